Background: an optimization exercise with open tools, aiming at small area, a short achievable clock period and few clock cycles per item. Do not read the settings as production practice.
At most, simulation tests tie the RTL to the original design; equivalence was not proved.
The runs stand in the order in which they began. Some may have run side by side, so a run need not build on the results above it, and the first need not be the original design.
Some runs may be left out. An edit can pass the tests and still lose a function that they never use.
No functional check of the RTL was part of runs 2 to 6 and 12 to 14.

==> design/flow/design.v <==
module Counter_arb#(parameter mx_cnt = 32) (count, clk, en, rst);
  output reg [$clog2(mx_cnt)-1:0] count;
  input clk;
  input en;
  input rst;
     always @(posedge clk or posedge rst)begin
       if (rst)begin
           count <= 0;
       end else if (en) begin
         if(count == mx_cnt-1)begin
           count <= 0;
         end else begin
           count <= count + 1;
         end
       end
     end
endmodule
module fifo_flops_no_full #(parameter depth = 16,parameter bits = 32)(
  input [bits-1:0] Din,
  output reg [bits-1:0] Dout,
  input push,
  input pop,
  input clk,
  output reg pndng,
  input rst
);
  reg [bits-1:0] q[depth-1:0];
  reg [$clog2(depth):0] count;
  reg [$clog2(depth):0] nxt_count;
  integer k;
  genvar i;
  generate
    for(i=0;i<depth;i=i+1)begin:_dp_
       if(i==0)begin: _dp2_
         always@(posedge clk or posedge rst)begin
           if(rst) q[i] <= {bits{1'b0}};
           else if(push) q[i] <= Din;
         end
       end else begin: _dp3_
         always@(posedge clk or posedge rst)begin
           if(rst) q[i] <= {bits{1'b0}};
           else if(push) q[i] <= q[i-1];
         end
       end
    end
  endgenerate
  always@(*)begin
    Dout = {bits{1'b0}};
    for(k=0;k<depth;k=k+1)
      Dout = Dout | ((count==k+1)?q[k]:{bits{1'b0}});
  end
  always@(*)begin
    case({push,pop})
      2'b00: nxt_count = count;
      2'b01: begin
        if(count == 0) begin
          nxt_count = 0;
        end else begin
          nxt_count =count - 1;
        end
      end
      2'b10:begin
         if(count == depth)begin
           nxt_count = count;
         end else begin
           nxt_count = count+1;
        end
      end
      2'b11: nxt_count = count;
    endcase
    pndng = (count==0)?{1'b0}:{1'b1};
  end
  always@(posedge clk or posedge rst)begin
    if(rst) begin
      count <= 0;
    end else begin
      count <= nxt_count;
    end
  end
endmodule
module router_bus_gnrtr #(parameter pck_sz = 40, parameter num_ntrfs=4, parameter broadcast = {8{1'b1}}, parameter fifo_depth=8,parameter id_c = 2,parameter id_r = 2,parameter columns= 4, parameter rows = 4)(
  input clk,
  input reset,
  input [num_ntrfs*pck_sz-1:0] data_out_i_in,
  input [num_ntrfs-1:0] pndng_i_in,
  input [num_ntrfs-1:0] pop,
  output [num_ntrfs-1:0] popin,
  output [num_ntrfs-1:0] pndng,
  output [num_ntrfs*pck_sz-1:0] data_out
);
  wire pop_i;
  wire push_i;
  wire [num_ntrfs-1:0]pndng_i;
  wire [num_ntrfs*pck_sz-1:0] data_out_i;
  wire [$clog2(num_ntrfs)-1:0]trn;
  wire [pck_sz-1:0] data_in_i;
  genvar i;
  generate
    for(i=0;i<num_ntrfs; i=i+1)begin:_nu_
      router_bus_interface #(.pck_sz(pck_sz),.num_ntrfs(num_ntrfs), .ntrfs_id(i),.broadcast(broadcast),.fifo_depth(fifo_depth),.id_c(id_c),.id_r(id_r),.rows(rows), .columns(columns)) rtr_ntrfs_ (
        .clk(clk),
        .reset(reset),
        .data_in_i(data_in_i),
        .trn(trn),
        .pop(pop[i]),
        .pop_i(pop_i),
        .push_i(push_i),
        .data_out_i(data_out_i[i*pck_sz +: pck_sz]),
        .data_out_i_in(data_out_i_in[i*pck_sz +: pck_sz]),
        .data_out(data_out[i*pck_sz +: pck_sz]),
        .pndng(pndng[i]),
        .pndng_i(pndng_i[i]),
        .popin(popin[i]),
        .pndng_i_in(pndng_i_in[i])
    );
    end
  endgenerate
  Router_arbiter #(.num_ntrfs(num_ntrfs),.pck_sz(pck_sz)) arbitro(
  .reset(reset),
  .clk(clk),
  .pndng_i(pndng_i),
  .data_out_i(data_out_i),
  .trn(trn),
  .push_i(push_i),
  .pop_i(pop_i),
  .data_in_i(data_in_i)
);
endmodule 
module router_bus_interface #(parameter pck_sz = 40, parameter num_ntrfs=4, parameter [7:0]ntrfs_id = 0, parameter broadcast = {8{1'b1}}, parameter fifo_depth=4, parameter id_c=0,parameter id_r=0, parameter rows= 4, parameter columns=4) (
  input clk,
  input reset,
  input [pck_sz-1:0]data_in_i,
  input [$clog2(num_ntrfs)-1:0]trn,
  input pop_i,
  input push_i,
  input pop,
  output [pck_sz-1:0]data_out_i,
  input [pck_sz-1:0]data_out_i_in,
  output [pck_sz-1:0]data_out,
  output pndng,
  output pndng_i,
  output logic popin,
  input pndng_i_in
  );
  logic pre_psh;
  logic pre_pop;
  logic psh;
  fifo_flops_no_full #(.depth(fifo_depth),.bits(pck_sz))fifo_out (
    .Din(data_in_i),
    .Dout(data_out),
    .push(psh),
    .pop(pop),
    .clk(clk),
    .pndng(pndng),
    .rst(reset)
  );
  s_routing_table #(.id_r(id_r),.id_c(id_c),.pckg_sz(pck_sz), .rows(rows),.columns(columns)) rt (
  .Data_in(data_out_i_in),
  .Data_out_i(data_out_i)
);
  assign psh = pre_psh & push_i;
  assign popin = pre_pop & pop_i;
  assign pre_psh = ((ntrfs_id == data_in_i[pck_sz-1:pck_sz-8])|(data_in_i[pck_sz-1:pck_sz-8]== broadcast))?1:0; 
  assign pre_pop = (ntrfs_id == trn)?1:0;
  assign pndng_i = pndng_i_in;
endmodule
module rtr_rbtr_cntrl (
  input clk,
  input en,
  input rst,
  input pndng,
  output logic cnt_en,
  output logic push_i,
  output logic pop_i
);
 reg [1:0]cur_st;
 logic [1:0]nxt_st;
 parameter rst_st = 0;
 parameter psh1_st = 1;
 parameter cnt1_st = 2;
 parameter pop1_st = 3;
 always_comb begin
   case(cur_st)
     rst_st: begin
       nxt_st = pndng?psh1_st:cnt1_st;
     end 
     psh1_st: nxt_st = pop1_st;
     pop1_st: nxt_st = cnt1_st;
     cnt1_st: nxt_st = rst_st;
     default: nxt_st = rst_st;
  endcase
 end
 always@(posedge clk or posedge rst) begin
   if(rst) cur_st <= rst_st;
   else if(en) cur_st <= nxt_st;
 end
 always_comb begin
  case(cur_st)
    rst_st: begin
      cnt_en = 0;
      push_i = 0;
      pop_i = 0;
    end
    psh1_st: begin
      cnt_en = 0;
      push_i = 1;
      pop_i = 0;
    end
    pop1_st: begin
      cnt_en = 0;
      push_i = 0;
      pop_i = 1;
    end
    default: begin
      cnt_en =1;
      push_i = 0;
      pop_i = 0;
    end
  endcase
 end
endmodule
module param_mux #(parameter num_slct_lns = 2, parameter pck_sz = 4) (
  input  [num_slct_lns-1:0] select,
  input  [(2**num_slct_lns)*pck_sz-1:0]input_signal,
  output [pck_sz-1:0] out
);
  assign out = input_signal[select*pck_sz +: pck_sz];
endmodule
module param_mux_single_bit #(parameter num_slct_lns = 2) (
  input  [num_slct_lns-1:0] select,
  input  [(2**num_slct_lns)-1:0]input_signal,
  output out
);
  assign out = input_signal[select];
endmodule
module Router_arbiter #(parameter num_ntrfs=4, parameter pck_sz = 32) (
  input reset,
  input clk,
  input [num_ntrfs-1:0]pndng_i,
  input [num_ntrfs*pck_sz-1:0]data_out_i,
  output [$clog2(num_ntrfs)-1:0]trn,
  output push_i,
  output pop_i,
  output [pck_sz-1:0]data_in_i
);
  logic clk_en;
  logic cnt_en;
  wire pndng;
  assign clk_en = (pndng_i == 0)?0:1;
Counter_arb #(.mx_cnt(num_ntrfs)) contador(
  .count(trn), 
  .clk(clk), 
  .en(clk_en & cnt_en),
  .rst(reset)
 );
param_mux_single_bit #(.num_slct_lns($clog2(num_ntrfs))) pndng_mx(
 .select(trn),
 .input_signal(pndng_i),
 .out(pndng)
);
param_mux #(.num_slct_lns($clog2(num_ntrfs)),.pck_sz(pck_sz)) data_mx(
 .select(trn),
 .input_signal(data_out_i),
 .out(data_in_i)
);
rtr_rbtr_cntrl arbitro (
  .clk(clk),
  .en(clk_en),
  .rst(reset),
  .pndng(pndng),
  .cnt_en(cnt_en),
  .push_i(push_i),
  .pop_i(pop_i)
);
endmodule
module s_routing_table #(parameter id_r =0, parameter id_c = 0, parameter pckg_sz =32, parameter columns=4, parameter rows=4) (
  input [pckg_sz-1:0] Data_in,
  output logic [pckg_sz-1:0] Data_out_i
);
  always_comb begin
    Data_out_i[pckg_sz-9:0] = Data_in[pckg_sz-9:0];
    Data_out_i[pckg_sz-1:pckg_sz-8] = 8'd4;  
    if((id_r != rows)&(id_r != 1)&(id_c != columns)&(id_c != 1)) begin  
      if(Data_in[pckg_sz-17]) begin  
        if(Data_in[pckg_sz-9:pckg_sz-12] < id_r) begin
          Data_out_i[pckg_sz-1:pckg_sz-8] = 8'd0;
        end
        if(Data_in[pckg_sz-9: pckg_sz-12] > id_r) begin
          Data_out_i[pckg_sz-1:pckg_sz-8] = 8'd2;
        end
        if(Data_in[pckg_sz-9: pckg_sz-12] == id_r) begin
          if(Data_in[pckg_sz-13: pckg_sz-16] < id_c) begin
            Data_out_i[pckg_sz-1:pckg_sz-8] = 8'd3;
          end
          if(Data_in[pckg_sz-13: pckg_sz-16] > id_c) begin
            Data_out_i[pckg_sz-1:pckg_sz-8] = 8'd1;
          end
          if(Data_in[pckg_sz-13: pckg_sz-16]== id_c) begin
            Data_out_i[pckg_sz-1:pckg_sz-8] = 8'd4;
          end
        end
      end else begin  
        if(Data_in[pckg_sz-13: pckg_sz-16] < id_c) begin
          Data_out_i[pckg_sz-1:pckg_sz-8] = 8'd3;
        end
        if(Data_in[pckg_sz-13: pckg_sz-16] > id_c) begin
          Data_out_i[pckg_sz-1:pckg_sz-8] = 8'd1;
        end
        if(Data_in[pckg_sz-13: pckg_sz-16] == id_c) begin
          if(Data_in[pckg_sz-9: pckg_sz-12] < id_r) begin
            Data_out_i[pckg_sz-1:pckg_sz-8] = 8'd0;
          end
          if(Data_in[pckg_sz-9: pckg_sz-12] > id_r) begin
            Data_out_i[pckg_sz-1:pckg_sz-8] = 8'd2;
          end
          if(Data_in[pckg_sz-9: pckg_sz-12] == id_r) begin
            Data_out_i[pckg_sz-1:pckg_sz-8] = 8'd4;
          end
        end
      end
    end else begin  
      if(((Data_in[pckg_sz-9:pckg_sz-12] < id_r)&(id_r == 1))| 
         ((Data_in[pckg_sz-9:pckg_sz-12] > id_r)&(id_r == rows))| 
         ((Data_in[pckg_sz-13:pckg_sz-16] < id_c)&(id_c == 1))| 
         ((Data_in[pckg_sz-13:pckg_sz-16] > id_c)&(id_c == columns))) begin  
        if((Data_in[pckg_sz-9:pckg_sz-12] < id_r)&(id_r == 1)) begin  
          if(Data_in[pckg_sz-13: pckg_sz-16] == id_c) begin  
            Data_out_i[pckg_sz-1:pckg_sz-8] = 8'd0;
          end
          if(Data_in[pckg_sz-13: pckg_sz-16] < id_c)begin  
            Data_out_i[pckg_sz-1:pckg_sz-8] = 8'd3;
          end
          if(Data_in[pckg_sz-13: pckg_sz-16] > id_c)begin  
            Data_out_i[pckg_sz-1:pckg_sz-8] = 8'd1;
          end
        end
        if((Data_in[pckg_sz-9:pckg_sz-12] > id_r)&(id_r == rows)) begin  
          if(Data_in[pckg_sz-13: pckg_sz-16] == id_c) begin  
            Data_out_i[pckg_sz-1:pckg_sz-8] = 8'd2;
          end
          if(Data_in[pckg_sz-13: pckg_sz-16] < id_c)begin  
            Data_out_i[pckg_sz-1:pckg_sz-8] = 8'd3;
          end
          if(Data_in[pckg_sz-13: pckg_sz-16] > id_c)begin  
            Data_out_i[pckg_sz-1:pckg_sz-8] = 8'd1;
          end
        end
        if((Data_in[pckg_sz-13:pckg_sz-16] < id_c)&(id_c == 1)) begin  
          if(Data_in[pckg_sz-9: pckg_sz-12] == id_r) begin  
            Data_out_i[pckg_sz-1:pckg_sz-8] = 8'd3;
          end
          if(Data_in[pckg_sz-9: pckg_sz-12] < id_r)begin  
            Data_out_i[pckg_sz-1:pckg_sz-8] = 8'd0;
          end
          if(Data_in[pckg_sz-9: pckg_sz-12] > id_r)begin  
            Data_out_i[pckg_sz-1:pckg_sz-8] = 8'd2;
          end
        end
        if((Data_in[pckg_sz-13:pckg_sz-16] > id_c)&(id_c == columns)) begin  
          if(Data_in[pckg_sz-9: pckg_sz-12] == id_r) begin  
            Data_out_i[pckg_sz-1:pckg_sz-8] = 8'd1;
          end
          if(Data_in[pckg_sz-9: pckg_sz-12] < id_r)begin  
            Data_out_i[pckg_sz-1:pckg_sz-8] = 8'd0;
          end
          if(Data_in[pckg_sz-9: pckg_sz-12] > id_r)begin  
            Data_out_i[pckg_sz-1:pckg_sz-8] = 8'd2;
          end
        end
      end else begin  
        if(Data_in[pckg_sz-17]) begin  
          if(Data_in[pckg_sz-9:pckg_sz-12] < id_r) begin
            Data_out_i[pckg_sz-1:pckg_sz-8] = 8'd0;
          end
          if(Data_in[pckg_sz-9: pckg_sz-12] > id_r) begin
            Data_out_i[pckg_sz-1:pckg_sz-8] = 8'd2;
          end
          if(Data_in[pckg_sz-9: pckg_sz-12] == id_r) begin
            if(Data_in[pckg_sz-13: pckg_sz-16] < id_c) begin
              Data_out_i[pckg_sz-1:pckg_sz-8] = 8'd3;
            end
            if(Data_in[pckg_sz-13: pckg_sz-16] > id_c) begin
              Data_out_i[pckg_sz-1:pckg_sz-8] = 8'd1;
            end
            if(Data_in[pckg_sz-13: pckg_sz-16]== id_c) begin
              Data_out_i[pckg_sz-1:pckg_sz-8] = 8'd4;
            end
          end
        end else begin  
          if(Data_in[pckg_sz-13: pckg_sz-16] < id_c) begin
            Data_out_i[pckg_sz-1:pckg_sz-8] = 8'd3;
          end
          if(Data_in[pckg_sz-13: pckg_sz-16] > id_c) begin
            Data_out_i[pckg_sz-1:pckg_sz-8] = 8'd1;
          end
          if(Data_in[pckg_sz-13: pckg_sz-16] == id_c) begin
            if(Data_in[pckg_sz-9: pckg_sz-12] < id_r) begin
              Data_out_i[pckg_sz-1:pckg_sz-8] = 8'd0;
            end
            if(Data_in[pckg_sz-9: pckg_sz-12] > id_r) begin
              Data_out_i[pckg_sz-1:pckg_sz-8] = 8'd2;
            end
            if(Data_in[pckg_sz-9: pckg_sz-12] == id_r) begin
              Data_out_i[pckg_sz-1:pckg_sz-8] = 8'd4;
            end
          end
        end
      end
    end 
  end 
endmodule
==> design/flow/run.sh <==
#!/bin/bash
# synth_recipe.tcl (not shown) runs the flow's synth.tcl, then flattens the netlist and writes it again
# the make line also repeats each setting of config.mk as NAME=value (left out here)
make -C /OpenROAD-flow-scripts/flow DESIGN_CONFIG=/design/flow/config.mk WORK_HOME=/design/flow/orfs CLKGATE_MAP_FILE= SYNTH_SCRIPT=/design/flow/synth_recipe.tcl finish
==> design/flow/config.mk <==
export PLATFORM = sky130hd
export DESIGN_NAME = router_bus_gnrtr
export DESIGN_NICKNAME = router_bus_gnrtr
export VERILOG_FILES = /design/flow/design.v
export SDC_FILE = /design/flow/constraint.sdc
export NUM_CORES = 4
export LEC_CHECK = 0
export CAP_MARGIN = 20
export CORE_MARGIN = 2
export CORE_UTILIZATION = 40
export SLEW_MARGIN = 20
==> design/flow/constraint.sdc <==
create_clock -name core_clock -period 5.0 [get_ports {clk}]
set_input_delay 1.0000 -clock core_clock [delete_from_list [all_inputs] [get_ports {clk}]]
set_output_delay 1.0000 -clock core_clock [all_outputs]
set_load 0.01 [all_outputs]
==> metrics.csv, run 1 <==
stage,metric,value,unit
detailed_routing,wl,129000,µm
global_route,global_route.usage.met1,27.1,%
setup_path,end_kind,output port,
cts,cts_tree,yes,
cts,clockBufferDepth,3,
setup_path,path_max_fanout,22,
setup_path,reg2reg_slack,1.53,ns
synthesis,syn_avg_cell_area,14.3,µm²
setup_path,path_class,reg -> out,
setup_path,cp.arrival,3.45,ns
cts,cts_hold_buf,0,
timing,timing.setup.tns,0,ns
synthesis,async_flop_share,100,%
floorplan,chipWidth,359,µm
timing,maxSlewViolCount,0,
detailed_routing,drc,0,
setup_path,r2r-start,arbitro.contador.count[0]$_DFFE_PP0P_,
worst_hold_path,whs_endpoint,_nu_[2].rtr_ntrfs_.fifo_out.q[7][21]$_DFFE_PP0P_,
setup_path,required,4.00,ns
worst_hold_path,hold_path_class,reg -> reg,
cts,clk_pin_slew_worst_paths,0.06,ns
timing,setup_violations,0,
timing,fin_crit,4.45,ns
synthesis,synth_cells,3515,
synthesis,synth-seq-cells,1140,
place,place_hpwl,81500,µm
cts,cts_resized,0,
global_route,grtUsageMet2,30.1,%
global_route,grt_pass1_vias,31300,
global_route,antenna_found_initial,51,
final_layout,synthToLayoutAreaGrowth,17.2,%
global_route,grt_max_degree,156,
global_route,overflow,0,
timing,hold_viol_final,0,
detailed_routing,vias,31100,
detailed_routing,wl_per_cell,23.5,µm
floorplan,num_rows,130,
detailed_routing,dr.pass1.iters,7,
synthesis,synth_top_family_by_area,multiplexers,
cts,clock_latency,0.72,ns
floorplan,die-area,129000,µm²
floorplan,die_h,359,µm
global_route,use_met3,6.35,%
synthesis,ys.flop_type,dfrtp_1,
timing,finalCritPeriodShare,89.0,%
synthesis,synth_mux_area_share,26.9,%
worst_hold_path,hold_path_depth,1,
timing,rsz0062_at_grt,false,
global_route,grtUsageTotal,19.9,%
job,drv_cap,0,
detailed_routing,vias_per_cell,5.66,
place,globalplace.congestion,0.803,
floorplan,initial_core_util,40.2,%
timing,max_freq,225,MHz
global_route,busiest_layer,met2,
synthesis,synthXorXnorAreaFrac,0.0522,%
detailed_routing,drt_iter0_markers,2550,
synthesis,ys_seq_area_share,56.7,%
cts,cts_buffers,121,
place,portBuffers,285,
final_layout,drive_gt1_share,35.0,%
timing,slew_headroom,33.4,%
worst_hold_path,hold_start,_nu_[2].rtr_ntrfs_.fifo_out.q[7][21]$_DFFE_PP0P_,
cts,post-cts-setup-buffer-count,0,
detailed_routing,antenna_left,0,
setup_path,worstSetupStartpointType,flip-flop,
outcome,status,no timing/DRC/antenna violations,
setup_path,rr_endpoint,_nu_[0].rtr_ntrfs_.fifo_out.q[5][17]$_DFFE_PP0P_,
cts,cts_sinks,1140,
timing,finClkSkew,0.0281,ns
synthesis,yosys.area_share.simple,3.12,%
synthesis,synth-edff-count,0,
final_layout,fin_nets,3936,
synthesis,syn_area,50400,µm²
cts,cts_root_buf,clkbuf_16,
timing,worst_slew_pin_slew,0.999,ns
floorplan,top_level_ports,338,
cts,h-tree-depth,3,
synthesis,yosysWarnings,5,
synthesis,yosys.area_share.adder,0.671,%
synthesis,synth-compound-area-share,9.35,%
synthesis,synthDistinctLibCells,53,
global_route,grt_first_pass_wirelength,197000,µm
floorplan,coreArea,125000,µm²
setup_path,reg2reg_depth,8,
[worst max path at each step]
stage	startpoint	slack, ns	cells after the start	to
detailed placement	data_out_i_in[30]	0.37	9	_nu_[1].rtr_ntrfs_.fifo_out.q[2][28]$_DFFE_PP0P_
CTS	_nu_[1].rtr_ntrfs_.fifo_out.count[0]$_DFFE_PP0P_	0.47	8	data_out[59]
global route	_nu_[2].rtr_ntrfs_.fifo_out.count[2]$_DFFE_PP0P_	0.40	6	data_out[99]
finish	_nu_[1].rtr_ntrfs_.fifo_out.count[0]$_DFFE_PP0P_	0.55	8	data_out[59]
global placement	data_out_i_in[30]	0.39	9	_nu_[1].rtr_ntrfs_.fifo_out.q[6][32]$_DFFE_PP0P_
floorplan	reset	-11.74	1	_nu_[0].rtr_ntrfs_.fifo_out.count[0]$_DFFE_PP0P_
[final cells by class]
cell class,count,area (µm²)
fillers,11000,66200
flip-flops and latches,1140,28500
multi-input cells,2085,20300
repair buffers,373,3850
clock buffers,186,3690
well taps,1650,2060
clock inverters,32,452
inverters,18,71.3
diodes,14,35.0
[synth_stat cells, drive strengths merged, types with 4 or more instances]
master | number | area [µm²]
a211o | 5 | 43.8
a21o | 4 | 30.0
a21oi | 7 | 35.0
a22o | 4 | 35.0
a22oi | 560 | 4200
and2 | 32 | 200
and3 | 4 | 25.0
buf | 153 | 1060
clkbuf | 138 | 518
dfrtp | 1140 | 28500
ha | 27 | 338
inv | 18 | 67.6
mux2 | 1102 | 12700
mux2i | 8 | 80.1
mux4 | 33 | 743
nand2 | 15 | 56.3
nand2b | 4 | 25.0
nand4 | 145 | 907
nor2 | 20 | 75.1
nor2b | 12 | 75.1
nor3 | 5 | 25.0
nor3b | 4 | 30.0
o211ai | 4 | 30.0
o21ai | 23 | 115
o22a | 5 | 43.8
or4 | 5 | 37.5
[cells by family (layout without fill, tap and decap cells)]
logic type	Yosys count	after routing
compound gates	632	632
xor+xnor	3	3
fa+ha+maj	27	27
buf+inv	309	609
flops	1140	1140
mux	1143	1143
other cells	1	34
simple gates	260	260
[sequential cells by signal, summed over array words and instances, names as in the netlist]
signal and cells:
arbitro.contador.count 2, arbitro.arbitro.cur_st 2, _nu_.rtr_ntrfs_.fifo_out.count 16, _nu_.rtr_ntrfs_.fifo_out.q 1120
[critical path: stages, from the launching register on]
cell             delay (ns)
dfrtp_1                0.43
inv_1                  0.16
ha_1                   0.28
nand2_1                0.12
nor2_4                 0.52
buf_12                 0.28
a22oi_1                0.11
nand4_1                0.25
clkdlybuf4s50_1        0.59
[layout by cell type (no fill, tap or decap), types with 7 or more instances in the layout]
master	n
mux2i_1	8
bufinv_16	9
ha_1	27
buf_12	27
buf_4	61
dfrtp_1	1138
nor2_1	15
mux2_4	80
diode_2	14
clkinv_2	13
clkbuf_16	124
mux4_2	33
conb_1	20
nor2b_1	12
nand2_1	14
clkdlybuf4s50_1	285
a22oi_1	560
clkbuf_1	27
clkbuf_8	35
mux2_1	86
inv_1	17
o21ai_0	23
and2_1	32
nand4_1	145
a21oi_1	7
mux2_2	936
[through the flow]
step,setup slack [ns],utilization [%],hold slack (ns),cells,cell area [µm²]
floorplan,-11.74,-,0.453,3534,50400
global placement,0.389,43.8,0.469,5266,54800
detailed placement,0.367,43.8,0.475,5266,54800
CTS,0.470,47.1,0.493,5484,59000
global route,0.396,47.1,0.506,5488,59000
finish,0.549,47.1,0.488,5498,59000
[routing by layer]
layer / part of all wire, % / vias up
met2: 45 / 866
met4: 2.6 / 36
met5: 0.18 / -
met3: 8.6 / 213
met1: 44 / 16200
li1: - / 13800
Testbench counts, summed over its fixed seeds: cycles 19,192, packets 4,800.
Power of run 1 is not shown: the default activity estimate is doubtful for this run.
==> inputs of run 2 (changes only) <==
==> design/flow/design.v (replaced) <==
module rr_arbiter #(parameter n = 4) (
  input clk,
  input rst,
  input [n-1:0] req,
  output logic [n-1:0] gnt
);
  reg [n-1:0] prio;
  integer k, d, j;
  logic path, clear;
  always_comb begin
    for (k = 0; k < n; k = k + 1) begin
      path = 1'b0;
      for (d = 0; d < n; d = d + 1) begin
        clear = prio[(k + n - d) % n];
        for (j = 1; j <= d; j = j + 1)
          clear = clear & ~req[(k + n - j) % n];
        path = path | clear;
      end
      gnt[k] = req[k] & path;
    end
  end
  always @(posedge clk or posedge rst) begin
    if (rst) prio <= {{(n-1){1'b0}}, 1'b1};
    else if (|req) prio <= {gnt[n-2:0], gnt[n-1]};
  end
endmodule
module out_fifo #(parameter depth = 8, parameter bits = 32) (
  input clk,
  input rst,
  input [bits-1:0] din,
  input push,
  input pop,
  output logic [bits-1:0] dout,
  output reg pndng
);
  reg [bits-1:0] q [depth-1:0];
  reg [depth-1:0] wp;    
  reg [depth-1:0] rp;    
  wire do_pop = pop & pndng;
  integer k;
  genvar i;
  generate
    for (i = 0; i < depth; i = i + 1) begin : _e_
      always @(posedge clk)
        if (push & wp[i]) q[i] <= din;
    end
  endgenerate
  always_comb begin
    dout = {bits{1'b0}};
    for (k = 0; k < depth; k = k + 1)
      dout = dout | (q[k] & {bits{rp[k]}});
  end
  wire last = ({rp[depth-2:0], rp[depth-1]} == wp);
  always @(posedge clk or posedge rst) begin
    if (rst) begin
      wp <= {{(depth-1){1'b0}}, 1'b1};
      rp <= {{(depth-1){1'b0}}, 1'b1};
      pndng <= 1'b0;
    end else begin
      if (push) wp <= {wp[depth-2:0], wp[depth-1]};
      if (do_pop) rp <= {rp[depth-2:0], rp[depth-1]};
      if (push) pndng <= 1'b1;
      else if (do_pop & last) pndng <= 1'b0;
    end
  end
endmodule
module router_bus_gnrtr #(parameter pck_sz = 40, parameter num_ntrfs=4, parameter broadcast = {8{1'b1}}, parameter fifo_depth=8,parameter id_c = 2,parameter id_r = 2,parameter columns= 4, parameter rows = 4)(
  input clk,
  input reset,
  input [num_ntrfs*pck_sz-1:0] data_out_i_in,
  input [num_ntrfs-1:0] pndng_i_in,
  input [num_ntrfs-1:0] pop,
  output [num_ntrfs-1:0] popin,
  output [num_ntrfs-1:0] pndng,
  output [num_ntrfs*pck_sz-1:0] data_out
);
  localparam pb = pck_sz - 8;     
  logic [3:0] req [0:3];    
  logic [3:0] gnt [0:3];
  logic [3:0] drop;         
  logic [3:0] take;
  logic [pb-1:0] win [0:3];
  genvar i, o;
  generate
    for (i = 0; i < 4; i = i + 1) begin : _in_
      wire [3:0] r = data_out_i_in[i*pck_sz + pb - 1 -: 4];
      wire [3:0] c = data_out_i_in[i*pck_sz + pb - 5 -: 4];
      wire m = data_out_i_in[i*pck_sz + pb - 9];
      wire rlt = r < id_r, rgt = r > id_r, clt = c < id_c, cgt = c > id_c;
      wire req0 = m ? rlt : (!clt & !cgt & rlt);
      wire req2 = m ? rgt : (!clt & !cgt & rgt);
      wire req3 = m ? (!rlt & !rgt & clt) : clt;
      wire req1 = m ? (!rlt & !rgt & cgt) : cgt;
      always_comb begin
        req[0][i] = pndng_i_in[i] & req0;
        req[1][i] = pndng_i_in[i] & req1;
        req[2][i] = pndng_i_in[i] & req2;
        req[3][i] = pndng_i_in[i] & req3;
        drop[i] = pndng_i_in[i] & !req0 & !req1 & !req2 & !req3;
        take[i] = drop[i] | gnt[0][i] | gnt[1][i] | gnt[2][i] | gnt[3][i];
      end
      assign popin[i] = take[i];
    end
    for (o = 0; o < 4; o = o + 1) begin : _out_
      rr_arbiter #(.n(4)) arb (
        .clk(clk), .rst(reset), .req(req[o]), .gnt(gnt[o])
      );
      always_comb begin
        win[o] = {pb{1'b0}};
        for (int j = 0; j < 4; j = j + 1)
          win[o] = win[o] | (data_out_i_in[j*pck_sz +: pb] & {pb{gnt[o][j]}});
      end
      out_fifo #(.depth(fifo_depth), .bits(pb)) fifo_out (
        .clk(clk), .rst(reset), .din(win[o]), .push(|req[o]), .pop(pop[o]),
        .dout(data_out[o*pck_sz +: pb]), .pndng(pndng[o])
      );
      assign data_out[o*pck_sz + pb +: 8] = 8'(o);
    end
  endgenerate
endmodule
==> run 2 against run 1 <==
Still clean on timing, DRC and antenna; first-iteration DRC count rose by 63%; global-route usage rose by 5.0 points; maximum frequency fell by 9.4%; critical path depth rose by 1; largest cell class unchanged.
==> metrics.csv, run 2 <==
stage,metric,value,unit
timing,hold_viol_final,0,
synthesis,synthDistinctLibCells,60,
setup_path,crit_top_cell,clkdlybuf4s50_1,
timing,worst_slew_pin_slew,1.05,ns
timing,setup_ws,0.0888,ns
synthesis,synth_top_area_cell,edfxtp_1,
final_layout,layout_commonest_cell,edfxtp_1,
final_layout,fin_nets,3157,
timing,setup_violations,0,
setup_path,r2r-start,_out_[0].fifo_out.rp[0]$_DFFE_PP1P_,
floorplan,initial_core_util,40.4,%
timing,timing.setup.tns,0,ns
synthesis,synth_cells,2622,
setup_path,cp.arrival,3.91,ns
setup_path,required,4.00,ns
worst_hold_path,hold_path_class,reg -> reg,
detailed_routing,drc,0,
synthesis,synth-seq-cells,1108,
place,place_hpwl,85800,µm
timing,slew_headroom,30.0,%
detailed_routing,wl,142000,µm
final_layout,synthToLayoutAreaGrowth,20.8,%
floorplan,coreArea,107000,µm²
cts,cts_sinks,1108,
final_layout,multi_input_comb_area,9850,µm²
floorplan,die-area,111000,µm²
cts,cts_resized,0,
place,globalplace.congestion,0.928,
synthesis,synth-edff-count,1024,
global_route,grt_pass1_vias,27300,
cts,clk_pin_slew_worst_paths,0.06,ns
detailed_routing,antenna_left,0,
setup_path,crit_chain,clkdlybuf4s50_1 -> nor4b_2 -> o21ai_1 -> a21oi_1 -> buf_4 -> a211oi_4 -> a311o_1 -> or4_1 -> clkdlybuf4s50_1,
global_route,grt_first_pass_wirelength,199000,µm
setup_path,rr_endpoint,_out_[0].fifo_out.pndng$_DFFE_PP0P_,
place,portBuffers,273,
worst_hold_path,hold_path_depth,1,
setup_path,path_max_fanout,3,
final_layout,final_cells,4495,
setup_path,worstSetupStartpointType,input port,
synthesis,synth_top_cell_area_share,71.1,%
synthesis,ys.flop_type,edfxtp_1,
cts,h-tree-depth,3,
final_layout,drive_gt1_share,13.9,%
global_route,antenna_found_initial,11,
cts,clockBufferDepth,3,
synthesis,async_flop_share,7.58,%
synthesis,yosysWarnings,9,
setup_path,reg2reg_slack,2.27,ns
setup_path,cp_slowest_cell,clkdlybuf4s50_1,
final_layout,n_fill_cell,8816,
setup_path,cpPeakStageDelay,0.51,ns
global_route,overflow,0,
synthesis,synth.most_common_cell,edfxtp_1,
detailed_routing,dr.pass1.iters,10,
floorplan,num_rows,120,
timing,finalCritPeriodShare,98.2,%
setup_path,path_class,in -> out,
final_layout,reg.largest.list,"_out_.fifo_out.q: 1024 flops, _out_.fifo_out.rp: 32 flops, _out_.fifo_out.wp: 32 flops",
global_route,grtUsageTotal,24.9,%
final_layout,regMostFlops,_out_.fifo_out.q,
floorplan,chipWidth,333,µm
synthesis,syn_avg_cell_area,16.5,µm²
synthesis,synthTopCellsByCount,"1024 x edfxtp_1, 540 x a22oi_1, 180 x clkbuf_1",
final_layout,layout_common_cells,"1024 x edfxtp_1, 540 x a22oi_1, 273 x clkdlybuf4s50_1",
place,pre_cts_ws,0.0771,ns
worst_hold_path,hold_start,_out_[2].fifo_out.wp[6]$_DFFE_PP0N_,
synthesis,synthTopCellsByArea,"edfxtp_1 71%, a22oi_1 9.4%, dfrtp_1 4.2%",
timing,rsz0062_at_grt,false,
detailed_routing,drt_iter0_markers,4168,
timing,holdWs,0.511,ns
final_layout,largest_reg_flops,1024,
synthesis,ys_seq_area_share,76.0,%
detailed_routing,wl_per_cell,31.6,µm
floorplan,top_level_ports,338,
global_route,grt_max_degree,62,
timing,maxSlewViolCount,0,
cts,post-cts-setup-buffer-count,0,
setup_path,end_kind,output port,
setup_path,crit_path_start,data_out_i_in[66],
cts,cts_tree,yes,
timing,fin_crit,4.91,ns
outcome,status,no timing/DRC/antenna violations,
timing,finClkSkew,0.0305,ns
job,drv_cap,0,
cts,cts_hold_buf,0,
floorplan,die_h,333,µm
detailed_routing,vias,28300,
synthesis,syn_area,43200,µm²
timing,max_freq,204,MHz
final_layout,final-seq-area,32900,µm²
worst_hold_path,whs_endpoint,_out_[2].fifo_out.wp[6]$_DFFE_PP0N_,
cts,clock_latency,0.70,ns
detailed_routing,vias_per_cell,6.29,
cts,cts_root_buf,clkbuf_16,
place,place_inst,4280,
setup_path,reg2reg_depth,5,
cts,cts_buffers,108,
## run 2: cell types whose count changed after synthesis, sizes merged, moves of 30 or more
cell,change
a221o,+62
clkbuf,+42
dfrtp,-1068
nand2,+103
mux2,-1062
a21o,+30
mux4,-33
nand3,+37
buf,-102
a222oi,+34
a32o,+60
edfxtp,+1024
## run 2: kinds of logic after synthesis
logic type | after synthesis | synth area share, %
other | 2 | 0.0174
and+or+nand+nor | 361 | 4.48
AOI/OAI and AO/OA | 833 | 15.3
buffers and inverters | 246 | 2.52
DFF | 1108 | 76.0
xor gates and xnor gates | 32 | 0.648
muxes | 40 | 1.04
## run 2: worst max path at each step
stage	cells after the start	slack, ns	to
2_1_floorplan	7	0.73	_out_[1].fifo_out.q[0][0]$_DFFE_PP_
3_3_place_gp	8	0.05	popin[3]
3_5_place_dp	8	0.08	popin[3]
4_1_cts	8	0.07	popin[3]
5_1_grt	10	0.01	popin[3]
6_report	9	0.09	popin[3]
## run 2: metrics by stage
step / utilization, % / instance area, µm²
2_1_floorplan: - / 43500
3_3_place_gp: 45.3 / 48500
3_5_place_dp: 45.3 / 48500
4_1_cts: 48.8 / 52200
5_1_grt: 48.8 / 52200
6_report: 48.8 / 52200
## run 2: critical path: cells and delay by family
kind	cells	cell delay (ns)
buffers and inverters	3	1.18
AOI/OAI and AO/OA	4	0.80
and+or+nand+nor	2	0.92
## run 2: layer usage
metal | vias up | routed length (µm) | global-route usage, %
li1 | 11600 | - | -
met1 | 14400 | 57600 | 35.3
met4 | 8 | 4150 | 7.51
met3 | 291 | 16800 | 6.66
met2 | 1900 | 63600 | 37.5
met5 | - | 49 | 0
## run 2: layout make-up
class	instances	share of cell area [%]
diodes	9	0.0431
clock buffers	139	5.55
clock inverters	67	1.52
inverters	15	0.113
well taps	1403	3.36
multi-input cells	1346	18.9
flip-flops and latches	1108	63.0
repair buffers	408	7.53
Power of run 2 is not shown: the default activity estimate is doubtful for this run.
==> inputs of run 3 (changes only) <==
--- a/design/flow/design.v
+++ b/design/flow/design.v
@@ -111,8 +111,24 @@
           win[o] = win[o] | (data_out_i_in[j*pck_sz +: pb] & {pb{gnt[o][j]}});
       end
-      out_fifo #(.depth(fifo_depth), .bits(pb)) fifo_out (
-        .clk(clk), .rst(reset), .din(win[o]), .push(|req[o]), .pop(pop[o]),
-        .dout(data_out[o*pck_sz +: pb]), .pndng(pndng[o])
-      );
+      if (o == 0) begin : _o0_
+        logic [pb-4:0] dq;
+        out_fifo #(.depth(fifo_depth), .bits(pb-3)) fifo_out (
+          .clk(clk), .rst(reset), .din({win[o][pb-4], win[o][pb-5:0]}), .push(|req[o]), .pop(pop[o]),
+          .dout(dq), .pndng(pndng[o])
+        );
+        assign data_out[o*pck_sz +: pb] = {3'b000, dq};
+      end else if (o == 3) begin : _o3_
+        logic [pb-4:0] dq;
+        out_fifo #(.depth(fifo_depth), .bits(pb-3)) fifo_out (
+          .clk(clk), .rst(reset), .din({win[o][pb-1 -: 4], win[o][pb-8:0]}), .push(|req[o]), .pop(pop[o]),
+          .dout(dq), .pndng(pndng[o])
+        );
+        assign data_out[o*pck_sz +: pb] = {dq[pb-4 -: 4], 3'b000, dq[pb-8:0]};
+      end else begin : _o12_
+        out_fifo #(.depth(fifo_depth), .bits(pb)) fifo_out (
+          .clk(clk), .rst(reset), .din(win[o]), .push(|req[o]), .pop(pop[o]),
+          .dout(data_out[o*pck_sz +: pb]), .pndng(pndng[o])
+        );
+      end
       assign data_out[o*pck_sz + pb +: 8] = 8'(o);
     end
==> design/flow/flow/run.sh (new file) <==
#!/bin/bash
set -euo pipefail
export BUFFER_PORTS_ARGS="-buffer_cell sky130_fd_sc_hd__buf_2"
bash standard.sh > flow_make.log 2>&1
==> design/flow/standard.sh (new file) <==
#!/bin/bash
# synth_recipe.tcl (not shown) runs the flow's synth.tcl, then flattens the netlist and writes it again
# the make line also repeats each setting of config.mk as NAME=value (left out here)
make -C /OpenROAD-flow-scripts/flow DESIGN_CONFIG=/design/flow/config.mk WORK_HOME=/design/flow/orfs CLKGATE_MAP_FILE= SYNTH_SCRIPT=/design/flow/synth_recipe.tcl "${@:-finish}"
--- a/design/flow/config.mk
+++ b/design/flow/config.mk
@@ -9,3 +9,4 @@
 export CORE_MARGIN = 2
 export CORE_UTILIZATION = 40
+export SETUP_SLACK_MARGIN = 1.5
 export SLEW_MARGIN = 20
removed: design/flow/run.sh
==> run 3 against run 2 <==
Now fails the layout checks on antenna rules; maximum frequency grew 18%; critical path depth grew 1; global-route usage grew 0.24 points; sequential cell count shrank 48; final cell count shrank 1.9%; register-to-register slack lost 0.32 ns; largest cell class unchanged; via count shrank 1.2%; cell area shrank 4.5%; setup slack gained 0.76 ns; sequential share of layout area grew 0.13 points; critical endpoint is now popin[0]; count of clock-buffer cells in the layout grew 7; critical path type unchanged.
==> metrics.csv, run 3 <==
stage,metric,value,unit
cts,h-tree-depth,3,
final_layout,layout_commonest_cell,edfxtp_1,
final_layout,final_core_util,48.1,%
timing,max_freq,241,MHz
timing,finalCritPeriodShare,82.9,%
timing,finClkSkew,0.0186,ns
synthesis,synth_top_area_cell,edfxtp_1,
synthesis,synth.most_common_cell,edfxtp_1,
outcome,status,failed layout checks,
place,globalplace.congestion,0.871,
global_route,overflow,0,
outcome,layout.failed_checks,antenna rules,
floorplan,top_level_ports,338,
setup_path,required,4.00,ns
global_route,antenna_found_initial,40,
global_route,grtUsageMet2,37.1,%
timing,hold_viol_final,0,
synthesis,syn_area,42000,µm²
place,portBuffers,267,
synthesis,synthDistinctLibCells,69,
job,drv_cap,0,
timing,setup_violations,0,
detailed_routing,wl,140000,µm
setup_path,path_max_fanout,6,
setup_path,cpPeakStageDelay,0.59,ns
setup_path,reg2reg_slack,1.95,ns
detailed_routing,dr.pass1.iters,6,
global_route,grtUsageTotal,25.1,%
setup_path,worstSetupStartpointType,input port,
setup_path,path_class,in -> out,
global_route,grt_max_degree,65,
synthesis,synth_top_cell_area_share,69.8,%
floorplan,coreArea,104000,µm²
floorplan,num_rows,118,
setup_path,cp.arrival,3.15,ns
synthesis,synth-edff-count,976,
cts,cts_root_buf,clkbuf_16,
detailed_routing,vias_per_cell,6.33,
global_route,busiest_layer,met2,
global_route,grt_first_pass_wirelength,194000,µm
global_route,grt_pass1_vias,26400,
setup_path,crit_chain,buf_8 -> or4b_4 -> a211oi_4 -> buf_4 -> buf_6 -> or2_4 -> o21a_1 -> nor2_2 -> or4_4 -> buf_6,
final_layout,layout_common_cells,"976 x edfxtp_1, 490 x a22oi_1, 252 x buf_2",
cts,cts_buffers,107,
cts,cts_hold_buf,0,
floorplan,chipWidth,328,µm
synthesis,synthTopCellsByCount,"976 x edfxtp_1, 490 x a22oi_1, 177 x clkbuf_1",
cts,cts_tree,yes,
worst_hold_path,hold_path_class,in -> async,
cts,clk_pin_slew_worst_paths,0.06,ns
synthesis,ys.flop_type,edfxtp_1,
synthesis,syn_avg_cell_area,16.2,µm²
cts,clock_latency,0.71,ns
timing,fin_crit,4.15,ns
setup_path,crit_top_cell,buf_6,
detailed_routing,drc,0,
floorplan,die-area,108000,µm²
floorplan,initial_core_util,40.5,%
final_layout,largest_reg_flops,512,
cts,clockBufferDepth,3,
global_route,global_route.usage.met1,36.2,%
detailed_routing,drt_iter0_markers,4103,
timing,maxSlewViolCount,0,
detailed_routing,vias,27900,
synthesis,synthTopCellsByArea,"edfxtp_1 70%, a22oi_1 8.8%, dfrtp_1 4.3%",
timing,slew_headroom,32.3,%
timing,timing.setup.tns,0,ns
place,place_area,44900,µm²
synthesis,ys_seq_area_share,74.8,%
setup_path,end_kind,output port,
final_layout,synthToLayoutAreaGrowth,18.8,%
global_route,use_met3,7.50,%
setup_path,cp_slowest_cell,or4b_4,
detailed_routing,wl_per_cell,31.7,µm
final_layout,fin_nets,3087,
detailed_routing,antenna_left,1,
synthesis,yosysWarnings,11,
synthesis,synth_cells,2588,
final_layout,regMostFlops,_out_.genblk1._o12_.fifo_out.q,
timing,worst_slew_pin_slew,1.01,ns
final_layout,drive_gt1_share,25.3,%
final_layout,finish.instance_area,49900,µm²
final_layout,reg.largest.list,"_out_.genblk1._o12_.fifo_out.q: 512 flops, _out_._o0_.fifo_out.q: 232 flops, _out_.genblk1._o3_.fifo_out.q: 232 flops",
cts,cts_sinks,1060,
floorplan,die_h,328,µm
place,place_hpwl,84900,µm
timing,rsz0062_at_grt,true,
synthesis,async_flop_share,7.92,%
synthesis,synth-seq-cells,1060,
run 3: cell types whose count changed in the layout (fill, tap and decap cells not counted), sizes merged, moves of 30 or more:
cell,change
a221o,+56
o22ai,+30
inv,+58
clkdlybuf4s50,-273
nand2,-39
a22oi,-50
buf,+279
a222oi,-34
conb,-42
edfxtp,-48
run 3: metrics by stage:
step           worst slack (ns)  hold WS, ns  std cells
2_1_floorplan              1.16        0.470       2624
5_1_grt                   0.832        0.521       4395
3_5_place_dp              0.554        0.503       4098
6_report                  0.853        0.471       4408
4_1_cts                   0.833        0.487       4346
3_3_place_gp              0.604        0.493       4098
run 3: logic make-up after synthesis:
logic type,synth area share [%]
muxes,0.858
AOI/OAI and AO/OA,16.4
and+or+nand+nor,3.96
other,0.0179
DFF,74.8
buffers and inverters,3.26
xor gates and xnor gates,0.668
run 3: path summary, 6_finish.rpt:
path,start,to,cells after the start
max,data_out_i_in[111],popin[0],10
min,reset,_out_[3].genblk1._o3_.fifo_out.rp[3]$_DFFE_PP0P_,2
max reg2reg,_out_[3].arb.prio[1]$_DFFE_PP0N_,_out_[3].genblk1._o3_.fifo_out.q[4][9]$_DFFE_PP_,18
min reg2reg,_out_[0]._o0_.fifo_out.wp[4]$_DFFE_PP0N_,_out_[0]._o0_.fifo_out.wp[4]$_DFFE_PP0N_,1
max in group asynchronous,reset,_out_[0]._o0_.fifo_out.rp[0]$_DFFE_PP1P_,3
min in group core_clock,_out_[0]._o0_.fifo_out.wp[4]$_DFFE_PP0N_,_out_[0]._o0_.fifo_out.wp[4]$_DFFE_PP0N_,1
run 3: metal layers:
layer / share of wire [%] / up-vias
met5: 0.20 / -
met4: 2.6 / 42
met3: 12 / 254
met2: 44 / 1703
met1: 41 / 14500
li1: - / 11400
run 3: area by class of cell:
| type | instances | area, µm² |
|---|---|---|
| well taps | 1380 | 1730 |
| clock buffers | 146 | 2850 |
| inverters | 72 | 273 |
| multi-input cells | 1255 | 9980 |
| repair buffers | 421 | 3040 |
| flip-flops and latches | 1060 | 31500 |
| fillers | 8708 | 53900 |
| diodes | 19 | 47.5 |
| clock inverters | 55 | 472 |
run 3: worst max-delay path: cells and delay by family:
family                 cells  cell delay [ns]
AND/OR/NAND/NOR            4             1.19
AO/OA/AOI/OAI              2             0.43
buffers and inverters      4             0.53
run 3: repair_timing:
| item | CTS | global route |
|---|---|---|
| endpoints found under the setup margin | 67 | 466 |
| gates cloned | 3 | 6 |
| setup buffers | 44 | 37 |
| pin swaps | 22 | 45 |
| resized for setup | 70 | 111 |
Power of run 3 is not shown: the default activity estimate is doubtful for this run.
==> inputs of run 4 (changes only) <==
==> design/flow/design.v (replaced) <==
module rr_pick #(parameter n = 4) (
  input [n-1:0] req,
  input [n-1:0] prio,
  output logic [n-1:0] gnt
);
  integer k, d, j;
  logic path, clear;
  always_comb begin
    for (k = 0; k < n; k = k + 1) begin
      path = 1'b0;
      for (d = 0; d < n; d = d + 1) begin
        clear = prio[(k + n - d) % n];
        for (j = 1; j <= d; j = j + 1)
          clear = clear & ~req[(k + n - j) % n];
        path = path | clear;
      end
      gnt[k] = req[k] & path;
    end
  end
endmodule
module out_fifo #(parameter bits = 32) (
  input clk,
  input rst,
  input [2:0] ctr,
  input [bits-1:0] din,
  input push,                  
  input pop,
  output logic [bits-1:0] dout,
  output reg pndng,
  output can_push,
  output can_push_nxt         
);
  reg [bits-1:0] r [7:0];
  reg [7:0] v;                 
  reg [7:0] h;                 
  reg [2:0] oq [7:0];          
  reg [3:0] ow, orp;           
  wire do_pop = pop & pndng;
  integer k;
  assign can_push = ~v[7];
  always @(posedge clk) begin
    r[0] <= push ? din : r[7];
    for (k = 1; k < 8; k = k + 1) r[k] <= r[k-1];
  end
  always_comb begin
    dout = {bits{1'b0}};
    for (k = 0; k < 8; k = k + 1)
      dout = dout | (r[k] & {bits{h[k]}});
  end
  wire [3:0] orp1 = orp + 4'd1;
  wire [2:0] nxt_ph = oq[orp1[2:0]];
  wire [2:0] nxt_pos = ctr - nxt_ph;
  always @(posedge clk)
    if (push) oq[ow[2:0]] <= ctr;
  wire empty = (ow == orp);
  wire one = (ow == orp1);
  wire new_head = push & (empty | (one & do_pop));
  wire [7:0] vp = v & ~(h & {8{do_pop}});
  assign can_push_nxt = ~vp[6];
  always @(posedge clk) begin
    if (new_head) h <= 8'd1;
    else if (do_pop) h <= 8'd1 << nxt_pos;
    else h <= {h[6:0], h[7]};
  end
  always @(posedge clk or posedge rst) begin
    if (rst) begin
      v <= 8'd0;
      ow <= 4'd0;
      orp <= 4'd0;
      pndng <= 1'b0;
    end else begin
      v <= {vp[6:0], push | vp[7]};
      if (push) ow <= ow + 4'd1;
      if (do_pop) orp <= orp1;
      pndng <= push | (pndng & ~(do_pop & one));
    end
  end
endmodule
module router_bus_gnrtr #(parameter pck_sz = 40, parameter num_ntrfs=4, parameter broadcast = {8{1'b1}}, parameter fifo_depth=8,parameter id_c = 2,parameter id_r = 2,parameter columns= 4, parameter rows = 4)(
  input clk,
  input reset,
  input [num_ntrfs*pck_sz-1:0] data_out_i_in,
  input [num_ntrfs-1:0] pndng_i_in,
  input [num_ntrfs-1:0] pop,
  output [num_ntrfs-1:0] popin,
  output [num_ntrfs-1:0] pndng,
  output [num_ntrfs*pck_sz-1:0] data_out
);
  localparam pb = pck_sz - 8;     
  reg [pb-1:0] sd [0:3];    
  reg [3:0] sq [0:3];       
  reg [3:0] gr [0:3];       
  reg [3:0] acc;            
  reg [3:0] prio [0:3];     
  reg [2:0] ctr;            
  logic [3:0] take;
  logic [3:0] sq_n [0:3];
  logic [3:0] req_n [0:3];   
  logic [3:0] gr_n [0:3];
  logic [3:0] prio_n [0:3];
  logic [3:0] room_n;        
  logic [3:0] leave;
  logic [pb-1:0] win [0:3];
  always @(posedge clk or posedge reset)
    if (reset) ctr <= 3'd0;
    else ctr <= ctr + 3'd1;
  genvar i, o;
  generate
    for (i = 0; i < 4; i = i + 1) begin : _in_
      wire [3:0] r = data_out_i_in[i*pck_sz + pb - 1 -: 4];
      wire [3:0] c = data_out_i_in[i*pck_sz + pb - 5 -: 4];
      wire m = data_out_i_in[i*pck_sz + pb - 9];
      wire rlt = r < id_r, rgt = r > id_r, clt = c < id_c, cgt = c > id_c;
      wire [3:0] fd;    
      assign fd[0] = m ? rlt : (!clt & !cgt & rlt);
      assign fd[2] = m ? rgt : (!clt & !cgt & rgt);
      assign fd[3] = m ? (!rlt & !rgt & clt) : clt;
      assign fd[1] = m ? (!rlt & !rgt & cgt) : cgt;
      assign take[i] = pndng_i_in[i] & acc[i];
      assign popin[i] = take[i];
      assign leave[i] = gr[0][i] | gr[1][i] | gr[2][i] | gr[3][i];
      always_comb begin
        if (take[i]) sq_n[i] = fd;
        else if (leave[i]) sq_n[i] = 4'd0;
        else sq_n[i] = sq[i];
      end
      always @(posedge clk)
        if (take[i]) sd[i] <= data_out_i_in[i*pck_sz +: pb];
      always @(posedge clk or posedge reset)
        if (reset) begin
          sq[i] <= 4'd0;
          acc[i] <= 1'b1;
        end else begin
          sq[i] <= sq_n[i];
          acc[i] <= (sq_n[i] == 4'd0) | gr_n[0][i] | gr_n[1][i] | gr_n[2][i] | gr_n[3][i];
        end
    end
    for (o = 0; o < 4; o = o + 1) begin : _out_
      wire can_push, can_push_nxt;
      assign room_n[o] = can_push_nxt;
      always_comb begin
        for (int j = 0; j < 4; j = j + 1)
          req_n[o][j] = sq_n[j][o] & room_n[o];
        prio_n[o] = (|gr[o]) ? {gr[o][2:0], gr[o][3]} : prio[o];
      end
      rr_pick #(.n(4)) arb (.req(req_n[o]), .prio(prio_n[o]), .gnt(gr_n[o]));
      always @(posedge clk or posedge reset)
        if (reset) begin
          gr[o] <= 4'd0;
          prio[o] <= 4'd1;
        end else begin
          gr[o] <= gr_n[o];
          prio[o] <= prio_n[o];
        end
      always_comb begin
        win[o] = {pb{1'b0}};
        for (int j = 0; j < 4; j = j + 1)
          win[o] = win[o] | (sd[j] & {pb{gr[o][j]}});
      end
      if (o == 0) begin : _o0_
        logic [pb-4:0] dq;
        out_fifo #(.bits(pb-3)) fifo_out (
          .clk(clk), .rst(reset), .ctr(ctr), .can_push(can_push), .can_push_nxt(can_push_nxt),
          .din({win[o][pb-4], win[o][pb-5:0]}), .push(|gr[o]), .pop(pop[o]),
          .dout(dq), .pndng(pndng[o])
        );
        assign data_out[o*pck_sz +: pb] = {3'b000, dq};
      end else if (o == 3) begin : _o3_
        logic [pb-4:0] dq;
        out_fifo #(.bits(pb-3)) fifo_out (
          .clk(clk), .rst(reset), .ctr(ctr), .can_push(can_push), .can_push_nxt(can_push_nxt),
          .din({win[o][pb-1 -: 4], win[o][pb-8:0]}), .push(|gr[o]), .pop(pop[o]),
          .dout(dq), .pndng(pndng[o])
        );
        assign data_out[o*pck_sz +: pb] = {dq[pb-4 -: 4], 3'b000, dq[pb-8:0]};
      end else begin : _o12_
        out_fifo #(.bits(pb)) fifo_out (
          .clk(clk), .rst(reset), .ctr(ctr), .can_push(can_push), .can_push_nxt(can_push_nxt),
          .din(win[o]), .push(|gr[o]), .pop(pop[o]),
          .dout(data_out[o*pck_sz +: pb]), .pndng(pndng[o])
        );
      end
      assign data_out[o*pck_sz + pb +: 8] = 8'(o);
    end
  endgenerate
endmodule
==> run 4 against run 3 <==
Setup slack better by 0.71 ns; final cell count is 15% higher; synthesized cell count is 28% higher; global-route usage is 0.98 points lower; clock skew is 0.036 ns higher; area after synthesis is 2.2% higher; the run now finishes clean; maximum frequency is 21% higher; cell area is 0.45% higher; non-clock buffer count is 110 lower.
==> metrics.csv, run 4 <==
stage,metric,value,unit
setup_path,required,4.00,ns
timing,setup_violations,0,
detailed_routing,dr.pass1.iters,6,
setup_path,worstSetupEndpoint,data_out[42],
final_layout,fin_nets,3718,
synthesis,syn_area,42900,µm²
cts,clk_pin_slew_worst_paths,0.06,ns
synthesis,syn_avg_cell_area,12.9,µm²
worst_hold_path,hold_start,_out_[0]._o0_.fifo_out.r[0][20]$_DFF_P_,
synthesis,ys_seq_area_share,69.9,%
final_layout,reg.largest.list,"_out_.genblk1._o12_.fifo_out.r: 512 flops, _out_._o0_.fifo_out.r: 232 flops, _out_.genblk1._o3_.fifo_out.r: 232 flops",
synthesis,synthTopCellsByArea,"dfxtp_1 47%, edfxtp_1 16%, a22oi_1 13%",
floorplan,chipWidth,332,µm
global_route,grt_pass1_vias,28500,
setup_path,path_max_fanout,18,
final_layout,regMostFlops,_out_.genblk1._o12_.fifo_out.r,
global_route,overflow,0,
synthesis,synth_cells,3321,
detailed_routing,vias_per_cell,5.81,
cts,cts_tree,yes,
timing,fin_crit,3.44,ns
floorplan,coreArea,107000,µm²
timing,hold_viol_final,0,
synthesis,synthDistinctLibCells,77,
detailed_routing,drt_iter0_markers,3051,
floorplan,top_level_ports,338,
synthesis,synth.most_common_cell,dfxtp_1,
detailed_routing,wl_met3,11400,µm
setup_path,r2r-start,_out_[1].genblk1._o12_.fifo_out.orp[0]$_DFFE_PP0P_,
floorplan,die-area,110000,µm²
final_layout,layout_commonest_cell,dfxtp_1,
detailed_routing,drc,0,
setup_path,reg2reg_slack,1.76,ns
global_route,grt_first_pass_wirelength,198000,µm
synthesis,synthTopCellsByCount,"1008 x dfxtp_1, 753 x a22oi_1, 224 x edfxtp_1",
global_route,grt_max_degree,124,
timing,slew_headroom,35.1,%
worst_hold_path,hold_path_class,reg -> reg,
floorplan,initial_core_util,40.2,%
cts,clock_latency,0.76,ns
setup_path,worstSetupStartpointType,flip-flop,
cts,clockBufferDepth,3,
final_layout,synthToLayoutAreaGrowth,16.7,%
job,drv_cap,0,
detailed_routing,antenna_left,0,
timing,finalCritPeriodShare,68.7,%
setup_path,cp.arrival,2.44,ns
place,place_hpwl,90700,µm
synthesis,synth_top_area_cell,dfxtp_1,
final_layout,layout_common_cells,"982 x dfxtp_1, 753 x a22oi_1, 267 x buf_2",
timing,worst_slew_pin_slew,0.973,ns
timing,finClkSkew,0.0548,ns
global_route,antenna_found_initial,19,
global_route,grtUsageTotal,24.1,%
cts,cts_sinks,1355,
outcome,status,no timing/DRC/antenna violations,
setup_path,path_class,reg -> out,
synthesis,synth-seq-cells,1355,
floorplan,num_rows,120,
detailed_routing,vias,29400,
detailed_routing,wl_per_cell,26.8,µm
timing,maxSlewViolCount,0,
cts,cts_root_buf,clkbuf_16,
final_layout,drive_gt1_share,17.3,%
detailed_routing,top_layer,met5,
timing,rsz0062_at_grt,false,
synthesis,synth_top_cell_area_share,47.0,%
setup_path,rr_endpoint,_out_[1].genblk1._o12_.fifo_out.h[4]$_SDFF_PP0_,
synthesis,async_flop_share,9.08,%
detailed_routing,wl,136000,µm
setup_path,crit_path_start,_out_[1].genblk1._o12_.fifo_out.h[7]$_SDFF_PP0_,
setup_path,end_kind,output port,
detailed_routing,wl_met2,62100,µm
timing,timing.setup.tns,0,ns
synthesis,yosysWarnings,23,
cts,cts_buffers,134,
place,portBuffers,267,
synthesis,ys.flop_type,dfxtp_1,
synthesis,synth-edff-count,224,
place,globalplace.congestion,0.903,
setup_path,reg2reg_depth,10,
final_layout,n_fill_cell,9372,
floorplan,die_h,332,µm
final_layout,largest_reg_flops,512,
detailed_routing,met1Wirelength,56800,µm
timing,max_freq,291,MHz
cts,h-tree-depth,4,
==> run 4: cell types whose count changed after synthesis, sizes merged, moves of 34 or more <==
cell and change:
clkbuf +34, xnor2 +38, a22oi +263, a31oi +128, edfxtp -752, dfxtp +1008
dfrtp +43, inv -41, a21o -40, a221o -118, nor2 +164
==> run 4: worst min path at each step <==
stage | endpoint | slack (ns) | cells after the start
2_1_floorplan | _out_[0]._o0_.fifo_out.r[1][10]$_DFF_P_ | 0.33 | 0
3_3_place_gp | _out_[2].genblk1._o12_.fifo_out.r[6][20]$_DFF_P_ | 0.33 | 0
3_5_place_dp | _out_[0]._o0_.fifo_out.r[4][0]$_DFF_P_ | 0.34 | 0
4_1_cts | _out_[0]._o0_.fifo_out.r[3][16]$_DFF_P_ | 0.33 | 0
5_1_grt | _out_[0]._o0_.fifo_out.r[1][20]$_DFF_P_ | 0.34 | 0
6_report | _out_[0]._o0_.fifo_out.r[1][20]$_DFF_P_ | 0.34 | 0
==> run 4: layout make-up <==
type | instances | area (µm²) | area share (%)
diodes | 7 | 17.5 | 0.0350
clock inverters | 53 | 803 | 1.60
flip-flops and latches | 1355 | 30100 | 60.0
well taps | 1403 | 1760 | 3.50
repair buffers | 311 | 1690 | 3.37
inverters | 32 | 125 | 0.250
clock buffers | 194 | 3910 | 7.81
multi-input cells | 1697 | 11800 | 23.5
==> run 4: layer usage <==
layer / track usage (%) / vias up
met2: 37.7 / 1437
met1: 32.5 / 14700
met3: 5.58 / 276
li1: - / 12900
met5: 0 / -
met4: 9.39 / 10
==> run 4: cells by family (layout without fill, tap and decap cells) <==
group	count (synthesis)	count (layout)	synth area share [%]
XOR/XNOR	68	68	1.39
AND/OR/NAND/NOR	531	531	6.31
AO/OA/AOI/OAI	1007	1007	17.2
buffers and inverters	305	590	3.12
flip-flops	1355	1355	69.9
adder cells (fa/ha/maj)	17	17	0.566
other	2	45	0.0175
multiplexers	36	36	1.55
==> run 4: metrics by stage <==
stage | hold WS [ns] | instances | area [µm²] | util, % | worst slack [ns]
4_1_cts | 0.325 | 5045 | 50100 | 46.9 | 1.51
6_report | 0.335 | 5052 | 50100 | 46.9 | 1.56
3_5_place_dp | 0.336 | 4798 | 45300 | 42.5 | 1.69
3_3_place_gp | 0.332 | 4798 | 45300 | 42.5 | 1.67
5_1_grt | 0.338 | 5049 | 50100 | 46.9 | 1.50
2_1_floorplan | 0.331 | 3357 | 43100 | - | 1.81
==> run 4: what timing repair did <==
item,4_1_cts,5_1_grt
cloned,0,0
hold buffers,0,0
resized for setup,11,9
setup buffers,0,0
setup endpoints to repair,42,23
==> run 4: critical path, cell delays in order, from the launching register on <==
cell and delay [ns]:
dfxtp_2 0.65, buf_4 0.39, a22oi_1 0.13, nand4_1 0.26
buf_2 0.23
Power of run 4 is not shown: the default activity estimate is doubtful for this run.
==> inputs of run 5 (changes only) <==
--- a/design/flow/design.v
+++ b/design/flow/design.v
@@ -35,5 +35,5 @@
   reg [7:0] h;                 
   reg [2:0] oq [7:0];          
-  reg [3:0] ow, orp;           
+  reg [2:0] ow, orp;           
   wire do_pop = pop & pndng;
   integer k;
@@ -48,12 +48,11 @@
       dout = dout | (r[k] & {bits{h[k]}});
   end
-  wire [3:0] orp1 = orp + 4'd1;
-  wire [2:0] nxt_ph = oq[orp1[2:0]];
-  wire [2:0] nxt_pos = ctr - nxt_ph;
+  reg [2:0] nph;
+  reg [3:0] cnt;
+  wire [2:0] orp2 = orp + 3'd2;
+  wire [2:0] nxt_pos = ctr - nph;
   always @(posedge clk)
-    if (push) oq[ow[2:0]] <= ctr;
-  wire empty = (ow == orp);
-  wire one = (ow == orp1);
-  wire new_head = push & (empty | (one & do_pop));
+    if (push) oq[ow] <= ctr;
+  wire new_head = push & ((cnt == 4'd0) | ((cnt == 4'd1) & do_pop));
   wire [7:0] vp = v & ~(h & {8{do_pop}});
   assign can_push_nxt = ~vp[6];
@@ -62,16 +61,20 @@
     else if (do_pop) h <= 8'd1 << nxt_pos;
     else h <= {h[6:0], h[7]};
+    if (do_pop) nph <= (cnt >= 4'd3) ? oq[orp2] : ctr;
+    else if (cnt < 4'd2) nph <= ctr;
   end
   always @(posedge clk or posedge rst) begin
     if (rst) begin
       v <= 8'd0;
-      ow <= 4'd0;
-      orp <= 4'd0;
+      ow <= 3'd0;
+      orp <= 3'd0;
+      cnt <= 4'd0;
       pndng <= 1'b0;
     end else begin
       v <= {vp[6:0], push | vp[7]};
-      if (push) ow <= ow + 4'd1;
-      if (do_pop) orp <= orp1;
-      pndng <= push | (pndng & ~(do_pop & one));
+      if (push) ow <= ow + 3'd1;
+      if (do_pop) orp <= orp + 3'd1;
+      cnt <= cnt + {3'd0, push} - {3'd0, do_pop};
+      pndng <= push | (pndng & ~(do_pop & (cnt == 4'd1)));
     end
   end
--- a/design/flow/config.mk
+++ b/design/flow/config.mk
@@ -9,4 +9,4 @@
 export CORE_MARGIN = 2
 export CORE_UTILIZATION = 40
-export SETUP_SLACK_MARGIN = 1.5
+export SETUP_SLACK_MARGIN = 2.2
 export SLEW_MARGIN = 20
==> run 5 against run 4 <==
Final cell count grew 7.6%; area after synthesis grew 2.1%; setup slack gained 0.14 ns; first-iteration DRC count grew 18%; sequential cell count grew 20; non-clock buffer count grew 249; synthesized cell count grew 3.3%; clock skew shrank 0.027 ns; utilization grew 5.2 points; cell area grew 13%; critical path depth is the same; register-to-register slack gained 0.56 ns; critical endpoint is now data_out[61]; highest routed layer is now met4.
==> metrics.csv, run 5 <==
stage,metric,value,unit
timing,max_freq,303,MHz
setup_path,critPathBufInv,2,
synthesis,synth_top_cell_area_share,46.1,%
final_layout,fin_nets,4117,
synthesis,synth_top_area_cell,dfxtp_1,
final_layout,largest_reg_flops,512,
setup_path,cp_top_family,buffers and inverters,
cts,cts_root_buf,clkbuf_16,
floorplan,num_rows,121,
floorplan,top_level_ports,338,
job,drv_cap,0,
setup_path,crit_cells,4,
detailed_routing,vias,32200,
detailed_routing,drt_iter0_markers,3605,
final_layout,synthToLayoutAreaGrowth,29.3,%
setup_path,r2r-start,gr[2][0]$_DFF_PP0_,
place,place_area,46300,µm²
final_layout,reg.largest.list,"_out_.genblk1._o12_.fifo_out.r: 512 flops, _out_._o0_.fifo_out.r: 232 flops, _out_.genblk1._o3_.fifo_out.r: 232 flops",
place,globalplace.congestion,0.961,
synthesis,synthTopCellsByCount,"1008 x dfxtp_1, 756 x a22oi_1, 236 x edfxtp_1",
final_layout,drive_gt1_share,29.9,%
cts,clockBufferDepth,3,
timing,setup_ws,1.70,ns
global_route,antenna_found_initial,13,
setup_path,rr_endpoint,acc[1]$_DFF_PP1_,
synthesis,synth-edff-count,236,
synthesis,synthTopCellsByArea,"dfxtp_1 46%, edfxtp_1 16%, a22oi_1 13%",
timing,slew_headroom,37.1,%
setup_path,crit_chain,buf_6 -> a22oi_2 -> nand4_1 -> buf_2,
floorplan,chipWidth,335,µm
synthesis,ys.flop_type,dfxtp_1,
worst_hold_path,hold_path_class,reg -> reg,
global_route,grt_first_pass_wirelength,219000,µm
final_layout,layout_commonest_cell,dfxtp_1,
synthesis,yosysWarnings,23,
timing,worst_slew_pin_slew,0.938,ns
cts,cts_sinks,1375,
setup_path,end_kind,output port,
synthesis,synth-seq-cells,1375,
place,pre_cts_ws,1.56,ns
cts,clock_latency,0.75,ns
setup_path,reg2reg_slack,2.32,ns
outcome,status,no timing/DRC/antenna violations,
setup_path,cpPeakStageDelay,0.48,ns
synthesis,async_flop_share,9.53,%
setup_path,worstSetupEndpoint,data_out[61],
place,place_hpwl,92900,µm
detailed_routing,wl,158000,µm
setup_path,cp.arrival,2.30,ns
final_layout,finish.instance_area,56600,µm²
cts,cts_buffers,138,
timing,hold_viol_final,0,
floorplan,die-area,112000,µm²
synthesis,ys_seq_area_share,69.7,%
setup_path,crit_path_start,_out_[1].genblk1._o12_.fifo_out.h[7]$_SDFF_PP0_,
detailed_routing,vias_per_cell,5.92,
synthesis,synth.most_common_cell,dfxtp_1,
timing,setup_violations,0,
setup_path,reg2reg_depth,8,
global_route,grt_max_degree,132,
worst_hold_path,hold_start,_out_[0]._o0_.fifo_out.r[4][21]$_DFF_P_,
detailed_routing,dr.pass1.iters,7,
synthesis,synthDistinctLibCells,72,
global_route,grt_pass1_vias,30900,
final_layout,regMostFlops,_out_.genblk1._o12_.fifo_out.r,
cts,h-tree-depth,4,
cts,clk_pin_slew_worst_paths,0.07,ns
timing,timing.setup.tns,0,ns
timing,maxSlewViolCount,0,
synthesis,synth_cells,3431,
setup_path,worstSetupStartpointType,flip-flop,
setup_path,required,4.00,ns
timing,finClkSkew,0.0278,ns
global_route,overflow,0,
setup_path,path_max_fanout,6,
final_layout,layout_common_cells,"976 x dfxtp_1, 448 x a22oi_1, 308 x a22oi_2",
cts,cts_hold_buf,0,
floorplan,die_h,335,µm
setup_path,path_class,reg -> out,
synthesis,syn_area,43800,µm²
setup_path,cp_slowest_cell,nand4_1,
timing,fin_crit,3.30,ns
synthesis,syn_avg_cell_area,12.8,µm²
detailed_routing,drc,0,
detailed_routing,wl_per_cell,29.1,µm
place,portBuffers,267,
cts,cts_tree,yes,
floorplan,initial_core_util,40.3,%
detailed_routing,antenna_left,0,
timing,rsz0062_at_grt,true,
global_route,grtUsageTotal,26.9,%
timing,finalCritPeriodShare,65.9,%
floorplan,coreArea,109000,µm²
-- run 5: cell count changes in the layout (fill, tap and decap cells not counted), moves of 16 or more --
| cell | change |
|---|---|
| a22oi_1 | -305 |
| a22oi_2 | +308 |
| buf_12 | +53 |
| buf_16 | +26 |
| buf_2 | -22 |
| buf_4 | +73 |
| buf_6 | +87 |
| buf_8 | +22 |
| dfxtp_2 | -16 |
| dfxtp_4 | +22 |
| ha_1 | +24 |
| inv_1 | +32 |
| mux2i_1 | +22 |
| nor2_1 | +16 |
-- run 5: worst min-delay path by stage --
| stage | endpoint | slack [ns] | depth (start not counted) |
|---|---|---|---|
| finish | _out_[0]._o0_.fifo_out.r[5][21]$_DFF_P_ | 0.34 | 0 |
| CTS | _out_[2].genblk1._o12_.fifo_out.r[6][0]$_DFF_P_ | 0.34 | 0 |
| detailed placement | _out_[1].genblk1._o12_.fifo_out.r[2][1]$_DFF_P_ | 0.34 | 0 |
| floorplan | _out_[3].genblk1._o3_.fifo_out.r[1][25]$_DFF_P_ | 0.33 | 0 |
| global route | _out_[1].genblk1._o12_.fifo_out.r[4][23]$_DFF_P_ | 0.35 | 0 |
| global placement | _out_[0]._o0_.fifo_out.r[6][17]$_DFF_P_ | 0.33 | 0 |
-- run 5: area by class of cell --
| class | instances | area, µm² |
|---|---|---|
| clock inverters | 47 | 633 |
| well taps | 1414 | 1770 |
| fillers | 9129 | 52100 |
| repair buffers | 560 | 5450 |
| diodes | 8 | 20.0 |
| inverters | 69 | 282 |
| clock buffers | 205 | 4160 |
| flip-flops and latches | 1375 | 30700 |
| multi-input cells | 1758 | 13600 |
-- run 5: worst reg2reg max path, cell delays in order, from the launching register on --
cell       delay (ns)
dfrtp_2          0.43
buf_8            0.19
or4_4            0.57
nor2_4           0.22
o2bb2ai_4        0.19
o31ai_1          0.14
o211a_1          0.27
nor2_1           0.09
or4b_1           0.47
-- run 5: cells by family (layout without fill, tap and decap cells) --
kind of cell             count (synthesis)  after routing  share of synthesized area (%)
XOR/XNOR                                41             41                          0.820
multiplexers                            44             44                           1.35
flip-flops                            1375           1375                           69.7
other                                    2             46                         0.0171
AND/OR/NAND/NOR                        545            545                           6.11
buffers and inverters                  334            881                           3.25
adder cells (fa/ha/maj)                 45             45                           1.42
AO/OA/AOI/OAI                         1045           1045                           17.3
-- run 5: per-layer routing --
metal / vias up / global-route usage, % / part of all wire (%)
met3: 346 / 7.98 / 11
met5: - / 0 / 0
met2: 1817 / 40.3 / 43
li1: 13800 / - / -
met1: 16200 / 36.6 / 41
met4: 0 / 10.7 / 4.3
-- run 5: what timing repair did --
action	CTS	global route
setup endpoints to repair	136	136
resized for setup	343	253
buffers inserted	163	61
gates cloned	20	7
pin swaps	148	178
-- run 5: metrics by stage --
step,util (%),hold WS [ns],cells
CTS,50.3,0.339,5360
detailed placement,42.6,0.336,4925
global route,52.1,0.353,5435
finish,52.1,0.343,5436
global placement,42.6,0.333,4925
floorplan,-,0.331,3467
Power of run 5 is not shown: the default activity estimate is doubtful for this run.
==> inputs of run 6 (changes only) <==
--- a/design/flow/config.mk
+++ b/design/flow/config.mk
@@ -9,4 +9,5 @@
 export CORE_MARGIN = 2
 export CORE_UTILIZATION = 40
+export CTS_BUF_LIST = sky130_fd_sc_hd__clkbuf_8
 export SETUP_SLACK_MARGIN = 2.2
 export SLEW_MARGIN = 20
==> run 6 against run 5 <==
First-iteration DRC count rose by 2.1%; via count increased by 0.70%; critical endpoint is now data_out[65]; wire length shrank 0.66%; area after synthesis unchanged; sequential share of layout area increased by 0.83 points; final cell count grew 2.4%; still clean on timing, DRC and antenna.
==> metrics.csv, run 6 <==
stage,metric,value,unit
worst_hold_path,hold_path_class,in -> async,
timing,fin_crit,3.42,ns
cts,clk_pin_slew_worst_paths,0.06,ns
detailed_routing,vias,32400,
synthesis,synth_top_cell_area_share,46.1,%
timing,hold_viol_final,0,
setup_path,end_kind,output port,
global_route,overflow,0,
floorplan,die_h,335,µm
global_route,antenna_found_initial,16,
timing,timing.setup.tns,0,ns
setup_path,required,4.00,ns
detailed_routing,wl_per_cell,28.2,µm
final_layout,layout_common_cells,"976 x dfxtp_1, 460 x a22oi_1, 296 x a22oi_2",
final_layout,finish.instance_area,55800,µm²
timing,setup_violations,0,
cts,clock_latency,0.90,ns
setup_path,path_class,reg -> out,
detailed_routing,drc,0,
outcome,status,no timing/DRC/antenna violations,
detailed_routing,dr.pass1.iters,7,
cts,cts_sinks,1375,
detailed_routing,antenna_left,0,
timing,rsz0062_at_grt,true,
place,place_inst,4925,
global_route,grt_pass1_vias,31500,
cts,cts_tree,yes,
timing,worst_slew_pin_slew,1.00,ns
detailed_routing,drt_iter0_markers,3680,
final_layout,regMostFlops,_out_.genblk1._o12_.fifo_out.r,
place,portBuffers,267,
final_layout,layout_commonest_cell,dfxtp_1,
synthesis,synth-compound-area-share,17.3,%
timing,finalCritPeriodShare,68.4,%
synthesis,synth_mux_area_share,1.35,%
global_route,grt_max_degree,132,
synthesis,ys_seq_area_share,69.7,%
synthesis,synth_top_family_by_area,compound AO/OA/AOI/OAI gates,
synthesis,synthTopCellsByCount,"1008 x dfxtp_1, 756 x a22oi_1, 236 x edfxtp_1",
floorplan,top_level_ports,338,
final_layout,synthToLayoutAreaGrowth,27.3,%
timing,max_freq,292,MHz
floorplan,chipWidth,335,µm
synthesis,synthDistinctLibCells,72,
final_layout,reg.largest.list,"_out_.genblk1._o12_.fifo_out.r: 512 flops, _out_._o0_.fifo_out.r: 232 flops, _out_.genblk1._o3_.fifo_out.r: 232 flops",
synthesis,syn_area,43800,µm²
synthesis,syn_avg_cell_area,12.8,µm²
synthesis,yosysWarnings,23,
cts,cts_root_buf,clkbuf_8,
place,globalplace.congestion,0.961,
global_route,grtUsageTotal,27.0,%
detailed_routing,vias_per_cell,5.82,
synthesis,yosys.area_share.simple,6.11,%
final_layout,drive_gt1_share,30.0,%
timing,maxSlewViolCount,0,
synthesis,yosys.area_share.adder,1.42,%
floorplan,initial_core_util,40.3,%
place,place_area,46300,µm²
final_layout,fin_nets,4177,
final_layout,final_core_util,51.3,%
cts,cts_buffers,209,
cts,h-tree-depth,4,
synthesis,synth.most_common_cell,dfxtp_1,
synthesis,ys.flop_type,dfxtp_1,
place,place_hpwl,92900,µm
floorplan,coreArea,109000,µm²
timing,slew_headroom,32.8,%
synthesis,synth_top_area_cell,dfxtp_1,
detailed_routing,wl,157000,µm
cts,clockBufferDepth,3,
setup_path,worstSetupStartpointType,flip-flop,
floorplan,num_rows,121,
job,drv_cap,0,
synthesis,synth-edff-count,236,
final_layout,largest_reg_flops,512,
synthesis,synthXorXnorAreaFrac,0.820,%
timing,finClkSkew,0.0751,ns
synthesis,synth_cells,3431,
final_layout,final_cells,5569,
floorplan,die-area,112000,µm²
setup_path,path_max_fanout,6,
synthesis,synth-seq-cells,1375,
global_route,grt_first_pass_wirelength,220000,µm
synthesis,async_flop_share,9.53,%
synthesis,synthTopCellsByArea,"dfxtp_1 46%, edfxtp_1 16%, a22oi_1 13%",
setup_path,cp.arrival,2.42,ns
run 6: per-layer routing:
metal / wire length, µm / GRT usage, % / share of wire, %
met5: 52 / 0 / 0.033
met2: 67500 / 39.3 / 43
met1: 64900 / 37.4 / 41
met3: 17300 / 7.17 / 11
met4: 7320 / 12.7 / 4.7
run 6: worst max-delay path, stage by stage, from the launching register on:
cell and delay, ns:
dfxtp_4 0.40, buf_4 0.20, a22oi_2 0.16, nand4_1 0.46, buf_2 0.33
run 6: final cells by class:
class | instances | area (µm²)
clock inverters | 143 | 721
clock buffers | 249 | 3430
diodes | 12 | 30.0
fillers | 9297 | 52900
inverters | 69 | 282
flip-flops and latches | 1375 | 30700
well taps | 1414 | 1770
repair buffers | 549 | 5290
multi-input cells | 1758 | 13600
run 6: final timing paths:
check | start | endpoint | slack, ns | cells after the start
max | _out_[1].genblk1._o12_.fifo_out.h[3]$_SDFF_PP0_ | data_out[65] | 1.58 | 4
min | reset | _out_[0]._o0_.fifo_out.cnt[2]$_DFF_PP0_ | 0.28 | 3
max reg2reg | acc[3]$_DFF_PP1_ | acc[1]$_DFF_PP1_ | 2.30 | 11
min reg2reg | _out_[1].genblk1._o12_.fifo_out.r[3][9]$_DFF_P_ | _out_[1].genblk1._o12_.fifo_out.r[4][9]$_DFF_P_ | 0.28 | 0
max in group asynchronous | reset | _out_[2].genblk1._o12_.fifo_out.orp[1]$_DFFE_PP0P_ | 4.00 | 3
min in group core_clock | data_out_i_in[135] | sd[3][15]$_DFFE_PP_ | 0.28 | 1
run 6: what timing repair did:
action	in CTS	in global routing
pin swaps	161	159
gates cloned	20	3
buffers inserted	171	46
endpoints found under the hold margin	0	0
hold buffers	0	0
resized for setup	357	223
setup endpoints to repair	136	146
run 6: cell families (layout without fill, tap and decap cells):
logic type      Yosys count  in the layout
compound gates         1045           1045
xor+xnor                 41             41
fa+ha+maj                45             45
buf+inv                 334           1010
flops                  1375           1375
mux                      44             44
other cells               2             50
simple gates            545            545
run 6: through the flow:
stage | hold WS (ns) | setup WS [ns]
final | 0.276 | 1.58
after global routing | 0.242 | 1.53
after CTS | 0.192 | 1.62
after detailed placement | 0.336 | 1.56
after global placement | 0.333 | 1.59
after floorplan | 0.331 | 2.08
Power of run 6 is not shown: the default activity estimate is doubtful for this run.
==> inputs of run 7 (changes only) <==
--- a/design/flow/design.v
+++ b/design/flow/design.v
@@ -23,58 +23,71 @@
   input rst,
   input [2:0] ctr,
-  input [bits-1:0] din,
-  input push,                  
+  input [bits-1:0] d0, d1, d2, d3,   
+  input [3:0] sel,             
   input pop,
-  output logic [bits-1:0] dout,
+  output [bits-1:0] dout,
   output reg pndng,
-  output can_push,
-  output can_push_nxt         
+  output can_push_nxt          
 );
-  reg [bits-1:0] r [7:0];
-  reg [7:0] v;                 
-  reg [7:0] h;                 
-  reg [2:0] oq [7:0];          
+  reg [bits-1:0] hd;           
+  reg [bits-1:0] r [6:0];
+  reg [6:0] v;                 
+  reg [6:0] h;                 
+  reg [2:0] oq [6:0];          
   reg [2:0] ow, orp;           
+  reg [2:0] nph;               
+  reg [2:0] cnt;               
+  integer k;
+  function automatic [2:0] inc7(input [2:0] x);
+    inc7 = (x == 3'd6) ? 3'd0 : x + 3'd1;
+  endfunction
+  wire push = |sel;
+  wire [bits-1:0] win = (d0 & {bits{sel[0]}}) | (d1 & {bits{sel[1]}}) |
+                        (d2 & {bits{sel[2]}}) | (d3 & {bits{sel[3]}});
   wire do_pop = pop & pndng;
-  integer k;
-  assign can_push = ~v[7];
+  wire adv = ~pndng | do_pop;            
+  wire ring_any = (cnt != 3'd0);
+  wire from_ring = adv & ring_any;
+  wire to_ring = push & ~(adv & ~ring_any);
+  logic [bits-1:0] rd;
+  always_comb begin
+    rd = {bits{1'b0}};
+    for (k = 0; k < 7; k = k + 1)
+      rd = rd | (r[k] & {bits{h[k]}});
+  end
+  assign dout = hd;
   always @(posedge clk) begin
-    r[0] <= push ? din : r[7];
-    for (k = 1; k < 8; k = k + 1) r[k] <= r[k-1];
+    if (adv) hd <= ring_any ? rd : win;
+    r[0] <= to_ring ? win : r[6];
+    for (k = 1; k < 7; k = k + 1) r[k] <= r[k-1];
   end
-  always_comb begin
-    dout = {bits{1'b0}};
-    for (k = 0; k < 8; k = k + 1)
-      dout = dout | (r[k] & {bits{h[k]}});
-  end
-  reg [2:0] nph;
-  reg [3:0] cnt;
-  wire [2:0] orp2 = orp + 3'd2;
-  wire [2:0] nxt_pos = ctr - nph;
+  wire [2:0] dpos = ctr - nph;
+  wire [2:0] nxt_pos = (ctr >= nph) ? dpos : dpos - 3'd1;
+  wire [2:0] orp2 = inc7(inc7(orp));
   always @(posedge clk)
-    if (push) oq[ow] <= ctr;
-  wire new_head = push & ((cnt == 4'd0) | ((cnt == 4'd1) & do_pop));
-  wire [7:0] vp = v & ~(h & {8{do_pop}});
-  assign can_push_nxt = ~vp[6];
+    if (to_ring) oq[ow] <= ctr;
+  wire new_old = to_ring & ((cnt == 3'd0) | ((cnt == 3'd1) & from_ring));
+  wire [6:0] vp = v & ~(h & {7{from_ring}});
+  assign can_push_nxt = ~vp[5];
   always @(posedge clk) begin
-    if (new_head) h <= 8'd1;
-    else if (do_pop) h <= 8'd1 << nxt_pos;
-    else h <= {h[6:0], h[7]};
-    if (do_pop) nph <= (cnt >= 4'd3) ? oq[orp2] : ctr;
-    else if (cnt < 4'd2) nph <= ctr;
+    if (new_old) h <= 7'd1;
+    else if (from_ring) h <= 7'd1 << nxt_pos;
+    else h <= {h[5:0], h[6]};
+    if (from_ring) nph <= (cnt >= 3'd3) ? oq[orp2] : ctr;
+    else if (cnt < 3'd2) nph <= ctr;
   end
   always @(posedge clk or posedge rst) begin
     if (rst) begin
-      v <= 8'd0;
+      v <= 7'd0;
       ow <= 3'd0;
       orp <= 3'd0;
-      cnt <= 4'd0;
+      cnt <= 3'd0;
       pndng <= 1'b0;
     end else begin
-      v <= {vp[6:0], push | vp[7]};
-      if (push) ow <= ow + 3'd1;
-      if (do_pop) orp <= orp + 3'd1;
-      cnt <= cnt + {3'd0, push} - {3'd0, do_pop};
-      pndng <= push | (pndng & ~(do_pop & (cnt == 4'd1)));
+      v <= {vp[5:0], to_ring | vp[6]};
+      if (to_ring) ow <= inc7(ow);
+      if (from_ring) orp <= inc7(orp);
+      cnt <= cnt + {2'd0, to_ring} - {2'd0, from_ring};
+      pndng <= (pndng & ~do_pop) | ring_any | push;
     end
   end
@@ -104,8 +117,7 @@
   logic [3:0] room_n;        
   logic [3:0] leave;
-  logic [pb-1:0] win [0:3];
   always @(posedge clk or posedge reset)
     if (reset) ctr <= 3'd0;
-    else ctr <= ctr + 3'd1;
+    else ctr <= (ctr == 3'd6) ? 3'd0 : ctr + 3'd1;
   genvar i, o;
   generate
@@ -140,5 +152,5 @@
     end
     for (o = 0; o < 4; o = o + 1) begin : _out_
-      wire can_push, can_push_nxt;
+      wire can_push_nxt;
       assign room_n[o] = can_push_nxt;
       always_comb begin
@@ -156,14 +168,10 @@
           prio[o] <= prio_n[o];
         end
-      always_comb begin
-        win[o] = {pb{1'b0}};
-        for (int j = 0; j < 4; j = j + 1)
-          win[o] = win[o] | (sd[j] & {pb{gr[o][j]}});
-      end
       if (o == 0) begin : _o0_
         logic [pb-4:0] dq;
         out_fifo #(.bits(pb-3)) fifo_out (
-          .clk(clk), .rst(reset), .ctr(ctr), .can_push(can_push), .can_push_nxt(can_push_nxt),
-          .din({win[o][pb-4], win[o][pb-5:0]}), .push(|gr[o]), .pop(pop[o]),
+          .clk(clk), .rst(reset), .ctr(ctr), .can_push_nxt(can_push_nxt),
+          .d0({sd[0][pb-4], sd[0][pb-5:0]}), .d1({sd[1][pb-4], sd[1][pb-5:0]}),
+          .d2({sd[2][pb-4], sd[2][pb-5:0]}), .d3({sd[3][pb-4], sd[3][pb-5:0]}), .sel(gr[o]), .pop(pop[o]),
           .dout(dq), .pndng(pndng[o])
         );
@@ -172,6 +180,7 @@
         logic [pb-4:0] dq;
         out_fifo #(.bits(pb-3)) fifo_out (
-          .clk(clk), .rst(reset), .ctr(ctr), .can_push(can_push), .can_push_nxt(can_push_nxt),
-          .din({win[o][pb-1 -: 4], win[o][pb-8:0]}), .push(|gr[o]), .pop(pop[o]),
+          .clk(clk), .rst(reset), .ctr(ctr), .can_push_nxt(can_push_nxt),
+          .d0({sd[0][pb-1 -: 4], sd[0][pb-8:0]}), .d1({sd[1][pb-1 -: 4], sd[1][pb-8:0]}),
+          .d2({sd[2][pb-1 -: 4], sd[2][pb-8:0]}), .d3({sd[3][pb-1 -: 4], sd[3][pb-8:0]}), .sel(gr[o]), .pop(pop[o]),
           .dout(dq), .pndng(pndng[o])
         );
@@ -179,6 +188,6 @@
       end else begin : _o12_
         out_fifo #(.bits(pb)) fifo_out (
-          .clk(clk), .rst(reset), .ctr(ctr), .can_push(can_push), .can_push_nxt(can_push_nxt),
-          .din(win[o]), .push(|gr[o]), .pop(pop[o]),
+          .clk(clk), .rst(reset), .ctr(ctr), .can_push_nxt(can_push_nxt),
+          .d0(sd[0]), .d1(sd[1]), .d2(sd[2]), .d3(sd[3]), .sel(gr[o]), .pop(pop[o]),
           .dout(data_out[o*pck_sz +: pb]), .pndng(pndng[o])
         );
--- a/design/flow/config.mk
+++ b/design/flow/config.mk
@@ -9,5 +9,4 @@
 export CORE_MARGIN = 2
 export CORE_UTILIZATION = 40
-export CTS_BUF_LIST = sky130_fd_sc_hd__clkbuf_8
-export SETUP_SLACK_MARGIN = 2.2
+export SETUP_SLACK_MARGIN = 2.3
 export SLEW_MARGIN = 20
==> run 7 against run 6 <==
Worst hold slack improved by 0.046 ns; first-iteration DRC count up 27%; sequential cell count down 24; maximum frequency grew 24%; die area increased by 3.6%; sequential share of layout area up 3.2 points; count of clock-buffer cells in the layout fell by 55; setup slack improved by 0.66 ns.
==> metrics.csv, run 7 <==
stage,metric,value,unit
place,place_hpwl,101000,µm
final_layout,drive_gt1_share,17.3,%
worst_hold_path,hold_path_class,reg -> reg,
cts,cts_sinks,1351,
synthesis,synthDistinctLibCells,69,
cts,clockBufferDepth,3,
global_route,grt_max_degree,124,
outcome,status,no timing/DRC/antenna violations,
place,globalplace.congestion,0.946,
synthesis,synthTopCellsByArea,"dfxtp_1 39%, edfxtp_1 23%, a22oi_1 8.1%",
detailed_routing,antenna_left,0,
setup_path,worstSetupStartpointType,input port,
timing,fin_crit,2.76,ns
synthesis,ys.flop_type,dfxtp_1,
floorplan,initial_core_util,40.4,%
detailed_routing,drt_iter0_markers,4665,
floorplan,chipWidth,341,µm
timing,holdWs,0.322,ns
global_route,antenna_found_initial,24,
final_layout,final_core_util,47.6,%
final_layout,synthToLayoutAreaGrowth,17.9,%
floorplan,die-area,116000,µm²
place,portBuffers,267,
final_layout,final-seq-area,31200,µm²
timing,maxSlewViolCount,0,
timing,slew_headroom,24.4,%
final_layout,largest_reg_flops,448,
synthesis,synth-seq-cells,1351,
synthesis,synth-edff-count,346,
setup_path,path_class,in -> out,
synthesis,synthXorXnorAreaFrac,0.328,%
timing,rsz0062_at_grt,true,
floorplan,coreArea,112000,µm²
synthesis,async_flop_share,9.10,%
timing,setup_violations,0,
detailed_routing,vias_per_cell,5.94,
global_route,overflow,0,
floorplan,die_h,341,µm
synthesis,synthTopCellsByCount,"882 x dfxtp_1, 490 x a22oi_1, 346 x edfxtp_1",
timing,setup_ws,2.24,ns
synthesis,synth_cells,3655,
synthesis,synth-compound-area-share,18.6,%
synthesis,synth_top_family_by_area,compound AO/OA/AOI/OAI gates,
final_layout,multi_input_comb_area,13200,µm²
cts,h-tree-depth,4,
timing,max_freq,362,MHz
final_layout,layout_commonest_cell,dfxtp_1,
cts,cts_buffers,139,
setup_path,path_max_fanout,3,
synthesis,synth_mux_area_share,0.761,%
synthesis,ys_seq_area_share,68.6,%
synthesis,synth_top_cell_area_share,38.9,%
cts,clock_latency,0.77,ns
setup_path,end_kind,output port,
detailed_routing,drc,0,
setup_path,cp.arrival,1.76,ns
final_layout,layout_common_cells,"865 x dfxtp_1, 490 x a22oi_1, 346 x edfxtp_1",
final_layout,reg.largest.list,"_out_.genblk1._o12_.fifo_out.r: 448 flops, _out_._o0_.fifo_out.r: 203 flops, _out_.genblk1._o3_.fifo_out.r: 203 flops",
cts,cts_hold_buf,0,
synthesis,synth.most_common_cell,dfxtp_1,
synthesis,syn_avg_cell_area,12.4,µm²
floorplan,num_rows,123,
timing,hold_viol_final,0,
detailed_routing,dr.pass1.iters,7,
floorplan,top_level_ports,338,
final_layout,regMostFlops,_out_.genblk1._o12_.fifo_out.r,
cts,cts_root_buf,clkbuf_16,
cts,cts_tree,yes,
global_route,grt_pass1_vias,30700,
final_layout,n_fill_cell,9955,
synthesis,syn_area,45400,µm²
detailed_routing,wl,153000,µm
detailed_routing,wl_per_cell,27.8,µm
job,drv_cap,0,
synthesis,yosys.area_share.simple,6.90,%
cts,clk_pin_slew_worst_paths,0.06,ns
place,pre_cts_ws,1.42,ns
synthesis,yosys.area_share.adder,1.23,%
global_route,grtUsageTotal,25.7,%
setup_path,required,4.00,ns
timing,finalCritPeriodShare,55.3,%
global_route,grt_first_pass_wirelength,217000,µm
final_layout,fin_nets,4095,
detailed_routing,vias,32800,
synthesis,yosysWarnings,21,
timing,finClkSkew,0.0383,ns
synthesis,synth_top_area_cell,dfxtp_1,
timing,worst_slew_pin_slew,1.13,ns
timing,timing.setup.tns,0,ns
-- run 7: cell types whose count changed after synthesis, sizes merged, moves of 17 or more --
cell and delta:
nand4 -122, dfxtp -126, a222oi +122, a22oi -266, xnor2 -21, o21ai +21, o211ai +19, buf +26
edfxtp +110, nand3 +145, o2111ai +17, inv +36, a31oi +139, nor2 +98
-- run 7: worst paths after layout --
kind / slack [ns] / cells past startpoint / endpoint / start
setup / recovery: 2.24 / 4 / popin[0] / pndng_i_in[0]
hold / removal: 0.32 / 0 / _out_[3].genblk1._o3_.fifo_out.r[4][18]$_DFF_P_ / _out_[3].genblk1._o3_.fifo_out.r[3][18]$_DFF_P_
setup reg to reg: 2.32 / 5 / _out_[2].genblk1._o12_.fifo_out.hd[20]$_DFFE_PN_ / _out_[2].genblk1._o12_.fifo_out.h[3]$_SDFF_PP0_
hold reg to reg: 0.32 / 0 / _out_[3].genblk1._o3_.fifo_out.r[4][18]$_DFF_P_ / _out_[3].genblk1._o3_.fifo_out.r[3][18]$_DFF_P_
max in group asynchronous: 3.98 / 3 / gr[2][1]$_DFF_PP0_ / reset
min in group asynchronous: 0.45 / 3 / _out_[3].genblk1._o3_.fifo_out.ow[2]$_DFFE_PP0P_ / reset
-- run 7: through the flow --
| step | cells | instance area [µm²] |
|---|---|---|
| 6_report | 5515 | 53500 |
| 3_5_place_dp | 5229 | 48200 |
| 3_3_place_gp | 5229 | 48200 |
| 4_1_cts | 5499 | 53300 |
| 5_1_grt | 5506 | 53500 |
| 2_1_floorplan | 3691 | 45800 |
-- run 7: layout make-up --
| class | instances | share of cell area [%] |
|---|---|---|
| antenna | 11 | 0.0514 |
| clock buffer | 194 | 7.61 |
| clock inverter | 66 | 1.54 |
| inverter | 106 | 0.839 |
| multi-input combinational | 1950 | 24.6 |
| sequential | 1351 | 58.2 |
| tap | 1500 | 3.51 |
| timing repair buffer | 337 | 3.64 |
-- run 7: cells by family (layout without fill, tap and decap cells) --
family	after synthesis	in the layout
other	2	49
DFF	1351	1351
and+or+nand+nor	683	683
adders and majority gates	40	40
AOI/OAI and AO/OA	1144	1144
buffers and inverters	390	703
xor gates and xnor gates	17	17
muxes	28	28
-- run 7: worst max-delay path, stage by stage --
cell,delay [ns]
buf_2,0.14
nand2_4,0.09
clkinvlp_4,0.28
buf_6,0.23
-- run 7: what timing repair did --
| item | 4_1_cts | 5_1_grt |
|---|---|---|
| setup endpoints to repair | 120 | 59 |
| pin swaps | 2 | 6 |
| buffers inserted | 10 | 5 |
| hold endpoints to repair | 0 | 0 |
| gates resized for setup | 36 | 17 |
-- run 7: layer usage --
metal	vias to the layer above	GRT usage (%)	share of wire [%]
met4	14	9.73	3.8
met5	-	0.654	0.12
met2	1919	37.1	42
met3	298	7.83	12
met1	16200	36.0	42
li1	14400	-	-
Testbench counts for the RTL of run 7, summed over its fixed seeds: cycles 1,890, packets 4,800.
Power of run 7 is not shown: the default activity estimate is doubtful for this run.
==> inputs of run 8 (changes only) <==
--- a/design/flow/design.v
+++ b/design/flow/design.v
@@ -107,5 +107,6 @@
   reg [3:0] sq [0:3];       
   reg [3:0] gr [0:3];       
-  reg [3:0] acc;            
+  reg [3:0] nacc;           
+  reg [3:0] lv;             
   reg [3:0] prio [0:3];     
   reg [2:0] ctr;            
@@ -114,7 +115,5 @@
   logic [3:0] req_n [0:3];   
   logic [3:0] gr_n [0:3];
-  logic [3:0] prio_n [0:3];
   logic [3:0] room_n;        
-  logic [3:0] leave;
   always @(posedge clk or posedge reset)
     if (reset) ctr <= 3'd0;
@@ -132,21 +131,23 @@
       assign fd[3] = m ? (!rlt & !rgt & clt) : clt;
       assign fd[1] = m ? (!rlt & !rgt & cgt) : cgt;
-      assign take[i] = pndng_i_in[i] & acc[i];
+      assign take[i] = pndng_i_in[i] & ~nacc[i];
       assign popin[i] = take[i];
-      assign leave[i] = gr[0][i] | gr[1][i] | gr[2][i] | gr[3][i];
       always_comb begin
         if (take[i]) sq_n[i] = fd;
-        else if (leave[i]) sq_n[i] = 4'd0;
+        else if (lv[i]) sq_n[i] = 4'd0;
         else sq_n[i] = sq[i];
       end
       always @(posedge clk)
-        if (take[i]) sd[i] <= data_out_i_in[i*pck_sz +: pb];
+        if (~nacc[i]) sd[i] <= data_out_i_in[i*pck_sz +: pb];
+      wire lv_n = gr_n[0][i] | gr_n[1][i] | gr_n[2][i] | gr_n[3][i];
       always @(posedge clk or posedge reset)
         if (reset) begin
           sq[i] <= 4'd0;
-          acc[i] <= 1'b1;
+          nacc[i] <= 1'b0;
+          lv[i] <= 1'b0;
         end else begin
           sq[i] <= sq_n[i];
-          acc[i] <= (sq_n[i] == 4'd0) | gr_n[0][i] | gr_n[1][i] | gr_n[2][i] | gr_n[3][i];
+          nacc[i] <= (sq_n[i] != 4'd0) & ~lv_n;
+          lv[i] <= lv_n;
         end
     end
@@ -157,7 +158,6 @@
         for (int j = 0; j < 4; j = j + 1)
           req_n[o][j] = sq_n[j][o] & room_n[o];
-        prio_n[o] = (|gr[o]) ? {gr[o][2:0], gr[o][3]} : prio[o];
       end
-      rr_pick #(.n(4)) arb (.req(req_n[o]), .prio(prio_n[o]), .gnt(gr_n[o]));
+      rr_pick #(.n(4)) arb (.req(req_n[o]), .prio(prio[o]), .gnt(gr_n[o]));
       always @(posedge clk or posedge reset)
         if (reset) begin
@@ -166,5 +166,5 @@
         end else begin
           gr[o] <= gr_n[o];
-          prio[o] <= prio_n[o];
+          if (|gr_n[o]) prio[o] <= {gr_n[o][2:0], gr_n[o][3]};
         end
       if (o == 0) begin : _o0_
--- a/design/flow/config.mk
+++ b/design/flow/config.mk
@@ -9,4 +9,6 @@
 export CORE_MARGIN = 2
 export CORE_UTILIZATION = 40
-export SETUP_SLACK_MARGIN = 2.3
+export CTS_CLUSTER_DIAMETER = 80
+export CTS_CLUSTER_SIZE = 20
+export SETUP_SLACK_MARGIN = 2.4
 export SLEW_MARGIN = 20
==> run 8 against run 7 <==
Critical endpoint is now _out_[1].genblk1._o12_.fifo_out.h[1]$_SDFF_PP0_; maximum frequency increased by 5.7%; global-route usage fell by 2.9 points; utilization shrank 1.9 points; first-iteration DRC count is 13% lower; worst hold slack better by 0.012 ns; clock skew up 0.0050 ns; sequential cell count grew 4; via count down 4.2%; final cell count down 2.1%; register-to-register slack improved by 0.07 ns; synthesized cell count increased by 0.66%.
==> metrics.csv, run 8 <==
stage,metric,value,unit
setup_path,required,5.59,ns
cts,cts_sinks,1355,
synthesis,synth-seq-cells,1355,
final_layout,layout_commonest_cell,dfxtp_1,
global_route,antenna_found_initial,9,
detailed_routing,wl,138000,µm
timing,fin_crit,2.61,ns
timing,slew_headroom,32.6,%
synthesis,async_flop_share,9.37,%
setup_path,cp_slowest_cell,fa_2,
final_layout,reg.largest.list,"_out_.genblk1._o12_.fifo_out.r: 448 flops, _out_._o0_.fifo_out.r: 203 flops, _out_.genblk1._o3_.fifo_out.r: 203 flops",
synthesis,synth.most_common_cell,dfxtp_1,
timing,timing.setup.tns,0,ns
job,drv_cap,0,
timing,rsz0062_at_grt,true,
floorplan,num_rows,123,
detailed_routing,drt_iter0_markers,4078,
cts,clock_latency,0.70,ns
synthesis,ys.flop_type,dfxtp_1,
detailed_routing,dr.pass1.iters,10,
global_route,grt_first_pass_wirelength,198000,µm
synthesis,synth-edff-count,346,
floorplan,initial_core_util,40.5,%
synthesis,syn_avg_cell_area,12.4,µm²
detailed_routing,vias,31400,
worst_hold_path,hold_path_class,reg -> reg,
final_layout,fin_nets,4052,
floorplan,coreArea,113000,µm²
final_layout,n_fill_cell,10200,
detailed_routing,vias_per_cell,5.82,
setup_path,crit_chain,clkinvlp_4 -> buf_6 -> ha_1 -> inv_2 -> fa_2 -> inv_2 -> ha_1 -> inv_1 -> a211oi_2 -> xnor2_1 -> or3_4 -> o21ai_0,
final_layout,regMostFlops,_out_.genblk1._o12_.fifo_out.r,
synthesis,synthDistinctLibCells,95,
final_layout,largest_reg_flops,448,
synthesis,yosysWarnings,19,
global_route,overflow,0,
cts,cts_buffers,81,
final_layout,multi_input_comb_area,13600,µm²
setup_path,path_class,reg -> reg,
detailed_routing,antenna_left,0,
cts,h-tree-depth,3,
global_route,grt_pass1_vias,29600,
final_layout,synthToLayoutAreaGrowth,12.8,%
synthesis,synth_top_area_cell,dfxtp_1,
synthesis,synthTopCellsByArea,"dfxtp_1 39%, edfxtp_1 23%, a22oi_1 7.1%",
setup_path,cp.arrival,3.21,ns
synthesis,ys_seq_area_share,68.4,%
floorplan,die_h,342,µm
setup_path,critPathBufInv,5,
cts,clockBufferDepth,3,
cts,cts_root_buf,clkbuf_16,
detailed_routing,wl_per_cell,25.6,µm
place,globalplace.congestion,0.934,
setup_path,cp_top_family,adder cells,
synthesis,synth_cells,3679,
timing,finClkSkew,0.0432,ns
timing,finalCritPeriodShare,52.3,%
final_layout,drive_gt1_share,16.0,%
place,portBuffers,267,
global_route,grtUsageTotal,22.8,%
floorplan,chipWidth,342,µm
cts,clk_pin_slew_worst_paths,0.08,ns
timing,max_freq,382,MHz
setup_path,cpPeakStageDelay,0.47,ns
timing,maxSlewViolCount,0,
setup_path,path_max_fanout,5,
setup_path,worstSetupStartpointType,flip-flop,
synthesis,synth_top_cell_area_share,38.7,%
detailed_routing,drc,0,
cts,cts_tree,yes,
final_layout,final-seq-area,31300,µm²
timing,hold_viol_final,0,
final_layout,layout_common_cells,"863 x dfxtp_1, 431 x a22oi_1, 346 x edfxtp_1",
place,place_hpwl,92000,µm
floorplan,die-area,117000,µm²
setup_path,end_kind,flip-flop,
timing,worst_slew_pin_slew,1.01,ns
timing,setup_violations,0,
floorplan,top_level_ports,338,
synthesis,syn_area,45700,µm²
global_route,grt_max_degree,93,
outcome,status,no timing/DRC/antenna violations,
synthesis,synthTopCellsByCount,"882 x dfxtp_1, 431 x a22oi_1, 346 x edfxtp_1",
[run 8: cell types whose count changed after synthesis, sizes merged, moves of 10 or more]
cell,before,now
buf,88,67
a221oi,6,33
a22o,0,32
a22oi,490,431
o2111ai,17,1
nand3,158,107
a21oi,55,30
nor2,286,318
o211ai,22,12
o21ai,50,81
clkbuf,196,218
nand2,130,148
[run 8: worst paths after layout]
check | from | endpoint | slack (ns) | cells past startpoint
max in group asynchronous | reset | ctr[0]$_DFF_PP0_ | 3.48 | 3
setup reg to reg | ctr[0]$_DFF_PP0_ | _out_[1].genblk1._o12_.fifo_out.h[1]$_SDFF_PP0_ | 2.39 | 12
hold reg to reg | _out_[1].genblk1._o12_.fifo_out.r[4][1]$_DFF_P_ | _out_[1].genblk1._o12_.fifo_out.r[5][1]$_DFF_P_ | 0.33 | 0
hold / removal | _out_[1].genblk1._o12_.fifo_out.r[4][1]$_DFF_P_ | _out_[1].genblk1._o12_.fifo_out.r[5][1]$_DFF_P_ | 0.33 | 0
min in group asynchronous | reset | _out_[0]._o0_.fifo_out.pndng$_DFF_PP0_ | 0.49 | 2
setup / recovery | ctr[0]$_DFF_PP0_ | _out_[1].genblk1._o12_.fifo_out.h[1]$_SDFF_PP0_ | 2.39 | 12
[run 8: cell families after synthesis]
family,after synthesis,share of synthesized area [%]
and+or+nand+nor,718,7.20
AOI/OAI and AO/OA,1133,18.5
other,2,0.0165
muxes,28,0.732
DFF,1355,68.4
adders and majority gates,40,1.23
xor gates and xnor gates,13,0.249
buffers and inverters,390,3.65
[run 8: cell type report]
| cell class | count | share of cell area [%] |
|---|---|---|
| diodes | 1 | 0.00486 |
| clock buffers | 125 | 4.44 |
| multi-input cells | 1970 | 26.4 |
| flip-flops and latches | 1355 | 60.7 |
| inverters | 104 | 0.884 |
| clock inverters | 12 | 0.231 |
| well taps | 1500 | 3.64 |
| repair buffers | 330 | 3.68 |
[run 8: layer usage]
layer	global-route usage, %	vias to the layer above	share of wire, %
met1	31.1	15500	41
met3	5.25	236	9.6
met2	35.3	1487	45
li1	-	14200	-
met4	8.31	4	3.5
met5	0.776	-	0.10
[run 8: stage by stage]
step | std cells | util, % | instance area (µm²) | setup slack [ns] | hold WS, ns
6_report | 5397 | 45.7 | 51500 | 2.39 | 0.334
5_1_grt | 5397 | 45.7 | 51500 | 2.27 | 0.347
4_1_cts | 5385 | 45.4 | 51300 | 2.28 | 0.341
3_5_place_dp | 5240 | 43.1 | 48600 | 1.51 | 0.336
3_3_place_gp | 5240 | 43.1 | 48600 | 1.50 | 0.332
2_1_floorplan | 3715 | - | 46400 | 1.83 | 0.330
[run 8: what timing repair did]
item                                    CTS  global route
hold buffers                              0             0
gates cloned                              1             0
endpoints found under the setup margin  191            49
gates resized for setup                  48            52
pin swaps                                 8            20
buffers inserted                          7            11
Testbench counts for the RTL of run 8, summed over its fixed seeds: cycles 1,890, packets 4,800.
Power of run 8 is not shown: the default activity estimate is doubtful for this run.
==> inputs of run 9 (changes only) <==
--- a/design/flow/design.v
+++ b/design/flow/design.v
@@ -23,4 +23,5 @@
   input rst,
   input [2:0] ctr,
+  input [6:0] ct1h,            
   input [bits-1:0] d0, d1, d2, d3,   
   input [3:0] sel,             
@@ -36,5 +37,5 @@
   reg [2:0] oq [6:0];          
   reg [2:0] ow, orp;           
-  reg [2:0] nph;               
+  reg [6:0] nph;               
   reg [2:0] cnt;               
   integer k;
@@ -49,5 +50,5 @@
   wire ring_any = (cnt != 3'd0);
   wire from_ring = adv & ring_any;
-  wire to_ring = push & ~(adv & ~ring_any);
+  wire to_ring = push;
   logic [bits-1:0] rd;
   always_comb begin
@@ -58,10 +59,16 @@
   assign dout = hd;
   always @(posedge clk) begin
-    if (adv) hd <= ring_any ? rd : win;
+    if (from_ring) hd <= rd;
     r[0] <= to_ring ? win : r[6];
     for (k = 1; k < 7; k = k + 1) r[k] <= r[k-1];
   end
-  wire [2:0] dpos = ctr - nph;
-  wire [2:0] nxt_pos = (ctr >= nph) ? dpos : dpos - 3'd1;
+  logic [6:0] nxt_pos;
+  integer c;
+  always_comb
+    for (k = 0; k < 7; k = k + 1) begin
+      nxt_pos[k] = 1'b0;
+      for (c = 0; c < 7; c = c + 1)
+        nxt_pos[k] = nxt_pos[k] | (ct1h[c] & nph[(c + 7 - k) % 7]);
+    end
   wire [2:0] orp2 = inc7(inc7(orp));
   always @(posedge clk)
@@ -72,8 +79,8 @@
   always @(posedge clk) begin
     if (new_old) h <= 7'd1;
-    else if (from_ring) h <= 7'd1 << nxt_pos;
+    else if (from_ring) h <= nxt_pos;
     else h <= {h[5:0], h[6]};
-    if (from_ring) nph <= (cnt >= 3'd3) ? oq[orp2] : ctr;
-    else if (cnt < 3'd2) nph <= ctr;
+    if (from_ring) nph <= (cnt >= 3'd3) ? 7'd1 << oq[orp2] : ct1h;
+    else if (cnt < 3'd2) nph <= ct1h;
   end
   always @(posedge clk or posedge rst) begin
@@ -89,5 +96,5 @@
       if (from_ring) orp <= inc7(orp);
       cnt <= cnt + {2'd0, to_ring} - {2'd0, from_ring};
-      pndng <= (pndng & ~do_pop) | ring_any | push;
+      pndng <= (pndng & ~do_pop) | ring_any;
     end
   end
@@ -111,4 +118,5 @@
   reg [3:0] prio [0:3];     
   reg [2:0] ctr;            
+  reg [6:0] ct1h;           
   logic [3:0] take;
   logic [3:0] sq_n [0:3];
@@ -117,6 +125,11 @@
   logic [3:0] room_n;        
   always @(posedge clk or posedge reset)
-    if (reset) ctr <= 3'd0;
-    else ctr <= (ctr == 3'd6) ? 3'd0 : ctr + 3'd1;
+    if (reset) begin
+      ctr <= 3'd0;
+      ct1h <= 7'd1;
+    end else begin
+      ctr <= (ctr == 3'd6) ? 3'd0 : ctr + 3'd1;
+      ct1h <= {ct1h[5:0], ct1h[6]};
+    end
   genvar i, o;
   generate
@@ -171,5 +184,5 @@
         logic [pb-4:0] dq;
         out_fifo #(.bits(pb-3)) fifo_out (
-          .clk(clk), .rst(reset), .ctr(ctr), .can_push_nxt(can_push_nxt),
+          .clk(clk), .rst(reset), .ctr(ctr), .ct1h(ct1h), .can_push_nxt(can_push_nxt),
           .d0({sd[0][pb-4], sd[0][pb-5:0]}), .d1({sd[1][pb-4], sd[1][pb-5:0]}),
           .d2({sd[2][pb-4], sd[2][pb-5:0]}), .d3({sd[3][pb-4], sd[3][pb-5:0]}), .sel(gr[o]), .pop(pop[o]),
@@ -180,5 +193,5 @@
         logic [pb-4:0] dq;
         out_fifo #(.bits(pb-3)) fifo_out (
-          .clk(clk), .rst(reset), .ctr(ctr), .can_push_nxt(can_push_nxt),
+          .clk(clk), .rst(reset), .ctr(ctr), .ct1h(ct1h), .can_push_nxt(can_push_nxt),
           .d0({sd[0][pb-1 -: 4], sd[0][pb-8:0]}), .d1({sd[1][pb-1 -: 4], sd[1][pb-8:0]}),
           .d2({sd[2][pb-1 -: 4], sd[2][pb-8:0]}), .d3({sd[3][pb-1 -: 4], sd[3][pb-8:0]}), .sel(gr[o]), .pop(pop[o]),
@@ -188,5 +201,5 @@
       end else begin : _o12_
         out_fifo #(.bits(pb)) fifo_out (
-          .clk(clk), .rst(reset), .ctr(ctr), .can_push_nxt(can_push_nxt),
+          .clk(clk), .rst(reset), .ctr(ctr), .ct1h(ct1h), .can_push_nxt(can_push_nxt),
           .d0(sd[0]), .d1(sd[1]), .d2(sd[2]), .d3(sd[3]), .sel(gr[o]), .pop(pop[o]),
           .dout(data_out[o*pck_sz +: pb]), .pndng(pndng[o])
==> design/flow/flow/run.sh (replaced) <==
#!/bin/bash
set -euo pipefail
export BUFFER_PORTS_ARGS="-buffer_cell sky130_fd_sc_hd__buf_1"
bash standard.sh > flow_make.log 2>&1
--- a/design/flow/config.mk
+++ b/design/flow/config.mk
@@ -8,7 +8,7 @@
 export CAP_MARGIN = 20
 export CORE_MARGIN = 2
-export CORE_UTILIZATION = 40
+export CORE_UTILIZATION = 55
 export CTS_CLUSTER_DIAMETER = 80
 export CTS_CLUSTER_SIZE = 20
-export SETUP_SLACK_MARGIN = 2.4
+export SETUP_SLACK_MARGIN = 2.5
 export SLEW_MARGIN = 20
==> run 9 against run 8 <==
Count of clock-buffer cells in the layout rose by 9; maximum frequency rose by 5.0%; synthesized cell count fell by 5.5%; cell area fell by 3.4%; global-route usage rose by 9.2 points; clock skew fell by 0.020 ns; register-to-register slack improved by 0.22 ns; area after synthesis fell by 0.98%; critical path depth fell by 4; wire length rose by 0.60%; largest cell class unchanged.
==> metrics.csv, run 9 <==
stage,metric,value,unit
outcome,status,no timing/DRC/antenna violations,
detailed_routing,vias,31300,
timing,rsz0062_at_grt,false,
synthesis,synthDistinctLibCells,85,
place,place_inst,4619,
setup_path,worstSetupEndpoint,nacc[3]$_DFF_PP0_,
cts,clockBufferDepth,3,
global_route,antenna_found_initial,5,
synthesis,synth.most_common_cell,dfxtp_1,
place,place_hpwl,90700,µm
floorplan,chipWidth,291,µm
cts,h-tree-depth,3,
final_layout,largest_reg_flops,448,
setup_path,cp.arrival,3.05,ns
timing,fin_crit,2.49,ns
timing,setup_violations,0,
setup_path,end_kind,flip-flop,
setup_path,rr_endpoint,_out_[1].genblk1._o12_.fifo_out.r[0][13]$_DFF_P_,
synthesis,async_flop_share,9.72,%
setup_path,reg2reg_depth,5,
cts,clock_latency,0.65,ns
setup_path,r2r-start,gr[1][3]$_DFF_PP0_,
detailed_routing,antenna_left,0,
global_route,grt_max_degree,135,
cts,clk_pin_slew_worst_paths,0.09,ns
place,globalplace.congestion,0.936,
synthesis,synth_top_cell_area_share,39.1,%
setup_path,crit_chain,buf_1 -> nor4b_1 -> o211ai_1 -> nand2_2 -> o21ai_2 -> and3_1 -> o311a_1 -> nor4b_2,
cts,cts_buffers,78,
synthesis,ys.flop_type,dfxtp_1,
cts,cts_sinks,1378,
detailed_routing,drt_iter0_markers,4203,
place,portBuffers,267,
final_layout,layout_commonest_cell,dfxtp_1,
synthesis,synth-seq-cells,1378,
detailed_routing,vias_per_cell,6.54,
detailed_routing,dr.pass1.iters,14,
final_layout,final_cells,4781,
final_layout,synthToLayoutAreaGrowth,10.1,%
synthesis,synth-edff-count,362,
floorplan,die-area,84500,µm²
detailed_routing,wl_per_cell,29.0,µm
setup_path,cpPeakStageDelay,0.39,ns
synthesis,synthTopCellsByCount,"882 x dfxtp_1, 532 x a22oi_1, 362 x edfxtp_1",
final_layout,reg.largest.list,"_out_.genblk1._o12_.fifo_out.r: 448 flops, _out_._o0_.fifo_out.r: 203 flops, _out_.genblk1._o3_.fifo_out.r: 203 flops",
worst_hold_path,hold_path_class,reg -> reg,
detailed_routing,wl,139000,µm
job,drv_cap,0,
final_layout,drive_gt1_share,8.39,%
floorplan,die_h,291,µm
synthesis,synth_top_area_cell,dfxtp_1,
global_route,grtUsageTotal,32.0,%
floorplan,top_level_ports,338,
worst_hold_path,hold_start,_out_[0]._o0_.fifo_out.r[2][20]$_DFF_P_,
global_route,grt_first_pass_wirelength,202000,µm
setup_path,reg2reg_slack,2.61,ns
floorplan,coreArea,81700,µm²
detailed_routing,drc,0,
global_route,grt_pass1_vias,30700,
synthesis,synthTopCellsByArea,"dfxtp_1 39%, edfxtp_1 24%, a22oi_1 8.8%",
setup_path,path_max_fanout,7,
timing,timing.setup.tns,0,ns
global_route,overflow,0,
timing,slew_headroom,20.8,%
synthesis,synth_cells,3478,
final_layout,layout_common_cells,"863 x dfxtp_1, 532 x a22oi_1, 362 x edfxtp_1",
setup_path,required,5.56,ns
synthesis,syn_area,45200,µm²
cts,cts_tree,yes,
timing,worst_slew_pin_slew,1.19,ns
synthesis,syn_avg_cell_area,13.0,µm²
timing,hold_viol_final,0,
setup_path,path_class,in -> reg,
floorplan,num_rows,105,
setup_path,worstSetupStartpointType,input port,
timing,finClkSkew,0.0235,ns
timing,maxSlewViolCount,0,
setup_path,crit_path_start,data_out_i_in[104],
timing,finalCritPeriodShare,49.8,%
synthesis,ys_seq_area_share,70.5,%
final_layout,fin_nets,3841,
setup_path,cp_slowest_cell,o311a_1,
floorplan,initial_core_util,55.3,%
final_layout,regMostFlops,_out_.genblk1._o12_.fifo_out.r,
timing,max_freq,402,MHz
synthesis,yosysWarnings,19,
cts,cts_root_buf,clkbuf_16,
## run 9: cell count changes after synthesis, sizes merged, moves of 16 or more
cell	before	now
a22o	32	10
a221oi	33	7
a31oi	268	158
edfxtp	346	362
nand3	107	142
a22oi	431	532
a21o	26	9
o21ai	81	59
nand2	148	114
nand2b	19	35
ha	32	16
a222oi	122	150
nor2	318	190
## run 9: worst min-delay path by stage
stage | slack, ns | endpoint | cells past startpoint
finish | 0.34 | _out_[0]._o0_.fifo_out.r[3][20]$_DFF_P_ | 0
global route | 0.34 | _out_[2].genblk1._o12_.fifo_out.r[5][21]$_DFF_P_ | 0
CTS | 0.33 | _out_[1].genblk1._o12_.fifo_out.r[2][25]$_DFF_P_ | 0
detailed placement | 0.34 | _out_[0]._o0_.fifo_out.r[4][21]$_DFF_P_ | 0
global placement | 0.33 | _out_[0]._o0_.fifo_out.r[6][5]$_DFF_P_ | 0
floorplan | 0.33 | _out_[3].genblk1._o3_.fifo_out.r[4][25]$_DFF_P_ | 0
## run 9: final cells by class
cell class,instances,area [µm²]
Clock buffer,134,2160
Fill cell,6443,32000
Antenna cell,2,5.00
Clock inverter,4,53.8
Inverter,88,353
Multi-Input combinational cell,1770,12300
Sequential cell,1378,31900
Tap cell,1070,1340
Timing Repair Buffer,335,1570
## run 9: kinds of logic (layout without fill, tap and decap cells)
| logic type | count (synthesis) | count (layout) | share of synthesized area (%) |
|---|---|---|---|
| other | 2 | 40 | 0.0166 |
| AO/OA/AOI/OAI | 1083 | 1083 | 18.2 |
| adder cells (fa/ha/maj) | 20 | 20 | 0.620 |
| AND/OR/NAND/NOR | 586 | 586 | 6.14 |
| XOR/XNOR | 4 | 4 | 0.0775 |
| flip-flops | 1378 | 1378 | 70.5 |
| buffers and inverters | 366 | 561 | 3.43 |
| multiplexers | 39 | 39 | 0.938 |
## run 9: per-layer routing
layer / wire, µm / vias to the layer above / global-route usage [%]
li1: - / 13600 / -
met1: 54300 / 15600 / 42.5
met2: 63900 / 1704 / 50.3
met3: 13100 / 329 / 6.50
met4: 7520 / 6 / 15.5
met5: 36 / - / 0
## run 9: what timing repair did
action	CTS	global route
endpoints found under the setup margin	141	70
buffers inserted	5	17
gates cloned	0	0
hold buffers	0	0
gates resized for setup	27	32
pin swaps	3	4
## run 9: per-stage QoR
step | setup slack, ns | hold slack (ns) | utilization (%) | cell area (µm²)
6_report | 2.51 | 0.337 | 60.9 | 49800
5_1_grt | 2.50 | 0.342 | 60.9 | 49700
4_1_cts | 2.48 | 0.335 | 60.6 | 49500
3_5_place_dp | 1.33 | 0.336 | 57.7 | 47100
3_3_place_gp | 1.37 | 0.334 | 57.7 | 47100
2_1_floorplan | 2.23 | 0.330 | - | 45700
## run 9: worst max-delay path: cells and delay by family
kind | cells | cell delay, ns
AND/OR/NAND/NOR | 4 | 1.10
AO/OA/AOI/OAI | 3 | 0.75
buffers and inverters | 1 | 0.19
Testbench counts for the RTL of run 9, summed over its fixed seeds: cycles 1,898, packets 4,800.
Power of run 9 is not shown: the default activity estimate is doubtful for this run.
==> inputs of run 10 (changes only) <==
==> design/flow/flow/run.sh (replaced) <==
#!/bin/bash
set -euo pipefail
export BUFFER_PORTS_ARGS="-buffer_cell sky130_fd_sc_hd__buf_2"
bash standard.sh > flow_make.log 2>&1
--- a/design/flow/config.mk
+++ b/design/flow/config.mk
@@ -8,5 +8,5 @@
 export CAP_MARGIN = 20
 export CORE_MARGIN = 2
-export CORE_UTILIZATION = 55
+export CORE_UTILIZATION = 40
 export CTS_CLUSTER_DIAMETER = 80
 export CTS_CLUSTER_SIZE = 20
==> run 10 against run 9 <==
Still clean; sequential share of layout area down 1.4 points; via count down 2.0%; maximum frequency up 0.31%; cell area up 2.3%; largest cell class unchanged.
==> metrics.csv, run 10 <==
stage,metric,value,unit
detailed_routing,wl,137000,µm
final_layout,drive_gt1_share,15.9,%
final_layout,final-seq-area,31900,µm²
timing,finalCritPeriodShare,49.7,%
synthesis,yosysWarnings,19,
detailed_routing,vias,30700,
synthesis,synth-edff-count,362,
floorplan,coreArea,112000,µm²
synthesis,synth_cells,3478,
synthesis,synth_top_cell_area_share,39.1,%
worst_hold_path,hold_start,_out_[3].genblk1._o3_.fifo_out.r[3][21]$_DFF_P_,
final_layout,n_fill_cell,10300,
floorplan,top_level_ports,338,
setup_path,path_max_fanout,6,
cts,clk_pin_slew_worst_paths,0.08,ns
setup_path,r2r-start,gr[1][1]$_DFF_PP0_,
detailed_routing,dr.pass1.iters,10,
cts,cts_root_buf,clkbuf_16,
worst_hold_path,hold_path_class,reg -> reg,
synthesis,syn_avg_cell_area,13.0,µm²
final_layout,reg.largest.list,"_out_.genblk1._o12_.fifo_out.r: 448 flops, _out_._o0_.fifo_out.r: 203 flops, _out_.genblk1._o3_.fifo_out.r: 203 flops",
timing,max_freq,403,MHz
detailed_routing,drc,0,
setup_path,end_kind,flip-flop,
synthesis,synthTopCellsByCount,"882 x dfxtp_1, 532 x a22oi_1, 362 x edfxtp_1",
final_layout,layout_commonest_cell,dfxtp_1,
synthesis,syn_area,45200,µm²
detailed_routing,vias_per_cell,5.87,
floorplan,chipWidth,340,µm
final_layout,regMostFlops,_out_.genblk1._o12_.fifo_out.r,
setup_path,required,5.55,ns
global_route,grt_first_pass_wirelength,198000,µm
detailed_routing,drt_iter0_markers,4062,
cts,cts_tree,yes,
place,place_hpwl,90200,µm
setup_path,crit_path_start,data_out_i_in[30],
synthesis,synthTopCellsByArea,"dfxtp_1 39%, edfxtp_1 24%, a22oi_1 8.8%",
synthesis,synth-compound-area-share,18.2,%
timing,setup_violations,0,
cts,cts_sinks,1378,
synthesis,ys_seq_area_share,70.5,%
synthesis,synth-seq-cells,1378,
setup_path,path_class,in -> reg,
final_layout,multi_input_comb_area,12300,µm²
timing,maxSlewViolCount,0,
timing,fin_crit,2.48,ns
global_route,overflow,0,
timing,setup_ws,2.52,ns
synthesis,synth_top_family_by_area,compound AO/OA/AOI/OAI gates,
global_route,grt_pass1_vias,28800,
cts,cts_buffers,81,
setup_path,crit_chain,buf_2 -> or4b_4 -> a221oi_2 -> or2_4 -> a21boi_2 -> o211ai_4 -> nand2b_1 -> or3_1,
timing,worst_slew_pin_slew,1.02,ns
final_layout,synthToLayoutAreaGrowth,12.5,%
place,pre_cts_ws,1.57,ns
floorplan,num_rows,123,
timing,rsz0062_at_grt,true,
cts,clockBufferDepth,3,
setup_path,cp_slowest_cell,or4b_4,
floorplan,die_h,340,µm
synthesis,yosys.area_share.adder,0.620,%
synthesis,synth_top_area_cell,dfxtp_1,
final_layout,layout_common_cells,"864 x dfxtp_1, 532 x a22oi_1, 362 x edfxtp_1",
final_layout,fin_nets,3850,
cts,clock_latency,0.68,ns
setup_path,worstSetupStartpointType,input port,
final_layout,largest_reg_flops,448,
synthesis,yosys.area_share.simple,6.14,%
job,drv_cap,0,
place,globalplace.congestion,0.926,
global_route,antenna_found_initial,18,
synthesis,synth_mux_area_share,0.938,%
floorplan,initial_core_util,40.2,%
detailed_routing,antenna_left,0,
synthesis,ys.flop_type,dfxtp_1,
place,portBuffers,267,
setup_path,cpPeakStageDelay,0.56,ns
synthesis,async_flop_share,9.72,%
synthesis,synthXorXnorAreaFrac,0.0775,%
timing,timing.setup.tns,0,ns
cts,h-tree-depth,3,
global_route,grt_max_degree,108,
synthesis,synth.most_common_cell,dfxtp_1,
timing,slew_headroom,31.7,%
synthesis,synthDistinctLibCells,85,
setup_path,cp.arrival,3.04,ns
floorplan,die-area,116000,µm²
timing,hold_viol_final,0,
global_route,grtUsageTotal,22.9,%
detailed_routing,wl_per_cell,26.3,µm
outcome,status,no timing/DRC/antenna violations,
timing,finClkSkew,0.0314,ns
==> run 10: cell counts after synthesis <==
Identical to the previous run, type by type.
==> run 10: per-stage QoR <==
| step | hold slack, ns | std cells | area (µm²) | utilization [%] |
|---|---|---|---|---|
| 2_1_floorplan | 0.330 | 3514 | 45700 | - |
| 3_3_place_gp | 0.332 | 5056 | 48000 | 42.8 |
| 3_5_place_dp | 0.336 | 5056 | 48000 | 42.8 |
| 4_1_cts | 0.331 | 5205 | 50700 | 45.1 |
| 5_1_grt | 0.336 | 5221 | 50900 | 45.3 |
| 6_report | 0.331 | 5222 | 50900 | 45.3 |
==> run 10: worst paths after layout <==
kind,slack (ns),endpoint,cells after the start
max,2.52,lv[2]$_DFF_PP0_,8
min,0.33,_out_[3].genblk1._o3_.fifo_out.r[4][21]$_DFF_P_,0
max reg2reg,2.58,_out_[1].genblk1._o12_.fifo_out.r[0][25]$_DFF_P_,7
min reg2reg,0.33,_out_[3].genblk1._o3_.fifo_out.r[4][21]$_DFF_P_,0
max in group asynchronous,3.47,_out_[3].genblk1._o3_.fifo_out.orp[2]$_DFFE_PP0N_,3
min in group asynchronous,0.43,prio[1][3]$_DFFE_PP0P_,2
==> run 10: layout make-up <==
class,instances,area share (%)
clock buffers,130,4.47
diodes,3,0.0148
well taps,1500,3.69
multi-input cells,1771,24.3
inverters,88,0.703
repair buffers,340,3.81
clock inverters,12,0.288
flip-flops and latches,1378,62.8
==> run 10: timing repair <==
item,in CTS,in global routing
buffers inserted,6,14
setup endpoints to repair,74,38
cloned,1,0
hold buffers,0,0
pin swaps,2,7
gates resized for setup,33,27
endpoints found under the hold margin,0,0
==> run 10: worst max-delay path, delay by kind of cell <==
family                 cells  cell delay (ns)
buffers and inverters      1             0.15
and+or+nand+nor            4             1.23
AOI/OAI and AO/OA          3             0.67
==> run 10: cells by family after synthesis <==
family	Yosys count
mux	39
compound gates	1083
xor+xnor	4
fa+ha+maj	20
simple gates	586
buf+inv	366
other cells	2
flops	1378
==> run 10: layer usage <==
layer	up-vias	share of wire, %	global-route usage (%)
met2	1515	45	35.6
met4	2	3.7	7.53
li1	13700	-	-
met3	243	10	6.13
met1	15200	41	31.0
met5	-	0.012	0
Power of run 10 is not shown: the default activity estimate is doubtful for this run.
==> inputs of run 11 (changes only) <==
--- a/design/flow/config.mk
+++ b/design/flow/config.mk
@@ -8,7 +8,7 @@
 export CAP_MARGIN = 20
 export CORE_MARGIN = 2
-export CORE_UTILIZATION = 40
+export CORE_UTILIZATION = 45
 export CTS_CLUSTER_DIAMETER = 80
 export CTS_CLUSTER_SIZE = 20
-export SETUP_SLACK_MARGIN = 2.5
+export SETUP_SLACK_MARGIN = 2.65
 export SLEW_MARGIN = 20
==> run 11 against run 10 <==
Sequential share of layout area fell by 0.35 points; maximum frequency rose by 1.1%; wire length fell by 1.2%; still clean; worst hold slack got worse by 0.024 ns; final cell count fell by 3.3%; via count rose by 0.20%; clock skew fell by 0.014 ns; critical path depth fell by 5; global-route usage rose by 2.7 points; register-to-register slack improved by 0.10 ns; die area fell by 11%; largest cell class unchanged.
==> metrics.csv, run 11 <==
stage,metric,value,unit
setup_path,reg2reg_slack,2.68,ns
detailed_routing,drt_iter0_markers,3952,
synthesis,synth_cells,3478,
synthesis,synth_top_area_cell,dfxtp_1,
final_layout,synthToLayoutAreaGrowth,13.2,%
synthesis,async_flop_share,9.72,%
timing,setup_violations,0,
timing,hold_viol_final,0,
detailed_routing,vias,30700,
timing,finalCritPeriodShare,49.1,%
synthesis,synthTopCellsByCount,"882 x dfxtp_1, 532 x a22oi_1, 362 x edfxtp_1",
final_layout,drive_gt1_share,17.8,%
detailed_routing,vias_per_cell,6.08,
place,portBuffers,267,
floorplan,chipWidth,321,µm
timing,max_freq,407,MHz
setup_path,worstSetupStartpointType,flip-flop,
place,globalplace.congestion,0.901,
floorplan,top_level_ports,338,
synthesis,synth-edff-count,362,
outcome,status,no timing/DRC/antenna violations,
job,drv_cap,0,
final_layout,finish.instance_area,51200,µm²
timing,slew_headroom,27.1,%
cts,cts_sinks,1378,
synthesis,synth-seq-cells,1378,
final_layout,final_cells,5051,
global_route,use_met3,5.62,%
floorplan,initial_core_util,45.3,%
setup_path,end_kind,output port,
cts,clockBufferDepth,3,
global_route,grt_max_degree,120,
cts,cts_buffers,79,
detailed_routing,drc,0,
synthesis,ys_seq_area_share,70.5,%
timing,maxSlewViolCount,0,
place,place_hpwl,89100,µm
synthesis,syn_area,45200,µm²
synthesis,syn_avg_cell_area,13.0,µm²
detailed_routing,dr.pass1.iters,13,
setup_path,r2r-start,nacc[0]$_DFF_PP0_,
global_route,busiest_layer,met2,
global_route,grt_pass1_vias,29200,
synthesis,synth.most_common_cell,dfxtp_1,
final_layout,fin_nets,3883,
final_layout,largest_reg_flops,448,
place,place_inst,4851,
timing,worst_slew_pin_slew,1.09,ns
cts,h-tree-depth,3,
synthesis,ys.flop_type,dfxtp_1,
final_layout,layout_commonest_cell,dfxtp_1,
final_layout,regMostFlops,_out_.genblk1._o12_.fifo_out.r,
final_layout,reg.largest.list,"_out_.genblk1._o12_.fifo_out.r: 448 flops, _out_._o0_.fifo_out.r: 203 flops, _out_.genblk1._o3_.fifo_out.r: 203 flops",
timing,rsz0062_at_grt,true,
cts,cts_root_buf,clkbuf_16,
global_route,antenna_found_initial,6,
detailed_routing,antenna_left,0,
cts,cts_tree,yes,
timing,timing.setup.tns,0,ns
floorplan,die_h,321,µm
final_layout,layout_common_cells,"861 x dfxtp_1, 532 x a22oi_1, 362 x edfxtp_1",
place,place_area,47800,µm²
setup_path,cp.arrival,1.45,ns
synthesis,synth_top_cell_area_share,39.1,%
global_route,grt_first_pass_wirelength,196000,µm
global_route,grtUsageTotal,25.5,%
setup_path,path_max_fanout,4,
setup_path,rr_endpoint,prio[1][2]$_DFFE_PP0P_,
cts,clk_pin_slew_worst_paths,0.09,ns
detailed_routing,wl_per_cell,26.8,µm
synthesis,yosysWarnings,19,
cts,clock_latency,0.68,ns
floorplan,num_rows,116,
timing,fin_crit,2.45,ns
timing,finClkSkew,0.0171,ns
global_route,overflow,0,
floorplan,die-area,103000,µm²
floorplan,coreArea,99900,µm²
detailed_routing,wl,135000,µm
synthesis,synthDistinctLibCells,85,
synthesis,synthTopCellsByArea,"dfxtp_1 39%, edfxtp_1 24%, a22oi_1 8.8%",
setup_path,path_class,reg -> out,
worst_hold_path,hold_path_class,in -> async,
setup_path,reg2reg_depth,9,
global_route,global_route.usage.met1,34.6,%
setup_path,required,4.00,ns
global_route,grtUsageMet2,40.4,%
-- run 11: timing repair --
item / CTS / global route
hold buffers: 0 / 0
gates resized for setup: 65 / 68
setup endpoints to repair: 153 / 92
endpoints found under the hold margin: 0 / 0
setup buffers: 25 / 34
pin swaps: 9 / 26
-- run 11: area by class of cell --
class                   instances  area [µm²]
diodes                          1        2.50
clock buffers                 133        2270
fillers                      8659       48700
repair buffers                376        2270
clock inverters                 7        91.3
multi-input cells            1770       12600
well taps                    1298        1620
inverters                      88         368
flip-flops and latches       1378       31900
-- run 11: routing by layer --
| metal | vias to the layer above | wire [µm] | share of wire [%] |
|---|---|---|---|
| li1 | 13700 | - | - |
| met1 | 15300 | 54700 | 40 |
| met2 | 1466 | 62500 | 46 |
| met3 | 251 | 13000 | 9.6 |
| met4 | 2 | 5250 | 3.9 |
| met5 | - | 8 | 0.0059 |
-- run 11: through the flow --
step                setup WS (ns)  util, %  hold slack [ns]
floorplan                    2.23        -            0.330
global placement             1.57     47.8            0.331
detailed placement           1.61     47.9            0.335
CTS                          2.52     50.7            0.286
global route                 2.51     51.3            0.315
finish                       2.55     51.3            0.307
-- run 11: worst max-delay path by stage --
| stage | from | end | slack, ns | depth (start not counted) |
|---|---|---|---|---|
| after floorplan | data_out_i_in[30] | lv[2]$_DFF_PP0_ | 2.23 | 8 |
| after global placement | data_out_i_in[106] | nacc[3]$_DFF_PP0_ | 1.57 | 8 |
| after detailed placement | data_out_i_in[106] | nacc[3]$_DFF_PP0_ | 1.61 | 8 |
| after CTS | nacc[2]$_DFF_PP0_ | popin[2] | 2.52 | 3 |
| after global routing | nacc[2]$_DFF_PP0_ | popin[2] | 2.51 | 3 |
| final | nacc[2]$_DFF_PP0_ | popin[2] | 2.55 | 3 |
-- run 11: kinds of logic after synthesis --
logic type               Yosys count  share of synthesized area, %
flip-flops                      1378                          70.5
AO/OA/AOI/OAI                   1083                          18.2
AND/OR/NAND/NOR                  586                          6.14
buffers and inverters            366                          3.43
multiplexers                      39                         0.938
adder cells (fa/ha/maj)           20                         0.620
XOR/XNOR                           4                        0.0775
other                              2                        0.0166
-- run 11: worst max-delay path, stage by stage (launching register included) --
cell and delay (ns):
dfrtp_1 0.42, nand2b_4 0.19, inv_4 0.07, buf_6 0.11
Power of run 11 is not shown: the default activity estimate is doubtful for this run.
==> inputs of run 12 (changes only) <==
--- a/design/flow/design.v
+++ b/design/flow/design.v
@@ -26,4 +26,5 @@
   input [bits-1:0] d0, d1, d2, d3,   
   input [3:0] sel,             
+  input push,                  
   input pop,
   output [bits-1:0] dout,
@@ -43,5 +44,4 @@
     inc7 = (x == 3'd6) ? 3'd0 : x + 3'd1;
   endfunction
-  wire push = |sel;
   wire [bits-1:0] win = (d0 & {bits{sel[0]}}) | (d1 & {bits{sel[1]}}) |
                         (d2 & {bits{sel[2]}}) | (d3 & {bits{sel[3]}});
@@ -114,4 +114,5 @@
   reg [3:0] sq [0:3];       
   reg [3:0] gr [0:3];       
+  reg [3:0] psh;            
   reg [3:0] nacc;           
   reg [3:0] lv;             
@@ -176,7 +177,9 @@
         if (reset) begin
           gr[o] <= 4'd0;
+          psh[o] <= 1'b0;
           prio[o] <= 4'd1;
         end else begin
           gr[o] <= gr_n[o];
+          psh[o] <= |gr_n[o];
           if (|gr_n[o]) prio[o] <= {gr_n[o][2:0], gr_n[o][3]};
         end
@@ -186,5 +189,5 @@
           .clk(clk), .rst(reset), .ctr(ctr), .ct1h(ct1h), .can_push_nxt(can_push_nxt),
           .d0({sd[0][pb-4], sd[0][pb-5:0]}), .d1({sd[1][pb-4], sd[1][pb-5:0]}),
-          .d2({sd[2][pb-4], sd[2][pb-5:0]}), .d3({sd[3][pb-4], sd[3][pb-5:0]}), .sel(gr[o]), .pop(pop[o]),
+          .d2({sd[2][pb-4], sd[2][pb-5:0]}), .d3({sd[3][pb-4], sd[3][pb-5:0]}), .sel(gr[o]), .push(psh[o]), .pop(pop[o]),
           .dout(dq), .pndng(pndng[o])
         );
@@ -195,5 +198,5 @@
           .clk(clk), .rst(reset), .ctr(ctr), .ct1h(ct1h), .can_push_nxt(can_push_nxt),
           .d0({sd[0][pb-1 -: 4], sd[0][pb-8:0]}), .d1({sd[1][pb-1 -: 4], sd[1][pb-8:0]}),
-          .d2({sd[2][pb-1 -: 4], sd[2][pb-8:0]}), .d3({sd[3][pb-1 -: 4], sd[3][pb-8:0]}), .sel(gr[o]), .pop(pop[o]),
+          .d2({sd[2][pb-1 -: 4], sd[2][pb-8:0]}), .d3({sd[3][pb-1 -: 4], sd[3][pb-8:0]}), .sel(gr[o]), .push(psh[o]), .pop(pop[o]),
           .dout(dq), .pndng(pndng[o])
         );
@@ -202,5 +205,5 @@
         out_fifo #(.bits(pb)) fifo_out (
           .clk(clk), .rst(reset), .ctr(ctr), .ct1h(ct1h), .can_push_nxt(can_push_nxt),
-          .d0(sd[0]), .d1(sd[1]), .d2(sd[2]), .d3(sd[3]), .sel(gr[o]), .pop(pop[o]),
+          .d0(sd[0]), .d1(sd[1]), .d2(sd[2]), .d3(sd[3]), .sel(gr[o]), .push(psh[o]), .pop(pop[o]),
           .dout(data_out[o*pck_sz +: pb]), .pndng(pndng[o])
         );
==> run 12 against run 11 <==
Sequential share of layout area decreased by 0.79 points; die area is 0.60% higher; global-route usage rose by 2.0 points; utilization up 0.67 points; via count is 3.8% higher; still clean on timing, DRC and antenna; largest cell class unchanged; maximum frequency fell by 3.7%; cell area grew 1.6%.
==> metrics.csv, run 12 <==
stage,metric,value,unit
floorplan,die_h,322,µm
timing,worst_slew_pin_slew,1.15,ns
cts,cts_buffers,80,
setup_path,worstSetupStartpointType,input port,
setup_path,path_max_fanout,4,
global_route,antenna_found_initial,15,
global_route,grt_max_degree,70,
final_layout,largest_reg_flops,448,
synthesis,syn_avg_cell_area,13.0,µm²
synthesis,yosysWarnings,19,
final_layout,synthToLayoutAreaGrowth,14.3,%
synthesis,synth_top_cell_area_share,38.8,%
synthesis,synthDistinctLibCells,84,
floorplan,coreArea,100000,µm²
global_route,grtUsageTotal,27.5,%
final_layout,fin_nets,3926,
synthesis,ys.flop_type,dfxtp_1,
detailed_routing,dr.pass1.iters,10,
synthesis,ys_seq_area_share,70.3,%
synthesis,synth.most_common_cell,dfxtp_1,
detailed_routing,drc,0,
floorplan,top_level_ports,338,
job,drv_cap,0,
synthesis,synth-seq-cells,1382,
synthesis,synth_cells,3492,
synthesis,synth_top_area_cell,dfxtp_1,
final_layout,layout_commonest_cell,dfxtp_1,
outcome,status,no timing/DRC/antenna violations,
synthesis,yosys.area_share.simple,6.33,%
detailed_routing,vias,31900,
detailed_routing,wl,147000,µm
final_layout,reg.largest.list,"_out_.genblk1._o12_.fifo_out.r: 448 flops, _out_._o0_.fifo_out.r: 203 flops, _out_.genblk1._o3_.fifo_out.r: 203 flops",
place,portBuffers,267,
timing,setup_violations,0,
timing,finalCritPeriodShare,51.0,%
synthesis,synthTopCellsByArea,"dfxtp_1 39%, edfxtp_1 24%, a22oi_1 9.0%",
floorplan,initial_core_util,45.4,%
floorplan,die-area,104000,µm²
timing,maxSlewViolCount,0,
timing,hold_viol_final,0,
global_route,grt_first_pass_wirelength,207000,µm
timing,fin_crit,2.55,ns
timing,max_freq,392,MHz
place,globalplace.congestion,0.978,
place,place_hpwl,99600,µm
timing,finClkSkew,0.0374,ns
worst_hold_path,hold_path_class,reg -> reg,
cts,cts_root_buf,clkbuf_16,
synthesis,async_flop_share,9.99,%
cts,clockBufferDepth,3,
cts,cts_sinks,1382,
synthesis,synthTopCellsByCount,"882 x dfxtp_1, 548 x a22oi_1, 362 x edfxtp_1",
detailed_routing,drt_iter0_markers,4344,
global_route,overflow,0,
setup_path,required,5.56,ns
detailed_routing,wl_per_cell,28.8,µm
synthesis,synth_mux_area_share,0.710,%
timing,timing.setup.tns,0,ns
synthesis,synth-edff-count,362,
synthesis,synth_top_family_by_area,compound AO/OA/AOI/OAI gates,
synthesis,syn_area,45500,µm²
final_layout,drive_gt1_share,18.5,%
synthesis,synthXorXnorAreaFrac,0.0770,%
synthesis,yosys.area_share.adder,0.616,%
timing,slew_headroom,23.3,%
detailed_routing,antenna_left,0,
floorplan,chipWidth,322,µm
cts,clock_latency,0.69,ns
setup_path,end_kind,flip-flop,
cts,cts_tree,yes,
final_layout,regMostFlops,_out_.genblk1._o12_.fifo_out.r,
setup_path,path_class,in -> reg,
timing,rsz0062_at_grt,true,
cts,clk_pin_slew_worst_paths,0.09,ns
cts,h-tree-depth,3,
final_layout,layout_common_cells,"867 x dfxtp_1, 548 x a22oi_1, 362 x edfxtp_1",
floorplan,num_rows,116,
synthesis,synth-compound-area-share,18.7,%
setup_path,cp.arrival,3.11,ns
global_route,grt_pass1_vias,29300,
detailed_routing,vias_per_cell,6.26,
-- run 12: cell count changes after synthesis, moves of 11 or more --
cell      delta
mux2i_1     -11
nand3_1     -16
nand3b_1    +12
o41ai_1     +15
inv_1       -11
a22oi_1     +16
-- run 12: path summary, 6_finish.rpt --
path	cells past startpoint	to	startpoint	slack [ns]
max in group asynchronous	3	prio[1][0]$_DFFE_PP1P_	reset	3.65
min in group asynchronous	2	sq[3][0]$_DFF_PP0_	reset	0.47
worst max-delay path	8	psh[3]$_DFF_PP0_	data_out_i_in[31]	2.45
worst min register to register	0	_out_[1].genblk1._o12_.fifo_out.r[3][1]$_DFF_P_	_out_[1].genblk1._o12_.fifo_out.r[2][1]$_DFF_P_	0.34
worst max register to register	7	lv[2]$_DFF_PP0_	_out_[1].genblk1._o12_.fifo_out.h[5]$_SDFF_PP0_	2.60
worst min-delay path	0	_out_[1].genblk1._o12_.fifo_out.r[3][1]$_DFF_P_	_out_[1].genblk1._o12_.fifo_out.r[2][1]$_DFF_P_	0.34
-- run 12: layout make-up --
class / count / area, µm²
Inverter: 80 / 344
Clock buffer: 133 / 2310
Clock inverter: 9 / 124
Timing Repair Buffer: 396 / 2580
Tap cell: 1298 / 1620
Sequential cell: 1382 / 32000
Antenna cell: 2 / 5.00
Fill cell: 8625 / 48100
Multi-Input combinational cell: 1796 / 13000
-- run 12: logic make-up (layout without fill, tap and decap cells) --
group	Yosys count	in the layout
AO/OA/AOI/OAI	1109	1109
XOR/XNOR	4	4
adder cells (fa/ha/maj)	20	20
buffers and inverters	350	618
flip-flops	1382	1382
multiplexers	28	28
other	2	40
AND/OR/NAND/NOR	597	597
-- run 12: stage by stage --
stage / utilization, % / hold WS, ns / worst slack [ns] / instance area, µm² / cells
6_report: 51.9 / 0.341 / 2.45 / 52000 / 5096
3_5_place_dp: 48.2 / 0.335 / 1.59 / 48200 / 4877
4_1_cts: 51.2 / 0.338 / 2.52 / 51300 / 5063
2_1_floorplan: - / 0.330 / 2.05 / 46000 / 3528
3_3_place_gp: 48.1 / 0.332 / 1.60 / 48200 / 4874
5_1_grt: 51.9 / 0.345 / 2.42 / 52000 / 5095
-- run 12: what timing repair did --
| item | 4_1_cts | 5_1_grt |
|---|---|---|
| resized for setup | 88 | 82 |
| pin swaps | 35 | 44 |
| cloned | 0 | 2 |
| endpoints found under the setup margin | 83 | 56 |
| endpoints found under the hold margin | 0 | 0 |
| setup buffers | 44 | 28 |
| hold buffers | 0 | 0 |
-- run 12: critical path: stages --
cell and delay, ns:
buf_8 0.10, or4b_4 0.55, a211o_1 0.34, and2_4 0.17
o211ai_1 0.24, or2_4 0.19, inv_2 0.04, or4_4 0.49
-- run 12: metal layers --
| metal | GRT usage (%) | wire length [µm] | up-vias |
|---|---|---|---|
| met4 | 11.4 | 6870 | 10 |
| li1 | - | - | 13900 |
| met2 | 39.4 | 62100 | 1892 |
| met1 | 40.2 | 61800 | 15800 |
| met5 | 0 | 66 | - |
| met3 | 6.12 | 16200 | 293 |
Power of run 12 is not shown: the default activity estimate is doubtful for this run.
==> inputs of run 13 (changes only) <==
--- a/design/flow/design.v
+++ b/design/flow/design.v
@@ -116,4 +116,5 @@
   reg [3:0] psh;            
   reg [3:0] nacc;           
+  reg [3:0] sld;            
   reg [3:0] lv;             
   reg [3:0] prio [0:3];     
@@ -153,5 +154,5 @@
       end
       always @(posedge clk)
-        if (~nacc[i]) sd[i] <= data_out_i_in[i*pck_sz +: pb];
+        if (sld[i]) sd[i] <= data_out_i_in[i*pck_sz +: pb];
       wire lv_n = gr_n[0][i] | gr_n[1][i] | gr_n[2][i] | gr_n[3][i];
       always @(posedge clk or posedge reset)
@@ -159,8 +160,10 @@
           sq[i] <= 4'd0;
           nacc[i] <= 1'b0;
+          sld[i] <= 1'b1;
           lv[i] <= 1'b0;
         end else begin
           sq[i] <= sq_n[i];
           nacc[i] <= (sq_n[i] != 4'd0) & ~lv_n;
+          sld[i] <= (sq_n[i] == 4'd0) | lv_n;
           lv[i] <= lv_n;
         end
==> run 13 against run 12 <==
Maximum frequency is 3.3% lower; global-route usage is 1.8 points lower; cell area is 1.1% lower; die area is 0.31% lower; non-clock buffer count is 24 lower; count of clock-buffer cells in the layout is 1 higher; first-iteration DRC count is 11% higher; wire length is 6.6% lower; via count is 2.3% lower; still clean on timing, DRC and antenna; area after synthesis is 0.31% lower; clock skew is 0.0099 ns lower.
==> metrics.csv, run 13 <==
stage,metric,value,unit
worst_hold_path,hold_path_class,in -> async,
detailed_routing,wl,137000,µm
synthesis,synth-edff-count,362,
global_route,grtUsageTotal,25.7,%
timing,finalCritPeriodShare,52.8,%
cts,clock_latency,0.68,ns
global_route,antenna_found_initial,14,
synthesis,async_flop_share,10.2,%
floorplan,die_h,321,µm
floorplan,coreArea,100000,µm²
final_layout,reg.largest.list,"_out_.genblk1._o12_.fifo_out.r: 448 flops, _out_._o0_.fifo_out.r: 203 flops, _out_.genblk1._o3_.fifo_out.r: 203 flops",
timing,maxSlewViolCount,0,
detailed_routing,wl_met3,12300,µm
job,drv_cap,0,
global_route,grt_first_pass_wirelength,198000,µm
floorplan,top_level_ports,338,
floorplan,chipWidth,321,µm
synthesis,syn_area,45300,µm²
timing,worst_slew_pin_slew,1.19,ns
timing,setup_violations,0,
detailed_routing,dr.pass1.iters,10,
cts,clk_pin_slew_worst_paths,0.09,ns
place,portBuffers,267,
cts,cts_buffers,80,
synthesis,synth.most_common_cell,dfxtp_1,
synthesis,synthDistinctLibCells,73,
setup_path,crit_chain,buf_6 -> or4b_4 -> a211o_1 -> a311oi_2 -> buf_4 -> a21oi_4 -> o311ai_4 -> nand2_2 -> or4_4,
detailed_routing,wl_met2,62700,µm
timing,max_freq,379,MHz
synthesis,synthTopCellsByCount,"882 x dfxtp_1, 544 x a22oi_1, 362 x edfxtp_1",
detailed_routing,drc,0,
detailed_routing,vias,31100,
setup_path,required,5.60,ns
cts,cts_sinks,1386,
synthesis,synth_top_cell_area_share,38.9,%
floorplan,num_rows,116,
global_route,overflow,0,
final_layout,layout_common_cells,"864 x dfxtp_1, 544 x a22oi_1, 362 x edfxtp_1",
global_route,grt_max_degree,135,
cts,cts_tree,yes,
outcome,status,no timing/DRC/antenna violations,
final_layout,drive_gt1_share,17.2,%
synthesis,ys_seq_area_share,70.8,%
detailed_routing,met1Wirelength,57200,µm
detailed_routing,vias_per_cell,6.14,
setup_path,path_max_fanout,3,
timing,fin_crit,2.64,ns
final_layout,largest_reg_flops,448,
place,globalplace.congestion,0.896,
timing,hold_viol_final,0,
timing,timing.setup.tns,0,ns
cts,cts_hold_buf,0,
setup_path,cp_top_family,simple AND/OR/NAND/NOR gates,
final_layout,layout_commonest_cell,dfxtp_1,
setup_path,reg2reg_slack,2.55,ns
synthesis,synthTopCellsByArea,"dfxtp_1 39%, edfxtp_1 24%, a22oi_1 9.0%",
setup_path,rr_endpoint,sld[2]$_DFF_PP1_,
global_route,grt_pass1_vias,29200,
detailed_routing,antenna_left,0,
setup_path,cpPeakStageDelay,0.53,ns
detailed_routing,drt_iter0_markers,4804,
timing,slew_headroom,20.6,%
synthesis,synth-seq-cells,1386,
final_layout,fin_nets,3895,
setup_path,critPathBufInv,2,
setup_path,worstSetupStartpointType,input port,
detailed_routing,wl_per_cell,27.1,µm
timing,finClkSkew,0.0276,ns
cts,cts_root_buf,clkbuf_16,
floorplan,die-area,103000,µm²
timing,rsz0062_at_grt,true,
final_layout,regMostFlops,_out_.genblk1._o12_.fifo_out.r,
setup_path,cp_slowest_cell,or4b_4,
setup_path,reg2reg_depth,8,
final_layout,synthToLayoutAreaGrowth,13.4,%
floorplan,initial_core_util,45.3,%
synthesis,syn_avg_cell_area,13.0,µm²
setup_path,path_class,in -> reg,
cts,h-tree-depth,3,
setup_path,r2r-start,_out_[1].genblk1._o12_.fifo_out.h[5]$_SDFF_PP0_,
setup_path,cp.arrival,3.24,ns
cts,clockBufferDepth,3,
synthesis,ys.flop_type,dfxtp_1,
setup_path,end_kind,flip-flop,
synthesis,yosysWarnings,19,
place,place_hpwl,90500,µm
synthesis,synth_cells,3475,
synthesis,synth_top_area_cell,dfxtp_1,
detailed_routing,top_layer,met5,
[run 13: cell count changes after synthesis, moves of 7 or more]
cell / previous run / this run
nor2_1: 198 / 191
nand2_1: 106 / 118
inv_2: 7 / 0
o41ai_1: 16 / 2
o21ai_0: 56 / 68
nand2b_1: 38 / 48
nor3_1: 31 / 24
o311ai_0: 10 / 2
nand3_1: 126 / 141
nand3b_1: 15 / 8
[run 13: timing repair]
action	4_1_cts	5_1_grt
hold endpoints to repair	0	0
buffers inserted	34	27
pin swaps	15	12
endpoints found under the setup margin	127	79
gates cloned	0	1
resized for setup	92	24
[run 13: how the worst max path moves through the flow]
stage	end	slack, ns	cells after the start	startpoint
after global placement	_out_[1].genblk1._o12_.fifo_out.cnt[1]$_DFF_PP0_	1.51	10	pop[1]
final	sld[2]$_DFF_PP1_	2.36	9	data_out_i_in[146]
after CTS	sld[2]$_DFF_PP1_	2.46	9	data_out_i_in[146]
after detailed placement	_out_[1].genblk1._o12_.fifo_out.cnt[1]$_DFF_PP0_	1.45	10	pop[1]
after floorplan	sld[2]$_DFF_PP1_	1.89	7	data_out_i_in[146]
after global routing	sld[2]$_DFF_PP1_	2.33	9	data_out_i_in[146]
[run 13: worst reg2reg max path: stages (launching register included)]
cell and delay, ns:
dfxtp_1 0.33, clkbuf_8 0.33, inv_1 0.11, o31ai_1 0.26, buf_4 0.22, o21ai_2 0.15
o21ai_2 0.26, a21oi_2 0.18, or4_4 0.54
[run 13: logic make-up after synthesis]
| kind of cell | after synthesis | synth area share [%] |
|---|---|---|
| buffers and inverters | 338 | 3.15 |
| adder cells (fa/ha/maj) | 20 | 0.618 |
| AND/OR/NAND/NOR | 596 | 6.18 |
| multiplexers | 34 | 0.869 |
| XOR/XNOR | 4 | 0.0773 |
| flip-flops | 1386 | 70.8 |
| other | 2 | 0.0166 |
| AO/OA/AOI/OAI | 1095 | 18.3 |
[run 13: per-layer routing]
layer | global-route usage (%) | up-vias
met3 | 5.35 | 243
li1 | - | 13800
met5 | 0 | -
met2 | 40.0 | 1543
met1 | 35.8 | 15600
met4 | 8.90 | 4
[run 13: layout make-up]
cell class,instances,area (µm²)
fillers,8546,48600
flip-flops and latches,1386,32100
multi-input cells,1787,12600
repair buffers,372,2280
clock buffers,134,2280
well taps,1298,1620
inverters,78,342
clock inverters,11,116
diodes,2,5.00
[run 13: per-stage QoR]
stage / cells / hold WS, ns / utilization [%] / setup WS, ns / area (µm²)
2_1_floorplan: 3511 / 0.330 / - / 1.89 / 45900
3_3_place_gp: 4858 / 0.331 / 48.0 / 1.51 / 48000
3_5_place_dp: 4858 / 0.336 / 48.0 / 1.45 / 48000
4_1_cts: 5037 / 0.264 / 51.1 / 2.46 / 51100
5_1_grt: 5068 / 0.285 / 51.4 / 2.33 / 51400
6_report: 5068 / 0.286 / 51.4 / 2.36 / 51400
Power of run 13 is not shown: the default activity estimate is doubtful for this run.
==> inputs of run 14 (changes only) <==
--- a/design/flow/design.v
+++ b/design/flow/design.v
@@ -22,6 +22,4 @@
   input clk,
   input rst,
-  input [2:0] ctr,
-  input [6:0] ct1h,            
   input [bits-1:0] d0, d1, d2, d3,   
   input [3:0] sel,             
@@ -34,19 +32,14 @@
   reg [bits-1:0] hd;           
   reg [bits-1:0] r [6:0];
+  reg [2:0] dl [6:0];          
   reg [6:0] v;                 
   reg [6:0] h;                 
-  reg [2:0] oq [6:0];          
-  reg [2:0] ow, orp;           
-  reg [6:0] nph;               
-  reg [2:0] cnt;               
-  integer k;
-  function automatic [2:0] inc7(input [2:0] x);
-    inc7 = (x == 3'd6) ? 3'd0 : x + 3'd1;
-  endfunction
+  reg [2:0] sc;                
+  integer k, m;
   wire [bits-1:0] win = (d0 & {bits{sel[0]}}) | (d1 & {bits{sel[1]}}) |
                         (d2 & {bits{sel[2]}}) | (d3 & {bits{sel[3]}});
   wire do_pop = pop & pndng;
   wire adv = ~pndng | do_pop;            
-  wire ring_any = (cnt != 3'd0);
+  wire ring_any = |v;
   wire from_ring = adv & ring_any;
   wire to_ring = push;
@@ -58,42 +51,35 @@
   end
   assign dout = hd;
+  logic [6:0] nxt;
+  always_comb
+    for (k = 0; k < 7; k = k + 1) begin
+      nxt[k] = 1'b0;
+      for (m = 1; m < 7; m = m + 1)
+        nxt[k] = nxt[k] | ((dl[k] == m) & h[(k + m) % 7]);
+      nxt[k] = nxt[k] & v[k];
+    end
+  wire [6:0] vp = v & ~(h & {7{from_ring}});
+  wire new_old = to_ring & ~(|vp);
+  assign can_push_nxt = ~vp[5];
   always @(posedge clk) begin
     if (from_ring) hd <= rd;
     r[0] <= to_ring ? win : r[6];
-    for (k = 1; k < 7; k = k + 1) r[k] <= r[k-1];
-  end
-  logic [6:0] nxt_pos;
-  integer c;
-  always_comb
-    for (k = 0; k < 7; k = k + 1) begin
-      nxt_pos[k] = 1'b0;
-      for (c = 0; c < 7; c = c + 1)
-        nxt_pos[k] = nxt_pos[k] | (ct1h[c] & nph[(c + 7 - k) % 7]);
+    dl[0] <= to_ring ? sc : dl[6];
+    for (k = 1; k < 7; k = k + 1) begin
+      r[k] <= r[k-1];
+      dl[k] <= dl[k-1];
     end
-  wire [2:0] orp2 = inc7(inc7(orp));
-  always @(posedge clk)
-    if (to_ring) oq[ow] <= ctr;
-  wire new_old = to_ring & ((cnt == 3'd0) | ((cnt == 3'd1) & from_ring));
-  wire [6:0] vp = v & ~(h & {7{from_ring}});
-  assign can_push_nxt = ~vp[5];
-  always @(posedge clk) begin
     if (new_old) h <= 7'd1;
-    else if (from_ring) h <= nxt_pos;
+    else if (from_ring) h <= {nxt[5:0], nxt[6]};
     else h <= {h[5:0], h[6]};
-    if (from_ring) nph <= (cnt >= 3'd3) ? 7'd1 << oq[orp2] : ct1h;
-    else if (cnt < 3'd2) nph <= ct1h;
   end
   always @(posedge clk or posedge rst) begin
     if (rst) begin
       v <= 7'd0;
-      ow <= 3'd0;
-      orp <= 3'd0;
-      cnt <= 3'd0;
+      sc <= 3'd0;
       pndng <= 1'b0;
     end else begin
       v <= {vp[5:0], to_ring | vp[6]};
-      if (to_ring) ow <= inc7(ow);
-      if (from_ring) orp <= inc7(orp);
-      cnt <= cnt + {2'd0, to_ring} - {2'd0, from_ring};
+      sc <= to_ring ? 3'd1 : ((sc == 3'd6) ? 3'd0 : sc + 3'd1);
       pndng <= (pndng & ~do_pop) | ring_any;
     end
@@ -119,6 +105,4 @@
   reg [3:0] lv;             
   reg [3:0] prio [0:3];     
-  reg [2:0] ctr;            
-  reg [6:0] ct1h;           
   logic [3:0] take;
   logic [3:0] sq_n [0:3];
@@ -126,12 +110,4 @@
   logic [3:0] gr_n [0:3];
   logic [3:0] room_n;        
-  always @(posedge clk or posedge reset)
-    if (reset) begin
-      ctr <= 3'd0;
-      ct1h <= 7'd1;
-    end else begin
-      ctr <= (ctr == 3'd6) ? 3'd0 : ctr + 3'd1;
-      ct1h <= {ct1h[5:0], ct1h[6]};
-    end
   genvar i, o;
   generate
@@ -190,5 +166,5 @@
         logic [pb-4:0] dq;
         out_fifo #(.bits(pb-3)) fifo_out (
-          .clk(clk), .rst(reset), .ctr(ctr), .ct1h(ct1h), .can_push_nxt(can_push_nxt),
+          .clk(clk), .rst(reset),  .can_push_nxt(can_push_nxt),
           .d0({sd[0][pb-4], sd[0][pb-5:0]}), .d1({sd[1][pb-4], sd[1][pb-5:0]}),
           .d2({sd[2][pb-4], sd[2][pb-5:0]}), .d3({sd[3][pb-4], sd[3][pb-5:0]}), .sel(gr[o]), .push(psh[o]), .pop(pop[o]),
@@ -199,5 +175,5 @@
         logic [pb-4:0] dq;
         out_fifo #(.bits(pb-3)) fifo_out (
-          .clk(clk), .rst(reset), .ctr(ctr), .ct1h(ct1h), .can_push_nxt(can_push_nxt),
+          .clk(clk), .rst(reset),  .can_push_nxt(can_push_nxt),
           .d0({sd[0][pb-1 -: 4], sd[0][pb-8:0]}), .d1({sd[1][pb-1 -: 4], sd[1][pb-8:0]}),
           .d2({sd[2][pb-1 -: 4], sd[2][pb-8:0]}), .d3({sd[3][pb-1 -: 4], sd[3][pb-8:0]}), .sel(gr[o]), .push(psh[o]), .pop(pop[o]),
@@ -207,5 +183,5 @@
       end else begin : _o12_
         out_fifo #(.bits(pb)) fifo_out (
-          .clk(clk), .rst(reset), .ctr(ctr), .ct1h(ct1h), .can_push_nxt(can_push_nxt),
+          .clk(clk), .rst(reset),  .can_push_nxt(can_push_nxt),
           .d0(sd[0]), .d1(sd[1]), .d2(sd[2]), .d3(sd[3]), .sel(gr[o]), .push(psh[o]), .pop(pop[o]),
           .dout(data_out[o*pck_sz +: pb]), .pndng(pndng[o])
==> run 14 against run 13 <==
Still clean on timing, DRC and antenna; area after synthesis shrank 8.7%; utilization grew 0.42 points; sequential share of layout area is essentially flat; sequential cell count shrank 62; wire length shrank 4.3%; maximum frequency shrank 1.2%; critical path depth shrank 1; non-clock buffer count grew 4; cell area shrank 7.9%; critical path type unchanged; largest cell class unchanged.
==> metrics.csv, run 14 <==
stage,metric,value,unit
outcome,status,no timing/DRC/antenna violations,
detailed_routing,drt_iter0_markers,4117,
synthesis,syn_avg_cell_area,12.8,µm²
cts,cts_tree,yes,
timing,fin_crit,2.67,ns
detailed_routing,vias_per_cell,6.10,
detailed_routing,drc,0,
floorplan,chipWidth,307,µm
floorplan,die_h,307,µm
timing,timing.setup.tns,0,ns
setup_path,end_kind,flip-flop,
cts,clock_latency,0.66,ns
place,pre_cts_ws,1.43,ns
setup_path,worstSetupStartpointType,input port,
timing,slew_headroom,26.9,%
timing,worst_slew_pin_slew,1.10,ns
place,place_area,43800,µm²
detailed_routing,wl,131000,µm
cts,h-tree-depth,3,
cts,cts_hold_buf,0,
final_layout,reg.largest.list,"_out_.genblk1._o12_.fifo_out.r: 448 flops, _out_._o0_.fifo_out.r: 203 flops, _out_.genblk1._o3_.fifo_out.r: 203 flops",
synthesis,synth.most_common_cell,dfxtp_1,
cts,cts_root_buf,clkbuf_16,
cts,clockBufferDepth,3,
job,drv_cap,0,
timing,finClkSkew,0.0340,ns
final_layout,layout_commonest_cell,dfxtp_1,
synthesis,synthDistinctLibCells,68,
floorplan,die-area,94400,µm²
final_layout,regMostFlops,_out_.genblk1._o12_.fifo_out.r,
global_route,grtUsageTotal,27.1,%
setup_path,path_max_fanout,6,
synthesis,ys_seq_area_share,71.4,%
timing,setup_violations,0,
global_route,overflow,0,
final_layout,n_fill_cell,7970,
timing,maxSlewViolCount,0,
final_layout,layout_common_cells,"950 x dfxtp_1, 488 x a22oi_1, 254 x buf_2",
detailed_routing,antenna_left,0,
synthesis,async_flop_share,8.16,%
final_layout,largest_reg_flops,448,
final_layout,synthToLayoutAreaGrowth,14.5,%
cts,clk_pin_slew_worst_paths,0.08,ns
synthesis,synth_top_cell_area_share,46.7,%
floorplan,top_level_ports,338,
detailed_routing,dr.pass1.iters,7,
cts,cts_sinks,1324,
timing,hold_viol_final,0,
setup_path,cp.arrival,3.25,ns
synthesis,ys.flop_type,dfxtp_1,
synthesis,synthTopCellsByCount,"966 x dfxtp_1, 488 x a22oi_1, 250 x edfxtp_1",
floorplan,initial_core_util,45.3,%
place,globalplace.congestion,0.964,
floorplan,coreArea,91400,µm²
global_route,grt_max_degree,75,
setup_path,path_class,in -> reg,
global_route,grt_pass1_vias,27000,
floorplan,num_rows,111,
timing,max_freq,374,MHz
detailed_routing,wl_per_cell,27.8,µm
timing,rsz0062_at_grt,true,
synthesis,synth_cells,3228,
global_route,grt_first_pass_wirelength,188000,µm
detailed_routing,vias,28800,
synthesis,synthTopCellsByArea,"dfxtp_1 47%, edfxtp_1 18%, a22oi_1 8.9%",
final_layout,fin_nets,3653,
synthesis,synth-edff-count,250,
synthesis,yosysWarnings,21,
global_route,antenna_found_initial,5,
place,portBuffers,267,
worst_hold_path,hold_path_class,reg -> reg,
final_layout,drive_gt1_share,18.2,%
synthesis,syn_area,41400,µm²
cts,cts_buffers,78,
setup_path,required,5.58,ns
final_layout,finish.instance_area,47400,µm²
timing,setup_ws,2.33,ns
place,place_hpwl,88300,µm
synthesis,synth-seq-cells,1324,
timing,finalCritPeriodShare,53.4,%
synthesis,synth_top_area_cell,dfxtp_1,
==> run 14: cell types whose count changed after synthesis, moves of 34 or more <==
cell / before / now
a21oi_1: 30 / 72
nand2_1: 118 / 49
a22oi_1: 544 / 488
clkbuf_1: 203 / 169
edfxtp_1: 362 / 250
dfxtp_1: 882 / 966
==> run 14: cell families after synthesis <==
logic type | count (synthesis) | synth area share [%]
flip-flops | 1324 | 71.4
AO/OA/AOI/OAI | 1021 | 18.3
AND/OR/NAND/NOR | 557 | 6.51
buffers and inverters | 304 | 3.16
multiplexers | 20 | 0.532
other | 2 | 0.0182
==> run 14: critical path, cell delays in order <==
cell       delay [ns]
buf_8            0.10
or4b_4           0.57
a211oi_4         0.32
o21ai_4          0.11
o2111ai_2        0.25
a21oi_4          0.11
or4b_4           0.57
or2_1            0.22
==> run 14: routing by layer <==
metal / track usage [%] / part of all wire [%] / up-vias
li1: - / - / 12800
met1: 39.4 / 43 / 14300
met2: 40.5 / 44 / 1546
met3: 4.81 / 9.2 / 218
met4: 10.3 / 4.0 / 2
met5: 0 / 0.0099 / -
==> run 14: final cells by class <==
type / count / area [µm²] / area share, %
Timing Repair Buffer: 376 / 2430 / 5.12
Antenna cell: 1 / 2.50 / 0.00528
Clock buffer: 123 / 2160 / 4.57
Timing Repair inverter: 4 / 30.0 / 0.0634
Sequential cell: 1324 / 29600 / 62.5
Clock inverter: 10 / 118 / 0.248
Tap cell: 1186 / 1480 / 3.13
Multi-Input combinational cell: 1636 / 11300 / 23.8
Inverter: 63 / 260 / 0.549
==> run 14: what timing repair did <==
item | 4_1_cts | 5_1_grt
setup buffers | 41 | 32
pin swaps | 20 | 33
gates cloned | 4 | 1
gates resized for setup | 69 | 54
setup endpoints to repair | 197 | 132
==> run 14: path summary, 6_finish.rpt <==
check,from,endpoint,slack (ns),cells after the start
max in group asynchronous,reset,psh[1]$_DFF_PP0_,3.63,3
hold / removal,_out_[1].genblk1._o12_.fifo_out.r[4][1]$_DFF_P_,_out_[1].genblk1._o12_.fifo_out.r[5][1]$_DFF_P_,0.34,0
setup / recovery,data_out_i_in[71],sld[0]$_DFF_PP1_,2.33,8
hold reg to reg,_out_[1].genblk1._o12_.fifo_out.r[4][1]$_DFF_P_,_out_[1].genblk1._o12_.fifo_out.r[5][1]$_DFF_P_,0.34,0
setup reg to reg,_out_[3].genblk1._o3_.fifo_out.h[5]$_SDFF_PP0_,sld[0]$_DFF_PP1_,2.46,7
min in group asynchronous,reset,_out_[0]._o0_.fifo_out.pndng$_DFF_PP0_,0.50,3
==> run 14: through the flow <==
step	util [%]	cells	hold slack, ns
after floorplan	-	3264	0.330
after global placement	48.0	4511	0.331
after detailed placement	48.0	4511	0.336
after CTS	51.3	4689	0.329
after global routing	51.8	4722	0.340
final	51.8	4723	0.335
Power of run 14 is not shown: the default activity estimate is doubtful for this run.
==> inputs of run 15 (changes only) <==
==> design/flow/design.v (replaced) <==
module rr_pick #(parameter n = 4) (
  input [n-1:0] req,
  input [n-1:0] prio,
  output logic [n-1:0] gnt
);
  integer k, d, j;
  logic path, clear;
  always_comb begin
    for (k = 0; k < n; k = k + 1) begin
      path = 1'b0;
      for (d = 0; d < n; d = d + 1) begin
        clear = prio[(k + n - d) % n];
        for (j = 1; j <= d; j = j + 1)
          clear = clear & ~req[(k + n - j) % n];
        path = path | clear;
      end
      gnt[k] = req[k] & path;
    end
  end
endmodule
module route_dest #(parameter id_r = 2, parameter id_c = 2) (
  input [3:0] r,
  input [3:0] c,
  input m,
  output [3:0] d
);
  wire rlt = r < id_r, rgt = r > id_r, clt = c < id_c, cgt = c > id_c;
  assign d[0] = m ? rlt : (!clt & !cgt & rlt);
  assign d[2] = m ? rgt : (!clt & !cgt & rgt);
  assign d[3] = m ? (!rlt & !rgt & clt) : clt;
  assign d[1] = m ? (!rlt & !rgt & cgt) : cgt;
endmodule
module out_fifo #(parameter bits = 32) (
  input clk,
  input rst,
  input [bits-1:0] d0, d1, d2, d3,   
  input [3:0] wr,              
  input pop,
  output [bits-1:0] dout,
  output reg pndng,
  output [3:0] free_nxt        
);
  reg [bits-1:0] hd;           
  reg [bits-1:0] r [6:0];
  reg [2:0] dl [6:0];          
  reg [6:0] v;                 
  reg [6:0] h;                 
  reg [6:0] tl;                
  integer k, m;
  wire do_pop = pop & pndng;
  wire adv = ~pndng | do_pop;            
  wire ring_any = |v;
  wire from_ring = adv & ring_any;
  logic [bits-1:0] rd;
  always_comb begin
    rd = {bits{1'b0}};
    for (k = 0; k < 7; k = k + 1)
      rd = rd | (r[k] & {bits{h[k]}});
  end
  assign dout = hd;
  logic [6:0] nxt;
  always_comb
    for (k = 0; k < 7; k = k + 1) begin
      nxt[k] = 1'b0;
      for (m = 1; m < 7; m = m + 1)
        nxt[k] = nxt[k] | ((dl[k] == m) & h[(k + m) % 7]);
      nxt[k] = nxt[k] & v[k];
    end
  function automatic [2:0] dist_tail(input [6:0] t, input integer p);
    integer q;
    begin
      dist_tail = 3'd0;
      for (q = 0; q < 7; q = q + 1)
        if (t[q]) dist_tail = dist_tail | 3'((q + 1 - p + 14) % 7);
    end
  endfunction
  logic [2:0] dn [0:3];
  always_comb begin
    dn[0] = dist_tail(tl, 0);
    dn[1] = wr[0] ? 3'd5 : dist_tail(tl, 2);
    dn[2] = wr[1] ? 3'd5 : (wr[0] ? 3'd3 : dist_tail(tl, 4));
    dn[3] = wr[2] ? 3'd5 : (wr[1] ? 3'd3 : (wr[0] ? 3'd1 : dist_tail(tl, 6)));
  end
  wire [6:0] vp = v & ~(h & {7{from_ring}});
  wire any_wr = |wr;
  wire new_old = any_wr & ~(|vp);
  wire [6:0] wpos = {wr[3], 1'b0, wr[2], 1'b0, wr[1], 1'b0, wr[0]};
  wire [6:0] first = wr[0] ? 7'd1 : wr[1] ? 7'd4 : wr[2] ? 7'd16 : 7'd64;
  wire [6:0] last = wr[3] ? 7'd64 : wr[2] ? 7'd16 : wr[1] ? 7'd4 : 7'd1;
  wire [6:0] v_n = {vp[5:0], vp[6]} | wpos;
  assign free_nxt = {~v_n[5], ~v_n[3], ~v_n[1], ~v_n[6]};
  always @(posedge clk) begin
    if (from_ring) hd <= rd;
    r[0] <= wr[0] ? d0 : r[6];
    r[2] <= wr[1] ? d1 : r[1];
    r[4] <= wr[2] ? d2 : r[3];
    r[6] <= wr[3] ? d3 : r[5];
    r[1] <= r[0];
    r[3] <= r[2];
    r[5] <= r[4];
    dl[0] <= wr[0] ? dn[0] : dl[6];
    dl[2] <= wr[1] ? dn[1] : dl[1];
    dl[4] <= wr[2] ? dn[2] : dl[3];
    dl[6] <= wr[3] ? dn[3] : dl[5];
    dl[1] <= dl[0];
    dl[3] <= dl[2];
    dl[5] <= dl[4];
    if (new_old) h <= first;
    else if (from_ring) h <= {nxt[5:0], nxt[6]};
    else h <= {h[5:0], h[6]};
    if (any_wr) tl <= last;
    else tl <= {tl[5:0], tl[6]};
  end
  always @(posedge clk or posedge rst) begin
    if (rst) begin
      v <= 7'd0;
      pndng <= 1'b0;
    end else begin
      v <= v_n;
      pndng <= (pndng & ~do_pop) | ring_any;
    end
  end
endmodule
module router_bus_gnrtr #(parameter pck_sz = 40, parameter num_ntrfs=4, parameter broadcast = {8{1'b1}}, parameter fifo_depth=8,parameter id_c = 2,parameter id_r = 2,parameter columns= 4, parameter rows = 4)(
  input clk,
  input reset,
  input [num_ntrfs*pck_sz-1:0] data_out_i_in,
  input [num_ntrfs-1:0] pndng_i_in,
  input [num_ntrfs-1:0] pop,
  output [num_ntrfs-1:0] popin,
  output [num_ntrfs-1:0] pndng,
  output [num_ntrfs*pck_sz-1:0] data_out
);
  localparam pb = pck_sz - 8;     
  reg [pb-1:0] sd [0:3];    
  reg [3:0] go;             
  reg [3:0] nacc;           
  reg [3:0] sld;            
  logic [3:0] take;
  logic [3:0] sq_n [0:3];
  logic [3:0] sdst [0:3];    
  logic [3:0] fr [0:3];      
  logic [3:0] wr [0:3];      
  logic [3:0] go_n;
  genvar i, o;
  generate
    for (i = 0; i < 4; i = i + 1) begin : _in_
      wire [3:0] fd;    
      wire [3:0] sdd;   
      assign sdst[i] = sdd;
      route_dest #(.id_r(id_r), .id_c(id_c)) rt_in (
        .r(data_out_i_in[i*pck_sz + pb - 1 -: 4]), .c(data_out_i_in[i*pck_sz + pb - 5 -: 4]),
        .m(data_out_i_in[i*pck_sz + pb - 9]), .d(fd)
      );
      route_dest #(.id_r(id_r), .id_c(id_c)) rt_st (
        .r(sd[i][pb-1 -: 4]), .c(sd[i][pb-5 -: 4]), .m(sd[i][pb-9]), .d(sdd)
      );
      assign take[i] = pndng_i_in[i] & ~nacc[i];
      assign popin[i] = take[i];
      always_comb begin
        if (nacc[i]) sq_n[i] = sdd;
        else if (take[i]) sq_n[i] = fd;
        else sq_n[i] = 4'd0;
      end
      always @(posedge clk)
        if (sld[i]) sd[i] <= data_out_i_in[i*pck_sz +: pb];
      assign go_n[i] = (sq_n[i][0] & fr[0][i]) | (sq_n[i][1] & fr[1][i]) |
                       (sq_n[i][2] & fr[2][i]) | (sq_n[i][3] & fr[3][i]);
      always @(posedge clk or posedge reset)
        if (reset) begin
          go[i] <= 1'b0;
          nacc[i] <= 1'b0;
          sld[i] <= 1'b1;
        end else begin
          go[i] <= go_n[i];
          nacc[i] <= (sq_n[i] != 4'd0) & ~go_n[i];
          sld[i] <= (sq_n[i] == 4'd0) | go_n[i];
        end
    end
    for (o = 0; o < 4; o = o + 1) begin : _out_
      always_comb
        for (int j = 0; j < 4; j = j + 1)
          wr[o][j] = go[j] & sdst[j][o];
      if (o == 0) begin : _o0_
        logic [pb-4:0] dq;
        out_fifo #(.bits(pb-3)) fifo_out (
          .clk(clk), .rst(reset),  .free_nxt(fr[o]),
          .d0({sd[0][pb-4], sd[0][pb-5:0]}), .d1({sd[1][pb-4], sd[1][pb-5:0]}),
          .d2({sd[2][pb-4], sd[2][pb-5:0]}), .d3({sd[3][pb-4], sd[3][pb-5:0]}), .wr(wr[o]), .pop(pop[o]),
          .dout(dq), .pndng(pndng[o])
        );
        assign data_out[o*pck_sz +: pb] = {3'b000, dq};
      end else if (o == 3) begin : _o3_
        logic [pb-4:0] dq;
        out_fifo #(.bits(pb-3)) fifo_out (
          .clk(clk), .rst(reset),  .free_nxt(fr[o]),
          .d0({sd[0][pb-1 -: 4], sd[0][pb-8:0]}), .d1({sd[1][pb-1 -: 4], sd[1][pb-8:0]}),
          .d2({sd[2][pb-1 -: 4], sd[2][pb-8:0]}), .d3({sd[3][pb-1 -: 4], sd[3][pb-8:0]}), .wr(wr[o]), .pop(pop[o]),
          .dout(dq), .pndng(pndng[o])
        );
        assign data_out[o*pck_sz +: pb] = {dq[pb-4 -: 4], 3'b000, dq[pb-8:0]};
      end else begin : _o12_
        out_fifo #(.bits(pb)) fifo_out (
          .clk(clk), .rst(reset),  .free_nxt(fr[o]),
          .d0(sd[0]), .d1(sd[1]), .d2(sd[2]), .d3(sd[3]), .wr(wr[o]), .pop(pop[o]),
          .dout(data_out[o*pck_sz +: pb]), .pndng(pndng[o])
        );
      end
      assign data_out[o*pck_sz + pb +: 8] = 8'(o);
    end
  endgenerate
endmodule
==> run 15 against run 14 <==
Still clean; final cell count up 15%; non-clock buffer count up 65; count of clock-buffer cells in the layout down 2; critical endpoint is now popin[1]; highest routed layer unchanged.
==> metrics.csv, run 15 <==
stage,metric,value,unit
setup_path,cpPeakStageDelay,0.50,ns
synthesis,synth-edff-count,250,
job,drv_cap,0,
global_route,grt_first_pass_wirelength,218000,µm
global_route,overflow,0,
setup_path,path_max_fanout,2,
timing,hold_viol_final,0,
floorplan,die-area,99800,µm²
global_route,use_met3,5.50,%
synthesis,synthTopCellsByArea,"dfxtp_1 45%, edfxtp_1 17%, mux2_2 7.1%",
synthesis,synthXorXnorAreaFrac,0,%
synthesis,synth.most_common_cell,dfxtp_1,
cts,h-tree-depth,3,
detailed_routing,wl,157000,µm
synthesis,synth-seq-cells,1288,
detailed_routing,vias,32600,
cts,cts_sinks,1288,
final_layout,layout_common_cells,"984 x dfxtp_1, 748 x nand2_1, 275 x mux2_2",
setup_path,cp.arrival,1.42,ns
setup_path,end_kind,output port,
final_layout,drive_gt1_share,21.5,%
cts,cts_root_buf,clkbuf_16,
detailed_routing,dr.pass1.iters,6,
synthesis,async_flop_share,3.42,%
place,portBuffers,267,
timing,rsz0062_at_grt,true,
cts,cts_buffers,75,
final_layout,largest_reg_flops,448,
floorplan,chipWidth,316,µm
detailed_routing,drc,0,
synthesis,synth_top_cell_area_share,45.4,%
synthesis,ys_seq_area_share,65.1,%
global_route,busiest_layer,met2,
setup_path,worstSetupStartpointType,flip-flop,
outcome,status,no timing/DRC/antenna violations,
timing,finalCritPeriodShare,48.5,%
cts,clock_latency,0.65,ns
cts,cts_hold_buf,0,
synthesis,yosysWarnings,18,
synthesis,synth_top_area_cell,dfxtp_1,
setup_path,cp_top_family,flip-flops,
place,globalplace.congestion,0.876,
final_layout,reg.largest.list,"_out_.genblk1._o12_.fifo_out.r: 448 flops, _out_._o0_.fifo_out.r: 203 flops, _out_.genblk1._o3_.fifo_out.r: 203 flops",
global_route,grt_max_degree,50,
timing,setup_violations,0,
global_route,grt_pass1_vias,30300,
setup_path,reg2reg_depth,5,
detailed_routing,wl_per_cell,28.9,µm
synthesis,synth_top_family_by_area,compound AO/OA/AOI/OAI gates,
synthesis,yosys.area_share.adder,0,%
synthesis,synthTopCellsByCount,"994 x dfxtp_1, 748 x nand2_1, 275 x mux2_2",
floorplan,coreArea,96600,µm²
setup_path,required,4.00,ns
setup_path,critPathBufInv,1,
timing,finClkSkew,0.0348,ns
detailed_routing,antenna_left,0,
synthesis,synth_cells,3789,
final_layout,synthToLayoutAreaGrowth,13.8,%
setup_path,path_class,reg -> out,
synthesis,syn_avg_cell_area,11.6,µm²
floorplan,initial_core_util,45.4,%
timing,timing.setup.tns,0,ns
worst_hold_path,hold_path_class,reg -> reg,
synthesis,syn_area,43800,µm²
setup_path,crit_cells,2,
floorplan,top_level_ports,338,
setup_path,crit_chain,nor2b_4 -> buf_6,
synthesis,ys.flop_type,dfxtp_1,
synthesis,synthDistinctLibCells,78,
final_layout,finish.instance_area,49800,µm²
floorplan,num_rows,114,
place,place_hpwl,98100,µm
setup_path,cp_slowest_cell,dfrtp_2,
global_route,global_route.usage.met1,41.1,%
global_route,grtUsageMet2,48.5,%
detailed_routing,vias_per_cell,6.02,
final_layout,regMostFlops,_out_.genblk1._o12_.fifo_out.r,
cts,clk_pin_slew_worst_paths,0.09,ns
global_route,antenna_found_initial,28,
place,place_area,46200,µm²
final_layout,fin_nets,4252,
final_layout,layout_commonest_cell,dfxtp_1,
floorplan,die_h,316,µm
cts,clockBufferDepth,3,
synthesis,synth_mux_area_share,7.13,%
synthesis,synth-compound-area-share,13.3,%
detailed_routing,drt_iter0_markers,4497,
synthesis,yosys.area_share.simple,11.2,%
cts,cts_tree,yes,
timing,fin_crit,2.42,ns
timing,worst_slew_pin_slew,0.996,ns
worst_hold_path,hold_path_depth,0,
timing,max_freq,413,MHz
global_route,grtUsageTotal,30.4,%
timing,slew_headroom,33.6,%
timing,maxSlewViolCount,0,
## run 15: path summary, 6_finish.rpt
kind,start,endpoint,slack [ns]
setup / recovery,nacc[1]$_DFF_PP0_,popin[1],2.58
hold / removal,_out_[2].genblk1._o12_.fifo_out.r[4][23]$_DFF_P_,_out_[2].genblk1._o12_.fifo_out.r[5][23]$_DFF_P_,0.34
setup reg to reg,sd[2][28]$_DFFE_PP_,_out_[3].genblk1._o3_.fifo_out.h[0]$_DFF_P_,2.64
hold reg to reg,_out_[2].genblk1._o12_.fifo_out.r[4][23]$_DFF_P_,_out_[2].genblk1._o12_.fifo_out.r[5][23]$_DFF_P_,0.34
max in group asynchronous,reset,nacc[0]$_DFF_PP0_,3.92
min in group asynchronous,reset,_out_[3].genblk1._o3_.fifo_out.v[4]$_DFF_PP0_,0.56
## run 15: cells by family after synthesis
group	after synthesis
DFF	1288
AOI/OAI and AO/OA	784
muxes	277
and+or+nand+nor	1114
other	2
buffers and inverters	324
## run 15: what timing repair did
item | in CTS | in global routing
resized for setup | 75 | 36
setup buffers | 82 | 30
setup endpoints to repair | 417 | 172
pin swaps | 9 | 4
cloned | 7 | 2
## run 15: metal layers
metal / vias to the layer above / routed length (µm)
li1: 14300 / -
met1: 16100 / 61600
met2: 1839 / 71700
met3: 330 / 16400
met4: 16 / 6830
met5: - / 119
## run 15: stage by stage
stage               hold WS [ns]  setup slack (ns)  util, %  std cells
detailed placement         0.336              1.69     47.8       5160
floorplan                  0.330              2.61        -       3825
global route               0.348              2.55     51.6       5407
finish                     0.339              2.58     51.6       5413
CTS                        0.338              2.56     51.2       5375
global placement           0.332              1.76     47.8       5160
## run 15: cell type report
cell class                      count  area, µm²
Sequential cell                  1288      28500
Timing Repair Buffer              441       2910
Fill cell                        8571      46700
Timing Repair inverter              4       30.0
Tap cell                         1276       1600
Clock buffer                      121       2140
Inverter                           56        229
Clock inverter                      5       72.6
Multi-Input combinational cell   2216      14300
Antenna cell                        6       15.0
Testbench counts for the RTL of run 15, summed over its fixed seeds: cycles 1,697, packets 4,800.
Power of run 15 is not shown: the default activity estimate is doubtful for this run.
==> inputs of run 16 (changes only) <==
--- a/design/flow/design.v
+++ b/design/flow/design.v
@@ -39,5 +39,5 @@
   output [bits-1:0] dout,
   output reg pndng,
-  output [3:0] free_nxt        
+  output [1:0] free_nxt        
 );
   reg [bits-1:0] hd;           
@@ -75,35 +75,26 @@
     end
   endfunction
-  logic [2:0] dn [0:3];
-  always_comb begin
-    dn[0] = dist_tail(tl, 0);
-    dn[1] = wr[0] ? 3'd5 : dist_tail(tl, 2);
-    dn[2] = wr[1] ? 3'd5 : (wr[0] ? 3'd3 : dist_tail(tl, 4));
-    dn[3] = wr[2] ? 3'd5 : (wr[1] ? 3'd3 : (wr[0] ? 3'd1 : dist_tail(tl, 6)));
-  end
+  wire wa = wr[0] | wr[1];     
+  wire wb = wr[2] | wr[3];     
+  wire [2:0] dna = dist_tail(tl, 0);
+  wire [2:0] dnb = wa ? 3'd4 : dist_tail(tl, 3);
   wire [6:0] vp = v & ~(h & {7{from_ring}});
-  wire any_wr = |wr;
+  wire any_wr = wa | wb;
   wire new_old = any_wr & ~(|vp);
-  wire [6:0] wpos = {wr[3], 1'b0, wr[2], 1'b0, wr[1], 1'b0, wr[0]};
-  wire [6:0] first = wr[0] ? 7'd1 : wr[1] ? 7'd4 : wr[2] ? 7'd16 : 7'd64;
-  wire [6:0] last = wr[3] ? 7'd64 : wr[2] ? 7'd16 : wr[1] ? 7'd4 : 7'd1;
+  wire [6:0] wpos = {3'b000, wb, 2'b00, wa};
+  wire [6:0] first = wa ? 7'd1 : 7'd8;
+  wire [6:0] last = wb ? 7'd8 : 7'd1;
   wire [6:0] v_n = {vp[5:0], vp[6]} | wpos;
-  assign free_nxt = {~v_n[5], ~v_n[3], ~v_n[1], ~v_n[6]};
+  assign free_nxt = {~v_n[2], ~v_n[6]};
   always @(posedge clk) begin
     if (from_ring) hd <= rd;
-    r[0] <= wr[0] ? d0 : r[6];
-    r[2] <= wr[1] ? d1 : r[1];
-    r[4] <= wr[2] ? d2 : r[3];
-    r[6] <= wr[3] ? d3 : r[5];
-    r[1] <= r[0];
-    r[3] <= r[2];
-    r[5] <= r[4];
-    dl[0] <= wr[0] ? dn[0] : dl[6];
-    dl[2] <= wr[1] ? dn[1] : dl[1];
-    dl[4] <= wr[2] ? dn[2] : dl[3];
-    dl[6] <= wr[3] ? dn[3] : dl[5];
-    dl[1] <= dl[0];
-    dl[3] <= dl[2];
-    dl[5] <= dl[4];
+    r[0] <= (d0 & {bits{wr[0]}}) | (d1 & {bits{wr[1]}}) | (r[6] & {bits{~wa}});
+    r[3] <= (d2 & {bits{wr[2]}}) | (d3 & {bits{wr[3]}}) | (r[2] & {bits{~wb}});
+    for (k = 1; k < 7; k = k + 1)
+      if (k != 3) r[k] <= r[k-1];
+    dl[0] <= wa ? dna : dl[6];
+    dl[3] <= wb ? dnb : dl[2];
+    for (k = 1; k < 7; k = k + 1)
+      if (k != 3) dl[k] <= dl[k-1];
     if (new_old) h <= first;
     else if (from_ring) h <= {nxt[5:0], nxt[6]};
@@ -140,5 +131,7 @@
   logic [3:0] sq_n [0:3];
   logic [3:0] sdst [0:3];    
-  logic [3:0] fr [0:3];      
+  logic [1:0] fr [0:3];      
+  logic [3:0] gn [0:3];      
+  reg [1:0] pp [0:3];        
   logic [3:0] wr [0:3];      
   logic [3:0] go_n;
@@ -165,6 +158,5 @@
       always @(posedge clk)
         if (sld[i]) sd[i] <= data_out_i_in[i*pck_sz +: pb];
-      assign go_n[i] = (sq_n[i][0] & fr[0][i]) | (sq_n[i][1] & fr[1][i]) |
-                       (sq_n[i][2] & fr[2][i]) | (sq_n[i][3] & fr[3][i]);
+      assign go_n[i] = gn[0][i] | gn[1][i] | gn[2][i] | gn[3][i];
       always @(posedge clk or posedge reset)
         if (reset) begin
@@ -179,7 +171,17 @@
     end
     for (o = 0; o < 4; o = o + 1) begin : _out_
-      always_comb
+      always_comb begin
         for (int j = 0; j < 4; j = j + 1)
           wr[o][j] = go[j] & sdst[j][o];
+        for (int g = 0; g < 2; g = g + 1) begin
+          gn[o][2*g] = sq_n[2*g][o] & fr[o][g] & (~sq_n[2*g+1][o] | ~pp[o][g]);
+          gn[o][2*g+1] = sq_n[2*g+1][o] & fr[o][g] & (~sq_n[2*g][o] | pp[o][g]);
+        end
+      end
+      always @(posedge clk or posedge reset)
+        if (reset) pp[o] <= 2'b00;
+        else
+          for (int g = 0; g < 2; g = g + 1)
+            if (gn[o][2*g] | gn[o][2*g+1]) pp[o][g] <= gn[o][2*g];
       if (o == 0) begin : _o0_
         logic [pb-4:0] dq;
==> run 16 against run 15 <==
Still clean; register-to-register slack worse by 0.05 ns; worst hold slack worse by 0.012 ns; setup slack better by 0.0046 ns; cell area is 2.7% lower; sequential cell count is 8 higher.
==> metrics.csv, run 16 <==
stage,metric,value,unit
cts,h-tree-depth,3,
setup_path,required,4.00,ns
detailed_routing,vias_per_cell,6.07,
place,place_inst,4838,
place,place_hpwl,89500,µm
setup_path,crit_chain,buf_2 -> nand2b_4 -> inv_6 -> buf_6,
synthesis,ys.flop_type,dfxtp_1,
cts,clk_pin_slew_worst_paths,0.09,ns
final_layout,layout_common_cells,"986 x dfxtp_1, 541 x nand2_1, 466 x a22oi_1",
detailed_routing,antenna_left,0,
global_route,grtUsageTotal,29.0,%
synthesis,syn_area,41700,µm²
final_layout,fin_nets,4036,
setup_path,worstSetupStartpointType,input port,
outcome,status,no timing/DRC/antenna violations,
final_layout,n_fill_cell,7961,
synthesis,synth_top_cell_area_share,47.7,%
timing,timing.setup.tns,0,ns
synthesis,yosysWarnings,20,
detailed_routing,vias,31000,
setup_path,cp_top_family,buffers and inverters,
detailed_routing,wl_per_cell,27.9,µm
final_layout,layout_commonest_cell,dfxtp_1,
cts,cts_root_buf,clkbuf_16,
final_layout,reg.largest.list,"_out_.genblk1._o12_.fifo_out.r: 448 flops, _out_._o0_.fifo_out.r: 203 flops, _out_.genblk1._o3_.fifo_out.r: 203 flops",
final_layout,final_cells,5107,
floorplan,coreArea,91700,µm²
synthesis,synthTopCellsByArea,"dfxtp_1 48%, edfxtp_1 18%, a22oi_1 8.6%",
final_layout,final-seq-area,28700,µm²
synthesis,synthTopCellsByCount,"994 x dfxtp_1, 546 x nand2_1, 478 x a22oi_1",
detailed_routing,drc,0,
floorplan,top_level_ports,338,
synthesis,synthDistinctLibCells,75,
timing,setup_ws,2.58,ns
cts,cts_sinks,1296,
floorplan,die-area,95100,µm²
cts,clockBufferDepth,3,
synthesis,ys_seq_area_share,68.9,%
setup_path,critPathBufInv,3,
floorplan,chipWidth,308,µm
global_route,grt_pass1_vias,28700,
timing,slew_headroom,24.8,%
final_layout,drive_gt1_share,17.6,%
cts,cts_buffers,75,
global_route,antenna_found_initial,17,
place,portBuffers,267,
place,pre_cts_ws,1.71,ns
floorplan,initial_core_util,45.5,%
cts,clock_latency,0.68,ns
setup_path,end_kind,output port,
floorplan,num_rows,111,
global_route,grt_max_degree,42,
timing,worst_slew_pin_slew,1.13,ns
job,drv_cap,0,
timing,fin_crit,2.42,ns
global_route,overflow,0,
setup_path,cp.arrival,1.42,ns
setup_path,path_class,in -> out,
floorplan,die_h,308,µm
detailed_routing,drt_iter0_markers,4065,
synthesis,synth_top_area_cell,dfxtp_1,
global_route,grt_first_pass_wirelength,200000,µm
setup_path,cpPeakStageDelay,0.16,ns
timing,maxSlewViolCount,0,
synthesis,async_flop_share,4.01,%
synthesis,synth-edff-count,250,
worst_hold_path,hold_path_class,reg -> reg,
detailed_routing,dr.pass1.iters,8,
synthesis,synth-seq-cells,1296,
timing,rsz0062_at_grt,true,
final_layout,multi_input_comb_area,12300,µm²
final_layout,regMostFlops,_out_.genblk1._o12_.fifo_out.r,
synthesis,synth.most_common_cell,dfxtp_1,
final_layout,largest_reg_flops,448,
timing,setup_violations,0,
timing,finalCritPeriodShare,48.4,%
final_layout,synthToLayoutAreaGrowth,16.3,%
synthesis,syn_avg_cell_area,11.8,µm²
setup_path,path_max_fanout,2,
timing,max_freq,413,MHz
setup_path,cp_slowest_cell,buf_2,
place,globalplace.congestion,0.879,
timing,finClkSkew,0.0275,ns
synthesis,synth_cells,3530,
detailed_routing,wl,143000,µm
timing,hold_viol_final,0,
cts,cts_tree,yes,
run 16: logic make-up after synthesis:
group,after synthesis,share of synthesized area (%)
multiplexers,2,0.0510
AO/OA/AOI/OAI,967,17.6
AND/OR/NAND/NOR,938,10.1
buffers and inverters,325,3.33
flip-flops,1296,68.9
other,2,0.0180
run 16: stage by stage:
step           utilization [%]  cell area, µm²  hold WS [ns]
3_3_place_gp              48.3           44300         0.331
2_1_floorplan                -           42000         0.330
6_report                  52.9           48500         0.327
4_1_cts                   52.0           47700         0.331
5_1_grt                   52.9           48500         0.351
3_5_place_dp              48.3           44300         0.335
run 16: layer usage:
layer | up-vias | GRT usage [%] | share of wire (%) | wire, µm
li1 | 13700 | - | - | -
met1 | 15300 | 41.1 | 41 | 59100
met2 | 1703 | 42.8 | 44 | 62300
met3 | 250 | 5.88 | 10 | 14900
met4 | 14 | 12.6 | 4.4 | 6240
met5 | - | 0 | 0.057 | 82
run 16: cell type report:
class | count | area share [%]
Timing Repair Buffer | 464 | 6.96
Tap cell | 1186 | 3.06
Multi-Input combinational cell | 1947 | 25.4
Timing Repair inverter | 3 | 0.0465
Sequential cell | 1296 | 59.3
Clock inverter | 5 | 0.160
Antenna cell | 7 | 0.0361
Clock buffer | 120 | 4.42
Inverter | 79 | 0.658
run 16: what timing repair did:
item	4_1_cts	5_1_grt
pin swaps	18	31
hold buffers	0	0
setup endpoints to repair	426	202
gates resized for setup	78	75
gates cloned	11	5
setup buffers	75	46
run 16: path summary, 6_finish.rpt:
| path | startpoint | endpoint | slack [ns] | depth (start not counted) |
|---|---|---|---|---|
| min in group asynchronous | reset | pp[0][0]$_DFFE_PP0P_ | 0.45 | 2 |
| worst min-delay path | _out_[2].genblk1._o12_.fifo_out.r[4][30]$_DFF_P_ | _out_[2].genblk1._o12_.fifo_out.r[5][30]$_DFF_P_ | 0.33 | 0 |
| worst min register to register | _out_[2].genblk1._o12_.fifo_out.r[4][30]$_DFF_P_ | _out_[2].genblk1._o12_.fifo_out.r[5][30]$_DFF_P_ | 0.33 | 0 |
| worst max-delay path | pndng_i_in[0] | popin[0] | 2.58 | 4 |
| max in group asynchronous | reset | _out_[1].genblk1._o12_.fifo_out.v[6]$_DFF_PP0_ | 3.61 | 3 |
| worst max register to register | sd[3][29]$_DFFE_PP_ | _out_[1].genblk1._o12_.fifo_out.r[3][26]$_DFF_P_ | 2.59 | 8 |
Testbench counts for the RTL of run 16, summed over its fixed seeds: cycles 1,728, packets 4,800.
Power of run 16 is not shown: the default activity estimate is doubtful for this run.
==> inputs of run 17 (changes only) <==
==> design/flow/design.v: back to that of run 15 <==
--- a/design/flow/config.mk
+++ b/design/flow/config.mk
@@ -9,6 +9,6 @@
 export CORE_MARGIN = 2
 export CORE_UTILIZATION = 45
-export CTS_CLUSTER_DIAMETER = 80
-export CTS_CLUSTER_SIZE = 20
+export CTS_CLUSTER_DIAMETER = 100
+export CTS_CLUSTER_SIZE = 30
 export SETUP_SLACK_MARGIN = 2.65
 export SLEW_MARGIN = 20
==> run 17 against run 16 <==
Wire length increased by 9.0%; register-to-register slack worse by 0.02 ns; non-clock buffer count down 28; critical path depth fell by 2; first-iteration DRC count grew 13%; setup slack worse by 0.032 ns; highest routed layer unchanged.
==> metrics.csv, run 17 <==
stage,metric,value,unit
outcome,status,no timing/DRC/antenna violations,
floorplan,chipWidth,316,µm
synthesis,synthTopCellsByCount,"994 x dfxtp_1, 748 x nand2_1, 275 x mux2_2",
global_route,grt_pass1_vias,29800,
place,portBuffers,267,
synthesis,synth_cells,3789,
global_route,overflow,0,
setup_path,required,4.00,ns
timing,hold_viol_final,0,
cts,cts_buffers,49,
timing,timing.setup.tns,0,ns
timing,rsz0062_at_grt,true,
place,globalplace.congestion,0.876,
setup_path,cp.arrival,1.45,ns
final_layout,multi_input_comb_area,14300,µm²
timing,finClkSkew,0.0324,ns
timing,maxSlewViolCount,0,
cts,cts_root_buf,clkbuf_16,
timing,worst_slew_pin_slew,1.01,ns
job,drv_cap,0,
cts,clock_latency,0.67,ns
synthesis,async_flop_share,3.42,%
setup_path,path_class,reg -> out,
detailed_routing,wl,155000,µm
detailed_routing,dr.pass1.iters,8,
timing,slew_headroom,32.3,%
global_route,grt_max_degree,50,
synthesis,synthTopCellsByArea,"dfxtp_1 45%, edfxtp_1 17%, mux2_2 7.1%",
floorplan,top_level_ports,338,
synthesis,synth.most_common_cell,dfxtp_1,
synthesis,synth_top_area_cell,dfxtp_1,
synthesis,synth-seq-cells,1288,
synthesis,ys_seq_area_share,65.1,%
cts,cts_sinks,1288,
cts,clockBufferDepth,3,
final_layout,drive_gt1_share,21.0,%
detailed_routing,wl_per_cell,28.9,µm
synthesis,syn_area,43800,µm²
final_layout,layout_common_cells,"984 x dfxtp_1, 748 x nand2_1, 275 x mux2_2",
floorplan,coreArea,96600,µm²
timing,max_freq,408,MHz
cts,cts_tree,yes,
detailed_routing,antenna_left,0,
floorplan,initial_core_util,45.4,%
place,place_hpwl,98100,µm
final_layout,reg.largest.list,"_out_.genblk1._o12_.fifo_out.r: 448 flops, _out_._o0_.fifo_out.r: 203 flops, _out_.genblk1._o3_.fifo_out.r: 203 flops",
final_layout,n_fill_cell,8638,
floorplan,num_rows,114,
timing,setup_violations,0,
setup_path,worstSetupStartpointType,flip-flop,
final_layout,regMostFlops,_out_.genblk1._o12_.fifo_out.r,
synthesis,ys.flop_type,dfxtp_1,
global_route,grtUsageTotal,30.1,%
final_layout,layout_commonest_cell,dfxtp_1,
cts,h-tree-depth,2,
cts,cts_hold_buf,0,
floorplan,die-area,99800,µm²
final_layout,synthToLayoutAreaGrowth,12.1,%
detailed_routing,vias,32200,
final_layout,final-seq-area,28500,µm²
cts,clk_pin_slew_worst_paths,0.12,ns
detailed_routing,drt_iter0_markers,4600,
synthesis,syn_avg_cell_area,11.6,µm²
synthesis,yosysWarnings,18,
synthesis,synth_top_cell_area_share,45.4,%
detailed_routing,vias_per_cell,6.00,
setup_path,path_max_fanout,3,
final_layout,fin_nets,4221,
detailed_routing,drc,0,
global_route,grt_first_pass_wirelength,215000,µm
synthesis,synthDistinctLibCells,78,
worst_hold_path,hold_path_class,reg -> reg,
timing,finalCritPeriodShare,49.0,%
floorplan,die_h,316,µm
global_route,antenna_found_initial,30,
timing,fin_crit,2.45,ns
final_layout,largest_reg_flops,448,
synthesis,synth-edff-count,250,
setup_path,end_kind,output port,
run 17: cell count changes in the layout (fill, tap and decap cells not counted), sizes merged, moves of 24 or more:
| cell | previous run | this run |
|---|---|---|
| nand2 | 546 | 748 |
| o21ai | 86 | 132 |
| o211ai | 10 | 42 |
| mux2 | 1 | 276 |
| clkbuf | 124 | 91 |
| a211oi | 35 | 3 |
| buf | 457 | 431 |
| inv | 77 | 53 |
| a22oi | 478 | 245 |
run 17: cell families after synthesis:
logic type	Yosys count	share of synthesized area, %
buffers and inverters	324	3.29
and+or+nand+nor	1114	11.2
other	2	0.0171
DFF	1288	65.1
muxes	277	7.13
AOI/OAI and AO/OA	784	13.3
run 17: area by class of cell:
cell class                 count  area share [%]
antenna                       10          0.0510
clock buffer                  86            2.87
clock inverter                 4          0.0918
inverter                      56           0.474
multi-input combinational   2216            29.2
sequential                  1288            58.1
tap                         1276            3.25
timing repair buffer         436            5.88
timing repair inverter         4          0.0612
run 17: critical path, stage by stage (launching register included):
cell and delay [ns]:
dfrtp_2 0.51, nor2b_4 0.15, buf_6 0.11
run 17: through the flow:
stage	worst slack [ns]	util (%)	cells	hold slack [ns]	instance area [µm²]
after floorplan	2.61	-	3825	0.330	44000
after global placement	1.76	47.8	5160	0.332	46200
after detailed placement	1.69	47.8	5160	0.336	46200
after CTS	2.55	50.3	5322	0.345	48600
after global routing	2.52	50.8	5366	0.350	49100
final	2.55	50.8	5376	0.345	49100
run 17: final timing paths:
kind,from,to,cells after the start,slack [ns]
max in group asynchronous,reset,nacc[3]$_DFF_PP0_,3,3.94
setup reg to reg,sd[1][27]$_DFFE_PP_,_out_[3].genblk1._o3_.fifo_out.r[2][5]$_DFF_P_,6,2.57
setup / recovery,nacc[1]$_DFF_PP0_,popin[1],2,2.55
hold reg to reg,_out_[1].genblk1._o12_.fifo_out.r[2][26]$_DFF_P_,_out_[1].genblk1._o12_.fifo_out.r[3][26]$_DFF_P_,0,0.35
min in group asynchronous,reset,go[0]$_DFF_PP0_,3,0.54
hold / removal,_out_[1].genblk1._o12_.fifo_out.r[2][26]$_DFF_P_,_out_[1].genblk1._o12_.fifo_out.r[3][26]$_DFF_P_,0,0.35
run 17: per-layer routing:
layer,vias up,global-route usage [%],part of all wire [%]
met2,1777,47.9,46
li1,14200,-,-
met5,-,0,0.026
met4,6,11.8,4.3
met1,16000,40.7,39
met3,284,5.37,10
run 17: what timing repair did:
| action | CTS | global route |
|---|---|---|
| gates resized for setup | 76 | 39 |
| gates cloned | 7 | 3 |
| buffers inserted | 65 | 41 |
| pin swaps | 8 | 4 |
| endpoints found under the setup margin | 428 | 207 |
Testbench counts for the RTL of run 17, summed over its fixed seeds: cycles 1,697, packets 4,800.
Power of run 17 is not shown: the default activity estimate is doubtful for this run.
==> inputs of run 18 (changes only) <==
==> design/flow/flow/run.sh (replaced) <==
#!/bin/bash
set -euo pipefail
export BUFFER_PORTS_ARGS="-buffer_cell sky130_fd_sc_hd__buf_1"
bash standard.sh > flow_make.log 2>&1
--- a/design/flow/config.mk
+++ b/design/flow/config.mk
@@ -8,7 +8,7 @@
 export CAP_MARGIN = 20
 export CORE_MARGIN = 2
-export CORE_UTILIZATION = 45
-export CTS_CLUSTER_DIAMETER = 100
-export CTS_CLUSTER_SIZE = 30
+export CORE_UTILIZATION = 50
+export CTS_CLUSTER_DIAMETER = 80
+export CTS_CLUSTER_SIZE = 20
 export SETUP_SLACK_MARGIN = 2.65
 export SLEW_MARGIN = 20
==> run 18 against run 17 <==
Sequential share of layout area down 0.40 points; count of clock-buffer cells in the layout up 40; worst hold slack lost 0.012 ns; non-clock buffer count increased by 19; highest routed layer unchanged; first-iteration DRC count fell by 5.0%; maximum frequency is 1.0% higher; die area down 9.9%; sequential cell count did not move.
==> metrics.csv, run 18 <==
stage,metric,value,unit
synthesis,syn_area,43800,µm²
setup_path,path_max_fanout,2,
synthesis,ys.flop_type,dfxtp_1,
setup_path,worstSetupStartpointType,flip-flop,
timing,finalCritPeriodShare,48.5,%
floorplan,chipWidth,300,µm
final_layout,n_fill_cell,7470,
detailed_routing,dr.pass1.iters,9,
setup_path,cp.arrival,1.42,ns
cts,cts_sinks,1288,
cts,cts_tree,yes,
setup_path,end_kind,output port,
setup_path,required,4.00,ns
cts,cts_buffers,74,
place,place_hpwl,96700,µm
detailed_routing,drc,0,
floorplan,top_level_ports,338,
global_route,overflow,0,
detailed_routing,vias,32700,
place,portBuffers,267,
floorplan,initial_core_util,50.5,%
synthesis,synth_top_cell_area_share,45.4,%
cts,clk_pin_slew_worst_paths,0.09,ns
timing,max_freq,412,MHz
synthesis,synthDistinctLibCells,78,
global_route,grt_pass1_vias,30000,
cts,cts_hold_buf,0,
cts,h-tree-depth,3,
floorplan,coreArea,86800,µm²
synthesis,async_flop_share,3.42,%
timing,finClkSkew,0.0282,ns
global_route,grtUsageTotal,33.5,%
floorplan,die-area,90000,µm²
detailed_routing,wl,157000,µm
timing,worst_slew_pin_slew,1.18,ns
synthesis,synth_top_area_cell,dfxtp_1,
detailed_routing,vias_per_cell,6.16,
detailed_routing,drt_iter0_markers,4370,
synthesis,yosysWarnings,18,
synthesis,synth.most_common_cell,dfxtp_1,
synthesis,synthTopCellsByArea,"dfxtp_1 45%, edfxtp_1 17%, mux2_2 7.1%",
timing,slew_headroom,21.7,%
setup_path,path_class,reg -> out,
synthesis,ys_seq_area_share,65.1,%
place,globalplace.congestion,0.888,
final_layout,reg.largest.list,"_out_.genblk1._o12_.fifo_out.r: 448 flops, _out_._o0_.fifo_out.r: 203 flops, _out_.genblk1._o3_.fifo_out.r: 203 flops",
final_layout,fin_nets,4266,
floorplan,die_h,300,µm
job,drv_cap,0,
global_route,antenna_found_initial,33,
final_layout,layout_common_cells,"987 x dfxtp_1, 748 x nand2_1, 275 x mux2_2",
synthesis,synthTopCellsByCount,"994 x dfxtp_1, 748 x nand2_1, 275 x mux2_2",
final_layout,layout_commonest_cell,dfxtp_1,
final_layout,final_core_util,57.0,%
cts,clockBufferDepth,3,
detailed_routing,wl_per_cell,29.5,µm
timing,maxSlewViolCount,0,
worst_hold_path,hold_path_class,reg -> reg,
synthesis,syn_avg_cell_area,11.6,µm²
final_layout,synthToLayoutAreaGrowth,12.8,%
synthesis,synth-edff-count,250,
timing,fin_crit,2.42,ns
timing,timing.setup.tns,0,ns
detailed_routing,antenna_left,0,
final_layout,drive_gt1_share,15.5,%
floorplan,num_rows,108,
synthesis,synth-seq-cells,1288,
cts,clock_latency,0.66,ns
cts,cts_root_buf,clkbuf_16,
timing,rsz0062_at_grt,true,
outcome,status,no timing/DRC/antenna violations,
synthesis,synth_cells,3789,
global_route,grt_first_pass_wirelength,216000,µm
global_route,grt_max_degree,46,
timing,hold_viol_final,0,
timing,setup_violations,0,
final_layout,regMostFlops,_out_.genblk1._o12_.fifo_out.r,
final_layout,largest_reg_flops,448,
[run 18: final timing paths]
check,startpoint,endpoint,slack [ns],depth (start not counted)
setup / recovery,nacc[1]$_DFF_PP0_,popin[1],2.58,2
hold reg to reg,_out_[0]._o0_.fifo_out.r[2][7]$_DFF_P_,_out_[0]._o0_.fifo_out.r[3][7]$_DFF_P_,0.33,0
hold / removal,_out_[0]._o0_.fifo_out.r[2][7]$_DFF_P_,_out_[0]._o0_.fifo_out.r[3][7]$_DFF_P_,0.33,0
min in group asynchronous,reset,_out_[1].genblk1._o12_.fifo_out.v[2]$_DFF_PP0_,0.51,3
max in group asynchronous,reset,nacc[3]$_DFF_PP0_,3.95,3
setup reg to reg,sd[1][26]$_DFFE_PP_,_out_[3].genblk1._o3_.fifo_out.h[0]$_DFF_P_,2.62,6
[run 18: critical path, stage by stage, from the launching register on]
cell	delay [ns]
dfrtp_2	0.50
nor2b_4	0.15
buf_6	0.11
[run 18: cells by family (layout without fill, tap and decap cells)]
| kind of cell | Yosys count | after routing | synth area share (%) |
|---|---|---|---|
| and+or+nand+nor | 1114 | 1115 | 11.2 |
| muxes | 277 | 277 | 7.13 |
| AOI/OAI and AO/OA | 784 | 788 | 13.3 |
| DFF | 1288 | 1288 | 65.1 |
| buffers and inverters | 324 | 647 | 3.29 |
| other | 2 | 45 | 0.0171 |
[run 18: repair_timing]
item	4_1_cts	5_1_grt
buffers inserted	89	34
pin swaps	13	5
endpoints found under the setup margin	478	143
cloned	8	4
hold endpoints to repair	0	0
gates resized for setup	83	33
[run 18: final cells by class]
class / instances / area [µm²] / share of cell area [%]
multi-input combinational: 2218 / 14400 / 29.1
clock inverter: 7 / 78.8 / 0.160
tap: 1155 / 1450 / 2.92
clock buffer: 126 / 2080 / 4.21
sequential: 1288 / 28500 / 57.7
timing repair inverter: 3 / 22.5 / 0.0456
inverter: 56 / 229 / 0.463
antenna: 7 / 17.5 / 0.0354
timing repair buffer: 455 / 2640 / 5.35
[run 18: layer usage]
| layer | GRT usage [%] | vias up | share of wire, % |
|---|---|---|---|
| li1 | - | 14300 | - |
| met1 | 45.3 | 16100 | 39 |
| met2 | 51.5 | 1873 | 45 |
| met3 | 6.71 | 366 | 10 |
| met4 | 16.7 | 18 | 5.3 |
| met5 | 0 | - | 0.077 |
[run 18: metrics by stage]
step | hold WS (ns) | instance area (µm²) | cells | worst slack [ns]
CTS | 0.344 | 49000 | 5270 | 2.56
floorplan | 0.330 | 44000 | 3825 | 2.61
detailed placement | 0.336 | 45700 | 5040 | 1.77
finish | 0.334 | 49400 | 5315 | 2.58
global route | 0.352 | 49400 | 5313 | 2.55
global placement | 0.332 | 45700 | 5040 | 1.38
Power of run 18 is not shown: the default activity estimate is doubtful for this run.
==> inputs of run 19 (changes only) <==
==> design/flow/design.v: back to that of run 16 <==
==> run 19 against run 18 <==
Still clean; final cell count is 6.2% lower; first-iteration DRC count increased by 0.53%; wire length fell by 8.0%; clock skew down 0.0064 ns; sequential share of layout area increased by 2.5 points; sequential cell count is 8 higher; via count is 3.2% lower; critical path type is now reg -> reg; critical endpoint is now _out_[2].genblk1._o12_.fifo_out.r[3][4]$_DFF_P_.
==> metrics.csv, run 19 <==
stage,metric,value,unit
outcome,status,no timing/DRC/antenna violations,
setup_path,critPathBufInv,2,
synthesis,synth_top_area_cell,dfxtp_1,
synthesis,synthXorXnorAreaFrac,0,%
synthesis,synth_cells,3530,
synthesis,synth-seq-cells,1296,
timing,setup_violations,0,
floorplan,chipWidth,293,µm
final_layout,synthToLayoutAreaGrowth,14.4,%
final_layout,fin_nets,4032,
setup_path,cp_top_family,simple AND/OR/NAND/NOR gates,
timing,worst_slew_pin_slew,1.19,ns
floorplan,die-area,85700,µm²
synthesis,ys_seq_area_share,68.9,%
detailed_routing,wl,144000,µm
final_layout,drive_gt1_share,10.2,%
cts,h-tree-depth,3,
worst_hold_path,hold_path_class,reg -> reg,
synthesis,ys.flop_type,dfxtp_1,
synthesis,synth-compound-area-share,17.6,%
floorplan,coreArea,82400,µm²
synthesis,syn_area,41700,µm²
setup_path,cpPeakStageDelay,0.66,ns
timing,maxSlewViolCount,0,
final_layout,layout_common_cells,"986 x dfxtp_1, 545 x nand2_1, 473 x a22oi_1",
detailed_routing,vias_per_cell,6.35,
place,globalplace.congestion,0.918,
floorplan,num_rows,105,
timing,slew_headroom,20.7,%
floorplan,top_level_ports,338,
cts,clk_pin_slew_worst_paths,0.09,ns
synthesis,yosysWarnings,20,
cts,cts_root_buf,clkbuf_16,
detailed_routing,wl_per_cell,28.9,µm
synthesis,synth-edff-count,250,
job,drv_cap,0,
final_layout,layout_commonest_cell,dfxtp_1,
synthesis,synthDistinctLibCells,75,
synthesis,yosys.area_share.adder,0,%
final_layout,final_core_util,57.9,%
detailed_routing,antenna_left,0,
final_layout,regMostFlops,_out_.genblk1._o12_.fifo_out.r,
timing,finalCritPeriodShare,48.1,%
setup_path,crit_chain,or4b_4 -> a211oi_4 -> buf_12 -> buf_4 -> a22oi_1 -> nand2_1,
synthesis,syn_avg_cell_area,11.8,µm²
timing,hold_viol_final,0,
cts,cts_buffers,75,
timing,rsz0062_at_grt,true,
synthesis,synth_mux_area_share,0.0510,%
final_layout,reg.largest.list,"_out_.genblk1._o12_.fifo_out.r: 448 flops, _out_._o0_.fifo_out.r: 203 flops, _out_.genblk1._o3_.fifo_out.r: 203 flops",
detailed_routing,drc,0,
timing,finClkSkew,0.0218,ns
timing,fin_crit,2.40,ns
synthesis,synth_top_family_by_area,compound AO/OA/AOI/OAI gates,
final_layout,largest_reg_flops,448,
setup_path,required,5.60,ns
setup_path,end_kind,flip-flop,
setup_path,path_class,reg -> reg,
global_route,grt_pass1_vias,30900,
floorplan,die_h,293,µm
synthesis,async_flop_share,4.01,%
timing,max_freq,416,MHz
setup_path,path_max_fanout,10,
cts,clockBufferDepth,3,
detailed_routing,dr.pass1.iters,9,
cts,cts_tree,yes,
global_route,antenna_found_initial,8,
place,portBuffers,267,
detailed_routing,vias,31700,
global_route,grt_max_degree,53,
cts,clock_latency,0.67,ns
global_route,overflow,0,
setup_path,worstSetupStartpointType,flip-flop,
synthesis,synthTopCellsByCount,"994 x dfxtp_1, 546 x nand2_1, 478 x a22oi_1",
synthesis,synthTopCellsByArea,"dfxtp_1 48%, edfxtp_1 18%, a22oi_1 8.6%",
synthesis,synth.most_common_cell,dfxtp_1,
synthesis,synth_top_cell_area_share,47.7,%
setup_path,cp.arrival,3.00,ns
floorplan,initial_core_util,50.6,%
global_route,grt_first_pass_wirelength,207000,µm
place,place_area,43800,µm²
setup_path,cp_slowest_cell,or4b_4,
cts,cts_sinks,1296,
timing,timing.setup.tns,0,ns
final_layout,finish.instance_area,47700,µm²
global_route,grtUsageTotal,32.7,%
synthesis,yosys.area_share.simple,10.1,%
place,place_hpwl,90500,µm
detailed_routing,drt_iter0_markers,4393,
run 19: worst register-to-register path, cell delays in order, from the launching register on:
cell and delay [ns]:
edfxtp_1 0.47, or4b_4 0.66, a211oi_4 0.34, buf_12 0.18
buf_4 0.27, a22oi_1 0.27, nand2_1 0.15
run 19: metal layers:
metal / global-route usage (%) / wire length [µm] / vias up
met1: 44.1 / 57100 / 15600
met3: 5.34 / 14000 / 398
li1: - / - / 13700
met5: 0 / 47 / -
met2: 51.2 / 65000 / 1963
met4: 16.3 / 8130 / 8
run 19: final cells by class:
class | count | area [µm²]
fill | 6783 | 34700
sequential | 1296 | 28700
multi-input combinational | 1952 | 12200
timing repair buffer | 455 | 2790
clock buffer | 122 | 2130
tap | 1070 | 1340
inverter | 79 | 317
clock inverter | 7 | 104
timing repair inverter | 3 | 22.5
antenna | 1 | 2.50
run 19: metrics by stage:
step / setup slack [ns] / hold slack [ns] / cells
after floorplan: 2.43 / 0.330 / 3566
after global placement: 1.71 / 0.333 / 4718
after detailed placement: 1.68 / 0.336 / 4719
after CTS: 2.55 / 0.335 / 4931
after global routing: 2.57 / 0.342 / 4984
final: 2.60 / 0.337 / 4985
run 19: cells by family after synthesis:
logic type             Yosys count
buffers and inverters          325
muxes                            2
and+or+nand+nor                938
AOI/OAI and AO/OA              967
DFF                           1296
other                            2
run 19: worst paths after layout:
| check | start | end | cells after the start | slack [ns] |
|---|---|---|---|---|
| max in group asynchronous | reset | nacc[2]$_DFF_PP0_ | 3 | 3.83 |
| setup reg to reg | sd[3][27]$_DFFE_PP_ | _out_[2].genblk1._o12_.fifo_out.r[3][4]$_DFF_P_ | 6 | 2.60 |
| setup / recovery | sd[3][27]$_DFFE_PP_ | _out_[2].genblk1._o12_.fifo_out.r[3][4]$_DFF_P_ | 6 | 2.60 |
| min in group asynchronous | reset | pp[1][0]$_DFFE_PP0P_ | 3 | 0.58 |
| hold / removal | _out_[3].genblk1._o3_.fifo_out.r[4][24]$_DFF_P_ | _out_[3].genblk1._o3_.fifo_out.r[5][24]$_DFF_P_ | 0 | 0.34 |
| hold reg to reg | _out_[3].genblk1._o3_.fifo_out.r[4][24]$_DFF_P_ | _out_[3].genblk1._o3_.fifo_out.r[5][24]$_DFF_P_ | 0 | 0.34 |
run 19: what timing repair did:
item / CTS / global route
hold buffers: 0 / 0
setup endpoints to repair: 435 / 273
pin swaps: 21 / 15
cloned: 12 / 2
buffers inserted: 71 / 51
gates resized for setup: 77 / 39
Testbench counts for the RTL of run 19, summed over its fixed seeds: cycles 1,728, packets 4,800.
Power of run 19 is not shown: the default activity estimate is doubtful for this run.
==> inputs of run 20 (changes only) <==
--- a/design/flow/config.mk
+++ b/design/flow/config.mk
@@ -9,6 +9,6 @@
 export CORE_MARGIN = 2
 export CORE_UTILIZATION = 50
-export CTS_CLUSTER_DIAMETER = 80
-export CTS_CLUSTER_SIZE = 20
+export CTS_CLUSTER_DIAMETER = 90
+export CTS_CLUSTER_SIZE = 25
 export SETUP_SLACK_MARGIN = 2.65
 export SLEW_MARGIN = 20
==> run 20 against run 19 <==
Still clean on timing, DRC and antenna; sequential cell count is the same; final cell count decreased by 0.30%; count of clock-buffer cells in the layout shrank 25; synthesized cell count did not move; critical endpoint unchanged; largest cell class unchanged; highest routed layer unchanged.
==> metrics.csv, run 20 <==
stage,metric,value,unit
detailed_routing,wl_per_cell,29.0,µm
final_layout,reg.largest.list,"_out_.genblk1._o12_.fifo_out.r: 448 flops, _out_._o0_.fifo_out.r: 203 flops, _out_.genblk1._o3_.fifo_out.r: 203 flops",
final_layout,regMostFlops,_out_.genblk1._o12_.fifo_out.r,
floorplan,chipWidth,293,µm
timing,max_freq,409,MHz
setup_path,end_kind,flip-flop,
setup_path,required,5.55,ns
cts,cts_root_buf,clkbuf_16,
timing,worst_slew_pin_slew,1.22,ns
timing,rsz0062_at_grt,true,
synthesis,synth_cells,3530,
timing,timing.setup.tns,0,ns
detailed_routing,top_layer,met5,
place,place_hpwl,90500,µm
synthesis,ys.flop_type,dfxtp_1,
cts,cts_tree,yes,
cts,cts_sinks,1296,
job,drv_cap,0,
synthesis,ys_seq_area_share,68.9,%
timing,maxSlewViolCount,0,
global_route,grt_first_pass_wirelength,205000,µm
timing,slew_headroom,19.0,%
setup_path,path_max_fanout,10,
final_layout,finish.instance_area,47400,µm²
place,portBuffers,267,
cts,clockBufferDepth,3,
synthesis,syn_area,41700,µm²
cts,cts_buffers,59,
synthesis,synthTopCellsByArea,"dfxtp_1 48%, edfxtp_1 18%, a22oi_1 8.6%",
worst_hold_path,hold_path_class,reg -> reg,
floorplan,die-area,85700,µm²
floorplan,num_rows,105,
final_layout,synthToLayoutAreaGrowth,13.6,%
final_layout,largest_reg_flops,448,
setup_path,cp.arrival,2.99,ns
timing,hold_viol_final,0,
synthesis,synth.most_common_cell,dfxtp_1,
place,place_area,43800,µm²
synthesis,synthDistinctLibCells,75,
setup_path,path_class,reg -> reg,
cts,clk_pin_slew_worst_paths,0.10,ns
global_route,antenna_found_initial,11,
floorplan,top_level_ports,338,
global_route,grtUsageTotal,32.4,%
synthesis,yosysWarnings,20,
timing,finClkSkew,0.0323,ns
detailed_routing,dr.pass1.iters,12,
final_layout,layout_common_cells,"986 x dfxtp_1, 546 x nand2_1, 473 x a22oi_1",
detailed_routing,drc,0,
detailed_routing,vias_per_cell,6.36,
cts,cts_hold_buf,0,
synthesis,synth_top_cell_area_share,47.7,%
synthesis,synth-seq-cells,1296,
timing,setup_violations,0,
global_route,grt_pass1_vias,30500,
place,globalplace.congestion,0.918,
detailed_routing,vias,31600,
synthesis,synthTopCellsByCount,"994 x dfxtp_1, 546 x nand2_1, 478 x a22oi_1",
floorplan,initial_core_util,50.6,%
cts,h-tree-depth,2,
cts,clock_latency,0.68,ns
final_layout,layout_commonest_cell,dfxtp_1,
timing,finalCritPeriodShare,49.0,%
final_layout,fin_nets,4026,
detailed_routing,antenna_left,0,
detailed_routing,wl_met3,14200,µm
place,place_inst,4719,
synthesis,async_flop_share,4.01,%
global_route,grt_max_degree,53,
synthesis,synth_top_area_cell,dfxtp_1,
detailed_routing,wl_met2,65300,µm
detailed_routing,wl,144000,µm
global_route,overflow,0,
synthesis,syn_avg_cell_area,11.8,µm²
detailed_routing,drt_iter0_markers,4382,
setup_path,worstSetupStartpointType,flip-flop,
floorplan,coreArea,82400,µm²
outcome,status,no timing/DRC/antenna violations,
final_layout,drive_gt1_share,10.2,%
detailed_routing,met1Wirelength,57300,µm
floorplan,die_h,293,µm
synthesis,synth-edff-count,250,
timing,fin_crit,2.45,ns
final_layout,final_cells,4970,
run 20: cell counts after synthesis:
Identical to the previous run, type by type.
run 20: final timing paths:
| path | start | end | slack (ns) | cells past startpoint |
|---|---|---|---|---|
| setup / recovery | sd[3][31]$_DFFE_PP_ | _out_[2].genblk1._o12_.fifo_out.r[3][4]$_DFF_P_ | 2.55 | 8 |
| hold / removal | _out_[2].genblk1._o12_.fifo_out.r[4][29]$_DFF_P_ | _out_[2].genblk1._o12_.fifo_out.r[5][29]$_DFF_P_ | 0.34 | 0 |
| setup reg to reg | sd[3][31]$_DFFE_PP_ | _out_[2].genblk1._o12_.fifo_out.r[3][4]$_DFF_P_ | 2.55 | 8 |
| hold reg to reg | _out_[2].genblk1._o12_.fifo_out.r[4][29]$_DFF_P_ | _out_[2].genblk1._o12_.fifo_out.r[5][29]$_DFF_P_ | 0.34 | 0 |
| max in group asynchronous | reset | nacc[2]$_DFF_PP0_ | 3.83 | 3 |
| min in group asynchronous | reset | _out_[2].genblk1._o12_.fifo_out.v[1]$_DFF_PP0_ | 0.57 | 3 |
run 20: cell families after synthesis:
group                  Yosys count  synth area share [%]
buffers and inverters          325                  3.33
muxes                            2                0.0510
AOI/OAI and AO/OA              967                  17.6
DFF                           1296                  68.9
other                            2                0.0180
and+or+nand+nor                938                  10.1
run 20: final cells by class:
cell class	count	area, µm²
repair buffers	466	2910
fillers	6799	35000
flip-flops and latches	1296	28700
repair inverters	3	22.5
diodes	2	5.00
clock buffers	97	1690
well taps	1070	1340
multi-input cells	1951	12300
clock inverters	6	75.1
inverters	79	320
run 20: per-layer routing:
layer	vias up	track usage, %
li1	13700	-
met1	15700	44.1
met2	1928	51.5
met3	332	5.00
met4	8	14.4
met5	-	0
run 20: critical path, stage by stage (launching register included):
cell,delay (ns)
edfxtp_1,0.43
buf_4,0.15
buf_4,0.12
a211oi_2,0.38
a211oi_4,0.10
buf_12,0.17
buf_4,0.21
a22oi_1,0.60
nand2_1,0.14
run 20: repair_timing:
action                                  in CTS  in global routing
buffers inserted                            70                 62
endpoints found under the hold margin        0                  0
pin swaps                                   22                 19
cloned                                      12                  2
endpoints found under the setup margin     438                268
resized for setup                           76                 45
run 20: stage by stage:
stage | util (%) | hold WS, ns | worst slack [ns]
3_5_place_dp | 53.2 | 0.336 | 1.68
6_report | 57.5 | 0.338 | 2.55
4_1_cts | 56.6 | 0.339 | 2.56
2_1_floorplan | - | 0.330 | 2.43
5_1_grt | 57.5 | 0.341 | 2.56
3_3_place_gp | 53.2 | 0.333 | 1.71
Power of run 20 is not shown: the default activity estimate is doubtful for this run.
==> inputs of run 21 (changes only) <==
--- a/design/flow/config.mk
+++ b/design/flow/config.mk
@@ -6,9 +6,9 @@
 export NUM_CORES = 4
 export LEC_CHECK = 0
-export CAP_MARGIN = 20
+export CAP_MARGIN = 10
 export CORE_MARGIN = 2
 export CORE_UTILIZATION = 50
-export CTS_CLUSTER_DIAMETER = 90
-export CTS_CLUSTER_SIZE = 25
+export CTS_CLUSTER_DIAMETER = 80
+export CTS_CLUSTER_SIZE = 20
 export SETUP_SLACK_MARGIN = 2.65
-export SLEW_MARGIN = 20
+export SLEW_MARGIN = 10
==> run 21 against run 20 <==
Still clean; cell area increased by 0.42%; wire length up 0.35%; sequential share of layout area shrank 0.26 points.
==> metrics.csv, run 21 <==
stage,metric,value,unit
outcome,status,no timing/DRC/antenna violations,
worst_hold_path,hold_path_class,reg -> reg,
timing,rsz0062_at_grt,true,
final_layout,finish.instance_area,47600,µm²
timing,fin_crit,2.40,ns
synthesis,synth_top_area_cell,dfxtp_1,
detailed_routing,antenna_left,0,
synthesis,syn_avg_cell_area,11.8,µm²
cts,cts_sinks,1296,
final_layout,regMostFlops,_out_.genblk1._o12_.fifo_out.r,
setup_path,crit_chain,or4b_4 -> a211oi_4 -> buf_4 -> buf_12 -> buf_4 -> a22oi_1 -> nand2_1,
final_layout,synthToLayoutAreaGrowth,14.1,%
synthesis,yosysWarnings,20,
cts,h-tree-depth,3,
floorplan,die-area,85700,µm²
setup_path,cp_slowest_cell,or4b_4,
cts,cts_tree,yes,
global_route,grt_pass1_vias,30600,
synthesis,synthTopCellsByCount,"994 x dfxtp_1, 546 x nand2_1, 478 x a22oi_1",
final_layout,largest_reg_flops,448,
synthesis,synth-seq-cells,1296,
setup_path,cp.arrival,2.99,ns
global_route,overflow,0,
setup_path,required,5.59,ns
timing,slew_headroom,15.3,%
synthesis,ys_seq_area_share,68.9,%
place,place_hpwl,90300,µm
synthesis,ys.flop_type,dfxtp_1,
timing,maxSlewViolCount,0,
detailed_routing,dr.pass1.iters,7,
timing,hold_viol_final,0,
place,portBuffers,267,
global_route,grtUsageMet2,51.9,%
detailed_routing,vias_per_cell,6.33,
final_layout,layout_commonest_cell,dfxtp_1,
floorplan,die_h,293,µm
detailed_routing,drc,0,
cts,cts_root_buf,clkbuf_16,
global_route,busiest_layer,met2,
cts,clk_pin_slew_worst_paths,0.09,ns
global_route,use_met3,5.93,%
final_layout,drive_gt1_share,10.3,%
job,drv_cap,0,
synthesis,syn_area,41700,µm²
final_layout,antenna_cells,0,
detailed_routing,wl_per_cell,29.0,µm
timing,max_freq,417,MHz
timing,finalCritPeriodShare,48.0,%
place,globalplace.congestion,0.918,
floorplan,chipWidth,293,µm
final_layout,reg.largest.list,"_out_.genblk1._o12_.fifo_out.r: 448 flops, _out_._o0_.fifo_out.r: 203 flops, _out_.genblk1._o3_.fifo_out.r: 203 flops",
floorplan,top_level_ports,338,
setup_path,critPathBufInv,3,
global_route,antenna_found_initial,11,
final_layout,layout_common_cells,"986 x dfxtp_1, 545 x nand2_1, 470 x a22oi_1",
synthesis,synth_cells,3530,
timing,timing.setup.tns,0,ns
global_route,grtUsageTotal,32.7,%
place,place_area,43800,µm²
cts,clock_latency,0.66,ns
global_route,grt_first_pass_wirelength,207000,µm
floorplan,initial_core_util,50.6,%
cts,cts_buffers,74,
global_route,grt_max_degree,53,
detailed_routing,vias,31600,
timing,finClkSkew,0.0300,ns
setup_path,path_class,reg -> reg,
floorplan,coreArea,82400,µm²
synthesis,synthDistinctLibCells,75,
floorplan,num_rows,105,
timing,worst_slew_pin_slew,1.27,ns
global_route,global_route.usage.met1,43.7,%
synthesis,synth.most_common_cell,dfxtp_1,
setup_path,cpPeakStageDelay,0.66,ns
setup_path,cp_top_family,simple AND/OR/NAND/NOR gates,
synthesis,synthTopCellsByArea,"dfxtp_1 48%, edfxtp_1 18%, a22oi_1 8.6%",
setup_path,end_kind,flip-flop,
setup_path,path_max_fanout,9,
synthesis,synth-edff-count,250,
final_layout,fin_nets,4035,
synthesis,synth_top_cell_area_share,47.7,%
detailed_routing,wl,144000,µm
cts,cts_hold_buf,0,
detailed_routing,drt_iter0_markers,4221,
cts,clockBufferDepth,3,
setup_path,crit_top_cell,buf_4,
setup_path,worstSetupStartpointType,flip-flop,
timing,setup_violations,0,
synthesis,async_flop_share,4.01,%
[run 21: logic make-up (layout without fill, tap and decap cells)]
family / after synthesis / count (layout) / share of synthesized area [%]
AO/OA/AOI/OAI: 967 / 967 / 17.6
buffers and inverters: 325 / 664 / 3.33
multiplexers: 2 / 2 / 0.0510
other: 2 / 38 / 0.0180
flip-flops: 1296 / 1296 / 68.9
AND/OR/NAND/NOR: 938 / 945 / 10.1
[run 21: path summary, 6_finish.rpt]
| kind | cells after the start | slack, ns | endpoint | start |
|---|---|---|---|---|
| max | 7 | 2.60 | _out_[2].genblk1._o12_.fifo_out.r[3][6]$_DFF_P_ | sd[3][27]$_DFFE_PP_ |
| min | 0 | 0.33 | _out_[1].genblk1._o12_.fifo_out.r[2][5]$_DFF_P_ | _out_[1].genblk1._o12_.fifo_out.r[1][5]$_DFF_P_ |
| max reg2reg | 7 | 2.60 | _out_[2].genblk1._o12_.fifo_out.r[3][6]$_DFF_P_ | sd[3][27]$_DFFE_PP_ |
| min reg2reg | 0 | 0.33 | _out_[1].genblk1._o12_.fifo_out.r[2][5]$_DFF_P_ | _out_[1].genblk1._o12_.fifo_out.r[1][5]$_DFF_P_ |
| max in group asynchronous | 3 | 3.83 | nacc[3]$_DFF_PP0_ | reset |
| min in group asynchronous | 3 | 0.59 | _out_[1].genblk1._o12_.fifo_out.v[6]$_DFF_PP0_ | reset |
[run 21: worst register-to-register path, stage by stage, from the launching register on]
cell and delay [ns]:
edfxtp_1 0.48, or4b_4 0.66, a211oi_4 0.28, buf_4 0.16, buf_12 0.12, buf_4 0.24
a22oi_1 0.26, nand2_1 0.13
[run 21: final cells by class]
cell class,count,area (µm²)
Tap cell,1070,1340
Fill cell,6797,34800
Timing Repair Buffer,459,2780
Clock inverter,6,67.6
Timing Repair inverter,3,22.5
Multi-Input combinational cell,1952,12200
Inverter,79,313
Sequential cell,1296,28700
Clock buffer,117,2060
[run 21: what timing repair did]
action                                  CTS  global route
resized for setup                        78            42
hold endpoints to repair                  0             0
gates cloned                             11             2
buffers inserted                         76            52
endpoints found under the setup margin  436           283
pin swaps                                23            28
[run 21: per-layer routing]
layer | vias to the layer above | share of wire (%)
met5 | - | 0.045
met4 | 8 | 4.9
met3 | 339 | 9.6
met2 | 1879 | 46
met1 | 15700 | 40
li1 | 13700 | -
[run 21: through the flow]
step / hold WS, ns / setup slack (ns) / utilization (%) / cells
6_report: 0.331 / 2.60 / 57.7 / 4982
5_1_grt: 0.339 / 2.57 / 57.7 / 4982
4_1_cts: 0.332 / 2.60 / 57.0 / 4928
3_5_place_dp: 0.335 / 1.71 / 53.2 / 4718
3_3_place_gp: 0.333 / 1.71 / 53.2 / 4718
2_1_floorplan: 0.330 / 2.43 / - / 3566
Power of run 21 is not shown: the default activity estimate is doubtful for this run.

## afterwards: timing with drivers on the ports
The results above use ideal ports. As a check the final layouts listed here were re-extracted and re-timed, cells and wires unchanged. Step 1, drivers: a clkbuf_16 drives clk and a buf_2 each remaining input, both assumed. Step 2 adds t to the input delays and takes it off the output delays; t is the mean of the earliest and latest rising clock arrival at the registers after step 1. Input paths then give back, and output paths get back, about the clock's delay inside the block. Slacks: no drivers / after step 1 / after step 2; pairs: no drivers / after step 1.
| run | t, ns | slack for setup (ns) | hold slack, ns | worst register clock-pin slew, ns |
|---|---|---|---|---|
| run 1 | 0.785 | 0.549 / 0.477 / 0.150 | 0.488 / 0.488 / 0.488 | 0.06 / 0.06 |
| run 2 | 0.754 | 0.089 / 0.060 / 0.060 | 0.511 / 0.511 / 0.511 | 0.07 / 0.07 |
| run 3 | 0.769 | 0.853 / 0.784 / 0.409 | 0.471 / 0.424 / 0.518 | 0.07 / 0.07 |
| run 4 | 0.807 | 1.565 / 1.490 / 1.593 | 0.335 / 0.305 / 0.335 | 0.07 / 0.07 |
| run 5 | 0.807 | 1.704 / 1.633 / 1.679 | 0.343 / 0.343 / 0.343 | 0.07 / 0.07 |
| run 6 | 0.926 | 1.578 / 1.513 / 1.530 | 0.276 / 0.233 / 0.284 | 0.07 / 0.07 |
| run 7 | 0.828 | 2.237 / 2.181 / 1.552 | 0.322 / 0.322 / 0.322 | 0.07 / 0.07 |
| run 8 | 0.744 | 2.385 / 2.375 / 1.712 | 0.334 / 0.334 / 0.334 | 0.09 / 0.09 |
| run 9 | 0.714 | 2.510 / 2.490 / 1.835 | 0.337 / 0.337 / 0.337 | 0.09 / 0.09 |
| run 10 | 0.740 | 2.517 / 2.491 / 1.831 | 0.331 / 0.331 / 0.331 | 0.09 / 0.09 |
| run 11 | 0.735 | 2.545 / 2.474 / 1.906 | 0.307 / 0.255 / 0.344 | 0.09 / 0.09 |
| run 12 | 0.746 | 2.450 / 2.479 / 1.734 | 0.341 / 0.341 / 0.341 | 0.09 / 0.09 |
| run 13 | 0.740 | 2.362 / 2.407 / 1.666 | 0.286 / 0.229 / 0.339 | 0.09 / 0.09 |
| run 14 | 0.722 | 2.329 / 2.363 / 1.641 | 0.335 / 0.335 / 0.335 | 0.09 / 0.09 |
| run 15 | 0.706 | 2.577 / 2.508 / 1.963 | 0.339 / 0.339 / 0.339 | 0.09 / 0.09 |
| run 16 | 0.734 | 2.581 / 2.512 / 2.062 | 0.327 / 0.327 / 0.327 | 0.09 / 0.09 |
| run 17 | 0.722 | 2.550 / 2.482 / 1.995 | 0.345 / 0.345 / 0.345 | 0.12 / 0.12 |
| run 18 | 0.712 | 2.575 / 2.509 / 2.051 | 0.334 / 0.334 / 0.334 | 0.09 / 0.09 |
| run 19 | 0.720 | 2.596 / 2.568 / 1.973 | 0.337 / 0.337 / 0.337 | 0.09 / 0.09 |
| run 20 | 0.736 | 2.552 / 2.527 / 2.010 | 0.338 / 0.338 / 0.338 | 0.10 / 0.10 |
| run 21 | 0.713 | 2.602 / 2.557 / 1.977 | 0.331 / 0.331 / 0.331 | 0.09 / 0.09 |
For run 12, which loses most, drivers alone change the setup slack by +0.029 ns; drivers and shift together by -0.716 ns.
